This is an optimization exercise on Yosys and OpenROAD, whose aim is small area and a short achievable clock period, not a production implementation.
At most, simulation tests tie the RTL to the original design; equivalence was not proved.
The runs stand in the order in which they began. Some may have run side by side, so a run need not build on the results above it, and the first need not be the original design.
Not every run is shown, and edits may drop behaviour that the tests do not exercise.
For runs 6 and 7, only the layout was checked, not whether the RTL still works.

===== run.sh =====
#!/bin/bash
# synth_recipe.tcl (not shown) runs the flow's synth.tcl, then flattens the netlist and writes it again
# the make line also repeats each setting of config.mk as NAME=value (left out here)
make -C /OpenROAD-flow-scripts/flow DESIGN_CONFIG=/design/flow/config.mk WORK_HOME=/design/flow/orfs CLKGATE_MAP_FILE= SYNTH_SCRIPT=/design/flow/synth_recipe.tcl finish

===== config.mk =====
export PLATFORM = sky130hd
export DESIGN_NAME = Systolic_Array
export DESIGN_NICKNAME = Systolic_Array
export VERILOG_FILES = /design/flow/design.v
export SDC_FILE = /design/flow/constraint.sdc
export NUM_CORES = 8
export LEC_CHECK = 0
export CAP_MARGIN = 20
export CORE_MARGIN = 2
export CORE_UTILIZATION = 40
export SLEW_MARGIN = 20

===== constraint.sdc =====
create_clock -name core_clock -period 14.0 [get_ports {Clk}]
set_input_delay 2.8000 -clock core_clock [delete_from_list [all_inputs] [get_ports {Clk}]]
set_output_delay 2.8000 -clock core_clock [all_outputs]
set_load 0.01 [all_outputs]

===== design.v =====
`timescale 1ns / 1ps
module PE(IP_Up, IP_Left, Clk, Reset, OP_Down, OP_Right, Result);
	input [31:0] IP_Up, IP_Left;
	output reg [31:0] OP_Down, OP_Right;
	input Clk, Reset;
	output reg [63:0] Result;
	wire [63:0] Mult;
	always @(posedge Reset or posedge Clk) begin
		if(Reset) begin
			Result <= 0;
			OP_Right <= 0;
			OP_Down <= 0;
		end
		else begin
			Result <= Result + Mult;
			OP_Right <= IP_Left;
			OP_Down <= IP_Up;
		end
	end
	assign Mult = IP_Up*IP_Left;
endmodule
`timescale 1ns / 1ps
module Systolic_Array(IP_Left0, IP_Left4, IP_Left8, IP_Left12,
		      IP_Up0, IP_Up1, IP_Up2, IP_Up3,Result0, 
		      Result1, Result2, Result3, Result4, Result5, Result6, Result7, 
		      Result8, Result9, Result10, Result11, Result12, Result13, Result14, Result15
		      ,Clk, Reset, Done);
	input [31:0] IP_Left0, IP_Left4, IP_Left8, IP_Left12,
		      IP_Up0, IP_Up1, IP_Up2, IP_Up3;
	output reg Done;
	output [63:0] Result0, Result1, Result2, Result3, Result4, Result5, 
	Result6, Result7, Result8, Result9, Result10, Result11, Result12, Result13, Result14, Result15;
	input Clk, Reset;
	reg [3:0] Count;
	wire [31:0] IP_Up0, IP_Up1, IP_Up2, IP_Up3;
	wire [31:0] IP_Left0, IP_Left4, IP_Left8, IP_Left12;
	wire [31:0] OP_Down0, OP_Down1, OP_Down2, OP_Down3, OP_Down4, OP_Down5, OP_Down6, OP_Down7, OP_Down8, OP_Down9, OP_Down10, OP_Down11, OP_Down12, OP_Down13, OP_Down14, OP_Down15;
	wire [31:0] OP_Right0, OP_Right1, OP_Right2, OP_Right3, OP_Right4, OP_Right5, OP_Right6, OP_Right7, OP_Right8, OP_Right9, OP_Right10, OP_Right11, OP_Right12, OP_Right13, OP_Right14, OP_Right15;
	PE P0 (IP_Up0, IP_Left0, Clk, Reset, OP_Down0, OP_Right0, Result0);
	PE P1 (IP_Up1, OP_Right0, Clk, Reset, OP_Down1, OP_Right1, Result1);
	PE P2 (IP_Up2, OP_Right1, Clk, Reset, OP_Down2, OP_Right2, Result2);
	PE P3 (IP_Up3, OP_Right2, Clk, Reset, OP_Down3, OP_Right3, Result3);
	PE P4 (OP_Down0, IP_Left4, Clk, Reset, OP_Down4, OP_Right4, Result4);
	PE P8 (OP_Down4, IP_Left8, Clk, Reset, OP_Down8, OP_Right8, Result8);
	PE P12 (OP_Down8, IP_Left12, Clk, Reset, OP_Down12, OP_Right12, Result12);
	PE P5 (OP_Down1, OP_Right4, Clk, Reset, OP_Down5, OP_Right5, Result5);
	PE P6 (OP_Down2, OP_Right5, Clk, Reset, OP_Down6, OP_Right6, Result6);
	PE P7 (OP_Down3, OP_Right6, Clk, Reset, OP_Down7, OP_Right7, Result7);
	PE P9 (OP_Down5, OP_Right8, Clk, Reset, OP_Down9, OP_Right9, Result9);
	PE P10 (OP_Down6, OP_Right9, Clk, Reset, OP_Down10, OP_Right10, Result10);
	PE P11 (OP_Down7, OP_Right10, Clk, Reset, OP_Down11, OP_Right11, Result11);
	PE P13 (OP_Down9, OP_Right12, Clk, Reset, OP_Down13, OP_Right13, Result13);
	PE P14 (OP_Down10, OP_Right13, Clk, Reset, OP_Down14, OP_Right14, Result14);
	PE P15 (OP_Down11, OP_Right14, Clk, Reset, OP_Down15, OP_Right15, Result15);
	always @(posedge Clk or posedge Reset) begin
		if(Reset) begin
			Done <= 0;
			Count <= 0;
		end
		else begin
			if(Count == 9) begin
				Done <= 1;
				Count <= 0;
			end
			else begin
				Done <= 0;
				Count <= Count + 1;
			end
		end	
	end 
endmodule

==> summary.md, run 1 <==
| Metric | Value |
|---|---|
| Post-synth EDFFs | `0` |
| Max Cap Viol | `0` |
| Std-Cell Rows | `448` |
| Routed via count | `424000` |
| Routed len/inst | `23.4 um` |
| Critical path fanouts, max | `19` |
| Post-route ant nets | `0` |
| FF+latch area | `about 0.045 mm2` |
| Count of final hold-check violations | `0` |
| Final min period | `11510 ps` |
| Ys flop type | `dfrtp_1` |
| Post-CTS Setup Bufs | `0` |
| Initial antenna violation count | `around 170` |
| Share of cells above drive strength 1 | `3.18%` |
| Vias/cell | `approximately 5.1` |
| DRC violations left | `0` |
| Fin nets | `just over 80000` |
| Clk slew on worst S/H paths | `50 ps` |
| Most common cell on crit path | `fa_1` |
| Post-synth ARST share | `100%` |
| GR Overflow Total | `0` |
| Status | `timing/DRC/antenna clean` |
| Top sig layer | `met5` |
| Yosys warnings | `2` |
| M1 WL | `762 mm` |
| Register area share after synthesis | `7.54%` |
| RSZ-0062 raised after global routing | `no` |
| Slowest cell delay on critical path | `1200 ps` |
| Area growth, synth to finish | `7.34%` |
| Routed wire length on met3 | `171 mm` |
| F_max | `86.9 MHz` |
| Vias in the first global route | `466000` |
| Num CTS Buffers | `302` |
| Synth unique cells | `94` |
| Clock buffer depth | `5` |
| Cell Count Post-Placement | `between 80000 and 90000` |
| Die Area | `1.50 mm2` |
| Cts repair resizes | `0` |
| Worst path required time | `14990 ps` |
| Met2 wire length | `883 mm` |
| Hold-fix buffers, CTS | `0` |
| Area of the multi-input gates | `0.475 mm2` |
| Max-slew headroom | `19.5%` |
| Layout Cells excl Fill | `83600` |
| Detailed Place HPWL | `1540 mm` |
| Hold Crit Class | `reg2reg` |
| Period utilization | `82.2%` |
| Initial Util | `40.1%` |
| Core area | `about 1.5 mm2` |
| Critical path's slowest cell | `clkdlybuf4s50_1` |
| WP data arrival | `12500 ps` |
| Clk sinks | `about 1800` |
| Die Height | `about 1.2 mm` |
| Finish-stage setup viols | `0` |
| DR pass1 iterations | `6` |
| Largest net degree at the start of global routing | `~120` |
| H-tree depth | `5` |
| Mean post-synth cell area | `9.30 um2` |
| Mapped Area | `0.597 mm2` |
| GRT Resource Usage Total | `26.6%` |
| Slew Viols, Final | `0` |
| Seq cells post-synth | `about 1800` |
| WS Path Type | `in2reg` |
| Final WL | `1950 mm` |
| Sum Neg Setup Slack | `0 ps` |
| Die Wd | `1.23 mm` |
| Worst slew pin tran | `between 1000 and 1500 ps` |
| I/O pin total | `1283` |
| Initial DRC Count | `28600` |
| GP Congestion | `0.932` |
| Filler Cell Count | `about 150k` |
| CTS tree | `yes` |
| Cell count after synthesis | `64100` |
| Crit start category | `input pin` |
| Clock latency (worst-skew pair) | `1140 ps` |
| Port bufs | `1282` |
| Worst Skew | `89.3 ps` |
| First-pass GRT wire length | `~3000 mm` |
| Crit end category | `flip-flop` |
| Clk root buf | `clkbuf_16` |
## critical path, delay by kind of cell
kind,cells,cell delay [ps]
compound gates,7,2250
simple gates,3,920
fa+ha+maj,9,4300
buf+inv,7,2040
xor+xnor,1,150
## synth_stat cells, drive strengths merged (18+ instances only)
master / count / area share [%]
a2111oi: 20 / 0.035
a211o: 25 / 0.037
a211oi: 100 / 0.13
a21boi: 39 / 0.050
a21o: 597 / 0.75
a21oi: 1035 / 0.87
a221o: 22 / 0.037
a221oi: 34 / 0.053
a31o: 24 / 0.035
a31oi: 103 / 0.11
a41oi: 27 / 0.040
and2: 7399 / 7.8
and3: 79 / 0.083
and4: 32 / 0.047
clkbuf: 3371 / 2.1
dfrtp: 1797 / 7.5
fa: 15300 / 51
ha: 3888 / 8.2
inv: 17100 / 11
nand2: 9688 / 6.1
nand2b: 88 / 0.092
nand3: 169 / 0.14
nand4: 229 / 0.24
nor2: 503 / 0.32
nor2b: 110 / 0.12
nor3: 117 / 0.098
nor4: 40 / 0.043
o211ai: 42 / 0.053
o21a: 103 / 0.13
o21ai: 544 / 0.46
o21bai: 161 / 0.20
o221ai: 21 / 0.031
o31ai: 52 / 0.065
o41ai: 18 / 0.033
or2: 23 / 0.024
or3: 20 / 0.021
xnor2: 644 / 0.95
xor2: 358 / 0.53
## metal layers
metal	vias to the layer above	GRT usage [%]
li1	180000	-
met1	224000	33.6
met2	15700	41.7
met3	3171	6.57
met4	40	15.0
met5	-	0.00942
## cell families (layout without fill, tap and decap cells)
logic type | after synthesis | after routing | synth area share [%]
and+or+nand+nor | 18500 | 18500 | 15.1
adders and majority gates | 19200 | 19200 | 59.6
muxes | 4 | 4 | 0.00671
AOI/OAI and AO/OA | 3113 | 3113 | 3.35
xor gates and xnor gates | 1002 | 1002 | 1.47
DFF | 1797 | 1797 | 7.54
other | 0 | 172 | 0
buffers and inverters | 20500 | 19900 | 12.9
## through the flow
stage	utilization [%]	worst slack, ps	hold slack (ps)	cell area (um2)
floorplan	-	-13730	412	597000
global placement	42.3	1440	365	629000
detailed placement	42.3	1640	364	629000
CTS	43.0	2810	376	640000
global route	43.0	2370	396	640000
finish	43.1	2490	373	640000
## cells in the final DEF, fill, tap and decap left out, drive strengths merged, types with 103 or more instances in the layout
| cell type | n |
|---|---|
| diode | 172 |
| nor2b | 110 |
| a21o | 597 |
| and2 | 7399 |
| xor2 | 358 |
| inv | 17100 |
| dfrtp | 1797 |
| nand3 | 169 |
| nand2 | 9688 |
| nand4 | 229 |
| o21ai | 544 |
| clkdlybuf4s50 | 1187 |
| a31oi | 103 |
| clkbuf | 377 |
| xnor2 | 644 |
| o21a | 103 |
| buf | 1111 |
| ha | 3888 |
| nor2 | 503 |
| o21bai | 161 |
| nor3 | 117 |
| a21oi | 1035 |
| fa | 15300 |
## area by class of cell
cell class	count	share of cell area, %
Antenna cell	172	0.0672
Clock buffer	376	1.30
Clock inverter	164	0.359
Inverter	17100	10.0
Multi-Input combinational cell	41900	74.2
Sequential cell	1797	7.08
Tap cell	19800	3.87
Timing Repair Buffer	2299	3.16
## sequential cells by signal (all words and copies together) (netlist names), 64 cells and up
signal      count
P6.Result      64
P11.Result     64
P10.Result     64
P2.Result      64
P3.Result      64
P15.Result     64
P12.Result     64
P7.Result      64
P5.Result      64
P4.Result      64
P9.Result      64
P8.Result      64
P0.Result      64
P1.Result      64
P14.Result     64
P13.Result     64
## final timing paths
| check | cells after the start | slack, ps | end | startpoint |
|---|---|---|---|---|
| max in group asynchronous | 5 | 9160 | P3.OP_Down[22] | Reset |
| hold reg to reg | 0 | 370 | P5.OP_Down[11] | P1.OP_Down[11] |
| min in group asynchronous | 2 | 2190 | P8.Result[15] | Reset |
| hold / removal | 0 | 370 | P5.OP_Down[11] | P1.OP_Down[11] |
| setup reg to reg | 27 | 4140 | P11.Result[62] | P7.OP_Down[25] |
| setup / recovery | 27 | 2490 | P4.Result[62] | IP_Left4[15] |
Power of run 1 is not shown: default switching activity piles up to over one toggle a cycle in this logic, so the estimate is an artifact.
## Run 2: large edit since run 1, in outline
design.v: 71 -> 9291 lines; modules unchanged: 0
  FA: new, 4 lines
  BS: new, 3 lines
  PE_cs_01: new, 2309 lines, shown in part
  PE_cs_10: new, 2309 lines, not shown
  PE_cs_11: new, 2309 lines, not shown
  PE_reg_00: new, 2309 lines, not shown
  Systolic_Array: edited, 49 -> 48 lines
  removed: PE
  code outside the modules changed too, not shown
==> module FA as of run 2 <==
module FA(input a, input b, input c, output s, output co);
  assign s = a ^ b ^ c;
  assign co = (a & b) | (a & c) | (b & c);
endmodule
==> module BS as of run 2 <==
module BS(input s, input d, input n, input b1, input b0, output o);
  assign o = ((s & b1) | (d & b0)) ^ n;
endmodule
==> module PE_cs_01 as of run 2, first 39 of 2309 lines <==
module PE_cs_01(input Clk, input Reset, input [31:0] up, input [31:0] left,
  output reg [31:0] down_o, output reg [31:0] right_o, output [63:0] result);
  wire [63:0] fb;
  wire db0 = up[1] & ~up[0];
  wire p1;
  BS up1 (.s(up[0]), .d(db0), .n(up[1]), .b1(left[0]), .b0(1'b0), .o(p1));
  wire p2;
  BS up2 (.s(up[0]), .d(db0), .n(up[1]), .b1(left[1]), .b0(left[0]), .o(p2));
  wire p3;
  BS up3 (.s(up[0]), .d(db0), .n(up[1]), .b1(left[2]), .b0(left[1]), .o(p3));
  wire p4;
  BS up4 (.s(up[0]), .d(db0), .n(up[1]), .b1(left[3]), .b0(left[2]), .o(p4));
  wire p5;
  BS up5 (.s(up[0]), .d(db0), .n(up[1]), .b1(left[4]), .b0(left[3]), .o(p5));
  wire p6;
  BS up6 (.s(up[0]), .d(db0), .n(up[1]), .b1(left[5]), .b0(left[4]), .o(p6));
  wire p7;
  BS up7 (.s(up[0]), .d(db0), .n(up[1]), .b1(left[6]), .b0(left[5]), .o(p7));
  wire p8;
  BS up8 (.s(up[0]), .d(db0), .n(up[1]), .b1(left[7]), .b0(left[6]), .o(p8));
  wire p9;
  BS up9 (.s(up[0]), .d(db0), .n(up[1]), .b1(left[8]), .b0(left[7]), .o(p9));
  wire p10;
  BS up10 (.s(up[0]), .d(db0), .n(up[1]), .b1(left[9]), .b0(left[8]), .o(p10));
  wire p11;
  BS up11 (.s(up[0]), .d(db0), .n(up[1]), .b1(left[10]), .b0(left[9]), .o(p11));
  wire p12;
  BS up12 (.s(up[0]), .d(db0), .n(up[1]), .b1(left[11]), .b0(left[10]), .o(p12));
  wire p13;
  BS up13 (.s(up[0]), .d(db0), .n(up[1]), .b1(left[12]), .b0(left[11]), .o(p13));
  wire p14;
  BS up14 (.s(up[0]), .d(db0), .n(up[1]), .b1(left[13]), .b0(left[12]), .o(p14));
  wire p15;
  BS up15 (.s(up[0]), .d(db0), .n(up[1]), .b1(left[14]), .b0(left[13]), .o(p15));
  wire p16;
  BS up16 (.s(up[0]), .d(db0), .n(up[1]), .b1(left[15]), .b0(left[14]), .o(p16));
  wire p17;
  BS up17 (.s(up[0]), .d(db0), .n(up[1]), .b1(left[16]), .b0(left[15]), .o(p17));
  wire p18;
==> module Systolic_Array as of run 2 <==
module Systolic_Array(IP_Left0, IP_Left4, IP_Left8, IP_Left12,
    IP_Up0, IP_Up1, IP_Up2, IP_Up3, Result0,
    Result1, Result2, Result3, Result4, Result5, Result6, Result7,
    Result8, Result9, Result10, Result11, Result12, Result13, Result14, Result15,
    Clk, Reset, Done);
  input [31:0] IP_Left0, IP_Left4, IP_Left8, IP_Left12, IP_Up0, IP_Up1, IP_Up2, IP_Up3;
  output reg Done;
  output [63:0] Result0, Result1, Result2, Result3, Result4, Result5, Result6, Result7, Result8, Result9, Result10, Result11, Result12, Result13, Result14, Result15;
  input Clk, Reset;
  reg [3:0] Count;
  wire [31:0] dn00, rt00;
  wire [31:0] dn01, rt01;
  wire [31:0] dn02, rt02;
  wire [31:0] dn03, rt03;
  wire [31:0] dn10, rt10;
  wire [31:0] dn11, rt11;
  wire [31:0] dn12, rt12;
  wire [31:0] dn13, rt13;
  wire [31:0] dn20, rt20;
  wire [31:0] dn21, rt21;
  wire [31:0] dn22, rt22;
  wire [31:0] dn23, rt23;
  wire [31:0] dn30, rt30;
  wire [31:0] dn31, rt31;
  wire [31:0] dn32, rt32;
  wire [31:0] dn33, rt33;
  PE_cs_11 P0 (.Clk(Clk), .Reset(Reset), .up(IP_Up0), .left(IP_Left0), .down_o(dn00), .right_o(rt00), .result(Result0));
  PE_cs_10 P1 (.Clk(Clk), .Reset(Reset), .up(IP_Up1), .left(rt00), .down_o(dn01), .right_o(rt01), .result(Result1));
  PE_cs_10 P2 (.Clk(Clk), .Reset(Reset), .up(IP_Up2), .left(rt01), .down_o(dn02), .right_o(rt02), .result(Result2));
  PE_cs_10 P3 (.Clk(Clk), .Reset(Reset), .up(IP_Up3), .left(rt02), .down_o(dn03), .right_o(rt03), .result(Result3));
  PE_cs_01 P4 (.Clk(Clk), .Reset(Reset), .up(dn00), .left(IP_Left4), .down_o(dn10), .right_o(rt10), .result(Result4));
  PE_reg_00 P5 (.Clk(Clk), .Reset(Reset), .up(dn01), .left(rt10), .down_o(dn11), .right_o(rt11), .result(Result5));
  PE_reg_00 P6 (.Clk(Clk), .Reset(Reset), .up(dn02), .left(rt11), .down_o(dn12), .right_o(rt12), .result(Result6));
  PE_reg_00 P7 (.Clk(Clk), .Reset(Reset), .up(dn03), .left(rt12), .down_o(dn13), .right_o(rt13), .result(Result7));
  PE_cs_01 P8 (.Clk(Clk), .Reset(Reset), .up(dn10), .left(IP_Left8), .down_o(dn20), .right_o(rt20), .result(Result8));
  PE_reg_00 P9 (.Clk(Clk), .Reset(Reset), .up(dn11), .left(rt20), .down_o(dn21), .right_o(rt21), .result(Result9));
  PE_reg_00 P10 (.Clk(Clk), .Reset(Reset), .up(dn12), .left(rt21), .down_o(dn22), .right_o(rt22), .result(Result10));
  PE_reg_00 P11 (.Clk(Clk), .Reset(Reset), .up(dn13), .left(rt22), .down_o(dn23), .right_o(rt23), .result(Result11));
  PE_cs_01 P12 (.Clk(Clk), .Reset(Reset), .up(dn20), .left(IP_Left12), .down_o(dn30), .right_o(rt30), .result(Result12));
  PE_reg_00 P13 (.Clk(Clk), .Reset(Reset), .up(dn21), .left(rt30), .down_o(dn31), .right_o(rt31), .result(Result13));
  PE_reg_00 P14 (.Clk(Clk), .Reset(Reset), .up(dn22), .left(rt31), .down_o(dn32), .right_o(rt32), .result(Result14));
  PE_reg_00 P15 (.Clk(Clk), .Reset(Reset), .up(dn23), .left(rt32), .down_o(dn33), .right_o(rt33), .result(Result15));
  always @(posedge Clk or posedge Reset) begin
    if (Reset) begin Done <= 1'b0; Count <= 4'd0; end
    else if (Count == 4'd9) begin Done <= 1'b1; Count <= 4'd0; end
    else begin Done <= 1'b0; Count <= Count + 4'd1; end
  end
endmodule
--- a/config.mk
+++ b/config.mk
@@ -9,3 +9,4 @@
 export CORE_MARGIN = 2
 export CORE_UTILIZATION = 40
 export SLEW_MARGIN = 20
+export SYNTH_HIERARCHICAL = 1
==> run 2 against run 1 <==
Net effect: still clean on timing, DRC and antenna; cell count fell by 28%; synthesized cell count fell by 37%; clock-buffer cell count rose by 50; routed wire length rose by 15%; final area fell by 14%; synthesized area fell by 18%; first-iteration DRC count rose by 43%; sequential share of layout area rose by 3.0 points; core utilization rose by 2.3 points; worst hold slack improved by 13 ps; via count fell by 7.1%; critical path depth fell by 16.
==> summary.md, run 2 <==
| Metric | Value |
|---|---|
| Status | `timing/DRC/antenna clean` |
| Core area | `1.22 mm2` |
| H-tree depth | `5` |
| Finish-stage setup viols | `0` |
| Cell count after synthesis | `about 40000` |
| Clock latency (worst-skew pair) | `1180 ps` |
| Critical path fanouts, max | `4` |
| Hold-fix buffers, CTS | `0` |
| Hold Crit Class | `reg2reg` |
| DR pass1 iterations | `6` |
| Mapped Area | `0.491 mm2` |
| F_max | `105 MHz` |
| Vias/cell | `6.57` |
| Worst Skew | `129 ps` |
| Largest net degree at the start of global routing | `146` |
| Fin nets | `between 50000 and 60000` |
| Crit start category | `flip-flop` |
| Sum Neg Setup Slack | `0 ps` |
| Worst path cell trace | `ha_1 > nand4_1 > nor3_1 > o2111ai_1 > a311oi_1 > o21ai_1 > a21o_1 > o211a_1 > o21ai_1 > xor2_1 > clkdlybuf4s50_1` |
| Commonest cells after routing, fill and taps aside | `9107 x xnor2_1, 8449 x fa_1, 8448 x a22oi_2` |
| Vias in the first global route | `between 400k and 500k` |
| Max-slew headroom | `15.9%` |
| Max Cap Viol | `0` |
| First-pass GRT wire length | `3210 mm` |
| Slew Viols, Final | `0` |
| Final WL | `approximately 2200 mm` |
| CP top delay family | `compound AO/OA/AOI/OAI gates` |
| Routed via count | `394000` |
| CP Capture Point | `Result12[58]` |
| GR Overflow Total | `0` |
| Length in cells of the worst reg-to-reg path | `22` |
| Worst path required time | `11200 ps` |
| Cts repair resizes | `0` |
| I/O pin total | `about 1300` |
| Worst r2r dst | `P10.acc[53]` |
| Post-route ant nets | `0` |
| Std-Cell Rows | `between 400 and 500` |
| Port bufs | `between 1000 and 1500` |
| Clk slew on worst S/H paths | `~60 ps` |
| Period utilization | `68.1%` |
| Most common cell on crit path | `o21ai_1` |
| Buf/Inv on CP | `1` |
| Count of final hold-check violations | `0` |
| Post-CTS Setup Bufs | `0` |
| Slowest cell delay on critical path | `1320 ps` |
| WS Path Type | `reg2out` |
| Yosys warnings | `11` |
| Worst slew pin tran | `1250 ps` |
| Initial antenna violation count | `153` |
| Critical path's slowest cell | `clkdlybuf4s50_1` |
| Final min period | `9540 ps` |
| Initial Util | `40.1%` |
| Clock buffer depth | `5` |
| Area growth, synth to finish | `12.9%` |
| Clk root buf | `clkbuf_16` |
| Initial DRC Count | `just over 40000` |
| Clk sinks | `2208` |
| GRT Resource Usage Total | `35.8%` |
| Crit end category | `output port` |
| RSZ-0062 raised after global routing | `no` |
| Die Wd | `1.11 mm` |
| DRC violations left | `0` |
| Filler Cell Count | `112000` |
| Most common cell after layout, fill and taps aside | `xnor2_1` |
| Share of cells above drive strength 1 | `27.6%` |
| Mean post-synth cell area | `12.2 um2` |
| CP startpoint | `P12.rs[7]` |
| WP data arrival | `6740 ps` |
| Num CTS Buffers | `roughly 340` |
| Origin of the critical flop-to-flop path | `P6.down_o[13]` |
| Detailed Place HPWL | `1560 mm` |
| Die Height | `1.11 mm` |
| Worst reg2reg setup slack | `about 5000 ps` |
| CTS tree | `yes` |
| GP Congestion | `0.997` |
| Routed len/inst | `37.5 um` |
| Die Area | `between 1 and 1.5 mm2` |
| Worst path depth | `11` |
-- run 2: metal layers --
layer / vias to the layer above / part of all wire (%) / global-route usage [%]
met5: - / 0.026 / 0.0534
met4: 90 / 9.9 / 28.3
met3: 8254 / 12 / 11.5
met2: 27500 / 42 / 52.5
met1: 207000 / 36 / 43.3
li1: 151000 / - / -
-- run 2: worst min-delay path by stage --
stage                        start             end  slack (ps)  cells after the start
finish               P9.right_o[3]  P10.right_o[3]         390                      0
global placement    P13.right_o[6]  P14.right_o[6]         380                      0
CTS                 P13.right_o[6]  P14.right_o[6]         390                      0
detailed placement  P13.right_o[6]  P14.right_o[6]         380                      0
floorplan           P0.right_o[30]  P1.right_o[30]         400                      0
global route         P9.right_o[3]  P10.right_o[3]         400                      0
-- run 2: per-stage QoR --
stage               worst slack (ps)  instance area (um2)  hold WS, ps  util [%]  std cells
global placement                5140               542000          375      44.3      59200
CTS                             4410               554000          391      45.3      59900
global route                    4420               554000          398      45.3      59900
detailed placement              5130               542000          383      44.3      59200
floorplan                       3750               492000          403         -      40700
finish                          4460               554000          386      45.3      59900
-- run 2: area by class of cell --
class                      instances  area, um2  share of cell area [%]
antenna                           76        190                  0.0343
clock buffer                     426       9340                    1.69
clock inverter                   187       2430                   0.439
inverter                        1328       5060                   0.914
multi-input combinational      36700     438000                    79.0
sequential                      2208      56100                    10.1
tap                            16300      20400                    3.69
timing repair buffer            2705      22600                    4.07
Power of run 2 is left out for the same reason.
==> inputs of run 3 (changes only) <==
--- a/config.mk
+++ b/config.mk
@@ -7,6 +7,6 @@
 export LEC_CHECK = 0
 export CAP_MARGIN = 20
 export CORE_MARGIN = 2
-export CORE_UTILIZATION = 40
+export CORE_UTILIZATION = 60
 export SLEW_MARGIN = 20
 export SYNTH_HIERARCHICAL = 1
==> run 3 against run 2 <==
Net effect: cell count fell by 9.1%; worst hold slack worse by 4.1 ps; synthesized area stayed put; critical path type unchanged.
==> summary.md, run 3 <==
| Metric | Value |
|---|---|
| Status | `timing/DRC/antenna clean` |
| Post-CTS Setup Bufs | `0` |
| Fin nets | `~54000` |
| Hold Crit Class | `reg2reg` |
| Clk sinks | `between 2000 and 2500` |
| Detailed Place HPWL | `1480 mm` |
| Worst r2r dst | `P10.acc[53]` |
| DR pass1 iterations | `13` |
| Die Height | `908 um` |
| Sum Neg Setup Slack | `0 ps` |
| Mean post-synth cell area | `12.2 um2` |
| Worst Skew | `roughly 90 ps` |
| Hold path cells | `0` |
| Final core area utilization | `66.9%` |
| Worst reg2reg setup slack | `4940 ps` |
| Length in cells of the worst reg-to-reg path | `21` |
| Period utilization | `66.6%` |
| Clock buffer depth | `4` |
| Origin of the critical flop-to-flop path | `P6.down_o[9]` |
| Initial Util | `60.1%` |
| Dpl ws | `5220 ps` |
| HP Start | `P13.right_o[0]` |
| Cell count after synthesis | `40200` |
| Commonest cells after routing, fill and taps aside | `9112 x xnor2_1, 8449 x fa_1, 8448 x a22oi_2` |
| Most common cell after layout, fill and taps aside | `xnor2_1` |
| Num CTS Buffers | `310` |
| Slew Viols, Final | `0` |
| Vias in the first global route | `439000` |
| Hold Path Sink | `P14.right_o[0]` |
| Max Cap Viol | `0` |
| Routed via count | `~410k` |
| Die Area | `0.825 mm2` |
| Final WL | `2160 mm` |
| Finish-stage setup viols | `0` |
| Worst path required time | `approximately 11000 ps` |
| Crit end category | `output port` |
| First-pass GRT wire length | `3120 mm` |
| CTS tree | `yes` |
| WP data arrival | `6530 ps` |
| Clk root buf | `clkbuf_16` |
| Max-slew headroom | `around 7.5%` |
| Die Wd | `approximately 910 um` |
| Mapped Area | `0.491 mm2` |
| Port bufs | `1282` |
| Initial DRC Count | `49300` |
| Routed len/inst | `39.7 um` |
| GP Congestion | `1.04` |
| Core area | `0.816 mm2` |
| Largest net degree at the start of global routing | `slightly above 80` |
| WS Path Type | `reg2out` |
| Critical path fanouts, max | `4` |
| Yosys warnings | `11` |
| Vias/cell | `approximately 7.5` |
| GR Overflow Total | `0` |
| Area growth, synth to finish | `11.3%` |
| F_max | `107 MHz` |
| RSZ-0062 raised after global routing | `no` |
| Initial antenna violation count | `172` |
| Worst hold margin | `381 ps` |
| Final min period | `9330 ps` |
| GRT Resource Usage Total | `51.9%` |
| I/O pin total | `1283` |
| Clock latency (worst-skew pair) | `1130 ps` |
| Cts repair resizes | `0` |
| Clk slew on worst S/H paths | `60 ps` |
| Crit start category | `flip-flop` |
| DRC violations left | `0` |
| Setup WS post-layout | `4670 ps` |
| Post-route ant nets | `0` |
| Hold-fix buffers, CTS | `0` |
| Share of cells above drive strength 1 | `27.5%` |
| Count of final hold-check violations | `0` |
| H-tree depth | `5` |
| Worst slew pin tran | `1380 ps` |
| Std-Cell Rows | `332` |
-- run 3: area by class of cell --
type	count	area, um2
diodes	145	363
clock buffers	391	8520
clock inverters	179	2530
fillers	61400	270000
inverters	1328	5060
multi-input cells	36700	438000
flip-flops and latches	2208	56100
well taps	10900	13600
repair buffers	2676	22200
-- run 3: how the worst max path moves through the flow --
stage                        endpoint           from  cells past startpoint
after global routing      Result8[37]       P8.rs[8]                     11
final                     Result8[37]       P8.rs[2]                     11
after floorplan           P10.acc[57]   P6.down_o[5]                     20
after global placement     P7.acc[57]   P3.down_o[3]                     20
after detailed placement   P7.acc[57]  P3.down_o[15]                     20
after CTS                 Result8[37]       P8.rs[9]                     11
-- run 3: metal layers --
layer	global-route usage (%)	share of wire, %	vias up
met5	0.688	0.070	-
met4	48.3	12	147
met3	21.7	15	13100
met2	73.3	41	35700
met1	59.6	32	206000
li1	-	-	151000
-- run 3: per-stage QoR --
| step | cell area, um2 | std cells |
|---|---|---|
| 6_report | 546000 | 54500 |
| 3_3_place_gp | 534000 | 53700 |
| 2_1_floorplan | 492000 | 40700 |
| 5_1_grt | 546000 | 54300 |
| 3_5_place_dp | 535000 | 53700 |
| 4_1_cts | 546000 | 54300 |
-- run 3: critical path: stages (launching register included) --
cell,delay (ps)
dfrtp_1,360
ha_1,330
a31oi_1,220
nor3_1,500
o21ai_0,250
a21oi_1,400
a31oi_1,260
o221ai_1,780
a21oi_1,210
o21ai_0,240
xor2_1,830
clkdlybuf4s50_1,1020
Power of run 3 is left out for the same reason.
--- run 4: outline of the changes from run 3 ---
design.v: 9291 -> 14117 lines; modules unchanged: 1
  AO: new, 3 lines
  BS: edited, 3 -> 5 lines
  KN: new, 3 lines
  KR: new, 3 lines
  KX: new, 3 lines
  KXN: new, 3 lines
  KIV: new, 3 lines
  KGA: new, 3 lines
  KGB: new, 3 lines
  PE_cs_00: new, 3509 lines, not shown
  PE_cs_01: edited, 2309 -> 3509 lines, shown in part
  PE_cs_10: edited, 2309 -> 3509 lines, not shown
  PE_cs_11: edited, 2309 -> 3509 lines, not shown
  Systolic_Array: edited, 48 -> 48 lines
  removed: PE_reg_00
==> module AO as of run 4 <==
module AO(input s, input d, input b1, input b0, output o);
  assign o = (s & b1) | (d & b0);
endmodule
==> module BS as of run 4 <==
module BS(input s, input d, input n, input b1, input b0, output o);
  wire m;
  AO u (.s(s), .d(d), .b1(b1), .b0(b0), .o(m));
  assign o = m ^ n;
endmodule
==> module KN as of run 4 <==
module KN(input a, input b, output y);
  assign y = ~(a & b);
endmodule
==> module KR as of run 4 <==
module KR(input a, input b, output y);
  assign y = ~(a | b);
endmodule
==> module KX as of run 4 <==
module KX(input a, input b, output y);
  assign y = a ^ b;
endmodule
==> module KXN as of run 4 <==
module KXN(input a, input b, output y);
  assign y = ~(a ^ b);
endmodule
==> module KIV as of run 4 <==
module KIV(input a, output y);
  assign y = ~a;
endmodule
==> module KGA as of run 4 <==
module KGA(input gh, input th, input gl, output gn);
  assign gn = ~(gh | (th & gl));
endmodule
==> module KGB as of run 4 <==
module KGB(input gh, input th, input gl, output g);
  assign g = ~(gh & (th | gl));
endmodule
==> module PE_cs_01, changes in run 4, first 53 of 5328 lines <==
@@ -1,2308 +1,3508 @@
 module PE_cs_01(input Clk, input Reset, input [31:0] up, input [31:0] left,
   output reg [31:0] down_o, output reg [31:0] right_o, output [63:0] result);
   wire [63:0] fb;
-  wire db0 = up[1] & ~up[0];
-  wire p1;
-  BS up1 (.s(up[0]), .d(db0), .n(up[1]), .b1(left[0]), .b0(1'b0), .o(p1));
+  reg [63:0] rs, rc;
+  wire g1786;
+  KN u_g1786 (.a(rs[0]), .b(rc[0]), .y(g1786));
+  wire t1787;
+  KR u_t1787 (.a(rs[0]), .b(rc[0]), .y(t1787));
+  wire x1788;
+  KX u_x1788 (.a(rs[0]), .b(rc[0]), .y(x1788));
+  wire g1789;
+  KN u_g1789 (.a(rs[1]), .b(rc[1]), .y(g1789));
+  wire t1790;
+  KR u_t1790 (.a(rs[1]), .b(rc[1]), .y(t1790));
+  wire x1791;
+  KX u_x1791 (.a(rs[1]), .b(rc[1]), .y(x1791));
+  wire g1792;
+  KN u_g1792 (.a(rs[2]), .b(rc[2]), .y(g1792));
+  wire t1793;
+  KR u_t1793 (.a(rs[2]), .b(rc[2]), .y(t1793));
+  wire x1794;
+  KX u_x1794 (.a(rs[2]), .b(rc[2]), .y(x1794));
+  wire g1795;
+  KN u_g1795 (.a(rs[3]), .b(rc[3]), .y(g1795));
+  wire t1796;
+  KR u_t1796 (.a(rs[3]), .b(rc[3]), .y(t1796));
+  wire x1797;
+  KX u_x1797 (.a(rs[3]), .b(rc[3]), .y(x1797));
+  wire g1798;
+  KN u_g1798 (.a(rs[4]), .b(rc[4]), .y(g1798));
+  wire t1799;
+  KR u_t1799 (.a(rs[4]), .b(rc[4]), .y(t1799));
+  wire x1800;
+  KX u_x1800 (.a(rs[4]), .b(rc[4]), .y(x1800));
+  wire g1801;
+  KN u_g1801 (.a(rs[5]), .b(rc[5]), .y(g1801));
+  wire t1802;
+  KR u_t1802 (.a(rs[5]), .b(rc[5]), .y(t1802));
+  wire x1803;
+  KX u_x1803 (.a(rs[5]), .b(rc[5]), .y(x1803));
+  wire g1804;
+  KN u_g1804 (.a(rs[6]), .b(rc[6]), .y(g1804));
+  wire t1805;
+  KR u_t1805 (.a(rs[6]), .b(rc[6]), .y(t1805));
+  wire x1806;
+  KX u_x1806 (.a(rs[6]), .b(rc[6]), .y(x1806));
+  wire g1807;
+  KN u_g1807 (.a(rs[7]), .b(rc[7]), .y(g1807));
+  wire t1808;
==> module Systolic_Array as of run 4 <==
module Systolic_Array(IP_Left0, IP_Left4, IP_Left8, IP_Left12,
    IP_Up0, IP_Up1, IP_Up2, IP_Up3, Result0,
    Result1, Result2, Result3, Result4, Result5, Result6, Result7,
    Result8, Result9, Result10, Result11, Result12, Result13, Result14, Result15,
    Clk, Reset, Done);
  input [31:0] IP_Left0, IP_Left4, IP_Left8, IP_Left12, IP_Up0, IP_Up1, IP_Up2, IP_Up3;
  output reg Done;
  output [63:0] Result0, Result1, Result2, Result3, Result4, Result5, Result6, Result7, Result8, Result9, Result10, Result11, Result12, Result13, Result14, Result15;
  input Clk, Reset;
  reg [3:0] Count;
  wire [31:0] dn00, rt00;
  wire [31:0] dn01, rt01;
  wire [31:0] dn02, rt02;
  wire [31:0] dn03, rt03;
  wire [31:0] dn10, rt10;
  wire [31:0] dn11, rt11;
  wire [31:0] dn12, rt12;
  wire [31:0] dn13, rt13;
  wire [31:0] dn20, rt20;
  wire [31:0] dn21, rt21;
  wire [31:0] dn22, rt22;
  wire [31:0] dn23, rt23;
  wire [31:0] dn30, rt30;
  wire [31:0] dn31, rt31;
  wire [31:0] dn32, rt32;
  wire [31:0] dn33, rt33;
  PE_cs_11 P0 (.Clk(Clk), .Reset(Reset), .up(IP_Up0), .left(IP_Left0), .down_o(dn00), .right_o(rt00), .result(Result0));
  PE_cs_10 P1 (.Clk(Clk), .Reset(Reset), .up(IP_Up1), .left(rt00), .down_o(dn01), .right_o(rt01), .result(Result1));
  PE_cs_10 P2 (.Clk(Clk), .Reset(Reset), .up(IP_Up2), .left(rt01), .down_o(dn02), .right_o(rt02), .result(Result2));
  PE_cs_10 P3 (.Clk(Clk), .Reset(Reset), .up(IP_Up3), .left(rt02), .down_o(dn03), .right_o(rt03), .result(Result3));
  PE_cs_01 P4 (.Clk(Clk), .Reset(Reset), .up(dn00), .left(IP_Left4), .down_o(dn10), .right_o(rt10), .result(Result4));
  PE_cs_00 P5 (.Clk(Clk), .Reset(Reset), .up(dn01), .left(rt10), .down_o(dn11), .right_o(rt11), .result(Result5));
  PE_cs_00 P6 (.Clk(Clk), .Reset(Reset), .up(dn02), .left(rt11), .down_o(dn12), .right_o(rt12), .result(Result6));
  PE_cs_00 P7 (.Clk(Clk), .Reset(Reset), .up(dn03), .left(rt12), .down_o(dn13), .right_o(rt13), .result(Result7));
  PE_cs_01 P8 (.Clk(Clk), .Reset(Reset), .up(dn10), .left(IP_Left8), .down_o(dn20), .right_o(rt20), .result(Result8));
  PE_cs_00 P9 (.Clk(Clk), .Reset(Reset), .up(dn11), .left(rt20), .down_o(dn21), .right_o(rt21), .result(Result9));
  PE_cs_00 P10 (.Clk(Clk), .Reset(Reset), .up(dn12), .left(rt21), .down_o(dn22), .right_o(rt22), .result(Result10));
  PE_cs_00 P11 (.Clk(Clk), .Reset(Reset), .up(dn13), .left(rt22), .down_o(dn23), .right_o(rt23), .result(Result11));
  PE_cs_01 P12 (.Clk(Clk), .Reset(Reset), .up(dn20), .left(IP_Left12), .down_o(dn30), .right_o(rt30), .result(Result12));
  PE_cs_00 P13 (.Clk(Clk), .Reset(Reset), .up(dn21), .left(rt30), .down_o(dn31), .right_o(rt31), .result(Result13));
  PE_cs_00 P14 (.Clk(Clk), .Reset(Reset), .up(dn22), .left(rt31), .down_o(dn32), .right_o(rt32), .result(Result14));
  PE_cs_00 P15 (.Clk(Clk), .Reset(Reset), .up(dn23), .left(rt32), .down_o(dn33), .right_o(rt33), .result(Result15));
  always @(posedge Clk or posedge Reset) begin
    if (Reset) begin Done <= 1'b0; Count <= 4'd0; end
    else if (Count == 4'd9) begin Done <= 1'b1; Count <= 4'd0; end
    else begin Done <= 1'b0; Count <= Count + 4'd1; end
  end
endmodule
--- a/config.mk
+++ b/config.mk
@@ -7,6 +7,6 @@
 export LEC_CHECK = 0
 export CAP_MARGIN = 20
 export CORE_MARGIN = 2
-export CORE_UTILIZATION = 60
+export CORE_UTILIZATION = 40
 export SLEW_MARGIN = 20
 export SYNTH_HIERARCHICAL = 1
==> run 4 against run 3 <==
Net effect: largest cell class unchanged; worst hold slack improved by 48 ps; highest routed layer unchanged; worst setup slack better by 710 ps; critical path type unchanged; maximum frequency is 8.2% higher.
==> summary.md, run 4 <==
| Metric | Value |
|---|---|
| Detailed Place HPWL | `1450 mm` |
| Clock buffer depth | `5` |
| Area of the multi-input gates | `between 0.3 and 0.4 mm2` |
| Routed via count | `393000` |
| Clk root buf | `clkbuf_16` |
| Clock latency (worst-skew pair) | `1190 ps` |
| Slew Viols, Final | `0` |
| Max Cap Viol | `0` |
| Worst Skew | `96.4 ps` |
| Clk slew on worst S/H paths | `70 ps` |
| Initial Util | `40.1%` |
| M3 GR Usage | `14.8%` |
| Sum Neg Setup Slack | `0 ps` |
| Core area | `1.17 mm2` |
| Die Height | `1.09 mm` |
| Most common cell after layout, fill and taps aside | `xor2_1` |
| Worst slew pin tran | `1280 ps` |
| Post-route ant nets | `0` |
| Port bufs | `1282` |
| Critical path's slowest cell | `o21ai_1` |
| Dpl ws | `5240 ps` |
| Filler Cell Count | `roughly 110k` |
| GR Overflow Total | `0` |
| GR Util met2 | `53.8%` |
| Mean post-synth cell area | `11.3 um2` |
| Share of cells above drive strength 1 | `9.63%` |
| GRT busiest layer | `met2` |
| RSZ-0062 raised after global routing | `no` |
| Cell area after layout | `around 0.53 mm2` |
| Commonest cells after routing, fill and taps aside | `10100 x xor2_1, 8544 x fa_1, 8448 x a22o_1` |
| DR pass1 iterations | `10` |
| Initial DRC Count | `46900` |
| F_max | `116 MHz` |
| Clk sinks | `2661` |
| Num CTS Buffers | `around 380` |
| Fin nets | `54400` |
| Vias/cell | `6.46` |
| Vias in the first global route | `428000` |
| Final WL | `2200 mm` |
| Worst path cell trace | `nor2_1 > nor2_1 > nand2_1 > nor2_1 > nand2_1 > o21ai_1 > inv_1 > o21ai_1 > xor2_1 > clkdlybuf4s50_1` |
| Critical path fanouts, max | `3` |
| Post-CTS Setup Bufs | `0` |
| Die Wd | `1.09 mm` |
| Placement-stage cell area | `0.513 mm2` |
| DRC violations left | `0` |
| Most common cell on crit path | `nor2_1` |
| Cts repair resizes | `0` |
| Crit start category | `flip-flop` |
| Yosys warnings | `11` |
| Count of final hold-check violations | `0` |
| H-tree depth | `5` |
| Routed len/inst | `between 30 and 40 um` |
| First-pass GRT wire length | `3140 mm` |
| Finish-stage setup viols | `0` |
| Largest net degree at the start of global routing | `between 100 and 150` |
| Crit end category | `output port` |
| FF+latch area | `between 0.06 and 0.07 mm2` |
| WS Path Type | `reg2out` |
| CTS tree | `yes` |
| Cell count after synthesis | `41800` |
| Final core area utilization | `44.9%` |
| Worst path required time | `11200 ps` |
| Slowest cell delay on critical path | `810 ps` |
| Mapped Area | `0.471 mm2` |
| Max-slew headroom | `13.8%` |
| GP Congestion | `0.983` |
| Final min period | `8620 ps` |
| Std-Cell Rows | `just under 400` |
| Hold Crit Class | `reg2reg` |
| Die Area | `1.19 mm2` |
| GRT Resource Usage Total | `36.6%` |
| Status | `timing/DRC/antenna clean` |
| Period utilization | `slightly above 60%` |
| Setup WS post-layout | `5380 ps` |
| I/O pin total | `1283` |
| Initial antenna violation count | `142` |
| Area growth, synth to finish | `12.0%` |
| Hold-fix buffers, CTS | `0` |
| GRT met1 Usage | `a little over two fifths` |
| WP data arrival | `just under 6000 ps` |
==> run 4: stage by stage <==
step / instances / hold slack (ps)
6_report: 60800 / 429
2_1_floorplan: 42800 / 403
3_5_place_dp: 60000 / 413
3_3_place_gp: 60000 / 428
4_1_cts: 60700 / 429
5_1_grt: 60700 / 443
==> run 4: final cells by class <==
type	instances	share of cell area, %
Timing Repair Buffer	2689	4.25
Clock inverter	205	0.508
Multi-Input combinational cell	37800	75.9
Tap cell	15600	3.70
Clock buffer	500	2.04
Sequential cell	2661	12.7
Antenna cell	59	0.0280
Inverter	1223	0.890
==> run 4: worst max-delay path, delay by kind of cell (launching register included) <==
family / cells / cell delay [ps]
buffers and inverters: 2 / 790
DFF: 1 / 500
xor gates and xnor gates: 1 / 740
AOI/OAI and AO/OA: 2 / 1010
and+or+nand+nor: 5 / 1640
==> run 4: final timing paths <==
check,startpoint,to,slack [ps],cells past startpoint
worst max-delay path,P0.rs[25],Result0[27],5380,10
worst min-delay path,P13.right_o[13],P14.right_o[13],430,0
worst max register to register,P12.rs[0],P12.rc[41],6490,24
worst min register to register,P13.right_o[13],P14.right_o[13],430,0
max in group asynchronous,Reset,P2.right_o[29],9520,5
min in group asynchronous,Reset,P9.rs[61],1940,2
==> run 4: layer usage <==
layer / vias to the layer above / routed length, um
met2: 32300 / 929000
met4: 144 / 213000
met1: 200000 / 749000
met3: 10100 / 310000
li1: 150000 / -
met5: - / 2220
Power of run 4 is left out for the same reason.
==> inputs of run 5 (changes only) <==
==> flow/run.sh (new file) <==
#!/bin/bash
# Standard layout, with the port buffers that buffer_ports inserts made
# sky130_fd_sc_hd__buf_4 instead of its default choice.
set -o pipefail
export BUFFER_PORTS_ARGS="-buffer_cell sky130_fd_sc_hd__buf_4"
bash standard.sh 2>&1 | tee standard.log
==> standard.sh (new file) <==
#!/bin/bash
# synth_recipe.tcl (not shown) runs the flow's synth.tcl, then flattens the netlist and writes it again
# the make line also repeats each setting of config.mk as NAME=value (left out here)
make -C /OpenROAD-flow-scripts/flow DESIGN_CONFIG=/design/flow/config.mk WORK_HOME=/design/flow/orfs CLKGATE_MAP_FILE= SYNTH_SCRIPT=/design/flow/synth_recipe.tcl "${@:-finish}"
removed: run.sh
==> run 5 against run 4 <==
Net effect: register-to-register slack better by 80 ps; critical path depth stayed put; global-route usage is 0.23 points higher; sequential share of layout area is 0.089 points higher; cell count is 0.28% lower; sequential cell count stayed put; non-clock buffer count is 207 lower; largest cell class unchanged; highest routed layer unchanged; maximum frequency is 9.9% higher; synthesized area stayed put; still clean on timing, DRC and antenna; first-iteration DRC count is 1.8% lower.
==> summary.md, run 5 <==
| Metric | Value |
|---|---|
| CP startpoint | `P6.rs[0]` |
| Sum Neg Setup Slack | `0 ps` |
| Mapped Area | `roughly 0.47 mm2` |
| DR pass1 iterations | `9` |
| Placement-stage cell area | `between 0.5 and 0.6 mm2` |
| Count of final hold-check violations | `0` |
| Worst Skew | `about 120 ps` |
| WS Path Type | `reg2out` |
| Final WL | `2220 mm` |
| Largest net degree at the start of global routing | `92` |
| Num CTS Buffers | `a little under 400` |
| Yosys warnings | `11` |
| Length in cells of the worst reg-to-reg path | `24` |
| Die Area | `around 1.2 mm2` |
| Routed len/inst | `between 30 and 40 um` |
| I/O pin total | `1283` |
| RSZ-0062 raised after global routing | `no` |
| Fin nets | `~54000` |
| Hold Crit Class | `reg2reg` |
| Critical path fanouts, max | `5` |
| Vias/cell | `6.46` |
| CP Capture Point | `Result6[25]` |
| Initial DRC Count | `around 46000` |
| Worst path required time | `11200 ps` |
| F_max | `about 130 MHz` |
| DRC violations left | `0` |
| Std-Cell Rows | `slightly below 400` |
| Worst reg2reg setup slack | `6570 ps` |
| Status | `timing/DRC/antenna clean` |
| Die Height | `roughly 1.1 mm` |
| Slew Viols, Final | `0` |
| H-tree depth | `5` |
| Post-route ant nets | `0` |
| Detailed Place HPWL | `around 1500 mm` |
| CTS tree | `yes` |
| Routed via count | `392000` |
| Share of cells above drive strength 1 | `11.6%` |
| Clk root buf | `clkbuf_16` |
| Core area | `1.17 mm2` |
| Clk sinks | `between 2000 and 3000` |
| Most common cell after layout, fill and taps aside | `xor2_1` |
| Post-CTS Setup Bufs | `0` |
| Period utilization | `56.0%` |
| Filler Cell Count | `around 110k` |
| Cell area after layout | `around 0.52 mm2` |
| Initial antenna violation count | `154` |
| GP Congestion | `0.989` |
| Area growth, synth to finish | `11.2%` |
| Worst r2r dst | `P2.rc[41]` |
| Initial Util | `around 40%` |
| Cts repair resizes | `0` |
| Origin of the critical flop-to-flop path | `P2.rc[0]` |
| Worst hold margin | `390 ps` |
| Crit end category | `output port` |
| Clock buffer depth | `5` |
| Max Cap Viol | `0` |
| Hold-fix buffers, CTS | `0` |
| Vias in the first global route | `428000` |
| Die Wd | `1.09 mm` |
| Final min period | `7840 ps` |
| WP data arrival | `slightly above 5000 ps` |
| Cell count after synthesis | `41800` |
| GR Overflow Total | `0` |
| Clk slew on worst S/H paths | `approximately 60 ps` |
| GRT Resource Usage Total | `about 37%` |
| Crit start category | `flip-flop` |
| Commonest cells after routing, fill and taps aside | `10100 x xor2_1, 8544 x fa_1, 8448 x a22o_1` |
| Clock latency (worst-skew pair) | `1190 ps` |
| Mean post-synth cell area | `11.3 um2` |
| First-pass GRT wire length | `3150 mm` |
| Port bufs | `1282` |
| Max-slew headroom | `11.5%` |
| Finish-stage setup viols | `0` |
| Worst slew pin tran | `1320 ps` |
==> run 5: final cells by class <==
type	count	area [um2]	area share, %
inverters	1223	4690	0.896
flip-flops and latches	2661	67200	12.8
repair buffers	2482	18700	3.56
clock inverters	199	2600	0.496
multi-input cells	37800	400000	76.4
clock buffers	509	11000	2.09
diodes	90	225	0.0430
well taps	15600	19500	3.73
==> run 5: stage by stage <==
step	cells	util (%)	worst slack, ps
2_1_floorplan	42800	-	5370
3_3_place_gp	59800	43.4	5390
3_5_place_dp	59800	43.4	5440
4_1_cts	60500	44.6	6060
5_1_grt	60500	44.6	6030
6_report	60600	44.6	6160
==> run 5: how the worst min path moves through the flow <==
stage / startpoint / end / cells after the start
floorplan: P0.right_o[10] / P1.right_o[10] / 0
global placement: P0.down_o[22] / P4.down_o[22] / 0
detailed placement: P0.down_o[22] / P4.down_o[22] / 0
CTS: P13.right_o[19] / P14.right_o[19] / 0
global route: P13.right_o[19] / P14.right_o[19] / 0
finish: P0.down_o[22] / P4.down_o[22] / 0
==> run 5: worst max-delay path: stages (launching register included) <==
cell	delay (ps)
dfrtp_1	360
nand2_1	90
o21ai_1	530
a21oi_2	260
o21ai_1	600
inv_1	280
o21ai_1	490
inv_1	80
o21ai_1	180
xor2_1	800
buf_4	260
==> run 5: routing by layer <==
| layer | wire length (um) | share of wire (%) | vias to the layer above | global-route usage, % |
|---|---|---|---|---|
| met1 | 757000 | 34 | 200000 | 42.7 |
| met2 | 940000 | 42 | 31900 | 54.6 |
| met5 | 1440 | 0.065 | - | 0.308 |
| li1 | - | - | 150000 | - |
| met3 | 311000 | 14 | 9934 | 15.0 |
| met4 | 210000 | 9.5 | 116 | 27.7 |
Power of run 5 is left out for the same reason.
--- run 6: outline of the changes from run 5 ---
design.v: 14117 -> 14820 lines; modules unchanged: 11
  HA: new, 4 lines
  FA1: new, 4 lines
  PE_cs_00: edited, 3509 -> 3509 lines, not shown
  PE_cs_01: edited, 3509 -> 3509 lines, not shown
  PE_cs_10: edited, 3509 -> 3509 lines, not shown
  PE_cs_11: edited, 3509 -> 4204 lines, shown in part
==> module HA as of run 6 <==
module HA(input a, input b, output s, output co);
  assign s = a ^ b;
  assign co = a & b;
endmodule
==> module FA1 as of run 6 <==
module FA1(input a, input b, output s, output co);
  assign s = ~(a ^ b);
  assign co = a | b;
endmodule
==> module PE_cs_11 as of run 6, first 55 of 4204 lines <==
module PE_cs_11(input Clk, input Reset, input [31:0] up, input [31:0] left,
  output reg [31:0] down_o, output reg [31:0] right_o, output [63:0] result);
  wire [63:0] fb;
  reg [63:0] rs, rc;
  wire g3009;
  KN u_g3009 (.a(rs[0]), .b(rc[0]), .y(g3009));
  wire t3010;
  KR u_t3010 (.a(rs[0]), .b(rc[0]), .y(t3010));
  wire x3011;
  KX u_x3011 (.a(rs[0]), .b(rc[0]), .y(x3011));
  wire g3012;
  KN u_g3012 (.a(rs[1]), .b(rc[1]), .y(g3012));
  wire t3013;
  KR u_t3013 (.a(rs[1]), .b(rc[1]), .y(t3013));
  wire x3014;
  KX u_x3014 (.a(rs[1]), .b(rc[1]), .y(x3014));
  wire g3015;
  KN u_g3015 (.a(rs[2]), .b(rc[2]), .y(g3015));
  wire t3016;
  KR u_t3016 (.a(rs[2]), .b(rc[2]), .y(t3016));
  wire x3017;
  KX u_x3017 (.a(rs[2]), .b(rc[2]), .y(x3017));
  wire g3018;
  KN u_g3018 (.a(rs[3]), .b(rc[3]), .y(g3018));
  wire t3019;
  KR u_t3019 (.a(rs[3]), .b(rc[3]), .y(t3019));
  wire x3020;
  KX u_x3020 (.a(rs[3]), .b(rc[3]), .y(x3020));
  wire g3021;
  KN u_g3021 (.a(rs[4]), .b(rc[4]), .y(g3021));
  wire t3022;
  KR u_t3022 (.a(rs[4]), .b(rc[4]), .y(t3022));
  wire x3023;
  KX u_x3023 (.a(rs[4]), .b(rc[4]), .y(x3023));
  wire g3024;
  KN u_g3024 (.a(rs[5]), .b(rc[5]), .y(g3024));
  wire t3025;
  KR u_t3025 (.a(rs[5]), .b(rc[5]), .y(t3025));
  wire x3026;
  KX u_x3026 (.a(rs[5]), .b(rc[5]), .y(x3026));
  wire g3027;
  KN u_g3027 (.a(rs[6]), .b(rc[6]), .y(g3027));
  wire t3028;
  KR u_t3028 (.a(rs[6]), .b(rc[6]), .y(t3028));
  wire x3029;
  KX u_x3029 (.a(rs[6]), .b(rc[6]), .y(x3029));
  wire g3030;
  KN u_g3030 (.a(rs[7]), .b(rc[7]), .y(g3030));
  wire t3031;
  KR u_t3031 (.a(rs[7]), .b(rc[7]), .y(t3031));
  wire x3032;
  KX u_x3032 (.a(rs[7]), .b(rc[7]), .y(x3032));
  wire g3033;
  KN u_g3033 (.a(rs[8]), .b(rc[8]), .y(g3033));
  wire t3034;
--- a/config.mk
+++ b/config.mk
@@ -7,6 +7,7 @@
 export LEC_CHECK = 0
 export CAP_MARGIN = 20
 export CORE_MARGIN = 2
-export CORE_UTILIZATION = 40
+export CORE_UTILIZATION = 55
+export PLACE_DENSITY = 0.8
 export SLEW_MARGIN = 20
 export SYNTH_HIERARCHICAL = 1
==> run 6 against run 5 <==
Net effect: critical path depth did not move; sequential share of layout area rose by 0.25 points; worst hold slack improved by 19 ps; still clean; synthesized cell count rose by 1.8%; final area fell by 0.23%; core utilization rose by 16 points; highest routed layer unchanged; register-to-register slack improved by 480 ps; sequential cell count rose by 49; non-clock buffer count fell by 202.
==> summary.md, run 6 <==
| Metric | Value |
|---|---|
| Initial antenna violation count | `130` |
| Origin of the critical flop-to-flop path | `P0.rs[0]` |
| Worst slew pin tran | `1400 ps` |
| Vias/cell | `7.17` |
| Mapped Area | `0.479 mm2` |
| Final core area utilization | `60.2%` |
| DR pass1 iterations | `14` |
| Initial Util | `55.2%` |
| Routed via count | `406000` |
| GR Overflow Total | `0` |
| CP top delay family | `compound AO/OA/AOI/OAI gates` |
| Cts repair resizes | `0` |
| Max Cap Viol | `0` |
| Crit start category | `flip-flop` |
| First-pass GRT wire length | `just over 3000 mm` |
| DRC violations left | `0` |
| Period utilization | `60.8%` |
| Hold Crit Class | `reg2reg` |
| Worst reg2reg setup slack | `7050 ps` |
| Clk slew on worst S/H paths | `60 ps` |
| Yosys warnings | `11` |
| Clock buffer depth | `4` |
| WP data arrival | `5710 ps` |
| Routed len/inst | `roughly 37 um` |
| Clk sinks | `2710` |
| CP Capture Point | `Result10[55]` |
| Vias in the first global route | `444000` |
| Std-Cell Rows | `342` |
| Final min period | `8510 ps` |
| Die Height | `937 um` |
| Largest net degree at the start of global routing | `126` |
| Fin nets | `~55000` |
| GP Congestion | `1.02` |
| Status | `timing/DRC/antenna clean` |
| Sum Neg Setup Slack | `0 ps` |
| H-tree depth | `5` |
| Critical path's slowest cell | `xor2_1` |
| Clk root buf | `clkbuf_16` |
| Hold-fix buffers, CTS | `0` |
| GRT Resource Usage Total | `47.2%` |
| Finish-stage setup viols | `0` |
| WS Path Type | `reg2out` |
| Worst r2r dst | `P0.rs[31]` |
| Post-CTS Setup Bufs | `0` |
| Crit end category | `output port` |
| Cell count after synthesis | `42500` |
| I/O pin total | `1283` |
| Worst path depth | `10` |
| CP startpoint | `P10.rs[0]` |
| Port bufs | `1282` |
| Worst path required time | `11200 ps` |
| Slew Viols, Final | `0` |
| Area growth, synth to finish | `9.08%` |
| Buf/Inv on CP | `3` |
| CTS tree | `yes` |
| Max-slew headroom | `6.18%` |
| Length in cells of the worst reg-to-reg path | `16` |
| Mean post-synth cell area | `11.3 um2` |
| Clock latency (worst-skew pair) | `1200 ps` |
| Worst hold margin | `a little over 400 ps` |
| Die Wd | `~940 um` |
| Critical path fanouts, max | `5` |
| Commonest cells after routing, fill and taps aside | `9602 x xor2_1, 8931 x fa_1, 7920 x a22o_1` |
| Share of cells above drive strength 1 | `between 10 and 15%` |
| Worst path cell trace | `nand2_1 > o21ai_1 > inv_1 > o21ai_1 > inv_1 > o21ai_1 > a21oi_2 > o21ai_1 > xor2_1 > buf_4` |
| Worst Skew | `105 ps` |
| Filler Cell Count | `69100` |
| Most common cell on crit path | `o21ai_1` |
| Detailed Place HPWL | `1360 mm` |
| Most common cell after layout, fill and taps aside | `xor2_1` |
| Post-route ant nets | `0` |
| Num CTS Buffers | `368` |
| RSZ-0062 raised after global routing | `no` |
| Core area | `0.868 mm2` |
| Count of final hold-check violations | `0` |
| Slowest cell delay on critical path | `between 800 and 900 ps` |
| Die Area | `0.878 mm2` |
| Final WL | `2100 mm` |
| F_max | `118 MHz` |
| Initial DRC Count | `between 50000 and 60000` |
run 6: final cells by class:
cell class                      count  area, um2  share of cell area, %
Sequential cell                  2710      68300                   13.1
Multi-Input combinational cell  37900     404000                   77.2
Antenna cell                       86        215                 0.0412
Inverter                         1460       5580                   1.07
Clock inverter                    219       2990                  0.573
Tap cell                        11500      14400                   2.76
Timing Repair Buffer             2280      17100                   3.28
Clock buffer                      469      10200                   1.96
run 6: through the flow:
stage | setup slack (ps) | std cells | area [um2]
2_1_floorplan | 6140 | 43300 | 482000
3_3_place_gp | 6060 | 55900 | 509000
3_5_place_dp | 6070 | 55900 | 509000
4_1_cts | 5780 | 56600 | 522000
5_1_grt | 5470 | 56600 | 522000
6_report | 5490 | 56700 | 523000
run 6: worst min-delay path by stage:
stage | start | end | cells past startpoint | slack [ps]
floorplan | P0.right_o[10] | P1.right_o[10] | 0 | 400
global placement | P0.down_o[21] | P4.down_o[21] | 0 | 380
detailed placement | P0.down_o[21] | P4.down_o[21] | 0 | 380
CTS | P0.down_o[21] | P4.down_o[21] | 0 | 400
global route | P0.down_o[21] | P4.down_o[21] | 0 | 410
finish | P0.down_o[21] | P4.down_o[21] | 0 | 410
run 6: metal layers:
layer / global-route usage (%) / share of wire (%) / up-vias / wire length [um]
met5: 2.72 / 0.15 / - / 3210
met4: 39.9 / 12 / 150 / 242000
met3: 25.6 / 18 / 15400 / 368000
met2: 66.1 / 40 / 40700 / 843000
met1: 52.1 / 31 / 200000 / 641000
li1: - / - / 150000 / -
run 6: worst reg2reg max path: cells and delay by family, from the launching register on:
| family | cells | cell delay [ps] |
|---|---|---|
| flops | 1 | 370 |
| simple gates | 1 | 100 |
| xor+xnor | 1 | 630 |
| fa+ha+maj | 7 | 3610 |
| buf+inv | 2 | 270 |
| compound gates | 5 | 1780 |
Power of run 6 is left out for the same reason.
## Run 7: large edit since run 6, in outline
design.v: 14820 -> 16884 lines; modules unchanged: 13
  PE_cs_00: edited, 3509 -> 4025 lines, not shown
  PE_cs_01: edited, 3509 -> 4025 lines, not shown
  PE_cs_10: edited, 3509 -> 4025 lines, not shown
  PE_cs_11: edited, 4204 -> 4720 lines, shown in part
==> module PE_cs_11, changes in run 7, first 43 of 1969 lines <==
@@ -389,804 +389,1320 @@
   wire G3201;
   KGB u_G3201 (.gh(g3012), .th(t3013), .gl(g3009), .g(G3201));
   wire G3202;
-  KGB u_G3202 (.gh(g3018), .th(t3019), .gl(g3015), .g(G3202));
+  KGB u_G3202 (.gh(g3015), .th(t3016), .gl(g3012), .g(G3202));
   wire T3203;
-  KR u_T3203 (.a(t3019), .b(t3016), .y(T3203));
+  KR u_T3203 (.a(t3016), .b(t3013), .y(T3203));
   wire G3204;
-  KGB u_G3204 (.gh(g3024), .th(t3025), .gl(g3021), .g(G3204));
+  KGB u_G3204 (.gh(g3018), .th(t3019), .gl(g3015), .g(G3204));
   wire T3205;
-  KR u_T3205 (.a(t3025), .b(t3022), .y(T3205));
+  KR u_T3205 (.a(t3019), .b(t3016), .y(T3205));
   wire G3206;
-  KGB u_G3206 (.gh(g3030), .th(t3031), .gl(g3027), .g(G3206));
+  KGB u_G3206 (.gh(g3021), .th(t3022), .gl(g3018), .g(G3206));
   wire T3207;
-  KR u_T3207 (.a(t3031), .b(t3028), .y(T3207));
+  KR u_T3207 (.a(t3022), .b(t3019), .y(T3207));
   wire G3208;
-  KGB u_G3208 (.gh(g3036), .th(t3037), .gl(g3033), .g(G3208));
+  KGB u_G3208 (.gh(g3024), .th(t3025), .gl(g3021), .g(G3208));
   wire T3209;
-  KR u_T3209 (.a(t3037), .b(t3034), .y(T3209));
+  KR u_T3209 (.a(t3025), .b(t3022), .y(T3209));
   wire G3210;
-  KGB u_G3210 (.gh(g3042), .th(t3043), .gl(g3039), .g(G3210));
+  KGB u_G3210 (.gh(g3027), .th(t3028), .gl(g3024), .g(G3210));
   wire T3211;
-  KR u_T3211 (.a(t3043), .b(t3040), .y(T3211));
+  KR u_T3211 (.a(t3028), .b(t3025), .y(T3211));
   wire G3212;
-  KGB u_G3212 (.gh(g3048), .th(t3049), .gl(g3045), .g(G3212));
+  KGB u_G3212 (.gh(g3030), .th(t3031), .gl(g3027), .g(G3212));
   wire T3213;
-  KR u_T3213 (.a(t3049), .b(t3046), .y(T3213));
+  KR u_T3213 (.a(t3031), .b(t3028), .y(T3213));
   wire G3214;
-  KGB u_G3214 (.gh(g3054), .th(t3055), .gl(g3051), .g(G3214));
+  KGB u_G3214 (.gh(g3033), .th(t3034), .gl(g3030), .g(G3214));
   wire T3215;
==> run 7 against run 6 <==
Net effect: routed wire length is 6.5% higher; die area is 4.7% higher; synthesized area is 4.7% higher; global-route usage is 0.67 points higher; sequential share of layout area is 0.58 points lower; cell count is 8.5% higher; via count is 7.6% higher; largest cell class unchanged.
==> summary.md, run 7 <==
| Metric | Value |
|---|---|
| DR pass1 iterations | `12` |
| Yosys warnings | `11` |
| Routed via count | `437000` |
| Die Area | `slightly above 0.9 mm2` |
| Die Height | `roughly 960 um` |
| Final WL | `2230 mm` |
| Largest net degree at the start of global routing | `around 120` |
| Clk slew on worst S/H paths | `60 ps` |
| Finish-stage setup viols | `0` |
| Status | `timing/DRC/antenna clean` |
| Hold-fix buffers, CTS | `0` |
| Origin of the critical flop-to-flop path | `P0.rs[28]` |
| Max-slew headroom | `under 10%` |
| Most common cell on crit path | `o21ai_1` |
| M1 WL | `722 mm` |
| Worst reg2reg setup slack | `6920 ps` |
| Cts repair resizes | `0` |
| Cell count after synthesis | `46700` |
| Critical path fanouts, max | `5` |
| DRC violations left | `0` |
| Filler Cell Count | `roughly 74000` |
| Num CTS Buffers | `359` |
| GR Overflow Total | `0` |
| CP startpoint | `P6.rs[0]` |
| GP Congestion | `1.08` |
| Count of final hold-check violations | `0` |
| Post-CTS Setup Bufs | `0` |
| Sum Neg Setup Slack | `0 ps` |
| Clock latency (worst-skew pair) | `1100 ps` |
| Max Cap Viol | `0` |
| Mean post-synth cell area | `10.7 um2` |
| Worst slew pin tran | `~1400 ps` |
| Worst path required time | `between 10000 and 15000 ps` |
| Worst r2r dst | `P0.rc[33]` |
| Commonest cells after routing, fill and taps aside | `9259 x xor2_1, 8931 x fa_1, 7920 x a22o_1` |
| Mapped Area | `roughly 0.50 mm2` |
| Final min period | `7780 ps` |
| RSZ-0062 raised after global routing | `no` |
| WP data arrival | `4980 ps` |
| I/O pin total | `1283` |
| Critical path's slowest cell | `xnor2_1` |
| Crit end category | `output port` |
| Detailed Place HPWL | `1550 mm` |
| Crit start category | `flip-flop` |
| Initial Util | `55.2%` |
| Fin nets | `59000` |
| Port bufs | `about 1300` |
| Slowest cell delay on critical path | `820 ps` |
| Vias in the first global route | `472000` |
| Routed wire length on met3 | `372 mm` |
| Slew Viols, Final | `0` |
| Vias/cell | `7.11` |
| Hold Crit Class | `reg2reg` |
| Die Wd | `around 960 um` |
| Clock buffer depth | `4` |
| Initial DRC Count | `roughly 62000` |
| Std-Cell Rows | `350` |
| Period utilization | `55.5%` |
| F_max | `129 MHz` |
| Clk sinks | `2710` |
| Core area | `0.909 mm2` |
| Worst Skew | `between 80 and 90 ps` |
| WS Path Type | `reg2out` |
| Met2 wire length | `~900 mm` |
| Share of cells above drive strength 1 | `12.6%` |
| H-tree depth | `5` |
| CP Capture Point | `Result6[56]` |
| First-pass GRT wire length | `approximately 3200 mm` |
| Length in cells of the worst reg-to-reg path | `15` |
| CTS tree | `yes` |
| Worst path cell trace | `nand2_1 > o21ai_1 > a21oi_2 > o21ai_1 > inv_1 > o21ai_1 > a21oi_2 > xnor2_1 > buf_4` |
| Most common cell after layout, fill and taps aside | `xor2_1` |
| Initial antenna violation count | `between 150 and 200` |
| Area growth, synth to finish | `8.81%` |
| GRT Resource Usage Total | `about 48%` |
| Top sig layer | `met5` |
| Post-route ant nets | `0` |
| Routed len/inst | `36.4 um` |
| Final core area utilization | `60.1%` |
| Clk root buf | `clkbuf_16` |
[run 7: worst max-delay path, delay by kind of cell, from the launching register on]
kind / cells / cell delay, ps
and+or+nand+nor: 1 / 170
buffers and inverters: 2 / 340
AOI/OAI and AO/OA: 5 / 2190
DFF: 1 / 360
xor gates and xnor gates: 1 / 820
[run 7: final cells by class]
cell class / count / area (um2) / area share (%)
Multi-Input combinational cell: 42000 / 426000 / 78.1
Sequential cell: 2710 / 68200 / 12.5
Tap cell: 12100 / 15200 / 2.78
Inverter: 1460 / 5580 / 1.02
Timing Repair Buffer: 2341 / 17600 / 3.23
Clock inverter: 210 / 2640 / 0.483
Clock buffer: 450 / 9840 / 1.80
Antenna cell: 96 / 240 / 0.0440
[run 7: metal layers]
layer / vias up / global-route usage [%]
met5: - / 1.88
met4: 146 / 37.5
met3: 15300 / 24.2
met2: 42600 / 67.1
met1: 214000 / 55.2
li1: 165000 / -
[run 7: worst min path at each step]
stage	start	endpoint	slack, ps	cells past startpoint
floorplan	P0.right_o[10]	P1.right_o[10]	400	0
global placement	P7.down_o[17]	P11.down_o[17]	370	0
detailed placement	P7.down_o[17]	P11.down_o[17]	380	0
CTS	P7.down_o[17]	P11.down_o[17]	390	0
global route	P7.down_o[17]	P11.down_o[17]	390	0
finish	P7.down_o[17]	P11.down_o[17]	370	0
[run 7: through the flow]
stage	cells	worst slack (ps)	cell area, um2	hold slack [ps]
2_1_floorplan	47500	6140	505000	403
3_3_place_gp	60700	5920	533000	372
3_5_place_dp	60700	5980	533000	377
4_1_cts	61300	6330	545000	387
5_1_grt	61400	6150	546000	388
6_report	61400	6220	546000	369
Power of run 7 is left out for the same reason.
## Run 8: large edit since run 7, in outline
design.v: 16884 -> 14704 lines; modules unchanged: 13
  PA: new, 3 lines
  PO: new, 3 lines
  PG: new, 3 lines
  SMX: new, 3 lines
  PE_cs_00: edited, 4025 -> 3477 lines, not shown
  PE_cs_01: edited, 4025 -> 3477 lines, not shown
  PE_cs_10: edited, 4025 -> 3477 lines, not shown
  PE_cs_11: edited, 4720 -> 4172 lines, shown in part
==> module PA as of run 8 <==
module PA(input a, input b, output y);
  assign y = a & b;
endmodule
==> module PO as of run 8 <==
module PO(input a, input b, output y);
  assign y = a | b;
endmodule
==> module PG as of run 8 <==
module PG(input gh, input th, input gl, output g);
  assign g = gh | (th & gl);
endmodule
==> module SMX as of run 8 <==
module SMX(input x, input c, output s);
  assign s = c ? ~x : x;
endmodule
==> module PE_cs_11, changes in run 8, first 50 of 2399 lines <==
@@ -3,1706 +3,1158 @@
   wire [63:0] fb;
   reg [63:0] rs, rc;
   wire g3009;
-  KN u_g3009 (.a(rs[0]), .b(rc[0]), .y(g3009));
+  PA u_g3009 (.a(rs[0]), .b(rc[0]), .y(g3009));
   wire t3010;
-  KR u_t3010 (.a(rs[0]), .b(rc[0]), .y(t3010));
+  PO u_t3010 (.a(rs[0]), .b(rc[0]), .y(t3010));
   wire x3011;
   KX u_x3011 (.a(rs[0]), .b(rc[0]), .y(x3011));
   wire g3012;
-  KN u_g3012 (.a(rs[1]), .b(rc[1]), .y(g3012));
+  PA u_g3012 (.a(rs[1]), .b(rc[1]), .y(g3012));
   wire t3013;
-  KR u_t3013 (.a(rs[1]), .b(rc[1]), .y(t3013));
+  PO u_t3013 (.a(rs[1]), .b(rc[1]), .y(t3013));
   wire x3014;
   KX u_x3014 (.a(rs[1]), .b(rc[1]), .y(x3014));
   wire g3015;
-  KN u_g3015 (.a(rs[2]), .b(rc[2]), .y(g3015));
+  PA u_g3015 (.a(rs[2]), .b(rc[2]), .y(g3015));
   wire t3016;
-  KR u_t3016 (.a(rs[2]), .b(rc[2]), .y(t3016));
+  PO u_t3016 (.a(rs[2]), .b(rc[2]), .y(t3016));
   wire x3017;
   KX u_x3017 (.a(rs[2]), .b(rc[2]), .y(x3017));
   wire g3018;
-  KN u_g3018 (.a(rs[3]), .b(rc[3]), .y(g3018));
+  PA u_g3018 (.a(rs[3]), .b(rc[3]), .y(g3018));
   wire t3019;
-  KR u_t3019 (.a(rs[3]), .b(rc[3]), .y(t3019));
+  PO u_t3019 (.a(rs[3]), .b(rc[3]), .y(t3019));
   wire x3020;
   KX u_x3020 (.a(rs[3]), .b(rc[3]), .y(x3020));
   wire g3021;
-  KN u_g3021 (.a(rs[4]), .b(rc[4]), .y(g3021));
+  PA u_g3021 (.a(rs[4]), .b(rc[4]), .y(g3021));
   wire t3022;
-  KR u_t3022 (.a(rs[4]), .b(rc[4]), .y(t3022));
+  PO u_t3022 (.a(rs[4]), .b(rc[4]), .y(t3022));
   wire x3023;
   KX u_x3023 (.a(rs[4]), .b(rc[4]), .y(x3023));
   wire g3024;
-  KN u_g3024 (.a(rs[5]), .b(rc[5]), .y(g3024));
+  PA u_g3024 (.a(rs[5]), .b(rc[5]), .y(g3024));
   wire t3025;
-  KR u_t3025 (.a(rs[5]), .b(rc[5]), .y(t3025));
+  PO u_t3025 (.a(rs[5]), .b(rc[5]), .y(t3025));
   wire x3026;
--- a/config.mk
+++ b/config.mk
@@ -7,7 +7,6 @@
 export LEC_CHECK = 0
 export CAP_MARGIN = 20
 export CORE_MARGIN = 2
-export CORE_UTILIZATION = 55
-export PLACE_DENSITY = 0.8
+export CORE_UTILIZATION = 40
 export SLEW_MARGIN = 20
 export SYNTH_HIERARCHICAL = 1
==> run 8 against run 7 <==
Net effect: clock skew up 26 ps; routed wire length decreased by 0.30%; worst setup slack gained 150 ps; core utilization down 16 points; largest cell class unchanged; final area fell by 0.59%; synthesized cell count shrank 9.4%; die area up 34%; critical endpoint is now Result0[35].
==> summary.md, run 8 <==
| Metric | Value |
|---|---|
| GR Util met2 | `52.6%` |
| Clock buffer depth | `5` |
| Mapped Area | `0.491 mm2` |
| M3 GR Usage | `14.7%` |
| Slew Viols, Final | `0` |
| DR pass1 iterations | `7` |
| Area growth, synth to finish | `10.5%` |
| Finish-stage setup viols | `0` |
| Clk root buf | `clkbuf_16` |
| Port bufs | `1282` |
| Routed len/inst | `36.3 um` |
| Num CTS Buffers | `389` |
| Hold path cells | `0` |
| Clock latency (worst-skew pair) | `1210 ps` |
| Sum Neg Setup Slack | `0 ps` |
| Initial antenna violation count | `149` |
| GRT Resource Usage Total | `about 35%` |
| Post-route ant nets | `0` |
| Die Height | `1.11 mm` |
| DRC violations left | `0` |
| WP data arrival | `~4800 ps` |
| Crit start category | `flip-flop` |
| Fin nets | `approximately 55000` |
| F_max | `131 MHz` |
| Cell count after synthesis | `42300` |
| Cell area after layout | `roughly 0.54 mm2` |
| Critical path fanouts, max | `3` |
| Post-CTS Setup Bufs | `0` |
| Worst r2r dst | `P0.rc[33]` |
| Core area | `about 1.2 mm2` |
| Critical path's slowest cell | `xor2_1` |
| Std-Cell Rows | `407` |
| Routed via count | `392000` |
| Period utilization | `a little over half` |
| Worst path required time | `11200 ps` |
| First-pass GRT wire length | `3180 mm` |
| Worst slew pin tran | `1340 ps` |
| Yosys warnings | `11` |
| Die Wd | `roughly 1.1 mm` |
| Worst path cell trace | `or2_1 > and2_1 > a21o_1 > a21o_1 > a21o_1 > a21o_1 > a21o_1 > a21o_1 > xor2_1 > buf_4` |
| GRT met1 Usage | `approximately two fifths` |
| Worst Skew | `112 ps` |
| FF+latch area | `0.0683 mm2` |
| Worst reg2reg setup slack | `7080 ps` |
| WS Path Type | `reg2out` |
| GRT busiest layer | `met2` |
| Initial Util | `between 40% and 50%` |
| Mean post-synth cell area | `11.6 um2` |
| Area of the multi-input gates | `between 0.4 and 0.5 mm2` |
| Length in cells of the worst reg-to-reg path | `15` |
| Vias in the first global route | `approximately 430k` |
| GP Congestion | `0.954` |
| Hold Crit Class | `reg2reg` |
| Initial DRC Count | `45100` |
| Clk sinks | `2710` |
| Most common cell on crit path | `a21o_1` |
| Hold Path Sink | `P4.down_o[25]` |
| Share of cells above drive strength 1 | `8.69%` |
| Filler Cell Count | `114000` |
| Crit end category | `output port` |
| Max-slew headroom | `a little over a tenth` |
| Origin of the critical flop-to-flop path | `P0.rs[0]` |
| Final WL | `2230 mm` |
| Most common cell after layout, fill and taps aside | `xor2_1` |
| Status | `timing/DRC/antenna clean` |
| Detailed Place HPWL | `1450 mm` |
| Die Area | `between 1 and 1.5 mm2` |
| I/O pin total | `between 1000 and 1500` |
| Hold-fix buffers, CTS | `0` |
| Commonest cells after routing, fill and taps aside | `9934 x xor2_1, 8931 x fa_1, 7920 x a22o_1` |
| Cts repair resizes | `0` |
| Count of final hold-check violations | `0` |
| Max Cap Viol | `0` |
| Vias/cell | `6.39` |
| Slowest cell delay on critical path | `just under 1000 ps` |
| Clk slew on worst S/H paths | `60 ps` |
| RSZ-0062 raised after global routing | `no` |
| CTS tree | `yes` |
| HP Start | `P0.down_o[25]` |
| H-tree depth | `5` |
| Largest net degree at the start of global routing | `~120` |
| Final min period | `7620 ps` |
| Placement-stage cell area | `approximately 0.53 mm2` |
| GR Overflow Total | `0` |
run 8: layout make-up:
cell class | instances | area share [%]
Multi-Input combinational cell | 37900 | 76.9
Tap cell | 16400 | 3.77
Antenna cell | 56 | 0.0258
Sequential cell | 2710 | 12.6
Inverter | 1204 | 0.851
Clock buffer | 508 | 2.00
Clock inverter | 204 | 0.523
Timing Repair Buffer | 2371 | 3.30
run 8: critical path: cells and delay by family, from the launching register on:
family / cells / cell delay, ps
AOI/OAI and AO/OA: 6 / 1350
xor gates and xnor gates: 1 / 990
and+or+nand+nor: 2 / 550
DFF: 1 / 450
buffers and inverters: 1 / 280
run 8: per-layer routing:
metal  up-vias  wire length, um
met5         -             1460
met4       112           206000
met3     10000           311000
met2     31500           945000
met1    201000           764000
li1     149000                -
run 8: worst max path at each step:
stage,startpoint,end,depth (start not counted)
floorplan,Reset,P0.down_o[0],1
global placement,IP_Up0[19],P0.rs[31],12
detailed placement,IP_Up0[19],P0.rc[33],12
CTS,P0.rc[19],Result0[53],10
global route,P0.rc[32],Result0[35],10
finish,P0.rc[32],Result0[35],10
run 8: through the flow:
| step | instances | hold slack [ps] | setup slack (ps) | util (%) |
|---|---|---|---|---|
| after floorplan | 43100 | 403 | 6140 | - |
| after global placement | 60500 | 386 | 6030 | 43.1 |
| after detailed placement | 60600 | 398 | 6070 | 43.1 |
| after CTS | 61300 | 418 | 6430 | 44.2 |
| after global routing | 61300 | 423 | 6420 | 44.2 |
| final | 61300 | 414 | 6380 | 44.2 |
Power of run 8 is left out for the same reason.
## Run 9: large edit since run 8, in outline
design.v: 14704 -> 14115 lines; modules unchanged: 17
  SMX2: new, 3 lines
  PE_cs_00: edited, 3477 -> 3327 lines, not shown
  PE_cs_01: edited, 3477 -> 3327 lines, not shown
  PE_cs_10: edited, 3477 -> 3327 lines, not shown
  PE_cs_11: edited, 4172 -> 4030 lines, shown in part
==> module SMX2 as of run 9 <==
module SMX2(input x, input xn, input c, output s);
  assign s = c ? xn : x;
endmodule
==> module PE_cs_11, changes in run 9, first 55 of 2134 lines <==
@@ -2,1159 +2,901 @@
   output reg [31:0] down_o, output reg [31:0] right_o, output [63:0] result);
   wire [63:0] fb;
   reg [63:0] rs, rc;
-  wire g3009;
-  PA u_g3009 (.a(rs[0]), .b(rc[0]), .y(g3009));
-  wire t3010;
-  PO u_t3010 (.a(rs[0]), .b(rc[0]), .y(t3010));
-  wire x3011;
-  KX u_x3011 (.a(rs[0]), .b(rc[0]), .y(x3011));
-  wire g3012;
-  PA u_g3012 (.a(rs[1]), .b(rc[1]), .y(g3012));
-  wire t3013;
-  PO u_t3013 (.a(rs[1]), .b(rc[1]), .y(t3013));
-  wire x3014;
-  KX u_x3014 (.a(rs[1]), .b(rc[1]), .y(x3014));
-  wire g3015;
-  PA u_g3015 (.a(rs[2]), .b(rc[2]), .y(g3015));
-  wire t3016;
-  PO u_t3016 (.a(rs[2]), .b(rc[2]), .y(t3016));
-  wire x3017;
-  KX u_x3017 (.a(rs[2]), .b(rc[2]), .y(x3017));
-  wire g3018;
-  PA u_g3018 (.a(rs[3]), .b(rc[3]), .y(g3018));
-  wire t3019;
-  PO u_t3019 (.a(rs[3]), .b(rc[3]), .y(t3019));
-  wire x3020;
-  KX u_x3020 (.a(rs[3]), .b(rc[3]), .y(x3020));
-  wire g3021;
-  PA u_g3021 (.a(rs[4]), .b(rc[4]), .y(g3021));
-  wire t3022;
-  PO u_t3022 (.a(rs[4]), .b(rc[4]), .y(t3022));
-  wire x3023;
-  KX u_x3023 (.a(rs[4]), .b(rc[4]), .y(x3023));
-  wire g3024;
-  PA u_g3024 (.a(rs[5]), .b(rc[5]), .y(g3024));
-  wire t3025;
-  PO u_t3025 (.a(rs[5]), .b(rc[5]), .y(t3025));
-  wire x3026;
-  KX u_x3026 (.a(rs[5]), .b(rc[5]), .y(x3026));
-  wire g3027;
-  PA u_g3027 (.a(rs[6]), .b(rc[6]), .y(g3027));
-  wire t3028;
-  PO u_t3028 (.a(rs[6]), .b(rc[6]), .y(t3028));
-  wire x3029;
-  KX u_x3029 (.a(rs[6]), .b(rc[6]), .y(x3029));
-  wire g3030;
-  PA u_g3030 (.a(rs[7]), .b(rc[7]), .y(g3030));
-  wire t3031;
-  PO u_t3031 (.a(rs[7]), .b(rc[7]), .y(t3031));
-  wire x3032;
-  KX u_x3032 (.a(rs[7]), .b(rc[7]), .y(x3032));
-  wire g3033;
-  PA u_g3033 (.a(rs[8]), .b(rc[8]), .y(g3033));
-  wire t3034;
==> run 9 against run 8 <==
Net effect: global-route usage shrank 0.25 points; register-to-register slack worse by 220 ps; critical path depth grew 4; worst setup slack improved by 480 ps; still clean; clock skew increased by 21 ps; clock-buffer cell count fell by 19; first-iteration DRC count is 4.5% lower; die area barely moved; routed wire length decreased by 0.71%; synthesized area is essentially flat; sequential cell count up 29.
==> summary.md, run 9 <==
| Metric | Value |
|---|---|
| Num CTS Buffers | `between 300 and 400` |
| Routed via count | `385000` |
| Cts repair resizes | `0` |
| Die Area | `1.24 mm2` |
| Filler Cell Count | `113000` |
| H-tree depth | `5` |
| Mean post-synth cell area | `between 10 and 15 um2` |
| WP data arrival | `8250 ps` |
| Commonest cells after routing, fill and taps aside | `8931 x fa_1, 7920 x xor2_1, 7920 x a22o_1` |
| Core area | `1.23 mm2` |
| Largest net degree at the start of global routing | `~140` |
| DRC violations left | `0` |
| Die Height | `1.11 mm` |
| Hold-fix buffers, CTS | `0` |
| Clock latency (worst-skew pair) | `1240 ps` |
| Crit end category | `flip-flop` |
| Vias/cell | `6.42` |
| Crit start category | `flip-flop` |
| Worst Skew | `133 ps` |
| I/O pin total | `roughly 1300` |
| Final min period | `7140 ps` |
| Post-CTS Setup Bufs | `0` |
| Max Cap Viol | `0` |
| Critical path fanouts, max | `24` |
| Count of final hold-check violations | `0` |
| RSZ-0062 raised after global routing | `no` |
| Share of cells above drive strength 1 | `11.2%` |
| Clk root buf | `clkbuf_16` |
| Period utilization | `between 50% and 60%` |
| Final WL | `2210 mm` |
| GR Overflow Total | `0` |
| Routed len/inst | `36.9 um` |
| Most common cell after layout, fill and taps aside | `fa_1` |
| FF+latch area | `0.0691 mm2` |
| Final core area utilization | `44.2%` |
| First-pass GRT wire length | `between 3000 and 4000 mm` |
| Initial DRC Count | `approximately 43000` |
| HP Start | `P13.right_o[24]` |
| Post-route ant nets | `0` |
| Fin nets | `about 54000` |
| Length in cells of the worst reg-to-reg path | `14` |
| Status | `timing/DRC/antenna clean` |
| Worst path required time | `15110 ps` |
| Die Wd | `1.11 mm` |
| Worst reg2reg setup slack | `6860 ps` |
| Detailed Place HPWL | `1470 mm` |
| Sum Neg Setup Slack | `0 ps` |
| DR pass1 iterations | `7` |
| Area of the multi-input gates | `0.412 mm2` |
| CP Capture Point | `P8.rc[35]` |
| Std-Cell Rows | `407` |
| Mapped Area | `0.491 mm2` |
| Finish-stage setup viols | `0` |
| WS Path Type | `reg2reg` |
| Yosys warnings | `11` |
| Hold Crit Class | `reg2reg` |
| Cell count after synthesis | `41200` |
| GP Congestion | `slightly below 1` |
| CTS tree | `yes` |
| Setup WS post-layout | `slightly below 7000 ps` |
| GRT Resource Usage Total | `35.1%` |
| Initial Util | `40.1%` |
| Origin of the critical flop-to-flop path | `P4.down_o[15]` |
| Slew Viols, Final | `0` |
| Clk sinks | `2739` |
| Worst r2r dst | `P8.rc[35]` |
| F_max | `140 MHz` |
| Port bufs | `1282` |
| Vias in the first global route | `427000` |
| CP startpoint | `P4.down_o[15]` |
| Dpl ws | `between 5000 and 6000 ps` |
| Clk slew on worst S/H paths | `60 ps` |
| Clock buffer depth | `5` |
| Area growth, synth to finish | `10.2%` |
| Worst slew pin tran | `1260 ps` |
| Initial antenna violation count | `166` |
| Max-slew headroom | `15.9%` |
## run 9: changes by cell type in the layout (fill, tap and decap cells not counted), moves of 258 or more
cell	change
mux2_4	+1008
inv_1	+1008
xor2_1	-2014
or2_1	-992
ha_1	+913
conb_1	-258
and2_1	-963
## run 9: layout make-up
| type | instances | share of cell area, % |
|---|---|---|
| repair buffers | 2314 | 3.22 |
| diodes | 94 | 0.0434 |
| clock inverters | 230 | 0.545 |
| flip-flops and latches | 2739 | 12.8 |
| multi-input cells | 35500 | 76.1 |
| clock buffers | 489 | 1.99 |
| well taps | 16400 | 3.78 |
| inverters | 2212 | 1.55 |
## run 9: worst min-delay path by stage
stage | end | depth (start not counted) | slack [ps]
global route | P14.right_o[24] | 0 | 420
global placement | P14.right_o[24] | 0 | 420
floorplan | P1.right_o[10] | 0 | 400
CTS | P14.right_o[24] | 0 | 420
finish | P14.right_o[24] | 0 | 420
detailed placement | P14.right_o[24] | 0 | 410
## run 9: through the flow
step                      area (um2)  hold slack [ps]  std cells
after floorplan               493000              403      41700
after global placement        528000              416      59100
after detailed placement      528000              412      59100
after CTS                     541000              425      59800
after global routing          541000              421      59800
final                         542000              415      59900
## run 9: critical path, cell delays in order (launching register included)
cell and delay, ps:
dfrtp_2 890, buf_4 620, xor2_2 840, buf_4 560, a22o_1 230, xor2_1 220, fa_1 480, fa_1 490
fa_1 420, fa_1 440, fa_1 480, fa_1 410, fa_1 480, ha_1 300, a21o_1 190
## run 9: routing by layer
layer  vias to the layer above  wire, um  track usage, %
met5                         -       861           0.126
met4                       106    213000            26.5
met3                     10000    295000            13.9
met2                     30200    940000            52.3
met1                    198000    763000            40.9
li1                     146000         -               -
Power of run 9 is left out for the same reason.
==> run 10: too many edits to list; what changed since run 9 <==
design.v: 14115 -> 13376 lines; modules unchanged: 18
  PG3: new, 3 lines
  A4: new, 3 lines
  PE_cs_00: edited, 3327 -> 3061 lines, not shown
  PE_cs_01: edited, 3327 -> 3061 lines, not shown
  PE_cs_10: edited, 3327 -> 3061 lines, not shown
  PE_cs_11: edited, 4030 -> 4083 lines, shown in part
==> module PG3 as of run 10 <==
module PG3(input gh, input t1, input t2, input gl, output g);
  assign g = gh | (t1 & t2 & gl);
endmodule
==> module A4 as of run 10 <==
module A4(input a, input b, input c, input d, output y);
  assign y = a & b & c & d;
endmodule
==> module PE_cs_11 as of run 10, first 50 of 4083 lines <==
module PE_cs_11(input Clk, input Reset, input [31:0] up, input [31:0] left,
  output reg [31:0] down_o, output reg [31:0] right_o, output [63:0] result);
  wire [63:0] fb;
  reg [63:0] rs;
  reg [62:0] rc;
  wire G3070;
  PG u_G3070 (.gh(rc[1]), .th(rs[1]), .gl(rc[0]), .g(G3070));
  wire T3071;
  PA u_T3071 (.a(rs[1]), .b(rs[0]), .y(T3071));
  wire G3072;
  PG u_G3072 (.gh(rc[3]), .th(rs[3]), .gl(rc[2]), .g(G3072));
  wire T3073;
  PA u_T3073 (.a(rs[3]), .b(rs[2]), .y(T3073));
  wire G3074;
  PG u_G3074 (.gh(rc[5]), .th(rs[5]), .gl(rc[4]), .g(G3074));
  wire T3075;
  PA u_T3075 (.a(rs[5]), .b(rs[4]), .y(T3075));
  wire G3076;
  PG u_G3076 (.gh(rc[7]), .th(rs[7]), .gl(rc[6]), .g(G3076));
  wire T3077;
  PA u_T3077 (.a(rs[7]), .b(rs[6]), .y(T3077));
  wire G3078;
  PG u_G3078 (.gh(rc[9]), .th(rs[9]), .gl(rc[8]), .g(G3078));
  wire T3079;
  PA u_T3079 (.a(rs[9]), .b(rs[8]), .y(T3079));
  wire G3080;
  PG u_G3080 (.gh(rc[11]), .th(rs[11]), .gl(rc[10]), .g(G3080));
  wire T3081;
  PA u_T3081 (.a(rs[11]), .b(rs[10]), .y(T3081));
  wire G3082;
  PG u_G3082 (.gh(rc[13]), .th(rs[13]), .gl(rc[12]), .g(G3082));
  wire T3083;
  PA u_T3083 (.a(rs[13]), .b(rs[12]), .y(T3083));
  wire G3084;
  PG u_G3084 (.gh(rc[15]), .th(rs[15]), .gl(rc[14]), .g(G3084));
  wire T3085;
  PA u_T3085 (.a(rs[15]), .b(rs[14]), .y(T3085));
  wire G3086;
  PG u_G3086 (.gh(rc[17]), .th(rs[17]), .gl(rc[16]), .g(G3086));
  wire T3087;
  PA u_T3087 (.a(rs[17]), .b(rs[16]), .y(T3087));
  wire G3088;
  PG u_G3088 (.gh(rc[19]), .th(rs[19]), .gl(rc[18]), .g(G3088));
  wire T3089;
  PA u_T3089 (.a(rs[19]), .b(rs[18]), .y(T3089));
  wire G3090;
  PG u_G3090 (.gh(rc[21]), .th(rs[21]), .gl(rc[20]), .g(G3090));
  wire T3091;
  PA u_T3091 (.a(rs[21]), .b(rs[20]), .y(T3091));
  wire G3092;
==> flow/run.sh (replaced) <==
#!/bin/bash
# Standard layout (standard.sh) with two changes to how it is made:
#  - buffer_ports inserts sky130_fd_sc_hd__buf_4 as the port buffers;
#  - timing repair aims for 7.8 ns of setup slack instead of 0, so that it
#    sizes and buffers the critical paths beyond the 14 ns constraint.
# The clock period and the SDC constraints are the design's, unchanged.
set -o pipefail
export BUFFER_PORTS_ARGS="-buffer_cell sky130_fd_sc_hd__buf_4"
export SETUP_SLACK_MARGIN=7.8
bash standard.sh 2>&1 | tee standard.log
==> run 10 against run 9 <==
Net effect: sequential cell count down 414; final area rose by 0.95%; clock skew fell by 36 ps; synthesized cell count decreased by 5.4%; register-to-register slack improved by 990 ps; global-route usage rose by 0.79 points; sequential share of layout area decreased by 1.8 points; die area is 2.9% lower.
==> summary.md, run 10 <==
| Metric | Value |
|---|---|
| Final min period | `6420 ps` |
| Sum Neg Setup Slack | `0 ps` |
| Worst Skew | `97.0 ps` |
| Post-route ant nets | `0` |
| Crit start category | `flip-flop` |
| Clock buffer depth | `5` |
| Die Area | `1.20 mm2` |
| RSZ-0062 raised after global routing | `yes` |
| Origin of the critical flop-to-flop path | `P1.right_o[7]` |
| Crit end category | `output port` |
| Initial Util | `40.1%` |
| Mean post-synth cell area | `approximately 12 um2` |
| Mapped Area | `0.477 mm2` |
| F_max | `around 160 MHz` |
| DR pass1 iterations | `9` |
| Worst path required time | `between 10000 and 15000 ps` |
| Critical path fanouts, max | `4` |
| Max-slew headroom | `16.8%` |
| Slew Viols, Final | `0` |
| First-pass GRT wire length | `3110 mm` |
| Vias/cell | `approximately 6.4` |
| H-tree depth | `5` |
| Clock latency (worst-skew pair) | `about 1200 ps` |
| I/O pin total | `1283` |
| Most common cell after layout, fill and taps aside | `xor2_1` |
| WP data arrival | `3620 ps` |
| GR Overflow Total | `0` |
| Initial DRC Count | `42600` |
| Fin nets | `53200` |
| Filler Cell Count | `108000` |
| HP Start | `P13.right_o[23]` |
| GP Congestion | `~0.95` |
| WS Path Type | `reg2out` |
| Worst slew pin tran | `1250 ps` |
| Count of final hold-check violations | `0` |
| Max Cap Viol | `0` |
| CTS tree | `yes` |
| Period utilization | `45.9%` |
| Dpl ws | `about 6300 ps` |
| Clk slew on worst S/H paths | `roughly 70 ps` |
| Finish-stage setup viols | `0` |
| Final core area utilization | `a little under half` |
| GRT Resource Usage Total | `35.9%` |
| Status | `timing/DRC/antenna clean` |
| Routed len/inst | `37.6 um` |
| Setup WS post-layout | `7580 ps` |
| Num CTS Buffers | `roughly 350` |
| Vias in the first global route | `417000` |
| Hold Crit Class | `reg2reg` |
| FF+latch area | `0.0598 mm2` |
| Area of the multi-input gates | `around 0.42 mm2` |
| Yosys warnings | `11` |
| Initial antenna violation count | `188` |
| Die Height | `between 1 and 1.5 mm` |
| DRC violations left | `0` |
| Share of cells above drive strength 1 | `20.4%` |
| CP startpoint | `P8.rs[18]` |
| Routed via count | `376000` |
| Die Wd | `1.10 mm` |
| Worst hold margin | `382 ps` |
| Detailed Place HPWL | `about 1400 mm` |
| Final WL | `between 2000 and 2500 mm` |
| Std-Cell Rows | `approximately 400` |
| Clk root buf | `clkbuf_16` |
| Largest net degree at the start of global routing | `160` |
| Commonest cells after routing, fill and taps aside | `8865 x xor2_1, 8535 x fa_1, 7920 x a22o_1` |
| Cell count after synthesis | `slightly below 40000` |
| Port bufs | `1282` |
| Clk sinks | `2325` |
| Core area | `around 1.2 mm2` |
| Area growth, synth to finish | `14.6%` |
| Hold-fix buffers, CTS | `0` |
## run 10: cell types whose count changed in the layout (fill, tap and decap cells not counted), moves of 234 or more
cell     change
a21o_1    -1829
and2_1    -1516
dfrtp_1   -1249
xor2_1     +945
fa_2       +901
dfrtp_2    +827
buf_6      +665
ha_1       -569
buf_4      +480
inv_1      -480
fa_1       -396
a31o_1     +234
## run 10: layout make-up
cell class / count / share of cell area, %
multi-input cells: 34100 / 76.1
flip-flops and latches: 2325 / 10.9
repair buffers: 3613 / 5.75
well taps: 15900 / 3.64
clock buffers: 449 / 1.79
inverters: 1732 / 1.20
clock inverters: 192 / 0.511
diodes: 68 / 0.0311
## run 10: stage by stage
step | cells | area (um2)
6_report | 58400 | 547000
5_1_grt | 58300 | 547000
4_1_cts | 57900 | 541000
3_5_place_dp | 56400 | 516000
3_3_place_gp | 56400 | 516000
2_1_floorplan | 39400 | 484000
## run 10: critical path, cell delays in order, from the launching register on
cell     delay, ps
dfrtp_2        450
a31o_4         290
buf_12         130
a21o_1         170
a21o_1         170
a21o_1         180
a21o_4         260
a31o_4         240
mux2_4         400
buf_6          150
## run 10: worst paths after layout
path	slack [ps]	cells past startpoint	to
max	7580	9	Result8[58]
min	380	0	P14.right_o[23]
max reg2reg	7850	14	P2.rc[16]
min reg2reg	380	0	P14.right_o[23]
max in group asynchronous	9450	4	P9.rc[24]
min in group asynchronous	2090	2	P3.down_o[22]
## run 10: metal layers
layer	GRT usage, %	vias up	share of wire, %
li1	-	142000	-
met1	42.5	196000	35
met2	53.3	29400	43
met3	13.4	9203	13
met4	27.0	178	9.6
met5	0.301	-	0.076
## run 10: repair_timing
item | in CTS | in global routing
endpoints found under the setup margin | 838 | 533
gates resized for setup | 2077 | 720
cloned | 0 | 6
buffers inserted | 840 | 378
pin swaps | 312 | 154
Power of run 10 is left out for the same reason.
## Run 11: large edit since run 10, in outline
design.v: 13376 -> 14480 lines; modules unchanged: 20
  PE_cs_00: edited, 3061 -> 3257 lines, not shown
  PE_cs_01: edited, 3061 -> 3257 lines, not shown
  PE_cs_10: edited, 3061 -> 3257 lines, not shown
  PE_cs_11: edited, 4083 -> 4599 lines, shown in part
==> module PE_cs_11, changes in run 11, first 50 of 2257 lines <==
@@ -128,756 +128,1272 @@
   wire T3131;
   PA u_T3131 (.a(rs[61]), .b(rs[60]), .y(T3131));
   wire G3132;
-  PG u_G3132 (.gh(G3072), .th(T3073), .gl(G3070), .g(G3132));
-  wire G3133;
-  PG u_G3133 (.gh(G3074), .th(T3075), .gl(G3072), .g(G3133));
-  wire T3134;
-  PA u_T3134 (.a(T3075), .b(T3073), .y(T3134));
-  wire G3135;
-  PG u_G3135 (.gh(G3076), .th(T3077), .gl(G3074), .g(G3135));
-  wire T3136;
-  PA u_T3136 (.a(T3077), .b(T3075), .y(T3136));
-  wire G3137;
-  PG u_G3137 (.gh(G3078), .th(T3079), .gl(G3076), .g(G3137));
-  wire T3138;
-  PA u_T3138 (.a(T3079), .b(T3077), .y(T3138));
-  wire G3139;
-  PG u_G3139 (.gh(G3080), .th(T3081), .gl(G3078), .g(G3139));
-  wire T3140;
-  PA u_T3140 (.a(T3081), .b(T3079), .y(T3140));
-  wire G3141;
-  PG u_G3141 (.gh(G3082), .th(T3083), .gl(G3080), .g(G3141));
-  wire T3142;
-  PA u_T3142 (.a(T3083), .b(T3081), .y(T3142));
-  wire G3143;
-  PG u_G3143 (.gh(G3084), .th(T3085), .gl(G3082), .g(G3143));
-  wire T3144;
-  PA u_T3144 (.a(T3085), .b(T3083), .y(T3144));
-  wire G3145;
-  PG u_G3145 (.gh(G3086), .th(T3087), .gl(G3084), .g(G3145));
-  wire T3146;
-  PA u_T3146 (.a(T3087), .b(T3085), .y(T3146));
-  wire G3147;
-  PG u_G3147 (.gh(G3088), .th(T3089), .gl(G3086), .g(G3147));
-  wire T3148;
-  PA u_T3148 (.a(T3089), .b(T3087), .y(T3148));
-  wire G3149;
-  PG u_G3149 (.gh(G3090), .th(T3091), .gl(G3088), .g(G3149));
-  wire T3150;
-  PA u_T3150 (.a(T3091), .b(T3089), .y(T3150));
-  wire G3151;
-  PG u_G3151 (.gh(G3092), .th(T3093), .gl(G3090), .g(G3151));
-  wire T3152;
-  PA u_T3152 (.a(T3093), .b(T3091), .y(T3152));
-  wire G3153;
-  PG u_G3153 (.gh(G3094), .th(T3095), .gl(G3092), .g(G3153));
-  wire T3154;
-  PA u_T3154 (.a(T3095), .b(T3093), .y(T3154));
-  wire G3155;
==> flow/run.sh (replaced) <==
#!/bin/bash
# Standard layout, with the port buffers that buffer_ports inserts made
# sky130_fd_sc_hd__buf_4 instead of its default choice.
set -o pipefail
export BUFFER_PORTS_ARGS="-buffer_cell sky130_fd_sc_hd__buf_4"
bash standard.sh 2>&1 | tee standard.log
==> run 11 against run 10 <==
Net effect: worst hold slack better by 4.6 ps; critical endpoint is now P4.rc[16]; largest cell class unchanged; cell count is 1.5% higher; still clean; global-route usage is 0.64 points lower; critical path type is now reg2reg; sequential cell count stayed put; core utilization is 1.9 points lower; final area is 1.7% lower.
==> summary.md, run 11 <==
| Metric | Value |
|---|---|
| Critical path fanouts, max | `33` |
| Worst slew pin tran | `1250 ps` |
| I/O pin total | `1283` |
| Hold-fix buffers, CTS | `0` |
| Placement-stage cell area | `0.525 mm2` |
| Crit end category | `flip-flop` |
| Num CTS Buffers | `350` |
| WP data arrival | `7820 ps` |
| CP startpoint | `P0.down_o[11]` |
| Routed len/inst | `37.1 um` |
| Crit start category | `flip-flop` |
| F_max | `between 100 and 150 MHz` |
| Initial Util | `40.1%` |
| DRC violations left | `0` |
| GP Congestion | `0.960` |
| Post-CTS Setup Bufs | `0` |
| Share of cells above drive strength 1 | `11.2%` |
| Hold Crit Class | `reg2reg` |
| Vias in the first global route | `429000` |
| Initial antenna violation count | `186` |
| GRT Resource Usage Total | `between 30% and 40%` |
| Worst reg2reg setup slack | `7210 ps` |
| Die Area | `1.23 mm2` |
| Die Wd | `1.11 mm` |
| Status | `timing/DRC/antenna clean` |
| Die Height | `1.11 mm` |
| GRT met1 Usage | `roughly 43%` |
| Worst Skew | `80.9 ps` |
| DR pass1 iterations | `10` |
| Worst path required time | `approximately 15000 ps` |
| Filler Cell Count | `113000` |
| Cell count after synthesis | `40700` |
| Largest net degree at the start of global routing | `106` |
| Sum Neg Setup Slack | `0 ps` |
| Detailed Place HPWL | `1450 mm` |
| WS Path Type | `reg2reg` |
| Clock buffer depth | `5` |
| Most common cell after layout, fill and taps aside | `fa_1` |
| Yosys warnings | `11` |
| Fin nets | `53600` |
| Area growth, synth to finish | `9.81%` |
| Core area | `1.22 mm2` |
| GR Overflow Total | `0` |
| H-tree depth | `5` |
| Initial DRC Count | `45300` |
| Slew Viols, Final | `0` |
| Final min period | `6790 ps` |
| Max-slew headroom | `17.0%` |
| Post-route ant nets | `0` |
| Vias/cell | `6.50` |
| Max Cap Viol | `0` |
| CTS tree | `yes` |
| Origin of the critical flop-to-flop path | `P0.down_o[11]` |
| Routed via count | `385000` |
| Clk slew on worst S/H paths | `~60 ps` |
| M3 GR Usage | `13.5%` |
| Count of final hold-check violations | `0` |
| Final WL | `about 2200 mm` |
| Finish-stage setup viols | `0` |
| Worst hold margin | `386 ps` |
| GR Util met2 | `52.5%` |
| Cell area after layout | `0.537 mm2` |
| Dpl ws | `6170 ps` |
| First-pass GRT wire length | `between 3000 and 4000 mm` |
| Mean post-synth cell area | `12.0 um2` |
| Clock latency (worst-skew pair) | `1180 ps` |
| Commonest cells after routing, fill and taps aside | `9436 x fa_1, 8865 x xor2_1, 7920 x a22o_1` |
| Std-Cell Rows | `406` |
| Worst r2r dst | `P4.rc[16]` |
| Port bufs | `1282` |
| Mapped Area | `between 0.4 and 0.5 mm2` |
| Clk root buf | `clkbuf_16` |
| Cts repair resizes | `0` |
| Length in cells of the worst reg-to-reg path | `15` |
| RSZ-0062 raised after global routing | `no` |
| Setup WS post-layout | `7210 ps` |
| GRT busiest layer | `met2` |
| Period utilization | `about half` |
| CP Capture Point | `P4.rc[16]` |
| Clk sinks | `2325` |
[run 11: final cells by class]
| class | count | area (um2) | share of cell area [%] |
|---|---|---|---|
| antenna | 66 | 165 | 0.0307 |
| clock buffer | 438 | 9620 | 1.79 |
| clock inverter | 194 | 2480 | 0.461 |
| inverter | 1732 | 6590 | 1.23 |
| multi-input combinational | 35800 | 422000 | 78.5 |
| sequential | 2325 | 58700 | 10.9 |
| tap | 16300 | 20400 | 3.80 |
| timing repair buffer | 2365 | 17800 | 3.30 |
[run 11: worst max-delay path, stage by stage, from the launching register on]
cell	delay, ps
dfrtp_2	1120
buf_4	570
nand2b_1	120
o21ai_2	130
buf_4	560
a22o_1	240
xor2_1	200
fa_1	490
fa_1	480
fa_1	430
fa_1	410
fa_1	460
fa_1	420
fa_1	490
ha_1	330
a21o_1	190
[run 11: how the worst min path moves through the flow]
stage	from	endpoint	slack (ps)	cells past startpoint
floorplan	P0.right_o[10]	P1.right_o[10]	400	0
global placement	P7.down_o[0]	P11.down_o[0]	370	0
detailed placement	P7.down_o[0]	P11.down_o[0]	370	0
CTS	P7.down_o[0]	P11.down_o[0]	390	0
global route	P7.down_o[1]	P11.down_o[1]	400	0
finish	P7.down_o[0]	P11.down_o[0]	390	0
[run 11: metal layers]
metal  part of all wire (%)  routed length (um)  up-vias
met3                     13              296000     9017
li1                       -                   -   146000
met1                     35              781000   200000
met5                  0.082                1810        -
met2                     43              944000    30600
met4                    8.1              178000      146
[run 11: stage by stage]
stage,utilization (%),std cells
finish,44.0,59300
global route,44.0,59200
CTS,44.0,59200
detailed placement,43.0,58600
global placement,43.0,58600
floorplan,-,41100
Power of run 11 is left out for the same reason.
==> inputs of run 12 (changes only) <==
==> flow/run.sh (replaced) <==
#!/bin/bash
# Standard layout (standard.sh) with two changes to how it is made:
#  - buffer_ports inserts sky130_fd_sc_hd__buf_4 as the port buffers;
#  - timing repair aims for 8.0 ns of setup slack instead of 0, so that it
#    sizes and buffers the critical paths beyond the 14 ns constraint.
# The clock period and the SDC constraints are the design's, unchanged.
set -o pipefail
export BUFFER_PORTS_ARGS="-buffer_cell sky130_fd_sc_hd__buf_4"
export SETUP_SLACK_MARGIN=8.0
bash standard.sh 2>&1 | tee standard.log
==> run 12 against run 11 <==
Net effect: still clean on timing, DRC and antenna; maximum frequency rose by 9.2%; clock-buffer cell count rose by 32; register-to-register slack improved by 800 ps; core utilization rose by 2.5 points; sequential cell count did not move; critical path type is now reg2out; largest cell class unchanged.
==> summary.md, run 12 <==
| Metric | Value |
|---|---|
| Status | `timing/DRC/antenna clean` |
| Slowest cell delay on critical path | `470 ps` |
| Final WL | `2230 mm` |
| Cell Count Post-Placement | `between 50000 and 60000` |
| RSZ-0062 raised after global routing | `yes` |
| Max Cap Viol | `0` |
| Die Area | `about 1.2 mm2` |
| Vias/cell | `6.46` |
| F_max | `161 MHz` |
| Critical path's slowest cell | `dfrtp_2` |
| Clk root buf | `clkbuf_16` |
| Clock buffer depth | `5` |
| Clk sinks | `2325` |
| Crit end category | `output port` |
| Initial DRC Count | `46100` |
| Worst path cell trace | `a21o_4 > a21o_1 > a21o_1 > a21o_4 > a21o_1 > a21o_1 > mux2_4 > buf_6` |
| Worst Skew | `around 120 ps` |
| Initial antenna violation count | `125` |
| Hold path cells | `1` |
| Yosys warnings | `11` |
| Cell count after synthesis | `40700` |
| Period utilization | `44.4%` |
| Std-Cell Rows | `406` |
| Num CTS Buffers | `358` |
| Slew Viols, Final | `0` |
| CTS tree | `yes` |
| Detailed Place HPWL | `1460 mm` |
| Initial Util | `approximately 40%` |
| Mean post-synth cell area | `12.0 um2` |
| Critical path fanouts, max | `4` |
| HP Start | `Count[0]` |
| Length in cells of the worst reg-to-reg path | `12` |
| Post-route ant nets | `0` |
| Clock latency (worst-skew pair) | `1180 ps` |
| Finish-stage setup viols | `0` |
| Port bufs | `1282` |
| Origin of the critical flop-to-flop path | `P1.down_o[31]` |
| Layout Cells excl Fill | `61000` |
| Max-slew headroom | `about a quarter` |
| Final min period | `roughly 6200 ps` |
| Die Wd | `1.11 mm` |
| Hold-fix buffers, CTS | `0` |
| WS Path Type | `reg2out` |
| Vias in the first global route | `435000` |
| Mapped Area | `approximately 0.5 mm2` |
| DRC violations left | `0` |
| Clk slew on worst S/H paths | `~60 ps` |
| Worst reg2reg setup slack | `between 8000 and 9000 ps` |
| Share of cells above drive strength 1 | `21.9%` |
| GP Congestion | `0.962` |
| Worst r2r dst | `P5.rc[16]` |
| Hold Path Sink | `Count[0]` |
| Worst slew pin tran | `1140 ps` |
| Largest net degree at the start of global routing | `between 150 and 200` |
| Core area | `1.22 mm2` |
| GR Overflow Total | `0` |
| Sum Neg Setup Slack | `0 ps` |
| WP data arrival | `3420 ps` |
| Routed via count | `394000` |
| GRT Resource Usage Total | `a little over a third` |
| Crit start category | `flip-flop` |
| Filler Cell Count | `between 100k and 150k` |
| Most common cell on crit path | `a21o_1` |
| Die Height | `1.11 mm` |
| Routed len/inst | `~37 um` |
| I/O pin total | `1283` |
| Count of final hold-check violations | `0` |
| Area growth, synth to finish | `16.1%` |
| H-tree depth | `5` |
| DR pass1 iterations | `8` |
| Fin nets | `55400` |
| Hold Crit Class | `reg2reg` |
| Commonest cells after routing, fill and taps aside | `8855 x xor2_1, 8311 x fa_1, 7920 x a22o_1` |
| Most common cell after layout, fill and taps aside | `xor2_1` |
| Worst path required time | `11200 ps` |
| First-pass GRT wire length | `3170 mm` |
## run 12: cell type report
type,instances,area [um2],area share [%]
Timing Repair Buffer,4131,39400,6.94
Tap cell,16300,20400,3.60
Inverter,1732,6560,1.15
Clock buffer,470,9870,1.74
Multi-Input combinational cell,35800,429000,75.5
Antenna cell,66,165,0.0291
Clock inverter,183,2480,0.436
Sequential cell,2325,60100,10.6
## run 12: what timing repair did
action / 4_1_cts / 5_1_grt
endpoints found under the setup margin: 1034 / 723
setup buffers: 1239 / 410
resized for setup: 2793 / 1189
cloned: 15 / 44
pin swaps: 384 / 336
## run 12: worst max-delay path: cells and delay by family (launching register included)
family / cells / cell delay (ps)
muxes: 1 / 350
AOI/OAI and AO/OA: 6 / 1290
buffers and inverters: 1 / 130
DFF: 1 / 470
## run 12: layer usage
layer	global-route usage [%]	up-vias	part of all wire [%]
met5	0.378	-	0.054
met4	22.2	77	7.8
met3	13.6	8912	14
met2	52.6	31300	43
met1	43.1	205000	36
li1	-	149000	-
## run 12: through the flow
stage                     area [um2]  setup slack [ps]  hold slack [ps]  util, %
final                         568000              7780              498     46.5
after CTS                     559000              7730              487     45.8
after global placement        529000              6180              454     43.3
after detailed placement      529000              6230              463     43.3
after floorplan               497000              6970              403        -
after global routing          568000              7740              517     46.5
## run 12: worst max-delay path by stage
stage | to | slack (ps) | start
2_1_floorplan | P0.rs[34] | 6970 | IP_Left0[31]
3_3_place_gp | P0.rs[34] | 6180 | IP_Up0[18]
3_5_place_dp | P0.rs[34] | 6230 | IP_Up0[18]
4_1_cts | Result0[58] | 7730 | P0.rs[9]
5_1_grt | Result0[58] | 7740 | P0.rs[9]
6_report | Result0[58] | 7780 | P0.rs[9]
Power of run 12 is left out for the same reason.
==> inputs of run 13 (changes only) <==
--- a/config.mk
+++ b/config.mk
@@ -10,3 +10,4 @@
 export CORE_UTILIZATION = 40
 export SLEW_MARGIN = 20
 export SYNTH_HIERARCHICAL = 1
+export TNS_END_PERCENT = 10
==> run 13 against run 12 <==
Net effect: synthesized area is the same; worst setup slack worse by 53 ps; sequential share of layout area grew 0.23 points; via count decreased by 0.44%; global-route usage up 0.20 points; cell count fell by 1.2%; non-clock buffer count fell by 745.
==> summary.md, run 13 <==
| Metric | Value |
|---|---|
| Clock buffer depth | `5` |
| Die Wd | `1.11 mm` |
| Critical path fanouts, max | `26` |
| Yosys warnings | `11` |
| Initial antenna violation count | `152` |
| CP top delay family | `adder cells` |
| Area of the multi-input gates | `0.424 mm2` |
| Clock latency (worst-skew pair) | `between 1000 and 1500 ps` |
| Routed len/inst | `37.0 um` |
| Routed via count | `393000` |
| Max Cap Viol | `0` |
| Mean post-synth cell area | `12.0 um2` |
| Clk sinks | `~2300` |
| Initial Util | `between 40% and 50%` |
| I/O pin total | `between 1000 and 1500` |
| Post-route ant nets | `0` |
| H-tree depth | `5` |
| Mapped Area | `0.489 mm2` |
| Std-Cell Rows | `around 400` |
| Num CTS Buffers | `approximately 360` |
| Vias/cell | `6.51` |
| Share of cells above drive strength 1 | `about 17%` |
| RSZ-0062 raised after global routing | `yes` |
| Crit start category | `input pin` |
| Slew Viols, Final | `0` |
| Hold-fix buffers, CTS | `0` |
| Buf/Inv on CP | `2` |
| Final WL | `2230 mm` |
| Final min period | `6270 ps` |
| Worst path cell trace | `buf_6 > buf_6 > and2_1 > fa_1 > fa_1 > fa_1 > fa_1 > fa_1 > fa_1 > fa_1 > ha_1` |
| Largest net degree at the start of global routing | `111` |
| Most common cell on crit path | `fa_1` |
| First-pass GRT wire length | `3180 mm` |
| Finish-stage setup viols | `0` |
| HP Start | `P4.down_o[2]` |
| Worst path depth | `11` |
| Origin of the critical flop-to-flop path | `P3.down_o[27]` |
| FF+latch area | `0.0598 mm2` |
| GP Congestion | `0.964` |
| Worst path required time | `15000 ps` |
| Slowest cell delay on critical path | `550 ps` |
| Filler Cell Count | `111000` |
| Core area | `1.22 mm2` |
| CP startpoint | `IP_Up0[0]` |
| Cell count after synthesis | `40700` |
| Port bufs | `1282` |
| WP data arrival | `7270 ps` |
| F_max | `160 MHz` |
| Worst reg2reg setup slack | `7870 ps` |
| Count of final hold-check violations | `0` |
| Die Area | `between 1 and 1.5 mm2` |
| Most common cell after layout, fill and taps aside | `fa_1` |
| CP Capture Point | `P0.rs[28]` |
| Max-slew headroom | `22.9%` |
| DRC violations left | `0` |
| Period utilization | `44.8%` |
| Clk slew on worst S/H paths | `70 ps` |
| Worst r2r dst | `P7.rc[16]` |
| Crit end category | `flip-flop` |
| GR Overflow Total | `0` |
| GRT Resource Usage Total | `around 36%` |
| Worst Skew | `124 ps` |
| Critical path's slowest cell | `fa_1` |
| Initial DRC Count | `between 40000 and 50000` |
| Detailed Place HPWL | `1440 mm` |
| Area growth, synth to finish | `13.1%` |
| Fin nets | `54700` |
| Hold Crit Class | `reg2reg` |
| Sum Neg Setup Slack | `0 ps` |
| Worst slew pin tran | `1160 ps` |
| Status | `timing/DRC/antenna clean` |
| Die Height | `1.11 mm` |
| WS Path Type | `in2reg` |
| Length in cells of the worst reg-to-reg path | `15` |
| DR pass1 iterations | `12` |
| CTS tree | `yes` |
| Clk root buf | `clkbuf_16` |
| Vias in the first global route | `around 430k` |
| Commonest cells after routing, fill and taps aside | `9054 x fa_1, 8864 x xor2_1, 7920 x a22o_1` |
==> run 13: layer usage <==
layer / global-route usage [%] / part of all wire [%] / up-vias
li1: - / - / 148000
met1: 43.1 / 35 / 204000
met2: 52.9 / 43 / 31700
met3: 13.5 / 14 / 9311
met4: 23.4 / 8.1 / 118
met5: 0.814 / 0.11 / -
==> run 13: worst min path at each step <==
stage	slack, ps	cells past startpoint	to
2_1_floorplan	400	0	P1.right_o[10]
3_3_place_gp	460	0	P8.down_o[2]
3_5_place_dp	460	0	P8.down_o[2]
4_1_cts	460	0	P8.down_o[2]
5_1_grt	480	0	P8.down_o[2]
6_report	460	0	P8.down_o[2]
==> run 13: stage by stage <==
stage	instance area, um2	hold slack (ps)	setup slack (ps)	instances	util [%]
CTS	546000	457	7790	59800	44.7
detailed placement	526000	460	6070	58600	43.1
finish	554000	458	7730	60300	45.4
global route	554000	477	7760	60200	45.3
global placement	526000	457	6030	58600	43.1
floorplan	493000	403	6910	41100	-
==> run 13: worst register-to-register path: stages, from the launching register on <==
cell      delay (ps)
dfrtp_2          350
buf_4            340
buf_4            630
nand3b_1         210
o21ai_2           90
buf_4            500
a22o_1           270
xor2_1            90
fa_1             460
fa_1             470
fa_1             540
fa_1             580
fa_1             450
fa_1             490
ha_1             330
a21o_1           190
==> run 13: repair_timing <==
item                                   in CTS  in global routing
pin swaps                                 151                 73
buffers inserted                          520                458
setup endpoints to repair                1029                999
endpoints found under the hold margin       0                  0
cloned                                      8                 14
resized for setup                        1366               1227
==> run 13: layout make-up <==
| class | count | area share, % |
|---|---|---|
| antenna | 100 | 0.0452 |
| clock buffer | 441 | 1.76 |
| multi-input combinational | 35800 | 76.6 |
| clock inverter | 208 | 0.469 |
| tap | 16300 | 3.69 |
| inverter | 1732 | 1.19 |
| sequential | 2325 | 10.8 |
| timing repair buffer | 3386 | 5.47 |
Power of run 13 is left out for the same reason.
--- run 14: outline of the changes from run 13 ---
design.v: 14480 -> 13985 lines; modules unchanged: 20
  XA: new, 3 lines
  PE_cs_00: edited, 3257 -> 3133 lines, not shown
  PE_cs_01: edited, 3257 -> 3133 lines, not shown
  PE_cs_10: edited, 3257 -> 3133 lines, shown in part
  PE_cs_11: edited, 4599 -> 4473 lines, not shown
==> module XA as of run 14 <==
module XA(input s, input k, input q, output y);
  assign y = s ^ (k & q);
endmodule
==> module PE_cs_10, changes in run 14, first 46 of 820 lines <==
@@ -441,255 +441,131 @@
   PG u_G2005 (.gh(G1988), .th(T1989), .gl(G1959), .g(G2005));
   wire G2006;
   PG u_G2006 (.gh(G1990), .th(T1991), .gl(G1960), .g(G2006));
-  wire xn2007;
-  KIV u_xn2007 (.a(rs[2]), .y(xn2007));
+  wire sm2007;
+  KX u_sm2007 (.a(rs[2]), .b(rc[0]), .y(sm2007));
   wire sm2008;
-  SMX2 u_sm2008 (.x(rs[2]), .xn(xn2007), .c(rc[0]), .s(sm2008));
-  wire xn2009;
-  KX u_xn2009 (.a(rs[3]), .b(rs[2]), .y(xn2009));
+  XA u_sm2008 (.s(rs[3]), .k(rc[0]), .q(rs[2]), .y(sm2008));
+  wire sm2009;
+  KX u_sm2009 (.a(rs[4]), .b(G1788), .y(sm2009));
   wire sm2010;
-  SMX2 u_sm2010 (.x(rs[3]), .xn(xn2009), .c(rc[0]), .s(sm2010));
-  wire xn2011;
-  KIV u_xn2011 (.a(rs[4]), .y(xn2011));
+  XA u_sm2010 (.s(rs[5]), .k(G1788), .q(rs[4]), .y(sm2010));
+  wire sm2011;
+  KX u_sm2011 (.a(rs[6]), .b(G1848), .y(sm2011));
   wire sm2012;
-  SMX2 u_sm2012 (.x(rs[4]), .xn(xn2011), .c(G1788), .s(sm2012));
-  wire xn2013;
-  KX u_xn2013 (.a(rs[5]), .b(rs[4]), .y(xn2013));
+  XA u_sm2012 (.s(rs[7]), .k(G1848), .q(rs[6]), .y(sm2012));
+  wire sm2013;
+  KX u_sm2013 (.a(rs[8]), .b(G1849), .y(sm2013));
   wire sm2014;
-  SMX2 u_sm2014 (.x(rs[5]), .xn(xn2013), .c(G1788), .s(sm2014));
-  wire xn2015;
-  KIV u_xn2015 (.a(rs[6]), .y(xn2015));
+  XA u_sm2014 (.s(rs[9]), .k(G1849), .q(rs[8]), .y(sm2014));
+  wire sm2015;
+  KX u_sm2015 (.a(rs[10]), .b(G1904), .y(sm2015));
   wire sm2016;
-  SMX2 u_sm2016 (.x(rs[6]), .xn(xn2015), .c(G1848), .s(sm2016));
-  wire xn2017;
-  KX u_xn2017 (.a(rs[7]), .b(rs[6]), .y(xn2017));
+  XA u_sm2016 (.s(rs[11]), .k(G1904), .q(rs[10]), .y(sm2016));
+  wire sm2017;
+  KX u_sm2017 (.a(rs[12]), .b(G1905), .y(sm2017));
   wire sm2018;
-  SMX2 u_sm2018 (.x(rs[7]), .xn(xn2017), .c(G1848), .s(sm2018));
-  wire xn2019;
==> run 14 against run 13 <==
Net effect: via count decreased by 1.4%; routed wire length decreased by 1.0%; maximum frequency decreased by 1.8%; core utilization increased by 0.33 points; sequential share of layout area increased by 0.097 points; largest cell class unchanged.
==> summary.md, run 14 <==
| Metric | Value |
|---|---|
| Status | `timing/DRC/antenna clean` |
| Routed len/inst | `37.3 um` |
| Filler Cell Count | `109000` |
| Hold Path Sink | `P10.right_o[2]` |
| Worst slew pin tran | `1300 ps` |
| Hold Crit Class | `reg2reg` |
| First-pass GRT wire length | `3150 mm` |
| Finish-stage setup viols | `0` |
| Mean post-synth cell area | `11.9 um2` |
| Sum Neg Setup Slack | `0 ps` |
| Die Height | `1.10 mm` |
| Fin nets | `between 50000 and 60000` |
| Post-route ant nets | `0` |
| Std-Cell Rows | `402` |
| Port bufs | `1282` |
| Worst Skew | `102 ps` |
| Detailed Place HPWL | `1420 mm` |
| Clk sinks | `2325` |
| Count of final hold-check violations | `0` |
| DR pass1 iterations | `9` |
| Num CTS Buffers | `354` |
| Worst r2r dst | `P11.rc[20]` |
| Commonest cells after routing, fill and taps aside | `9031 x fa_1, 8792 x xor2_1, 7915 x a22o_1` |
| Cell count after synthesis | `40100` |
| H-tree depth | `5` |
| GRT Resource Usage Total | `~36%` |
| I/O pin total | `between 1000 and 1500` |
| Clk root buf | `clkbuf_16` |
| GP Congestion | `0.973` |
| Crit end category | `output port` |
| Vias/cell | `6.53` |
| Vias in the first global route | `428000` |
| Length in cells of the worst reg-to-reg path | `13` |
| Die Area | `1.21 mm2` |
| Slew Viols, Final | `0` |
| HP Start | `P9.right_o[2]` |
| Origin of the critical flop-to-flop path | `P7.down_o[3]` |
| Worst reg2reg setup slack | `~7800 ps` |
| Largest net degree at the start of global routing | `95` |
| Max Cap Viol | `0` |
| Clk slew on worst S/H paths | `60 ps` |
| F_max | `157 MHz` |
| Clock buffer depth | `5` |
| Final WL | `2210 mm` |
| Share of cells above drive strength 1 | `14.8%` |
| RSZ-0062 raised after global routing | `yes` |
| Most common cell after layout, fill and taps aside | `fa_1` |
| WP data arrival | `around 3600 ps` |
| GR Overflow Total | `0` |
| Hold path cells | `0` |
| DRC violations left | `0` |
| Period utilization | `~46%` |
| Routed via count | `387000` |
| Critical path fanouts, max | `3` |
| Initial DRC Count | `45800` |
| Initial Util | `40.0%` |
| Hold-fix buffers, CTS | `0` |
| Die Wd | `1.10 mm` |
| Yosys warnings | `11` |
| CTS tree | `yes` |
| Area growth, synth to finish | `14.1%` |
| Core area | `1.20 mm2` |
| WS Path Type | `reg2out` |
| Final min period | `6390 ps` |
| Mapped Area | `0.479 mm2` |
| Max-slew headroom | `between 10% and 20%` |
| Initial antenna violation count | `141` |
| Worst path required time | `approximately 11000 ps` |
| Crit start category | `flip-flop` |
| Clock latency (worst-skew pair) | `1200 ps` |
==> run 14: timing repair <==
item,CTS,global route
resized for setup,1121,1969
pin swaps,200,183
buffers inserted,372,390
endpoints found under the setup margin,954,1082
cloned,2,48
==> run 14: worst max-delay path by stage <==
stage	startpoint	endpoint	slack, ps
after floorplan	Reset	P1.down_o[0]	6910
after global placement	IP_Up0[11]	P0.rs[31]	6100
after detailed placement	IP_Up0[11]	P0.rs[31]	6140
after CTS	P15.rs[19]	Result15[57]	7660
after global routing	P8.rs[36]	Result8[47]	7640
final	P8.rc[17]	Result8[38]	7610
==> run 14: through the flow <==
step	util, %	setup WS [ps]	hold slack, ps	area, um2	cells
after floorplan	-	6910	403	482000	40600
after global placement	43.1	6100	475	515000	57800
after detailed placement	43.1	6140	482	515000	57800
after CTS	44.8	7660	483	535000	58800
after global routing	45.7	7640	483	546000	59200
final	45.7	7610	469	547000	59300
==> run 14: per-layer routing <==
layer  GRT usage (%)  part of all wire [%]  vias up
met3            12.5                    13     9548
li1                -                     -   145000
met2            53.8                    43    31800
met4            25.3                   8.9       92
met5           0.254                 0.042        -
met1            43.1                    35   200000
==> run 14: critical path, stage by stage (launching register included) <==
cell	delay (ps)
dfrtp_1	500
a31o_1	330
a21o_1	210
a21o_1	180
a21o_1	160
a21o_1	190
xor2_2	580
buf_4	250
==> run 14: layout make-up <==
cell class | count | area [um2] | area share, %
Inverter | 1204 | 4600 | 0.841
Multi-Input combinational cell | 35800 | 419000 | 76.6
Antenna cell | 67 | 168 | 0.0307
Clock buffer | 461 | 9940 | 1.82
Sequential cell | 2325 | 59600 | 10.9
Timing Repair Buffer | 3265 | 31000 | 5.68
Clock inverter | 187 | 2550 | 0.467
Tap cell | 16000 | 20000 | 3.65
Power of run 14 is left out for the same reason.
==> inputs of run 15 (changes only) <==
--- a/config.mk
+++ b/config.mk
@@ -8,6 +8,8 @@
 export CAP_MARGIN = 20
 export CORE_MARGIN = 2
 export CORE_UTILIZATION = 40
+export CTS_CLUSTER_DIAMETER = 100
+export CTS_CLUSTER_SIZE = 25
 export SLEW_MARGIN = 20
 export SYNTH_HIERARCHICAL = 1
 export TNS_END_PERCENT = 10
==> run 15 against run 14 <==
Net effect: still clean; first-iteration DRC count shrank 2.6%; die area is the same; register-to-register slack lost 120 ps; worst setup slack gained 50 ps; via count grew 0.11%; worst hold slack lost 19 ps; sequential share of layout area grew 0.11 points; critical endpoint is now Result6[14]; largest cell class unchanged.
==> summary.md, run 15 <==
| Metric | Value |
|---|---|
| Worst path required time | `11200 ps` |
| Worst slew pin tran | `1330 ps` |
| Critical path's slowest cell | `xor2_1` |
| Hold Crit Class | `reg2reg` |
| Final WL | `2200 mm` |
| Vias in the first global route | `around 430k` |
| GP Congestion | `0.973` |
| Critical path fanouts, max | `4` |
| Num CTS Buffers | `roughly 250` |
| Top sig layer | `met5` |
| Commonest cells after routing, fill and taps aside | `9082 x fa_1, 8799 x xor2_1, 7920 x a22o_1` |
| RSZ-0062 raised after global routing | `yes` |
| Count of final hold-check violations | `0` |
| Post-route ant nets | `0` |
| Clk slew on worst S/H paths | `90 ps` |
| Final min period | `6340 ps` |
| FF+latch area | `0.0599 mm2` |
| Std-Cell Rows | `402` |
| Area of the multi-input gates | `0.419 mm2` |
| Period utilization | `45.3%` |
| DRC violations left | `0` |
| F_max | `around 160 MHz` |
| Initial Util | `40.0%` |
| Crit start category | `flip-flop` |
| First-pass GRT wire length | `roughly 3100 mm` |
| Clk sinks | `between 2000 and 2500` |
| Die Wd | `1.10 mm` |
| Initial antenna violation count | `177` |
| WP data arrival | `3540 ps` |
| Vias/cell | `6.52` |
| Max Cap Viol | `0` |
| Detailed Place HPWL | `1420 mm` |
| Mapped Area | `around 0.48 mm2` |
| Routed wire length on met3 | `approximately 280 mm` |
| H-tree depth | `4` |
| Status | `timing/DRC/antenna clean` |
| Routed via count | `387000` |
| GR Overflow Total | `0` |
| WS Path Type | `reg2out` |
| CP top delay family | `XOR/XNOR gates` |
| Max-slew headroom | `10.8%` |
| Finish-stage setup viols | `0` |
| Most common cell after layout, fill and taps aside | `fa_1` |
| Core area | `1.20 mm2` |
| I/O pin total | `1283` |
| M1 WL | `766 mm` |
| Mean post-synth cell area | `11.9 um2` |
| Worst path cell trace | `and4_1 > a21o_1 > a21o_4 > xor2_1 > buf_4` |
| Routed len/inst | `between 30 and 40 um` |
| Die Height | `roughly 1.1 mm` |
| CTS tree | `yes` |
| Clock buffer depth | `5` |
| Yosys warnings | `11` |
| Share of cells above drive strength 1 | `16.0%` |
| Met2 wire length | `955 mm` |
| Area growth, synth to finish | `13.7%` |
| Port bufs | `1282` |
| Worst Skew | `roughly 120 ps` |
| Die Area | `1.21 mm2` |
| Clock latency (worst-skew pair) | `1240 ps` |
| Clk root buf | `clkbuf_16` |
| Crit end category | `output port` |
| Cell count after synthesis | `40100` |
| Fin nets | `about 54000` |
| GRT Resource Usage Total | `35.8%` |
| Slew Viols, Final | `0` |
| DR pass1 iterations | `10` |
| Buf/Inv on CP | `1` |
| Filler Cell Count | `109000` |
| Largest net degree at the start of global routing | `95` |
| Slowest cell delay on critical path | `940 ps` |
| Sum Neg Setup Slack | `0 ps` |
| Initial DRC Count | `around 45000` |
[run 15: final timing paths]
path	start	endpoint	slack (ps)	cells after the start
max in group asynchronous	Reset	P0.right_o[31]	9210	5
hold reg to reg	P6.down_o[30]	P10.down_o[30]	450	0
setup / recovery	P6.rs[3]	Result6[14]	7660	5
hold / removal	P6.down_o[30]	P10.down_o[30]	450	0
setup reg to reg	P10.down_o[17]	P14.rc[16]	7700	15
min in group asynchronous	Reset	P14.right_o[28]	1910	2
[run 15: stage by stage]
stage	hold WS, ps	instance area [um2]	utilization, %	setup WS, ps	instances
floorplan	403	482000	-	6910	40600
global placement	475	515000	43.1	6100	57800
CTS	460	533000	44.6	7650	58600
global route	443	544000	45.5	7610	59400
detailed placement	482	515000	43.1	6140	57800
finish	450	544000	45.5	7660	59400
[run 15: per-layer routing]
metal / up-vias / track usage (%)
li1: 146000 / -
met3: 9453 / 12.4
met4: 88 / 25.1
met1: 200000 / 43.1
met5: - / 0.191
met2: 31700 / 53.8
[run 15: layout make-up]
cell class	count	share of cell area [%]
Tap cell	16000	3.67
Timing Repair Buffer	3548	5.59
Clock inverter	202	0.619
Inverter	1204	0.844
Sequential cell	2325	11.0
Clock buffer	262	1.17
Antenna cell	112	0.0515
Multi-Input combinational cell	35800	77.1
[run 15: repair_timing]
action                                  4_1_cts  5_1_grt
gates resized for setup                    1216     1743
setup buffers                               385      694
gates cloned                                  1       13
hold buffers                                  0        0
pin swaps                                   251      194
endpoints found under the setup margin     1058     1134
Power of run 15 is left out for the same reason.
## Run 16: large edit since run 15, in outline
design.v: 13985 -> 13391 lines; modules unchanged: 24
  PE_cs_11: edited, 4473 -> 3879 lines, shown in part
==> module PE_cs_11, changes in run 16, first 39 of 4662 lines <==
@@ -2,1272 +2,570 @@
   output reg [31:0] down_o, output reg [31:0] right_o, output [63:0] result);
   wire [63:0] fb;
   reg [63:0] rs;
-  reg [62:0] rc;
+  reg [30:0] rc;
+  wire G3068;
+  PG3 u_G3068 (.gh(rc[1]), .t1(rs[2]), .t2(rs[3]), .gl(rc[0]), .g(G3068));
+  wire T3069;
+  A4 u_T3069 (.a(rs[2]), .b(rs[3]), .c(rs[0]), .d(rs[1]), .y(T3069));
   wire G3070;
-  PG u_G3070 (.gh(rc[1]), .th(rs[1]), .gl(rc[0]), .g(G3070));
+  PG3 u_G3070 (.gh(rc[3]), .t1(rs[6]), .t2(rs[7]), .gl(rc[2]), .g(G3070));
   wire T3071;
-  PA u_T3071 (.a(rs[1]), .b(rs[0]), .y(T3071));
+  A4 u_T3071 (.a(rs[6]), .b(rs[7]), .c(rs[4]), .d(rs[5]), .y(T3071));
   wire G3072;
-  PG u_G3072 (.gh(rc[3]), .th(rs[3]), .gl(rc[2]), .g(G3072));
+  PG3 u_G3072 (.gh(rc[5]), .t1(rs[10]), .t2(rs[11]), .gl(rc[4]), .g(G3072));
   wire T3073;
-  PA u_T3073 (.a(rs[3]), .b(rs[2]), .y(T3073));
+  A4 u_T3073 (.a(rs[10]), .b(rs[11]), .c(rs[8]), .d(rs[9]), .y(T3073));
   wire G3074;
-  PG u_G3074 (.gh(rc[5]), .th(rs[5]), .gl(rc[4]), .g(G3074));
+  PG3 u_G3074 (.gh(rc[7]), .t1(rs[14]), .t2(rs[15]), .gl(rc[6]), .g(G3074));
   wire T3075;
-  PA u_T3075 (.a(rs[5]), .b(rs[4]), .y(T3075));
+  A4 u_T3075 (.a(rs[14]), .b(rs[15]), .c(rs[12]), .d(rs[13]), .y(T3075));
   wire G3076;
-  PG u_G3076 (.gh(rc[7]), .th(rs[7]), .gl(rc[6]), .g(G3076));
+  PG3 u_G3076 (.gh(rc[9]), .t1(rs[18]), .t2(rs[19]), .gl(rc[8]), .g(G3076));
   wire T3077;
-  PA u_T3077 (.a(rs[7]), .b(rs[6]), .y(T3077));
+  A4 u_T3077 (.a(rs[18]), .b(rs[19]), .c(rs[16]), .d(rs[17]), .y(T3077));
   wire G3078;
-  PG u_G3078 (.gh(rc[9]), .th(rs[9]), .gl(rc[8]), .g(G3078));
+  PG3 u_G3078 (.gh(rc[11]), .t1(rs[22]), .t2(rs[23]), .gl(rc[10]), .g(G3078));
   wire T3079;
-  PA u_T3079 (.a(rs[9]), .b(rs[8]), .y(T3079));
--- a/config.mk
+++ b/config.mk
@@ -8,8 +8,6 @@
 export CAP_MARGIN = 20
 export CORE_MARGIN = 2
 export CORE_UTILIZATION = 40
-export CTS_CLUSTER_DIAMETER = 100
-export CTS_CLUSTER_SIZE = 25
 export SLEW_MARGIN = 20
 export SYNTH_HIERARCHICAL = 1
 export TNS_END_PERCENT = 10
==> run 16 against run 15 <==
Net effect: synthesized area shrank 0.59%; register-to-register slack gained 200 ps; worst hold slack lost 71 ps; global-route usage grew 0.36 points; routed wire length grew 1.4%; clock skew shrank 21 ps; sequential share of layout area shrank 0.25 points; critical path type is now in2reg.
==> summary.md, run 16 <==
| Metric | Value |
|---|---|
| Status | `timing/DRC/antenna clean` |
| Num CTS Buffers | `350` |
| Initial Util | `between 40 and 50%` |
| Vias/cell | `6.55` |
| Count of final hold-check violations | `0` |
| H-tree depth | `5` |
| WS Path Type | `in2reg` |
| Share of cells above drive strength 1 | `between 15 and 20%` |
| RSZ-0062 raised after global routing | `yes` |
| Detailed Place HPWL | `1410 mm` |
| GP Congestion | `0.964` |
| Worst path required time | `about 15000 ps` |
| WP data arrival | `7430 ps` |
| GRT Resource Usage Total | `36.2%` |
| DR pass1 iterations | `7` |
| Die Height | `1.09 mm` |
| Mapped Area | `0.476 mm2` |
| Slew Viols, Final | `0` |
| DRC violations left | `0` |
| Period utilization | `46.0%` |
| Post-route ant nets | `0` |
| Fin nets | `between 50000 and 60000` |
| Cell count after synthesis | `around 40000` |
| F_max | `155 MHz` |
| GR Overflow Total | `0` |
| Max-slew headroom | `19.0%` |
| Port bufs | `1282` |
| Core area | `1.19 mm2` |
| Finish-stage setup viols | `0` |
| Final min period | `6440 ps` |
| Max Cap Viol | `0` |
| Vias in the first global route | `425000` |
| Area growth, synth to finish | `14.7%` |
| I/O pin total | `1283` |
| Clk slew on worst S/H paths | `60 ps` |
| Initial DRC Count | `between 40000 and 50000` |
| Mean post-synth cell area | `~12 um2` |
| Clock buffer depth | `5` |
| Yosys warnings | `11` |
| Hold Crit Class | `reg2reg` |
| Sum Neg Setup Slack | `0 ps` |
| CTS tree | `yes` |
| Clk sinks | `2293` |
| Clk root buf | `clkbuf_16` |
| Final WL | `2230 mm` |
| Routed via count | `between 300k and 400k` |
| First-pass GRT wire length | `about 3100 mm` |
| Routed len/inst | `between 30 and 40 um` |
| Critical path fanouts, max | `33` |
| Largest net degree at the start of global routing | `114` |
| Die Wd | `1.09 mm` |
| Commonest cells after routing, fill and taps aside | `8813 x fa_1, 8807 x xor2_1, 7916 x a22o_1` |
| Std-Cell Rows | `400` |
| Worst Skew | `102 ps` |
| Crit end category | `flip-flop` |
| Most common cell after layout, fill and taps aside | `fa_1` |
| Worst slew pin tran | `between 1000 and 1500 ps` |
| Die Area | `1.20 mm2` |
| Clock latency (worst-skew pair) | `1180 ps` |
| Initial antenna violation count | `~160` |
| Crit start category | `input pin` |
run 16: worst max-delay path, stage by stage:
cell	delay, ps
buf_16	160
and2_1	240
fa_1	520
fa_2	470
fa_2	400
fa_2	350
fa_2	390
fa_2	370
fa_1	510
fa_2	450
fa_2	370
ha_4	180
a21o_1	150
run 16: final cells by class:
cell class | count | area [um2]
Inverter | 1204 | 4610
Sequential cell | 2293 | 58700
Multi-Input combinational cell | 35500 | 418000
Tap cell | 15900 | 19900
Clock inverter | 205 | 2860
Fill cell | 107000 | 641000
Clock buffer | 436 | 9570
Timing Repair Buffer | 3292 | 32600
Antenna cell | 77 | 193
run 16: final timing paths:
check / startpoint / endpoint / slack (ps) / cells after the start
max: IP_Up0[26] / P0.rc[18] / 7560 / 13
min in group asynchronous: Reset / P15.rs[35] / 2230 / 2
max in group asynchronous: Reset / P9.down_o[31] / 9280 / 5
min reg2reg: P13.right_o[21] / P14.right_o[21] / 380 / 0
max reg2reg: P1.down_o[3] / P5.rc[20] / 7900 / 13
min: P13.right_o[21] / P14.right_o[21] / 380 / 0
run 16: metrics by stage:
stage	util, %	setup WS, ps	cell area (um2)	hold WS, ps	instances
after global placement	43.2	5880	513000	367	57300
after CTS	45.1	7610	535000	377	58400
after detailed placement	43.2	5850	513000	364	57300
after floorplan	-	6750	480000	403	40300
after global routing	46.0	7560	546000	385	58900
final	46.0	7560	546000	378	58900
run 16: what timing repair did:
action | CTS | global route
pin swaps | 202 | 232
hold buffers | 0 | 0
setup buffers | 436 | 350
endpoints found under the setup margin | 921 | 1102
cloned | 29 | 66
gates resized for setup | 1313 | 1805
hold endpoints to repair | 0 | 0
run 16: layer usage:
| layer | global-route usage, % | vias up | wire length (um) |
|---|---|---|---|
| li1 | - | 145000 | - |
| met1 | 43.5 | 199000 | 776000 |
| met2 | 53.1 | 32200 | 939000 |
| met3 | 14.4 | 9446 | 317000 |
| met4 | 24.9 | 170 | 194000 |
| met5 | 0.851 | - | 2660 |
Power of run 16 is left out for the same reason.

## port drivers added, routing unchanged
How much do the figures lean on ideal ports? The routed layouts below were timed once more, with nothing changed but the port constraints. Step 1 sets driving cells, clkbuf_16 on the clock port and buf_2 on the other inputs (assumed; they add their load-dependent delay and slew). Step 2 also shifts input and output timing later by t, the mid clock arrival at the registers, as if the neighbouring blocks saw the same clock. a / b / c = ideal ports / drivers / drivers and shift; a / b = the first two.
run | t (ns) | slack for setup (ns) | worst hold slack (ns) | worst register clock-pin slew, ns | worst slew at a driven data input, ns
run 1 | 1.282 | 2.490 / 2.570 / 1.287 | 0.373 / 0.373 / 0.373 | 0.07 / 0.07 | 0.67
run 2 | 1.294 | 4.460 / 4.273 / 5.046 | 0.386 / 0.386 / 0.386 | 0.08 / 0.08 | 0.41
run 3 | 1.258 | 4.671 / 4.500 / 4.940 | 0.381 / 0.381 / 0.381 | 0.08 / 0.08 | 0.25
run 4 | 1.325 | 5.376 / 5.190 / 5.198 | 0.429 / 0.429 / 0.429 | 0.07 / 0.07 | 0.27
run 5 | 1.308 | 6.155 / 5.977 / 5.352 | 0.390 / 0.390 / 0.390 | 0.08 / 0.08 | 0.30
run 6 | 1.314 | 5.493 / 5.319 / 6.011 | 0.408 / 0.408 / 0.408 | 0.08 / 0.08 | 0.32
run 7 | 1.232 | 6.224 / 6.046 / 5.896 | 0.369 / 0.369 / 0.369 | 0.08 / 0.08 | 0.27
run 8 | 1.333 | 6.376 / 6.201 / 6.067 | 0.414 / 0.414 / 0.414 | 0.08 / 0.08 | 0.39
run 9 | 1.367 | 6.860 / 6.860 / 5.796 | 0.415 / 0.415 / 0.415 | 0.09 / 0.09 | 0.40
run 10 | 1.338 | 7.576 / 7.390 / 6.301 | 0.382 / 0.382 / 0.382 | 0.07 / 0.07 | 0.38
run 11 | 1.308 | 7.211 / 7.090 / 5.946 | 0.386 / 0.386 / 0.386 | 0.08 / 0.08 | 0.37
run 12 | 1.290 | 7.785 / 7.619 / 6.477 | 0.498 / 0.498 / 0.498 | 0.07 / 0.07 | 0.54
run 13 | 1.325 | 7.732 / 7.608 / 6.447 | 0.458 / 0.458 / 0.458 | 0.08 / 0.08 | 0.41
run 14 | 1.303 | 7.615 / 7.469 / 6.433 | 0.469 / 0.469 / 0.469 | 0.09 / 0.09 | 0.52
run 15 | 1.341 | 7.665 / 7.502 / 6.401 | 0.450 / 0.450 / 0.450 | 0.11 / 0.11 | 0.39
run 16 | 1.294 | 7.564 / 7.423 / 6.211 | 0.378 / 0.378 / 0.378 | 0.08 / 0.08 | 0.60
After both steps setup and hold are still met in every run listed. For run 16, which loses most, drivers alone change the setup slack by -0.141 ns; drivers and shift together by -1.353 ns.
